Context: an optimization exercise on an open-source flow, tuned for small area. The choices shown serve that exercise and are no tape-out recipe. At most, simulation tests tie the RTL to the original design; equivalence was not proved. The runs stand in the order in which they began. Some may have run side by side, so a run need not build on the results above it, and the first need not be the original design. The series may have gaps, and a smaller design here may also do less where the tests do not look. No functional check of the RTL was part of run 16. The clock input has no modelled driver; a real chip could not lean on it and would need a root buffer or a full tree. Power and IR drop assume default switching activity.

File: flow/run.sh
#!/bin/bash
# synth_recipe.tcl (not shown) runs the flow's synth.tcl, then flattens the netlist and writes it again
# the make line also repeats each setting of config.mk as NAME=value (left out here)
make -C /OpenROAD-flow-scripts/flow DESIGN_CONFIG=/design/flow/config.mk WORK_HOME=/design/flow/orfs CLKGATE_MAP_FILE= SYNTH_SCRIPT=/design/flow/synth_recipe.tcl finish
File: flow/config.mk
export PLATFORM = sky130hd
export DESIGN_NAME = process
export DESIGN_NICKNAME = process
export VERILOG_FILES = /design/flow/design.v
export SDC_FILE = /design/flow/constraint.sdc
export NUM_CORES = 4
export LEC_CHECK = 0
export CAP_MARGIN = 20
export CORE_MARGIN = 2
export CORE_UTILIZATION = 40
export SLEW_MARGIN = 20
File: flow/constraint.sdc
create_clock -name core_clock -period 10.0 [get_ports {clka}]
set_input_delay 2.0000 -clock core_clock [delete_from_list [all_inputs] [get_ports {clka}]]
set_output_delay 2.0000 -clock core_clock [all_outputs]
set_load 0.01 [all_outputs]
File: flow/design.v
`timescale 1ns / 1ps
module process(Rout,Gout,Bout,OKout,Rin,Gin,Bin,operation,value,clka,reset,OKin);
input clka,reset,OKin;
input [7:0]Rin,Gin,Bin,value;
input [2:0]operation;
output reg [7:0]Rout,Gout,Bout;
output reg OKout;
wire [8:0]Rinc = Rin + value;
wire [8:0]Ginc = Gin + value;
wire [8:0]Binc = Bin + value;
wire [8:0]Rdec = Rin - value;
wire [8:0]Gdec = Gin - value;
wire [8:0]Bdec = Bin - value;
wire [7:0]Gray = (Rin >> 2) + (Rin >> 5) + (Rin >> 6) + (Gin >>1) + (Gin >>4) + (Gin >>6) + (Bin >>4) + (Bin >>5) + (Bin >>6);
always@(posedge clka)
    begin
        if(reset)
            begin
                Rout <= 8'd0;
			    Gout <= 8'd0;
			    Bout <= 8'd0;
			    OKout <= 1'b0;
            end
        else
            begin
                OKout <= OKin;
                if(!OKin)
                    begin
                        Rout <= 8'd0;
                        Gout <= 8'd0;
                        Bout <= 8'd0;
                    end
                else if(operation == 3'b000) 
                    begin
                        if(Rinc[8]) Rout <= 8'd255;
                        else Rout <= Rinc[7:0];
                        if(Ginc[8]) Gout <= 8'd255;
                        else Gout <= Ginc[7:0];
                        if(Binc[8]) Bout <= 8'd255;
                        else Bout <= Binc[7:0];
                    end
                else if(operation == 3'b001) 
                    begin
                        if(Rdec[8]) Rout <= 8'd0;
                        else Rout <= Rdec[7:0];
                        if(Gdec[8]) Gout <= 8'd0;
                        else Gout <= Gdec[7:0];
                        if(Bdec[8]) Bout <= 8'd0;
                        else Bout <= Bdec[7:0];
                    end
                else if(operation == 3'b010) 
                    begin
                        Rout <= Gray;
                        Gout <= Gray;
                        Bout <= Gray;
                    end
                else if(operation == 3'b011) 
                    begin
                        Rout <= Rin;
                        Gout <= 8'd0;
                        Bout <= 8'd0;
                    end
                else if(operation == 3'b100) 
                    begin
                        Rout <= 8'd0;
                        Gout <= Gin;
                        Bout <= 8'd0;
                    end
                else if(operation == 3'b101) 
                    begin
                        Rout <= 8'd0;
                        Gout <= 8'd0;
                        Bout <= Bin;
                    end
                else if(operation == 3'b110) 
                    begin
                        if(Gray > value) Rout <= 8'd0;
                        else Rout <= 8'd255;
                        if(Gray > value) Gout <= 8'd0;
                        else Gout <= 8'd255;
                        if(Gray > value) Bout <= 8'd0;
                        else Bout <= 8'd255;
                    end
                else 
                    begin
                        Rout <= 255 - Rin;
                        Gout <= 255 - Gin;
                        Bout <= 255 - Bin;
                    end
            end
    end
endmodule
==> impl_metrics.yaml, run 1 <==
run_status:
  run_status: "complete, no violations"
place:
  port_buffers: 62
  gp_congestion: 0.971
  post-dp-hpwl_um: 13200
  post-place-ws_ps: 1390
  detailed_place.area_sq_um: 5570
  dpl.cell_count: 815
setup_path:
  path_delay_family: "adder cells"
  cell_by_cell_trace_of_the_critical_path: "clkdlybuf4s50_1, inv_1, fa_1, inv_1, fa_1, fa_1, inv_1, fa_1, inv_1, ha_1, nor2b_1, o31a_1, o21ai_1, xnor2_1, inv_1, ha_1, nand4_1, or4_1, a21oi_2, nor2_2, a32oi_1, a211oi_1"
  critPathMostFrequentCell: "sky130_fd_sc_hd__inv_1"
  crit_path_top_delay_cell: "sky130_fd_sc_hd__clkdlybuf4s50_1"
  worst_ep_arrival_time_ps: 8490
  crit_buf_inv: 6
  critical-path-max-stage-delay_ps: 660
  critPathMaxFanout: 12
  timing.setup.critical_path_class: "input pin to flip-flop"
  cp.required_ps: 10160
  critPathCaptureType: "flip-flop"
  timing.critical_path.from_type: "input pin"
detailed_routing:
  avgRoutedWirePerCell_um: 20.3
  dr.first_iter.drc_count: 463
  route.detailed.vias_per_inst: 5.82
  via_count: 4766
  antenna_violating_nets_left: 0
  route.detailed.drc: 0
  drt-pass1-iter-count: 5
  detail_route.wirelength_um: 16700
layout:
  filler_cell_count: 1212
  multiInputGateArea_sq_um: 3940
  layoutNonFillerInstCount: 819
  register_area_sq_um: 500
  drive_gt1_share_pct: 4.17
  syn_to_final_growth_pct: 16.1
  fin_area_sq_um: 5650
  finalNetCount: 810
  antenna_cells: 0
  share_of_the_core_filled_with_cells_in_the_final_layout_pct: 47.2
pwr:
  vdd_drop_max_mv: 0.151
  p_leak_nw: 2.44
  total_power_after_layout_uw: 956
  p_per_area_nw_per_um2: 169
floorplanning:
  fp-row-count: 40
  die_outline_area_sq_um: 13100
  boundaryPins: 63
  chipWidth_um: 114
  fp.dieH_um: 114
  design.core.area_sq_um: 12000
  initial_utilization_pct: 40.7
yosys:
  synth_nets: 767
  synth-async-reset-ratio_pct: 0
  synth_ff_type: "sky130_fd_sc_hd__dfxtp_1"
  ys_seq_area_share_pct: 10.3
  synth.top_cell.area_share_pct: 18.8
  largest_area_contributor_in_the_netlist: "sky130_fd_sc_hd__ha_1"
  ys_seq_elements: 25
  syn_inst: 630
  mapped_area_sq_um: 4870
  synth.distinct_cells: 69
  ys_warnings: 1
  synthesis.area_per_instance_sq_um: 7.72
  synth_top_cells_by_area: "sky130_fd_sc_hd__ha_1, sky130_fd_sc_hd__fa_1, sky130_fd_sc_hd__dfxtp_1"
  number_of_enable_type_register_cells_in_the_synthesized_netlist: 0
worst_hold_path:
  hold_path_class: "input pin to flip-flop"
sta:
  max-slew-margin-rel_pct: 40.8
  post-route-period-util_pct: 83.3
  layout_min_cycle_time_ps: 8330
  worst-slew-pin-transition_ps: 881
  rsz0062_at_grt: "no"
  report.final.slew_viol_count: 0
  hold_slack_ps: 2490
  setup_tns_ps: 0
  final_hold_viol_count: 0
  fmax_mhz: 120
  count_of_endpoints_failing_setup_in_the_final_report: 0
  setup_ws_ps: 1670
global_route:
  maximum_number_of_pins_on_one_net_before_global_route_repair: 52
  grt_pass1_vias: 4646
  groute.usage.overall_pct: 26.2
  grt_pass1_wl_um: 26100
  gr-total-overflow: 0
  grt_antenna_before_repair: 0
clocking:
  path_clk_slew_ps: 80
  ctsResizeCount: 0
  clock_tree_from_tritoncts: "yes"
  cts-htree-levels: 1
  tritoncts.num_buffers: 3
  cts_root_buf: "sky130_fd_sc_hd__clkbuf_16"
  cts_setup_buffers: 0
  hold_buffers: 0
  cts_sinks: 25
  clockBufferDepth: 2
run:
  maximum_capacitance_violations: 0
[power by group]
part / leakage (nW) / switching (mW) / internal, mW
Clock: 0.0409 / 0.0485 / 0.0545
Combinational: 2.20 / 0.438 / 0.301
Sequential: 0.205 / 0.00290 / 0.110
[final cells by class]
type                            count  share of cell area (%)
Clock buffer                        3                    1.33
Inverter                           80                    5.31
Multi-Input combinational cell    497                    69.6
Clock inverter                      1                  0.0886
Timing Repair Buffer               66                    11.5
Sequential cell                    25                    8.86
Tap cell                          147                    3.25
[flip-flops by register name (all words and copies together) (netlist names)]
name / count
Gout: 8
Rout: 8
Bout: 8
OKout: 1
[cells by family (layout without fill, tap and decap cells)]
group / after synthesis / count (layout) / share of synthesized area, %
adder cells (fa/ha/maj): 99 / 99 / 29.5
flip-flops: 25 / 25 / 10.3
multiplexers: 2 / 2 / 0.437
AND/OR/NAND/NOR: 174 / 174 / 18.5
XOR/XNOR: 31 / 31 / 5.58
AO/OA/AOI/OAI: 191 / 191 / 26.9
buffers and inverters: 108 / 150 / 8.82
[layer usage]
| layer | GRT usage [%] | vias to the layer above | wire, um |
|---|---|---|---|
| met1 | 35.7 | 2242 | 7420 |
| li1 | - | 2312 | - |
| met2 | 42.8 | 178 | 7620 |
| met4 | 10.2 | 0 | 618 |
| met3 | 2.65 | 34 | 1010 |
| met5 | 0 | - | 0 |
[Yosys cell counts (all sizes together) (3+ instances only)]
cell type / n
nand3b: 4
nor4: 6
or3: 6
o21ai: 37
xnor2: 25
o31a: 3
xor2: 6
nand4: 4
nand2b: 19
a21o: 3
dfxtp: 25
o211ai: 3
o32ai: 3
a32oi: 3
inv: 80
ha: 73
a211oi: 17
o21bai: 10
nor3: 17
a21oi: 48
a22oi: 3
buf: 19
a31oi: 9
nor2: 42
fa: 26
nor2b: 9
nand2: 45
o31ai: 3
o21a: 11
clkbuf: 9
a221oi: 17
nand3: 9
or4: 4
[path summary, 6_finish.rpt]
path                  cells past startpoint  endpoint   start
worst max-delay path                     22   Gout[4]  Rin[6]
worst min-delay path                      4   Bout[0]  Bin[0]
[placed cells by master, fill, tap and decap left out, types with 4 or more instances in the layout]
master,count
sky130_fd_sc_hd__o21a_1,11
sky130_fd_sc_hd__nor2_1,41
sky130_fd_sc_hd__xor2_1,6
sky130_fd_sc_hd__buf_4,4
sky130_fd_sc_hd__o21bai_1,10
sky130_fd_sc_hd__xnor2_1,25
sky130_fd_sc_hd__nand3b_1,4
sky130_fd_sc_hd__dfxtp_1,25
sky130_fd_sc_hd__a211oi_1,14
sky130_fd_sc_hd__nand2_1,45
sky130_fd_sc_hd__nand4_1,4
sky130_fd_sc_hd__inv_1,80
sky130_fd_sc_hd__ha_1,73
sky130_fd_sc_hd__a221oi_1,15
sky130_fd_sc_hd__nor2b_1,9
sky130_fd_sc_hd__nor3_1,17
sky130_fd_sc_hd__nand2b_1,19
sky130_fd_sc_hd__fa_1,26
sky130_fd_sc_hd__o21ai_0,31
sky130_fd_sc_hd__clkdlybuf4s50_1,62
sky130_fd_sc_hd__or3_1,6
sky130_fd_sc_hd__o21ai_1,6
sky130_fd_sc_hd__a21oi_1,46
sky130_fd_sc_hd__a31oi_1,9
sky130_fd_sc_hd__nand3_1,8
[worst min-delay path, cell delays in order]
cell,delay (ps)
sky130_fd_sc_hd__clkdlybuf4s50_1,450
sky130_fd_sc_hd__inv_1,70
sky130_fd_sc_hd__ha_1,130
sky130_fd_sc_hd__a211oi_1,70
==> run 2: changes to the inputs <==
==> flow/design.v (replaced) <==
`timescale 1ns / 1ps
module pp_fa(input a, input b, input c, output s, output co);
    assign s  = a ^ b ^ c;
    assign co = (a & b) | (a & c) | (b & c);
endmodule
module pp_ha(input a, input b, output s, output co);
    assign s  = a ^ b;
    assign co = a & b;
endmodule
module process(Rout,Gout,Bout,OKout,Rin,Gin,Bin,operation,value,clka,reset,OKin);
input clka,reset,OKin;
input [7:0]Rin,Gin,Bin,value;
input [2:0]operation;
output reg [7:0]Rout,Gout,Bout;
output reg OKout;
wire en = OKin & ~reset;
wire op_inc = (operation == 3'd0);
wire op_dec = (operation == 3'd1);
wire op_gry = (operation == 3'd2);
wire op_red = (operation == 3'd3);
wire op_grn = (operation == 3'd4);
wire op_blu = (operation == 3'd5);
wire op_thr = (operation == 3'd6);
wire op_inv = (operation == 3'd7);
wire [7:0] b = op_inc ? value : ((op_dec | op_thr) ? ~value : 8'd0);
wire cin = op_dec;
wire [8:0] Rc, Gc, Bc;
wire [8:0] Rs, Gs, Bs;
assign Rc[0] = cin;
assign Gc[0] = cin;
assign Bc[0] = cin;
genvar j;
generate
    for (j = 0; j < 8; j = j + 1) begin : add
        pp_fa fr(Rin[j], b[j], Rc[j], Rs[j], Rc[j+1]);
        pp_fa fg(Gin[j], b[j], Gc[j], Gs[j], Gc[j+1]);
        pp_fa fb(Bin[j], b[j], Bc[j], Bs[j], Bc[j+1]);
    end
endgenerate
assign Rs[8] = Rc[8];
assign Gs[8] = Gc[8];
assign Bs[8] = Bc[8];
wire s0a, c0a, s0b, c0b, s0c, c0c, s0d, c0d;
pp_fa f0a(Rin[2], Rin[5], Rin[6], s0a, c0a);
pp_fa f0b(Gin[1], Gin[4], Gin[6], s0b, c0b);
pp_fa f0c(Bin[4], Bin[5], Bin[6], s0c, c0c);
pp_fa f0d(s0a, s0b, s0c, s0d, c0d);
wire s1a, c1a, s1b, c1b, s1c, c1c, s1d, c1d, s1e, c1e, s1f, c1f;
pp_fa f1a(Rin[3], Rin[6], Rin[7], s1a, c1a);
pp_fa f1b(Gin[2], Gin[5], Gin[7], s1b, c1b);
pp_fa f1c(Bin[5], Bin[6], Bin[7], s1c, c1c);
pp_fa f1d(c0a, c0b, c0c, s1d, c1d);
pp_fa f1e(s1a, s1b, s1c, s1e, c1e);
pp_fa f1f(s1d, s1e, c0d, s1f, c1f);
wire s2a, c2a, s2b, c2b, s2c, c2c, s2d, c2d, s2e, c2e, s2f, c2f;
pp_fa f2a(Rin[4], Rin[7], Gin[3], s2a, c2a);
pp_fa f2b(Gin[6], Bin[6], Bin[7], s2b, c2b);
pp_fa f2c(c1a, c1b, c1c, s2c, c2c);
pp_fa f2d(s2a, s2b, s2c, s2d, c2d);
pp_fa f2e(c1d, c1e, c1f, s2e, c2e);
pp_ha h2f(s2d, s2e, s2f, c2f);
wire s3a, c3a, s3b, c3b, s3c, c3c, s3d, c3d, s3e, c3e;
pp_fa f3a(Rin[5], Gin[4], Gin[7], s3a, c3a);
pp_fa f3b(Bin[7], c2a, c2b, s3b, c3b);
pp_fa f3c(c2c, c2d, c2e, s3c, c3c);
pp_fa f3d(s3a, s3b, s3c, s3d, c3d);
pp_ha h3e(s3d, c2f, s3e, c3e);
wire s4a, c4a, s4b, c4b, s4c, c4c;
pp_fa f4a(Rin[6], Gin[5], c3a, s4a, c4a);
pp_fa f4b(c3b, c3c, c3d, s4b, c4b);
pp_fa f4c(s4a, s4b, c3e, s4c, c4c);
wire s5a, c5a, s5b, c5b;
pp_fa f5a(Rin[7], Gin[6], c4a, s5a, c5a);
pp_fa f5b(s5a, c4b, c4c, s5b, c5b);
wire s6a, c6a;
pp_fa f6a(Gin[7], c5a, c5b, s6a, c6a);
wire [7:0] Y = {c6a, s6a, s5b, s4c, s3e, s2f, s1f, s0d};
wire [8:0] gt;
assign gt[0] = 1'b0;
genvar i;
generate
    for (i = 0; i < 8; i = i + 1) begin : cmp
        assign gt[i+1] = (Y[i] & b[i]) | (Y[i] & gt[i]) | (b[i] & gt[i]);
    end
endgenerate
wire white = ~gt[8];
wire rP = en & (op_inc | (op_dec & Rs[8]) | op_red | (op_thr & white));
wire rQ = en & ((op_inc & Rs[8]) | op_inv | (op_thr & white));
wire gP = en & (op_inc | (op_dec & Gs[8]) | op_grn | (op_thr & white));
wire gQ = en & ((op_inc & Gs[8]) | op_inv | (op_thr & white));
wire bP = en & (op_inc | (op_dec & Bs[8]) | op_blu | (op_thr & white));
wire bQ = en & ((op_inc & Bs[8]) | op_inv | (op_thr & white));
wire [7:0] yo = Y & {8{en & op_gry}};
integer k;
reg [7:0] Rn, Gn, Bn;
always @* begin
    for (k = 0; k < 8; k = k + 1) begin
        Rn[k] = (Rs[k] ? rP : rQ) | yo[k];
        Gn[k] = (Gs[k] ? gP : gQ) | yo[k];
        Bn[k] = (Bs[k] ? bP : bQ) | yo[k];
    end
end
always @(posedge clka) begin
    OKout <= en;
    Rout <= Rn;
    Gout <= Gn;
    Bout <= Bn;
end
endmodule
--- a/flow/config.mk
+++ b/flow/config.mk
@@ -5,6 +5,7 @@
 export SDC_FILE = /design/flow/constraint.sdc
 export NUM_CORES = 4
 export LEC_CHECK = 0
+export ABC_AREA = 1
 export CAP_MARGIN = 20
 export CORE_MARGIN = 2
 export CORE_UTILIZATION = 40
==> run 2 against run 1 <==
Against the previous run:
- sequential share of layout area is 5.9 points higher
- first-iteration DRC count is 79% lower
- via count is 54% lower
- critical path type unchanged
- critical path depth is 2 higher
- power is 47% lower
- wire length is 61% lower
- final cell count is 42% lower
- non-clock buffer count is 2 lower
- combinational power is 55% lower
==> impl_metrics.yaml, run 2 <==
run_status:
  run_status: "complete, no violations"
sta:
  layout_min_cycle_time_ps: 8100
  worst-slew-pin-transition_ps: 573
  report.final.slew_viol_count: 0
  fmax_mhz: 124
  max-slew-margin-rel_pct: 61.8
  post-route-period-util_pct: 81.0
  final_hold_viol_count: 0
  setup_tns_ps: 0
  count_of_endpoints_failing_setup_in_the_final_report: 0
  rsz0062_at_grt: "no"
clocking:
  cts_root_buf: "sky130_fd_sc_hd__clkbuf_8"
  hold_buffers: 0
  clock_tree_from_tritoncts: "yes"
  path_clk_slew_ps: 90
  cts_sinks: 25
  cts-htree-levels: 1
  cts_setup_buffers: 0
  ctsResizeCount: 0
  tritoncts.num_buffers: 3
  clockBufferDepth: 2
setup_path:
  critPathCaptureType: "flip-flop"
  cp.required_ps: 10220
  worst_ep_arrival_time_ps: 8310
  timing.critical_path.from_type: "input pin"
  path_delay_family: "adder cells"
  critPathMostFrequentCell: "sky130_fd_sc_hd__fa_1"
  critical-path-max-stage-delay_ps: 610
  timing.setup.critical_path_class: "input pin to flip-flop"
  critPathMaxFanout: 8
  cell_by_cell_trace_of_the_critical_path: "clkdlybuf4s50_1, inv_1, fa_1, fa_1, fa_1, inv_1, fa_1, fa_1, fa_1, fa_1, inv_1, fa_1, fa_1, inv_1, fa_1, o21ai_0, inv_1, nand2_1, nand2_1, nand2_1, nand3_2, nand2_2, nand2_1, nand3_1"
  crit_path_top_delay_cell: "sky130_fd_sc_hd__clkdlybuf4s50_1"
  crit_buf_inv: 6
layout:
  leading_registers_by_flop_count: "Bout (8), Gout (8), Rout (8)"
  finalNetCount: 488
  register_area_sq_um: 500
  antenna_cells: 0
  filler_cell_count: 597
  mostFrequentLayoutCell: "sky130_fd_sc_hd__inv_1"
  drive_gt1_share_pct: 5.28
  syn_to_final_growth_pct: 29.6
  layout_common_cells: "sky130_fd_sc_hd__inv_1, sky130_fd_sc_hd__nand2_1, sky130_fd_sc_hd__clkdlybuf4s50_1"
  multiInputGateArea_sq_um: 1730
floorplanning:
  die_outline_area_sq_um: 7200
  fp.dieH_um: 84.9
  design.core.area_sq_um: 6350
  chipWidth_um: 84.9
  initial_utilization_pct: 41.2
  fp-row-count: 29
  boundaryPins: 63
pwr:
  p_leak_nw: 1.72
  combPwrFrac_pct: 65.2
  vdd_drop_max_mv: 0.0923
  net-switching-power_uw: 221
  power_switching_share_pct: 43.4
  clock_power_share_pct: 11.9
  share_seq_of_total_power_pct: 22.9
  cellInternalPower_uw: 289
  total_power_after_layout_uw: 511
  p_per_area_nw_per_um2: 151
global_route:
  maximum_number_of_pins_on_one_net_before_global_route_repair: 23
  groute.usage.overall_pct: 20.0
  grt_pass1_wl_um: 11300
  grt_antenna_before_repair: 0
  gr-total-overflow: 0
  grt_pass1_vias: 2360
yosys:
  ys_warnings: 1
  synth_ff_type: "sky130_fd_sc_hd__dfxtp_1"
  synth_top_cells_by_area: "sky130_fd_sc_hd__fa_1, sky130_fd_sc_hd__dfxtp_1, sky130_fd_sc_hd__inv_1"
  ys_seq_elements: 25
  synth-async-reset-ratio_pct: 0
  yosysMostFrequentCell: "sky130_fd_sc_hd__inv_1"
  ys_seq_area_share_pct: 19.1
  synth.top_cell.area_share_pct: 37.5
  largest_area_contributor_in_the_netlist: "sky130_fd_sc_hd__fa_1"
  synthesis.area_per_instance_sq_um: 7.88
  mapped_area_sq_um: 2620
  syn_inst: 332
  synth.top_cells.by_count: "sky130_fd_sc_hd__inv_1, sky130_fd_sc_hd__nand2_1, sky130_fd_sc_hd__fa_1, sky130_fd_sc_hd__nand3_1, sky130_fd_sc_hd__dfxtp_1"
  synth.distinct_cells: 23
  synth_nets: 421
  number_of_enable_type_register_cells_in_the_synthesized_netlist: 0
run:
  maximum_capacitance_violations: 0
place:
  port_buffers: 62
  post-dp-hpwl_um: 5700
  gp_congestion: 0.851
detailed_routing:
  dr.first_iter.drc_count: 97
  drt-pass1-iter-count: 4
  detail_route.wirelength_um: 6560
  avgRoutedWirePerCell_um: 13.8
  antenna_violating_nets_left: 0
  via_count: 2195
  route.detailed.drc: 0
  route.detailed.vias_per_inst: 4.62
worst_hold_path:
  hold_path_class: "input pin to flip-flop"
run 2: cell count changes after synthesis, sizes merged, moves of 20 or more:
cell   change
a21oi     -46
fa        +23
ha        -71
inv       +20
nand2     +34
nand3     +44
nor2      -37
o21ai     -29
xnor2     -25
run 2: path summary, 6_finish.rpt:
kind    from       to  slack [ps]  cells after the start
max   Gin[7]  Rout[7]        1900                     24
min     OKin    OKout        2510                      4
run 2: power by group through the flow:
stage                     logic (mW)  clock network, mW  registers [mW]
after CTS                      0.337             0.0622           0.117
final                          0.333             0.0607           0.117
after global placement         0.329                  0           0.120
after detailed placement       0.335                  0           0.119
after global routing           0.391             0.0659           0.118
after floorplan                0.218                  0           0.127
run 2: logic make-up after synthesis:
| logic type | Yosys count | share of synthesized area (%) |
|---|---|---|
| AND/OR/NAND/NOR | 141 | 24.7 |
| buffers and inverters | 102 | 14.6 |
| adder cells (fa/ha/maj) | 51 | 38.5 |
| flip-flops | 25 | 19.1 |
| AO/OA/AOI/OAI | 13 | 3.01 |
run 2: area by class of cell:
| type | instances | share of cell area (%) |
|---|---|---|
| sequential | 25 | 14.8 |
| timing repair buffer | 64 | 18.8 |
| tap | 77 | 2.84 |
| inverter | 100 | 11.1 |
| multi-input combinational | 205 | 51.1 |
| clock inverter | 1 | 0.222 |
| clock buffer | 3 | 1.22 |
run 2: metal layers:
layer	global-route usage [%]	wire [um]	up-vias
li1	-	-	1109
met1	26.1	2860	1013
met2	34.8	3200	59
met3	1.75	274	14
met4	7.36	222	0
met5	0	0	-
run 2: through the flow:
| step | util, % | instance area [sq um] | setup slack (ps) | hold slack (ps) | instances |
|---|---|---|---|---|---|
| 2_1_floorplan | - | 2620 | 2520 | 2300 | 332 |
| 3_3_place_gp | 52.6 | 3340 | 1620 | 2740 | 471 |
| 3_5_place_dp | 52.6 | 3340 | 1570 | 2730 | 471 |
| 4_1_cts | 53.4 | 3390 | 1860 | 2510 | 475 |
| 5_1_grt | 53.4 | 3390 | 1490 | 2530 | 475 |
| 6_report | 53.4 | 3390 | 1900 | 2510 | 475 |
==> run 3: changes to the inputs <==
--- a/flow/design.v
+++ b/flow/design.v
@@ -6,6 +6,15 @@
 module pp_ha(input a, input b, output s, output co);
     assign s  = a ^ b;
     assign co = a & b;
+endmodule
+module pp_bop(input v, input inc, input dt, output b);
+    assign b = v ? inc : dt;
+endmodule
+module pp_maj(input a, input b, input c, output m);
+    assign m = (a & b) | (a & c) | (b & c);
+endmodule
+module pp_omux(input s, input P, input Q, input yn, output o);
+    assign o = (s ? P : Q) | ~yn;
 endmodule
 module process(Rout,Gout,Bout,OKout,Rin,Gin,Bin,operation,value,clka,reset,OKin);
 input clka,reset,OKin;
@@ -22,7 +31,14 @@
 wire op_blu = (operation == 3'd5);
 wire op_thr = (operation == 3'd6);
 wire op_inv = (operation == 3'd7);
-wire [7:0] b = op_inc ? value : ((op_dec | op_thr) ? ~value : 8'd0);
+wire [7:0] b;
+wire op_dt = op_dec | op_thr;
+genvar m;
+generate
+    for (m = 0; m < 8; m = m + 1) begin : bop
+        pp_bop u(value[m], op_inc, op_dt, b[m]);
+    end
+endgenerate
 wire cin = op_dec;
 wire [8:0] Rc, Gc, Bc;
 wire [8:0] Rs, Gs, Bs;
@@ -77,10 +93,11 @@
 wire [7:0] Y = {c6a, s6a, s5b, s4c, s3e, s2f, s1f, s0d};
 wire [8:0] gt;
 assign gt[0] = 1'b0;
+assign gt[1] = Y[0] & b[0];
 genvar i;
 generate
-    for (i = 0; i < 8; i = i + 1) begin : cmp
-        assign gt[i+1] = (Y[i] & b[i]) | (Y[i] & gt[i]) | (b[i] & gt[i]);
+    for (i = 1; i < 8; i = i + 1) begin : cmp
+        pp_maj u(Y[i], b[i], gt[i], gt[i+1]);
     end
 endgenerate
 wire white = ~gt[8];
@@ -90,16 +107,17 @@
 wire gQ = en & ((op_inc & Gs[8]) | op_inv | (op_thr & white));
 wire bP = en & (op_inc | (op_dec & Bs[8]) | op_blu | (op_thr & white));
 wire bQ = en & ((op_inc & Bs[8]) | op_inv | (op_thr & white));
-wire [7:0] yo = Y & {8{en & op_gry}};
-integer k;
-reg [7:0] Rn, Gn, Bn;
-always @* begin
-    for (k = 0; k < 8; k = k + 1) begin
-        Rn[k] = (Rs[k] ? rP : rQ) | yo[k];
-        Gn[k] = (Gs[k] ? gP : gQ) | yo[k];
-        Bn[k] = (Bs[k] ? bP : bQ) | yo[k];
+wire selY = en & op_gry;
+wire [7:0] yn = ~(Y & {8{selY}});
+wire [7:0] Rn, Gn, Bn;
+genvar k;
+generate
+    for (k = 0; k < 8; k = k + 1) begin : omux
+        pp_omux ur(Rs[k], rP, rQ, yn[k], Rn[k]);
+        pp_omux ug(Gs[k], gP, gQ, yn[k], Gn[k]);
+        pp_omux ub(Bs[k], bP, bQ, yn[k], Bn[k]);
     end
-end
+endgenerate
 always @(posedge clka) begin
     OKout <= en;
     Rout <= Rn;
--- a/flow/config.mk
+++ b/flow/config.mk
@@ -5,8 +5,10 @@
 export SDC_FILE = /design/flow/constraint.sdc
 export NUM_CORES = 4
 export LEC_CHECK = 0
-export ABC_AREA = 1
 export CAP_MARGIN = 20
 export CORE_MARGIN = 2
-export CORE_UTILIZATION = 40
+export CORE_UTILIZATION = 70
+export CTS_BUF_LIST = sky130_fd_sc_hd__clkbuf_2 sky130_fd_sc_hd__clkbuf_4
+export PLACE_DENSITY = 0.8
 export SLEW_MARGIN = 20
+export SYNTH_HIERARCHICAL = 1
==> run 3 against run 2 <==
Against the previous run:
- the run now fails in global routing (5_1_grt)
- area after synthesis is 12% lower
- synthesized cell count down 45%
==> impl_metrics.yaml, run 3 <==
run_status:
  run_status: "did not finish"
  failing_step: "global routing (5_1_grt)"
  error_line: "[ERROR GRT-0232] Routing congestion too high. Check the congestion heatmap in the GUI."
clocking:
  clockBufferDepth: 2
  ctsResizeCount: 0
  cts_setup_buffers: 0
  cts_sinks: 25
  cts_root_buf: "sky130_fd_sc_hd__clkbuf_4"
  hold_buffers: 0
  tritoncts.num_buffers: 3
  cts-htree-levels: 1
yosys:
  synth.distinct_cells: 25
  synth_ff_type: "sky130_fd_sc_hd__dfxtp_1"
  ys_seq_elements: 25
  syn_inst: 181
  synth-async-reset-ratio_pct: 0
  largest_area_contributor_in_the_netlist: "sky130_fd_sc_hd__fa_1"
  ys_seq_area_share_pct: 21.9
  synthesis.area_per_instance_sq_um: 12.6
  ys_warnings: 7
  synth.top_cell.area_share_pct: 42.9
  synth_nets: 270
  synth.top_cells.by_count: "sky130_fd_sc_hd__fa_1, sky130_fd_sc_hd__nand2_1, sky130_fd_sc_hd__dfxtp_1"
  yosysMostFrequentCell: "sky130_fd_sc_hd__fa_1"
  synth_top_cells_by_area: "sky130_fd_sc_hd__fa_1, sky130_fd_sc_hd__dfxtp_1, sky130_fd_sc_hd__mux2i_1"
  number_of_enable_type_register_cells_in_the_synthesized_netlist: 0
  mapped_area_sq_um: 2290
place:
  post-dp-hpwl_um: 6470
  dpl.cell_count: 283
  port_buffers: 62
  gp_congestion: 0.901
  detailed_place.area_sq_um: 2940
floorplanning:
  fp.dieH_um: 61.2
  initial_utilization_pct: 74.3
  boundaryPins: 63
  fp-row-count: 20
  chipWidth_um: 61.2
global_route:
  maximum_number_of_pins_on_one_net_before_global_route_repair: 16
  gr-total-overflow: 4
  groute.usage.overall_pct: 67.4
[run 3: power by group through the flow]
stage / registers, mW / clock network (mW) / logic [mW]
floorplan: 0.124 / 0 / 0.161
global placement: 0.117 / 0 / 0.249
detailed placement: 0.119 / 0 / 0.279
CTS: 0.117 / 0.0476 / 0.295
[run 3: per-stage QoR]
| stage | power (mW) | setup WS, ps | hold WS [ps] | utilization (%) |
|---|---|---|---|---|
| 2_1_floorplan | 0.285 | 2180 | 2220 | - |
| 3_3_place_gp | 0.366 | 1140 | 2660 | 95.4 |
| 4_1_cts | 0.459 | 768 | 2350 | 96.3 |
| 3_5_place_dp | 0.397 | 571 | 2680 | 95.4 |
[run 3: cell families after synthesis]
kind of cell               after synthesis  share of synthesized area, %
AOI/OAI and AO/OA                       10                          2.52
adders and majority gates               58                          47.4
buffers and inverters                    7                          1.75
DFF                                     25                          21.9
muxes                                   32                          15.7
and+or+nand+nor                         49                          10.7
[run 3: worst max path at each step]
stage | end | slack (ps) | from | cells after the start
3_3_place_gp | Rout[6] | 1140 | Rin[6] | 18
2_1_floorplan | Rout[0] | 2180 | Rin[3] | 17
4_1_cts | Rout[4] | 770 | Rin[7] | 18
3_5_place_dp | Rout[4] | 570 | Rin[6] | 18
[run 3: routing by layer]
metal	GRT usage (%)	GRT overflow
met2	88.0	0
met4	66.8	4
met3	47.1	0
met5	4.29	0
met1	68.5	0
[run 3: Yosys stat by module, one instance, submodules excluded]
module	flops+latches	area, sq um	times used	cells inside
pp_ha	0	12.5	2	1
process	25	753	1	67
pp_bop	0	15.0	8	1
pp_fa	0	20.0	49	1
pp_omux	0	13.8	24	2
pp_maj	0	11.3	7	1
==> run 4: changes to the inputs <==
--- a/flow/config.mk
+++ b/flow/config.mk
@@ -7,8 +7,6 @@
 export LEC_CHECK = 0
 export CAP_MARGIN = 20
 export CORE_MARGIN = 2
-export CORE_UTILIZATION = 70
-export CTS_BUF_LIST = sky130_fd_sc_hd__clkbuf_2 sky130_fd_sc_hd__clkbuf_4
-export PLACE_DENSITY = 0.8
+export CORE_UTILIZATION = 55
 export SLEW_MARGIN = 20
 export SYNTH_HIERARCHICAL = 1
==> run 4 against run 3 <==
Against the previous run:
- now clean on timing, DRC and antenna
- synthesized cell count unchanged
- area after synthesis is the same
==> impl_metrics.yaml, run 4 <==
run_status:
  run_status: "complete, no violations"
setup_path:
  critical-path-max-stage-delay_ps: 700
  crit_buf_inv: 1
  timing.setup.critical_path_class: "input pin to flip-flop"
  timing.critical_path.from_type: "input pin"
  cell_by_cell_trace_of_the_critical_path: "clkdlybuf4s50_1, fa_1, fa_1, fa_1, fa_1, fa_1, fa_1, fa_1, fa_1, fa_1, fa_1, maj3_2, maj3_2, nor2_1, nand3_1, a31oi_1, mux2i_1, nand2_1"
  crit_path_top_delay_cell: "sky130_fd_sc_hd__a31oi_1"
  critical_path_depth: 18
  critPathMaxFanout: 8
  worst_ep_arrival_time_ps: 8980
  cp.required_ps: 10200
  path_delay_family: "adder cells"
  critPathCaptureType: "flip-flop"
  timing.critical_path.from: "Gin[7]"
  critPathMostFrequentCell: "sky130_fd_sc_hd__fa_1"
run:
  maximum_capacitance_violations: 0
sta:
  report.final.slew_viol_count: 0
  rsz0062_at_grt: "no"
  max-slew-margin-rel_pct: 42.6
  setup_tns_ps: 0
  post-route-period-util_pct: 87.8
  final_hold_viol_count: 0
  fmax_mhz: 114
  count_of_endpoints_failing_setup_in_the_final_report: 0
  worst-slew-pin-transition_ps: 857
  layout_min_cycle_time_ps: 8780
yosys:
  yosysMostFrequentCell: "sky130_fd_sc_hd__fa_1"
  synth.top_cells.by_count: "sky130_fd_sc_hd__fa_1, sky130_fd_sc_hd__nand2_1, sky130_fd_sc_hd__dfxtp_1"
  number_of_enable_type_register_cells_in_the_synthesized_netlist: 0
  synth.mux.area_fraction_pct: 15.7
  synth_top_cells_by_area: "sky130_fd_sc_hd__fa_1, sky130_fd_sc_hd__dfxtp_1, sky130_fd_sc_hd__mux2i_1"
  ys_seq_elements: 25
  synth-compound-area-share_pct: 2.52
  synthesis.area_per_instance_sq_um: 12.6
  synth_top_family_by_area: "adder cells"
  mapped_area_sq_um: 2290
  synth.top_cell.area_share_pct: 42.9
  synth_ff_type: "sky130_fd_sc_hd__dfxtp_1"
  synth_nets: 270
  ys_seq_area_share_pct: 21.9
  synthSimpleGateAreaFrac_pct: 10.7
  yosys.area_share.adder_pct: 47.4
  synth-async-reset-ratio_pct: 0
  largest_area_contributor_in_the_netlist: "sky130_fd_sc_hd__fa_1"
  syn_inst: 181
  synthXorXnorAreaFrac_pct: 0
  synth.distinct_cells: 25
  ys_warnings: 7
worst_hold_path:
  hold_path_class: "input pin to flip-flop"
  hold_depth: 3
  end_of_the_worst_hold_path: "OKout"
  hold_start: "reset"
global_route:
  grt_antenna_before_repair: 0
  groute.usage.overall_pct: 25.8
  maximum_number_of_pins_on_one_net_before_global_route_repair: 15
  grt_pass1_vias: 1727
  grt_pass1_wl_um: 8430
  gr-total-overflow: 0
layout:
  drive_gt1_share_pct: 9.05
  layout_common_cells: "sky130_fd_sc_hd__clkdlybuf4s50_1, sky130_fd_sc_hd__fa_1, sky130_fd_sc_hd__nand2_1"
  fin_area_sq_um: 2990
  syn_to_final_growth_pct: 30.6
  finalNetCount: 333
  layoutNonFillerInstCount: 293
  mostFrequentLayoutCell: "sky130_fd_sc_hd__clkdlybuf4s50_1"
  leading_registers_by_flop_count: "Bout (8), Gout (8), Rout (8)"
  antenna_cells: 0
floorplanning:
  boundaryPins: 63
  die_outline_area_sq_um: 4690
  fp.dieH_um: 68.5
  fp-row-count: 23
  chipWidth_um: 68.5
  design.core.area_sq_um: 4000
  initial_utilization_pct: 57.2
clocking:
  path_clk_slew_ps: 90
  tritoncts.num_buffers: 3
  cts_sinks: 25
  clockBufferDepth: 2
  cts-htree-levels: 1
  hold_buffers: 0
  ctsResizeCount: 0
  cts_setup_buffers: 0
  cts_root_buf: "sky130_fd_sc_hd__clkbuf_8"
  clock_tree_from_tritoncts: "yes"
detailed_routing:
  antenna_violating_nets_left: 0
  dr.first_iter.drc_count: 107
  avgRoutedWirePerCell_um: 18.3
  top_layer: "met4"
  route.detailed.drc: 0
  dr_wl_met2_um: 2740
  via_count: 1610
  route.detailed.vias_per_inst: 5.49
  detail_route.wirelength_um: 5350
  wl_met1_um: 2290
  wl_met3_um: 254
  drt-pass1-iter-count: 4
pwr:
  p_per_area_nw_per_um2: 146
  vdd_drop_max_mv: 0.0999
  p_leak_nw: 1.34
  total_power_after_layout_uw: 437
place:
  detailed_place.area_sq_um: 2940
  post-dp-hpwl_um: 4530
  gp_congestion: 0.936
  dpl.cell_count: 289
  port_buffers: 62
==> run 4: cell counts after synthesis <==
No cell type changed its count.
==> run 4: cells by family after synthesis <==
logic type / count (synthesis)
adder cells (fa/ha/maj): 58
AND/OR/NAND/NOR: 49
multiplexers: 32
flip-flops: 25
AO/OA/AOI/OAI: 10
buffers and inverters: 7
==> run 4: final cells by class <==
cell class	instances	area, sq um
clock buffers	3	41.3
multi-input cells	149	1750
well taps	50	62.6
repair buffers	62	621
inverters	3	11.3
flip-flops and latches	25	500
clock inverters	1	5.00
fillers	270	1010
==> run 4: worst max path at each step <==
stage               endpoint  slack, ps
floorplan            Rout[0]       2180
global placement     Rout[5]       1050
detailed placement   Rout[1]        920
CTS                  Rout[1]       1190
global route         Rout[2]        920
finish               Rout[5]       1220
==> run 4: metal layers <==
| layer | GRT usage, % | up-vias |
|---|---|---|
| li1 | - | 725 |
| met1 | 34.3 | 806 |
| met3 | 1.95 | 8 |
| met4 | 8.00 | 0 |
| met5 | 0 | - |
| met2 | 45.2 | 71 |
==> run 4: report_power, final <==
group | total [mW] | internal (mW) | switching (mW) | leakage (nW)
combinational | 0.262 | 0.136 | 0.126 | 1.11
sequential | 0.115 | 0.112 | 0.00318 | 0.205
clock | 0.0592 | 0.0279 | 0.0313 | 0.0255
==> run 4: modules after synthesis, one instance, submodules excluded <==
module / area (sq um) / cells inside
pp_fa: 20.0 / 1
pp_maj: 11.3 / 1
pp_omux: 13.8 / 2
pp_bop: 15.0 / 1
pp_ha: 12.5 / 1
process: 753 / 67
==> run 4: metrics by stage <==
step,utilization [%],hold WS [ps],setup slack (ps)
2_1_floorplan,-,2220,2180
3_3_place_gp,73.6,2660,1050
3_5_place_dp,73.6,2670,917
4_1_cts,74.7,2380,1190
5_1_grt,74.7,2410,921
6_report,74.7,2380,1220
==> run 5: changes to the inputs <==
==> flow/flow/run.sh (new file) <==
#!/bin/bash
# Own layout flow: the standard flow (standard.sh) with three changes:
#  * synthesis is synth_recipe.tcl unchanged except that ABC maps each module for
#    area with area.abc (no buffering/upsizing) instead of ORFS's speed script;
#  * the port buffers are buf_1 instead of the buffer_ports default;
#  * everything else (floorplan, PDN, taps, CTS, routing) is the standard flow.
set -euo pipefail
WORK=$(pwd)
mkdir -p "$WORK/own"
sed 's#log_cmd abc {\*}$abc_args#log_cmd abc -script $::env(OWN_ABC_SCRIPT) {*}[lrange $abc_args 2 end]#' \
  "$FLOW_HOME/scripts/synth.tcl" > "$WORK/own/synth_mod.tcl"
grep -q OWN_ABC_SCRIPT "$WORK/own/synth_mod.tcl"
export OWN_SYNTH_MOD="$WORK/own/synth_mod.tcl"
export OWN_ABC_SCRIPT="$WORK/flow/area.abc"
bash standard.sh \
  "SYNTH_SCRIPT=$WORK/flow/own_synth.tcl" \
  "BUFFER_PORTS_ARGS=-buffer_cell sky130_fd_sc_hd__buf_1" \
  finish > "$WORK/standard_flow.log" 2>&1
==> flow/flow/area.abc (new file) <==
strash
&get -n
&dch -f
&nf -R 1000
&put
==> flow/flow/own_synth.tcl (new file) <==
# The standard synthesis (synth_recipe.tcl) with one change: ORFS's synth.tcl is used as
# synth_mod.tcl, a copy whose ABC call maps for area with flow/area.abc (written by run.sh).
proc synth {args} { yosys synth -nofsm -noshare {*}$args }
source $::env(OWN_SYNTH_MOD)
# left out here: clear keep_hierarchy, flatten, clean up, hide names made inside functions, write 1_2_yosys.v
==> flow/standard.sh (new file) <==
#!/bin/bash
# synth_recipe.tcl (not shown) runs the flow's synth.tcl, then flattens the netlist and writes it again
# the make line also repeats each setting of config.mk as NAME=value (left out here)
make -C /OpenROAD-flow-scripts/flow DESIGN_CONFIG=/design/flow/config.mk WORK_HOME=/design/flow/orfs CLKGATE_MAP_FILE= SYNTH_SCRIPT=/design/flow/synth_recipe.tcl "${@:-finish}"
removed: flow/run.sh
==> run 5 against run 4 <==
Against the previous run:
- synthesized cell count down 3.3%
- non-clock buffer count up 1
- still clean
- global-route usage about the same
- hold slack worse by 300 ps
- die area down 5.0%
- utilization down 6.9 points
- critical path depth down 1
- sequential share of layout area up 3.1 points
- sequential cell count unchanged
- via count down 1.4%
- first-iteration DRC count up 18%
- cell area down 16%
==> impl_metrics.yaml, run 5 <==
setup_path:
  critPathCaptureType: "flip-flop"
  critPathMaxFanout: 8
  cp.required_ps: 10200
  crit_path_top_delay_cell: "sky130_fd_sc_hd__a31oi_1"
  worst_ep_arrival_time_ps: 8940
  critPathMostFrequentCell: "sky130_fd_sc_hd__fa_1"
  critical-path-max-stage-delay_ps: 730
  timing.setup.critical_path_class: "input pin to flip-flop"
  timing.critical_path.from_type: "input pin"
  cell_by_cell_trace_of_the_critical_path: "buf_1, fa_1, fa_1, fa_1, fa_1, fa_1, fa_1, fa_1, fa_1, maj3_1, maj3_1, maj3_1, maj3_1, or3_1, a31oi_1, mux2i_1, nand2_1"
layout:
  antenna_cells: 0
  fin_area_sq_um: 2520
  leading_registers_by_flop_count: "Bout (8), Gout (8), Rout (8)"
  layoutNonFillerInstCount: 290
  finalNetCount: 332
  drive_gt1_share_pct: 2.07
  register_area_sq_um: 500
  layout_common_cells: "sky130_fd_sc_hd__buf_1, sky130_fd_sc_hd__fa_1, sky130_fd_sc_hd__nand2_1"
  mostFrequentLayoutCell: "sky130_fd_sc_hd__buf_1"
  multiInputGateArea_sq_um: 1670
  filler_cell_count: 307
  syn_to_final_growth_pct: 16.2
worst_hold_path:
  hold_path_class: "input pin to flip-flop"
yosys:
  synthesis.area_per_instance_sq_um: 12.4
  synth_ff_type: "sky130_fd_sc_hd__dfxtp_1"
  synth-async-reset-ratio_pct: 0
  synth_nets: 264
  synth.top_cell.area_share_pct: 45.3
  synth.top_cells.by_count: "sky130_fd_sc_hd__fa_1, sky130_fd_sc_hd__nand2_1, sky130_fd_sc_hd__dfxtp_1"
  synth_top_cells_by_area: "sky130_fd_sc_hd__fa_1, sky130_fd_sc_hd__dfxtp_1, sky130_fd_sc_hd__mux2i_1"
  number_of_enable_type_register_cells_in_the_synthesized_netlist: 0
  mapped_area_sq_um: 2170
  synth.distinct_cells: 19
  syn_inst: 175
  ys_seq_area_share_pct: 23.1
  ys_seq_elements: 25
  yosysMostFrequentCell: "sky130_fd_sc_hd__fa_1"
  largest_area_contributor_in_the_netlist: "sky130_fd_sc_hd__fa_1"
  ys_warnings: 7
place:
  dpl.cell_count: 286
  post-dp-hpwl_um: 4290
  gp_congestion: 0.892
  post-place-ws_ps: 1000
  detailed_place.area_sq_um: 2470
  port_buffers: 62
floorplanning:
  chipWidth_um: 66.8
  initial_utilization_pct: 58.3
  fp-row-count: 22
  fp.dieH_um: 66.8
  die_outline_area_sq_um: 4460
  boundaryPins: 63
  design.core.area_sq_um: 3720
detailed_routing:
  via_count: 1588
  drt-pass1-iter-count: 4
  dr.first_iter.drc_count: 126
  avgRoutedWirePerCell_um: 17.1
  route.detailed.drc: 0
  detail_route.wirelength_um: 4960
  route.detailed.vias_per_inst: 5.48
  antenna_violating_nets_left: 0
clocking:
  clockBufferDepth: 2
  ctsResizeCount: 0
  hold_buffers: 0
  cts_root_buf: "sky130_fd_sc_hd__clkbuf_8"
  clock_tree_from_tritoncts: "yes"
  path_clk_slew_ps: 80
  cts_setup_buffers: 0
  cts_sinks: 25
  tritoncts.num_buffers: 3
  cts-htree-levels: 1
sta:
  setup_ws_ps: 1260
  report.final.slew_viol_count: 0
  fmax_mhz: 114
  post-route-period-util_pct: 87.4
  worst-slew-pin-transition_ps: 960
  count_of_endpoints_failing_setup_in_the_final_report: 0
  final_hold_viol_count: 0
  max-slew-margin-rel_pct: 35.7
  rsz0062_at_grt: "no"
  setup_tns_ps: 0
  layout_min_cycle_time_ps: 8740
pwr:
  p_per_area_nw_per_um2: 156
  p_leak_nw: 1.13
  vdd_drop_max_mv: 0.112
global_route:
  grt_pass1_wl_um: 8250
  grt_pass1_vias: 1736
  maximum_number_of_pins_on_one_net_before_global_route_repair: 14
  grt_antenna_before_repair: 0
  groute.usage.overall_pct: 25.8
  gr-total-overflow: 0
run:
  maximum_capacitance_violations: 0
run_status:
  run_status: "complete, no violations"
==> run 5: worst paths after layout <==
path | cells after the start | endpoint | from
hold / removal | 3 | OKout | OKin
setup / recovery | 17 | Rout[5] | Rin[6]
==> run 5: cell families after synthesis <==
logic type	after synthesis	share of synthesized area, %
AO/OA/AOI/OAI	10	2.54
flip-flops	25	23.1
adder cells (fa/ha/maj)	58	49.7
multiplexers	32	15.2
AND/OR/NAND/NOR	48	9.12
buffers and inverters	2	0.347
==> run 5: per-stage QoR <==
stage / hold WS (ps) / total power [mW] / util [%]
2_1_floorplan: 2210 / 0.268 / -
3_3_place_gp: 2340 / 0.331 / 66.6
3_5_place_dp: 2350 / 0.337 / 66.6
4_1_cts: 2080 / 0.395 / 67.8
5_1_grt: 2130 / 0.429 / 67.8
6_report: 2080 / 0.393 / 67.8
==> run 5: where the power goes <==
group / switching [mW] / internal (mW) / total (mW)
sequential: 0.00281 / 0.112 / 0.114
combinational: 0.119 / 0.102 / 0.221
clock: 0.0291 / 0.0284 / 0.0575
total: 0.151 / 0.242 / 0.393
==> run 5: cell type report <==
cell class / count / share of cell area [%]
Timing Repair Buffer: 63 / 9.54
Inverter: 2 / 0.298
Multi-Input combinational cell: 148 / 66.1
Sequential cell: 25 / 19.9
Tap cell: 48 / 2.38
Clock buffer: 4 / 1.79
==> run 5: Yosys stat by module (local to each module, per instance) <==
module,cell area (sq um),cells
pp_bop,11.3,1
process,671,61
pp_maj,10.0,1
pp_omux,13.8,2
pp_fa,20.0,1
pp_ha,12.5,1
==> run 5: per-layer routing <==
layer | share of wire [%] | global-route usage, %
met1 | 42 | 34.8
met2 | 48 | 42.4
met3 | 7.7 | 3.89
met4 | 2.1 | 9.95
met5 | 0 | 0
==> run 5: worst max-delay path, delay by kind of cell <==
kind                       cells  cell delay [ps]
and+or+nand+nor                2              570
buffers and inverters          1              290
AOI/OAI and AO/OA              1              730
adders and majority gates     12             5180
muxes                          1              170
==> run 6: changes to the inputs <==
--- a/flow/design.v
+++ b/flow/design.v
@@ -7,8 +7,8 @@
     assign s  = a ^ b;
     assign co = a & b;
 endmodule
-module pp_bop(input v, input inc, input dt, output b);
-    assign b = v ? inc : dt;
+module pp_bop(input v, input ninc, input ndt, output b);
+    assign b = ~(v ? ninc : ndt);
 endmodule
 module pp_maj(input a, input b, input c, output m);
     assign m = (a & b) | (a & c) | (b & c);
@@ -36,7 +36,7 @@
 genvar m;
 generate
     for (m = 0; m < 8; m = m + 1) begin : bop
-        pp_bop u(value[m], op_inc, op_dt, b[m]);
+        pp_bop u(value[m], ~op_inc, ~op_dt, b[m]);
     end
 endgenerate
 wire cin = op_dec;
==> run 6 against run 5 <==
Against the previous run:
- wire length rose by 4.6%
- final cell count decreased by 0.34%
- power up 1.4%
- first-iteration DRC count shrank 32%
- synthesized cell count stayed put
- maximum frequency barely moved
- sequential cell count unchanged
- clock-buffer cell count down 1
- combinational power about the same
- sequential power about the same
- non-clock buffer count is 1 lower
- clock power grew 4.2%
- largest cell class unchanged
- largest power group unchanged
==> impl_metrics.yaml, run 6 <==
pwr:
  net-switching-power_uw: 156
  total_power_after_layout_uw: 399
  vdd_drop_max_mv: 0.103
  clock_power_share_pct: 15.0
  share_seq_of_total_power_pct: 28.7
  combPwrFrac_pct: 56.2
  p_per_area_nw_per_um2: 159
  power_switching_share_pct: 39.2
  p_leak_nw: 1.13
  cellInternalPower_uw: 242
clocking:
  cts-htree-levels: 1
  cts_sinks: 25
  clock_tree_from_tritoncts: "yes"
  cts_root_buf: "sky130_fd_sc_hd__clkbuf_8"
  clockBufferDepth: 2
  tritoncts.num_buffers: 3
  hold_buffers: 0
  path_clk_slew_ps: 90
  cts_setup_buffers: 0
  ctsResizeCount: 0
yosys:
  ys_seq_area_share_pct: 23.2
  mapped_area_sq_um: 2160
  synth_nets: 264
  ys_warnings: 7
  yosysMostFrequentCell: "sky130_fd_sc_hd__fa_1"
  synthesis.area_per_instance_sq_um: 12.3
  number_of_enable_type_register_cells_in_the_synthesized_netlist: 0
  synth-async-reset-ratio_pct: 0
  synth_ff_type: "sky130_fd_sc_hd__dfxtp_1"
  ys_seq_elements: 25
  synth.distinct_cells: 19
  largest_area_contributor_in_the_netlist: "sky130_fd_sc_hd__fa_1"
  synth_top_cells_by_area: "sky130_fd_sc_hd__fa_1, sky130_fd_sc_hd__dfxtp_1, sky130_fd_sc_hd__mux2i_1"
  synth.top_cells.by_count: "sky130_fd_sc_hd__fa_1, sky130_fd_sc_hd__nand2_1, sky130_fd_sc_hd__mux2i_1"
  syn_inst: 175
  synth.top_cell.area_share_pct: 45.4
layout:
  antenna_cells: 0
  layout_common_cells: "sky130_fd_sc_hd__buf_1, sky130_fd_sc_hd__fa_1, sky130_fd_sc_hd__nand2_1"
  drive_gt1_share_pct: 2.07
  fin_area_sq_um: 2510
  finalNetCount: 331
  syn_to_final_growth_pct: 16.0
  leading_registers_by_flop_count: "Bout (8), Gout (8), Rout (8)"
  mostFrequentLayoutCell: "sky130_fd_sc_hd__buf_1"
  layoutNonFillerInstCount: 289
  share_of_the_core_filled_with_cells_in_the_final_layout_pct: 67.4
  filler_cell_count: 320
floorplanning:
  chipWidth_um: 66.7
  die_outline_area_sq_um: 4440
  fp-row-count: 22
  boundaryPins: 63
  fp.dieH_um: 66.7
  initial_utilization_pct: 58.1
  design.core.area_sq_um: 3720
detailed_routing:
  dr.first_iter.drc_count: 86
  detail_route.wirelength_um: 5190
  via_count: 1606
  route.detailed.vias_per_inst: 5.56
  route.detailed.drc: 0
  avgRoutedWirePerCell_um: 18.0
  antenna_violating_nets_left: 0
  drt-pass1-iter-count: 4
global_route:
  grt_pass1_wl_um: 8270
  maximum_number_of_pins_on_one_net_before_global_route_repair: 16
  gr-total-overflow: 0
  groute.usage.overall_pct: 26.1
  grt_antenna_before_repair: 0
  grt_pass1_vias: 1783
setup_path:
  critPathMostFrequentCell: "sky130_fd_sc_hd__fa_1"
  worst_ep_arrival_time_ps: 8950
  timing.setup.critical_path_class: "input pin to flip-flop"
  critical-path-max-stage-delay_ps: 730
  critPathCaptureType: "flip-flop"
  crit_path_top_delay_cell: "sky130_fd_sc_hd__a31oi_1"
  cp.required_ps: 10210
  timing.critical_path.from_type: "input pin"
  cell_by_cell_trace_of_the_critical_path: "buf_1, fa_1, fa_1, fa_1, fa_1, fa_1, fa_1, fa_1, fa_1, fa_1, fa_1, maj3_1, maj3_1, or3_1, a31oi_1, mux2i_1, nand2_1"
  critPathMaxFanout: 8
sta:
  setup_tns_ps: 0
  fmax_mhz: 114
  count_of_endpoints_failing_setup_in_the_final_report: 0
  setup_ws_ps: 1260
  rsz0062_at_grt: "no"
  post-route-period-util_pct: 87.4
  worst-slew-pin-transition_ps: 871
  final_hold_viol_count: 0
  report.final.slew_viol_count: 0
  max-slew-margin-rel_pct: 41.7
  layout_min_cycle_time_ps: 8740
  hold_slack_ps: 2090
place:
  dpl.cell_count: 285
  gp_congestion: 0.863
  post-place-ws_ps: 945
  detailed_place.area_sq_um: 2450
  post-dp-hpwl_um: 4430
  port_buffers: 62
worst_hold_path:
  hold_start: "OKin"
  end_of_the_worst_hold_path: "OKout"
  hold_depth: 3
  hold_path_class: "input pin to flip-flop"
run:
  maximum_capacitance_violations: 0
run_status:
  run_status: "complete, no violations"
## run 6: kinds of logic after synthesis
group | share of synthesized area [%]
buffers and inverters | 0.521
multiplexers | 14.8
adder cells (fa/ha/maj) | 49.8
flip-flops | 23.2
AO/OA/AOI/OAI | 2.84
AND/OR/NAND/NOR | 8.81
## run 6: power by group through the flow
| stage | Clock [mW] | Combinational, mW | Sequential, mW |
|---|---|---|---|
| after floorplan | 0 | 0.146 | 0.123 |
| after global placement | 0 | 0.216 | 0.116 |
| after detailed placement | 0 | 0.221 | 0.117 |
| after CTS | 0.0605 | 0.224 | 0.115 |
| after global routing | 0.0642 | 0.250 | 0.116 |
| final | 0.0599 | 0.224 | 0.115 |
## run 6: per-module statistics from Yosys, one instance, submodules excluded
module	cells	area (sq um)	copies in the design	flip-flops and latches
pp_fa	1	20.0	49	0
pp_maj	1	10.0	7	0
process	61	673	1	25
pp_omux	2	13.8	24	0
pp_ha	1	12.5	2	0
pp_bop	1	10.0	8	0
## run 6: layer usage
metal  up-vias  part of all wire, %  GRT usage (%)
met3        15                  6.9           3.04
li1        713                    -              -
met5         -                    0              0
met4         0                  2.8           10.2
met2        75                   50           45.6
met1       803                   40           33.1
## run 6: worst max path at each step
stage | startpoint | endpoint | cells past startpoint
4_1_cts | Rin[7] | Bout[6] | 17
2_1_floorplan | Rin[3] | Bout[0] | 16
3_5_place_dp | Rin[7] | Bout[5] | 17
6_report | Rin[7] | Bout[6] | 17
3_3_place_gp | Rin[6] | Bout[5] | 17
5_1_grt | Rin[7] | Bout[6] | 17
## run 6: cell type report
type | instances | area (sq um) | share of cell area [%]
Clock buffer | 3 | 41.3 | 1.65
Clock inverter | 1 | 7.51 | 0.300
Inverter | 3 | 11.3 | 0.449
Multi-Input combinational cell | 147 | 1650 | 66.0
Sequential cell | 25 | 500 | 20.0
Tap cell | 48 | 60.1 | 2.40
Timing Repair Buffer | 62 | 233 | 9.29
## run 6: worst max-delay path: cells and delay by family
family          cells  cell delay [ps]
mux                 1              190
fa+ha+maj          12             5230
simple gates        2              520
compound gates      1              730
buf+inv             1              290
==> run 7: changes to the inputs <==
--- a/flow/config.mk
+++ b/flow/config.mk
@@ -8,5 +8,7 @@
 export CAP_MARGIN = 20
 export CORE_MARGIN = 2
 export CORE_UTILIZATION = 55
+export CTS_CLUSTER_DIAMETER = 200
+export CTS_CLUSTER_SIZE = 30
 export SLEW_MARGIN = 20
 export SYNTH_HIERARCHICAL = 1
==> run 7 against run 6 <==
Against the previous run:
- via count stayed put
- largest cell class unchanged
- sequential cell count unchanged
- sequential power about the same
==> impl_metrics.yaml, run 7 <==
yosys:
  syn_inst: 175
  synth-async-reset-ratio_pct: 0
  number_of_enable_type_register_cells_in_the_synthesized_netlist: 0
  ys_seq_area_share_pct: 23.2
  synth.top_cell.area_share_pct: 45.4
  synthesis.area_per_instance_sq_um: 12.3
  yosysMostFrequentCell: "sky130_fd_sc_hd__fa_1"
  synth.distinct_cells: 19
  synth_ff_type: "sky130_fd_sc_hd__dfxtp_1"
  synth_nets: 264
  synth_top_cells_by_area: "sky130_fd_sc_hd__fa_1, sky130_fd_sc_hd__dfxtp_1, sky130_fd_sc_hd__mux2i_1"
  largest_area_contributor_in_the_netlist: "sky130_fd_sc_hd__fa_1"
  ys_warnings: 7
  ys_seq_elements: 25
  synth.top_cells.by_count: "sky130_fd_sc_hd__fa_1, sky130_fd_sc_hd__nand2_1, sky130_fd_sc_hd__mux2i_1"
  mapped_area_sq_um: 2160
worst_hold_path:
  end_of_the_worst_hold_path: "OKout"
  hold_depth: 3
  hold_start: "OKin"
  hold_path_class: "input pin to flip-flop"
clocking:
  hold_buffers: 0
  cts-htree-levels: 1
  clockBufferDepth: 2
  cts_root_buf: "sky130_fd_sc_hd__clkbuf_8"
  cts_sinks: 25
  tritoncts.num_buffers: 3
  path_clk_slew_ps: 90
  clock_tree_from_tritoncts: "yes"
  cts_setup_buffers: 0
  ctsResizeCount: 0
floorplanning:
  initial_utilization_pct: 58.1
  fp.dieH_um: 66.7
  die_outline_area_sq_um: 4440
  boundaryPins: 63
  design.core.area_sq_um: 3720
  fp-row-count: 22
  chipWidth_um: 66.7
layout:
  syn_to_final_growth_pct: 16.0
  multiInputGateArea_sq_um: 1650
  finalNetCount: 331
  share_of_the_core_filled_with_cells_in_the_final_layout_pct: 67.4
  drive_gt1_share_pct: 2.07
  register_area_sq_um: 500
  mostFrequentLayoutCell: "sky130_fd_sc_hd__buf_1"
  filler_cell_count: 320
  layout_common_cells: "sky130_fd_sc_hd__buf_1, sky130_fd_sc_hd__fa_1, sky130_fd_sc_hd__nand2_1"
  leading_registers_by_flop_count: "Bout (8), Gout (8), Rout (8)"
  antenna_cells: 0
global_route:
  grt_pass1_wl_um: 8270
  grt_pass1_vias: 1783
  maximum_number_of_pins_on_one_net_before_global_route_repair: 16
  groute.usage.overall_pct: 26.1
  grt_antenna_before_repair: 0
  gr-total-overflow: 0
sta:
  setup_tns_ps: 0
  worst-slew-pin-transition_ps: 871
  fmax_mhz: 114
  count_of_endpoints_failing_setup_in_the_final_report: 0
  max-slew-margin-rel_pct: 41.7
  final_hold_viol_count: 0
  report.final.slew_viol_count: 0
  rsz0062_at_grt: "no"
  post-route-period-util_pct: 87.4
  layout_min_cycle_time_ps: 8740
  setup_ws_ps: 1260
detailed_routing:
  route.detailed.drc: 0
  route.detailed.vias_per_inst: 5.56
  dr.first_iter.drc_count: 86
  via_count: 1606
  drt-pass1-iter-count: 4
  detail_route.wirelength_um: 5190
  avgRoutedWirePerCell_um: 18.0
  antenna_violating_nets_left: 0
setup_path:
  timing.setup.critical_path_class: "input pin to flip-flop"
  cp.required_ps: 10210
  critPathMaxFanout: 8
  worst_ep_arrival_time_ps: 8950
  critPathCaptureType: "flip-flop"
  timing.critical_path.from_type: "input pin"
pwr:
  p_leak_nw: 1.13
  p_per_area_nw_per_um2: 159
  vdd_drop_max_mv: 0.103
place:
  post-place-ws_ps: 945
  post-dp-hpwl_um: 4430
  gp_congestion: 0.863
  port_buffers: 62
run_status:
  run_status: "complete, no violations"
run:
  maximum_capacitance_violations: 0
## run 7: cell counts in the layout (fill, tap and decap cells not counted)
No cell type changed its count.
## run 7: worst max-delay path, cell delays in order
cell	delay, ps
sky130_fd_sc_hd__buf_1	290
sky130_fd_sc_hd__fa_1	510
sky130_fd_sc_hd__fa_1	510
sky130_fd_sc_hd__fa_1	420
sky130_fd_sc_hd__fa_1	390
sky130_fd_sc_hd__fa_1	470
sky130_fd_sc_hd__fa_1	400
sky130_fd_sc_hd__fa_1	470
sky130_fd_sc_hd__fa_1	430
sky130_fd_sc_hd__fa_1	400
sky130_fd_sc_hd__fa_1	490
sky130_fd_sc_hd__maj3_1	360
sky130_fd_sc_hd__maj3_1	380
sky130_fd_sc_hd__or3_1	400
sky130_fd_sc_hd__a31oi_1	730
sky130_fd_sc_hd__mux2i_1	190
sky130_fd_sc_hd__nand2_1	120
## run 7: power breakdown
part / switching (mW) / internal, mW / total (mW)
logic: 0.122 / 0.103 / 0.224
clock network: 0.0317 / 0.0282 / 0.0599
registers: 0.00306 / 0.112 / 0.115
## run 7: cells by family after synthesis
| kind of cell | after synthesis | share of synthesized area [%] |
|---|---|---|
| AO/OA/AOI/OAI | 11 | 2.84 |
| multiplexers | 32 | 14.8 |
| buffers and inverters | 3 | 0.521 |
| flip-flops | 25 | 23.2 |
| adder cells (fa/ha/maj) | 58 | 49.8 |
| AND/OR/NAND/NOR | 46 | 8.81 |
## run 7: metal layers
metal / share of wire (%) / global-route usage [%]
met1: 40 / 33.1
met2: 50 / 45.6
met3: 6.9 / 3.04
met4: 2.8 / 10.2
met5: 0 / 0
## run 7: per-module statistics from Yosys, one instance, submodules excluded
module / cells / flops+latches / copies in the design
pp_bop: 1 / 0 / 8
pp_fa: 1 / 0 / 49
pp_omux: 2 / 0 / 24
process: 61 / 25 / 1
pp_maj: 1 / 0 / 7
pp_ha: 1 / 0 / 2
## run 7: worst max path at each step
stage	endpoint	from	depth (start not counted)	slack [ps]
after CTS	Bout[6]	Rin[7]	17	1170
final	Bout[6]	Rin[7]	17	1260
after floorplan	Bout[0]	Rin[3]	16	1910
after global placement	Bout[5]	Rin[6]	17	1150
after detailed placement	Bout[5]	Rin[7]	17	950
after global routing	Bout[6]	Rin[7]	17	950
## run 7: final cells by class
class	instances	area share, %
multi-input cells	147	66.0
repair buffers	62	9.29
flip-flops and latches	25	20.0
clock buffers	3	1.65
well taps	48	2.40
clock inverters	1	0.300
inverters	3	0.449
## run 7: per-stage QoR
step	instances	power (mW)	area [sq um]	hold WS [ps]
floorplan	175	0.269	2160	2210
global placement	285	0.332	2450	2330
detailed placement	285	0.339	2450	2350
CTS	289	0.399	2500	2070
global route	289	0.430	2510	2130
finish	289	0.399	2510	2090
==> run 8: changes to the inputs <==
--- a/flow/flow/run.sh
+++ b/flow/flow/run.sh
@@ -15,4 +15,5 @@
 bash standard.sh \
   "SYNTH_SCRIPT=$WORK/flow/own_synth.tcl" \
   "BUFFER_PORTS_ARGS=-buffer_cell sky130_fd_sc_hd__buf_1" \
+  "CTS_ARGS=-repair_clock_nets -dont_use_dummy_load -buf_list sky130_fd_sc_hd__clkbuf_8 -root_buf sky130_fd_sc_hd__clkbuf_8" \
   finish > "$WORK/standard_flow.log" 2>&1
--- a/flow/config.mk
+++ b/flow/config.mk
@@ -8,7 +8,5 @@
 export CAP_MARGIN = 20
 export CORE_MARGIN = 2
 export CORE_UTILIZATION = 55
-export CTS_CLUSTER_DIAMETER = 200
-export CTS_CLUSTER_SIZE = 30
 export SLEW_MARGIN = 20
 export SYNTH_HIERARCHICAL = 1
==> run 8 against run 7 <==
Against the previous run:
- clock power is 9.0% lower
- critical path depth stayed put
- combinational power hardly changed
- cell area is 0.30% lower
- maximum frequency is 0.40% lower
- critical endpoint unchanged
- highest routed layer unchanged
==> impl_metrics.yaml, run 8 <==
run_status:
  run_status: "complete, no violations"
setup_path:
  critPathCaptureType: "flip-flop"
  timing.critical_path.from_type: "input pin"
  timing.setup.critical_path_class: "input pin to flip-flop"
  cp.required_ps: 10210
  worst_ep_arrival_time_ps: 8990
  critPathMaxFanout: 8
detailed_routing:
  route.detailed.drc: 0
  drt-pass1-iter-count: 4
  route.detailed.vias_per_inst: 5.66
  avgRoutedWirePerCell_um: 18.0
  detail_route.wirelength_um: 5180
  via_count: 1631
  dr.first_iter.drc_count: 82
  antenna_violating_nets_left: 0
global_route:
  maximum_number_of_pins_on_one_net_before_global_route_repair: 16
  gr-total-overflow: 0
  grt_pass1_vias: 1794
  grt_antenna_before_repair: 0
  groute.usage.overall_pct: 26.2
  grt_pass1_wl_um: 8290
sta:
  final_hold_viol_count: 0
  worst-slew-pin-transition_ps: 929
  count_of_endpoints_failing_setup_in_the_final_report: 0
  setup_ws_ps: 1220
  setup_tns_ps: 0
  fmax_mhz: 114
  report.final.slew_viol_count: 0
  rsz0062_at_grt: "no"
  layout_min_cycle_time_ps: 8780
  max-slew-margin-rel_pct: 37.8
  post-route-period-util_pct: 87.8
layout:
  leading_registers_by_flop_count: "Bout (8), Gout (8), Rout (8)"
  multiInputGateArea_sq_um: 1650
  filler_cell_count: 324
  layout_common_cells: "sky130_fd_sc_hd__buf_1, sky130_fd_sc_hd__fa_1, sky130_fd_sc_hd__nand2_1"
  syn_to_final_growth_pct: 15.7
  finalNetCount: 331
  layoutNonFillerInstCount: 288
  register_area_sq_um: 500
  mostFrequentLayoutCell: "sky130_fd_sc_hd__buf_1"
  antenna_cells: 0
  drive_gt1_share_pct: 1.67
clocking:
  cts_root_buf: "sky130_fd_sc_hd__clkbuf_8"
  cts_setup_buffers: 0
  cts-htree-levels: 1
  tritoncts.num_buffers: 3
  cts_sinks: 25
  clock_tree_from_tritoncts: "yes"
  path_clk_slew_ps: 90
  clockBufferDepth: 2
  hold_buffers: 0
  ctsResizeCount: 0
yosys:
  ys_seq_elements: 25
  number_of_enable_type_register_cells_in_the_synthesized_netlist: 0
  synth.top_cell.area_share_pct: 45.4
  synth.distinct_cells: 19
  yosysMostFrequentCell: "sky130_fd_sc_hd__fa_1"
  ys_warnings: 7
  mapped_area_sq_um: 2160
  synth_top_cells_by_area: "sky130_fd_sc_hd__fa_1, sky130_fd_sc_hd__dfxtp_1, sky130_fd_sc_hd__mux2i_1"
  largest_area_contributor_in_the_netlist: "sky130_fd_sc_hd__fa_1"
  ys_seq_area_share_pct: 23.2
  synth_ff_type: "sky130_fd_sc_hd__dfxtp_1"
  synth-async-reset-ratio_pct: 0
  synth.top_cells.by_count: "sky130_fd_sc_hd__fa_1, sky130_fd_sc_hd__nand2_1, sky130_fd_sc_hd__mux2i_1"
  syn_inst: 175
  synth_nets: 264
  synthesis.area_per_instance_sq_um: 12.3
floorplanning:
  chipWidth_um: 66.7
  boundaryPins: 63
  die_outline_area_sq_um: 4440
  fp.dieH_um: 66.7
  fp-row-count: 22
  design.core.area_sq_um: 3720
  initial_utilization_pct: 58.1
place:
  post-place-ws_ps: 945
  gp_congestion: 0.863
  post-dp-hpwl_um: 4430
  dpl.cell_count: 285
  port_buffers: 62
pwr:
  vdd_drop_max_mv: 0.113
  p_leak_nw: 1.13
  p_per_area_nw_per_um2: 157
  total_power_after_layout_uw: 393
run:
  maximum_capacitance_violations: 0
worst_hold_path:
  hold_path_class: "input pin to flip-flop"
==> run 8: cell families after synthesis <==
| family | after synthesis | synth area share, % |
|---|---|---|
| muxes | 32 | 14.8 |
| and+or+nand+nor | 46 | 8.81 |
| DFF | 25 | 23.2 |
| adders and majority gates | 58 | 49.8 |
| buffers and inverters | 3 | 0.521 |
| AOI/OAI and AO/OA | 11 | 2.84 |
==> run 8: layout make-up <==
class | count | share of cell area [%]
clock buffers | 3 | 1.65
well taps | 48 | 2.40
flip-flops and latches | 25 | 20.0
multi-input cells | 147 | 66.1
inverters | 3 | 0.451
repair buffers | 62 | 9.31
==> run 8: power breakdown <==
group          internal, mW  switching (mW)
logic                 0.102           0.121
registers             0.112         0.00309
clock network        0.0269          0.0277
==> run 8: path summary, 6_finish.rpt <==
kind | slack, ps | cells past startpoint | endpoint | startpoint
max | 1220 | 17 | Bout[6] | Bin[6]
min | 2090 | 3 | OKout | OKin
==> run 8: through the flow <==
| stage | cell area [sq um] | hold slack [ps] | util (%) |
|---|---|---|---|
| 3_5_place_dp | 2450 | 2350 | 66.0 |
| 2_1_floorplan | 2160 | 2210 | - |
| 4_1_cts | 2490 | 2060 | 67.1 |
| 3_3_place_gp | 2450 | 2330 | 66.0 |
| 5_1_grt | 2500 | 2120 | 67.2 |
| 6_report | 2500 | 2090 | 67.2 |
==> run 8: metal layers <==
metal / wire (um) / GRT usage (%) / part of all wire, %
met1: 2050 / 32.5 / 40
met2: 2620 / 45.6 / 51
met3: 357 / 4.22 / 6.9
met4: 142 / 10.5 / 2.7
met5: 0 / 0 / 0
==> run 8: worst max-delay path: stages <==
cell	delay (ps)
sky130_fd_sc_hd__buf_1	330
sky130_fd_sc_hd__fa_1	510
sky130_fd_sc_hd__fa_1	470
sky130_fd_sc_hd__fa_1	420
sky130_fd_sc_hd__fa_1	400
sky130_fd_sc_hd__fa_1	470
sky130_fd_sc_hd__fa_1	400
sky130_fd_sc_hd__fa_1	470
sky130_fd_sc_hd__fa_1	430
sky130_fd_sc_hd__fa_1	400
sky130_fd_sc_hd__fa_1	490
sky130_fd_sc_hd__maj3_1	360
sky130_fd_sc_hd__maj3_1	370
sky130_fd_sc_hd__or3_1	390
sky130_fd_sc_hd__a31oi_1	770
sky130_fd_sc_hd__mux2i_1	190
sky130_fd_sc_hd__nand2_1	120
==> run 8: per-module statistics from Yosys (local to each module, per instance) <==
module / area (sq um) / cells inside / flops+latches
pp_fa: 20.0 / 1 / 0
pp_omux: 13.8 / 2 / 0
pp_maj: 10.0 / 1 / 0
process: 673 / 61 / 25
pp_ha: 12.5 / 1 / 0
pp_bop: 10.0 / 1 / 0
==> run 9: changes to the inputs <==
--- a/flow/flow/run.sh
+++ b/flow/flow/run.sh
@@ -15,5 +15,5 @@
 bash standard.sh \
   "SYNTH_SCRIPT=$WORK/flow/own_synth.tcl" \
   "BUFFER_PORTS_ARGS=-buffer_cell sky130_fd_sc_hd__buf_1" \
-  "CTS_ARGS=-repair_clock_nets -dont_use_dummy_load -buf_list sky130_fd_sc_hd__clkbuf_8 -root_buf sky130_fd_sc_hd__clkbuf_8" \
+  "CTS_ARGS=-sink_clustering_enable -repair_clock_nets -dont_use_dummy_load" \
   finish > "$WORK/standard_flow.log" 2>&1
==> run 9 against run 8 <==
Against the previous run:
- clock-buffer cell count did not move
- synthesized cell count did not move
- wire length did not move
- via count did not move
- non-clock buffer count did not move
- utilization did not move
- largest cell class unchanged
==> impl_metrics.yaml, run 9 <==
layout:
  drive_gt1_share_pct: 1.67
  share_of_the_core_filled_with_cells_in_the_final_layout_pct: 67.2
  finalNetCount: 331
  antenna_cells: 0
  fin_area_sq_um: 2500
  filler_cell_count: 324
  layoutNonFillerInstCount: 288
  syn_to_final_growth_pct: 15.7
  layout_common_cells: "sky130_fd_sc_hd__buf_1, sky130_fd_sc_hd__fa_1, sky130_fd_sc_hd__nand2_1"
  mostFrequentLayoutCell: "sky130_fd_sc_hd__buf_1"
  leading_registers_by_flop_count: "Bout (8), Gout (8), Rout (8)"
yosys:
  largest_area_contributor_in_the_netlist: "sky130_fd_sc_hd__fa_1"
  number_of_enable_type_register_cells_in_the_synthesized_netlist: 0
  ys_warnings: 7
  synth.top_cells.by_count: "sky130_fd_sc_hd__fa_1, sky130_fd_sc_hd__nand2_1, sky130_fd_sc_hd__mux2i_1"
  mapped_area_sq_um: 2160
  synth-async-reset-ratio_pct: 0
  syn_inst: 175
  yosysMostFrequentCell: "sky130_fd_sc_hd__fa_1"
  ys_seq_area_share_pct: 23.2
  synthesis.area_per_instance_sq_um: 12.3
  synth_nets: 264
  synth_top_cells_by_area: "sky130_fd_sc_hd__fa_1, sky130_fd_sc_hd__dfxtp_1, sky130_fd_sc_hd__mux2i_1"
  ys_seq_elements: 25
  synth_ff_type: "sky130_fd_sc_hd__dfxtp_1"
  synth.distinct_cells: 19
  synth.top_cell.area_share_pct: 45.4
detailed_routing:
  via_count: 1631
  route.detailed.vias_per_inst: 5.66
  avgRoutedWirePerCell_um: 18.0
  route.detailed.drc: 0
  detail_route.wirelength_um: 5180
  antenna_violating_nets_left: 0
  dr.first_iter.drc_count: 82
  drt-pass1-iter-count: 4
pwr:
  total_power_after_layout_uw: 393
  p_per_area_nw_per_um2: 157
  vdd_drop_max_mv: 0.113
  p_leak_nw: 1.13
global_route:
  maximum_number_of_pins_on_one_net_before_global_route_repair: 16
  grt_antenna_before_repair: 0
  groute.usage.overall_pct: 26.2
  grt_pass1_vias: 1794
  grt_pass1_wl_um: 8290
  gr-total-overflow: 0
clocking:
  cts_sinks: 25
  tritoncts.num_buffers: 3
  path_clk_slew_ps: 90
  ctsResizeCount: 0
  clockBufferDepth: 2
  hold_buffers: 0
  cts-htree-levels: 1
  cts_setup_buffers: 0
  cts_root_buf: "sky130_fd_sc_hd__clkbuf_8"
  clock_tree_from_tritoncts: "yes"
sta:
  layout_min_cycle_time_ps: 8780
  final_hold_viol_count: 0
  worst-slew-pin-transition_ps: 929
  max-slew-margin-rel_pct: 37.8
  post-route-period-util_pct: 87.8
  rsz0062_at_grt: "no"
  setup_tns_ps: 0
  fmax_mhz: 114
  report.final.slew_viol_count: 0
  count_of_endpoints_failing_setup_in_the_final_report: 0
floorplanning:
  die_outline_area_sq_um: 4440
  design.core.area_sq_um: 3720
  boundaryPins: 63
  initial_utilization_pct: 58.1
  chipWidth_um: 66.7
  fp.dieH_um: 66.7
  fp-row-count: 22
setup_path:
  worst_ep_arrival_time_ps: 8990
  timing.critical_path.from_type: "input pin"
  timing.setup.critical_path_class: "input pin to flip-flop"
  critPathCaptureType: "flip-flop"
  critPathMaxFanout: 8
  cp.required_ps: 10210
place:
  gp_congestion: 0.863
  detailed_place.area_sq_um: 2450
  port_buffers: 62
  post-dp-hpwl_um: 4430
  dpl.cell_count: 285
worst_hold_path:
  hold_path_class: "input pin to flip-flop"
run:
  maximum_capacitance_violations: 0
run_status:
  run_status: "complete, no violations"
run 9: final timing paths:
path	from	to	cells past startpoint
setup / recovery	Bin[6]	Bout[6]	17
hold / removal	OKin	OKout	3
run 9: final cells by class:
cell class,count,area [sq um],share of cell area [%]
clock buffer,3,41.3,1.65
sequential,25,500,20.0
inverter,3,11.3,0.451
multi-input combinational,147,1650,66.1
timing repair buffer,62,233,9.31
tap,48,60.1,2.40
run 9: logic make-up after synthesis:
family                     synth area share [%]
AOI/OAI and AO/OA                          2.84
adders and majority gates                  49.8
buffers and inverters                     0.521
DFF                                        23.2
muxes                                      14.8
and+or+nand+nor                            8.81
run 9: routing by layer:
metal / vias to the layer above / wire [um] / track usage, %
li1: 712 / - / -
met1: 827 / 2050 / 32.5
met2: 77 / 2620 / 45.6
met3: 15 / 357 / 4.22
met4: 0 / 142 / 10.5
met5: - / 0 / 0
run 9: Yosys stat by module, one instance, submodules excluded:
module / area (sq um) / copies in the design
pp_bop: 10.0 / 8
pp_fa: 20.0 / 49
pp_ha: 12.5 / 2
pp_maj: 10.0 / 7
pp_omux: 13.8 / 24
process: 673 / 1
run 9: where the power goes:
group          internal [mW]  switching (mW)
Combinational          0.102           0.121
Sequential             0.112         0.00309
Clock                 0.0269          0.0277
Total                  0.241           0.152
run 9: through the flow:
stage / worst slack, ps / hold slack, ps
after global routing: 952 / 2120
final: 1220 / 2090
after CTS: 1180 / 2060
after global placement: 1150 / 2330
after detailed placement: 945 / 2350
after floorplan: 1910 / 2210
run 9: critical path, stage by stage:
cell and delay (ps):
sky130_fd_sc_hd__buf_1 330, sky130_fd_sc_hd__fa_1 510, sky130_fd_sc_hd__fa_1 470, sky130_fd_sc_hd__fa_1 420, sky130_fd_sc_hd__fa_1 400, sky130_fd_sc_hd__fa_1 470, sky130_fd_sc_hd__fa_1 400, sky130_fd_sc_hd__fa_1 470
sky130_fd_sc_hd__fa_1 430, sky130_fd_sc_hd__fa_1 400, sky130_fd_sc_hd__fa_1 490, sky130_fd_sc_hd__maj3_1 360, sky130_fd_sc_hd__maj3_1 370, sky130_fd_sc_hd__or3_1 390, sky130_fd_sc_hd__a31oi_1 770, sky130_fd_sc_hd__mux2i_1 190
sky130_fd_sc_hd__nand2_1 120
==> run 10: changes to the inputs <==
--- a/flow/flow/run.sh
+++ b/flow/flow/run.sh
@@ -15,5 +15,5 @@
 bash standard.sh \
   "SYNTH_SCRIPT=$WORK/flow/own_synth.tcl" \
   "BUFFER_PORTS_ARGS=-buffer_cell sky130_fd_sc_hd__buf_1" \
-  "CTS_ARGS=-sink_clustering_enable -repair_clock_nets -dont_use_dummy_load" \
+  "CTS_ARGS=-repair_clock_nets -dont_use_dummy_load -buf_list sky130_fd_sc_hd__clkbuf_8 -root_buf sky130_fd_sc_hd__clkbuf_8 -sink_clustering_enable -sink_clustering_size 25 -sink_clustering_max_diameter 500" \
   finish > "$WORK/standard_flow.log" 2>&1
==> run 10 against run 9 <==
Against the previous run:
- synthesized cell count unchanged
- via count unchanged
- sequential share of layout area unchanged
- maximum frequency unchanged
- sequential power about the same
- power unchanged
- die area unchanged
- cell area unchanged
- final cell count unchanged
- sequential cell count unchanged
- critical path depth unchanged
- clock power about the same
- critical endpoint unchanged
- highest routed layer unchanged
==> impl_metrics.yaml, run 10 <==
detailed_routing:
  route.detailed.vias_per_inst: 5.66
  avgRoutedWirePerCell_um: 18.0
  drt-pass1-iter-count: 4
  via_count: 1631
  route.detailed.drc: 0
  dr.first_iter.drc_count: 82
  antenna_violating_nets_left: 0
  detail_route.wirelength_um: 5180
yosys:
  synth_nets: 264
  synth.top_cells.by_count: "sky130_fd_sc_hd__fa_1, sky130_fd_sc_hd__nand2_1, sky130_fd_sc_hd__mux2i_1"
  yosysMostFrequentCell: "sky130_fd_sc_hd__fa_1"
  ys_seq_elements: 25
  synthesis.area_per_instance_sq_um: 12.3
  number_of_enable_type_register_cells_in_the_synthesized_netlist: 0
  ys_warnings: 7
  mapped_area_sq_um: 2160
  ys_seq_area_share_pct: 23.2
  synth-async-reset-ratio_pct: 0
  synth_top_cells_by_area: "sky130_fd_sc_hd__fa_1, sky130_fd_sc_hd__dfxtp_1, sky130_fd_sc_hd__mux2i_1"
  synth.distinct_cells: 19
  syn_inst: 175
  largest_area_contributor_in_the_netlist: "sky130_fd_sc_hd__fa_1"
  synth_ff_type: "sky130_fd_sc_hd__dfxtp_1"
  synth.top_cell.area_share_pct: 45.4
clocking:
  hold_buffers: 0
  path_clk_slew_ps: 90
  cts_root_buf: "sky130_fd_sc_hd__clkbuf_8"
  cts_setup_buffers: 0
  cts-htree-levels: 1
  clockBufferDepth: 2
  ctsResizeCount: 0
  cts_sinks: 25
  clock_tree_from_tritoncts: "yes"
  tritoncts.num_buffers: 3
floorplanning:
  design.core.area_sq_um: 3720
  fp.dieH_um: 66.7
  boundaryPins: 63
  fp-row-count: 22
  die_outline_area_sq_um: 4440
  initial_utilization_pct: 58.1
  chipWidth_um: 66.7
worst_hold_path:
  hold_path_class: "input pin to flip-flop"
  end_of_the_worst_hold_path: "OKout"
  hold_depth: 3
  hold_start: "OKin"
setup_path:
  timing.setup.critical_path_class: "input pin to flip-flop"
  critPathMaxFanout: 8
  critPathCaptureType: "flip-flop"
  timing.critical_path.from_type: "input pin"
  worst_ep_arrival_time_ps: 8990
  cp.required_ps: 10210
global_route:
  grt_antenna_before_repair: 0
  groute.usage.overall_pct: 26.2
  grt_pass1_vias: 1794
  gr-total-overflow: 0
  maximum_number_of_pins_on_one_net_before_global_route_repair: 16
  grt_pass1_wl_um: 8290
sta:
  hold_slack_ps: 2090
  final_hold_viol_count: 0
  count_of_endpoints_failing_setup_in_the_final_report: 0
  fmax_mhz: 114
  report.final.slew_viol_count: 0
  max-slew-margin-rel_pct: 37.8
  setup_ws_ps: 1220
  post-route-period-util_pct: 87.8
  worst-slew-pin-transition_ps: 929
  setup_tns_ps: 0
  layout_min_cycle_time_ps: 8780
  rsz0062_at_grt: "no"
place:
  post-place-ws_ps: 945
  gp_congestion: 0.863
  post-dp-hpwl_um: 4430
  port_buffers: 62
  detailed_place.area_sq_um: 2450
layout:
  mostFrequentLayoutCell: "sky130_fd_sc_hd__buf_1"
  drive_gt1_share_pct: 1.67
  multiInputGateArea_sq_um: 1650
  syn_to_final_growth_pct: 15.7
  filler_cell_count: 324
  layout_common_cells: "sky130_fd_sc_hd__buf_1, sky130_fd_sc_hd__fa_1, sky130_fd_sc_hd__nand2_1"
  fin_area_sq_um: 2500
  leading_registers_by_flop_count: "Bout (8), Gout (8), Rout (8)"
  finalNetCount: 331
  antenna_cells: 0
  register_area_sq_um: 500
run_status:
  run_status: "complete, no violations"
pwr:
  p_leak_nw: 1.13
  total_power_after_layout_uw: 393
  vdd_drop_max_mv: 0.113
  p_per_area_nw_per_um2: 157
run:
  maximum_capacitance_violations: 0
-- run 10: cell counts in the layout (fill, tap and decap cells not counted) --
No cell type changed its count.
-- run 10: stage by stage --
stage	std cells	util, %
after global routing	288	67.2
final	288	67.2
after detailed placement	285	66.0
after floorplan	175	-
after global placement	285	66.0
after CTS	288	67.1
-- run 10: final cells by class --
| class | count | area share (%) |
|---|---|---|
| inverters | 3 | 0.451 |
| well taps | 48 | 2.40 |
| repair buffers | 62 | 9.31 |
| flip-flops and latches | 25 | 20.0 |
| multi-input cells | 147 | 66.1 |
| clock buffers | 3 | 1.65 |
-- run 10: worst max-delay path by stage --
stage               startpoint       to  slack [ps]  depth (start not counted)
finish                  Bin[6]  Bout[6]        1220                         17
global route            Rin[7]  Bout[6]         950                         17
CTS                     Rin[7]  Bout[6]        1180                         17
detailed placement      Rin[7]  Bout[5]         950                         17
global placement        Rin[6]  Bout[5]        1150                         17
floorplan               Rin[3]  Bout[0]        1910                         16
-- run 10: cell families (layout without fill, tap and decap cells) --
kind of cell / Yosys count / count (layout) / share of synthesized area [%]
flops: 25 / 25 / 23.2
mux: 32 / 32 / 14.8
simple gates: 46 / 46 / 8.81
fa+ha+maj: 58 / 58 / 49.8
compound gates: 11 / 11 / 2.84
buf+inv: 3 / 68 / 0.521
-- run 10: critical path, stage by stage --
cell and delay [ps]:
sky130_fd_sc_hd__buf_1 330, sky130_fd_sc_hd__fa_1 510, sky130_fd_sc_hd__fa_1 470, sky130_fd_sc_hd__fa_1 420, sky130_fd_sc_hd__fa_1 400, sky130_fd_sc_hd__fa_1 470, sky130_fd_sc_hd__fa_1 400, sky130_fd_sc_hd__fa_1 470
sky130_fd_sc_hd__fa_1 430, sky130_fd_sc_hd__fa_1 400, sky130_fd_sc_hd__fa_1 490, sky130_fd_sc_hd__maj3_1 360, sky130_fd_sc_hd__maj3_1 370, sky130_fd_sc_hd__or3_1 390, sky130_fd_sc_hd__a31oi_1 770, sky130_fd_sc_hd__mux2i_1 190
sky130_fd_sc_hd__nand2_1 120
-- run 10: modules after synthesis, one instance, submodules excluded --
module   copies in the design  cells  flip-flops and latches  area (sq um)
process                     1     61                      25           673
pp_bop                      8      1                       0          10.0
pp_maj                      7      1                       0          10.0
pp_ha                       2      1                       0          12.5
pp_omux                    24      2                       0          13.8
pp_fa                      49      1                       0          20.0
-- run 10: metal layers --
| metal | vias to the layer above | GRT usage (%) | part of all wire (%) | wire (um) |
|---|---|---|---|---|
| li1 | 712 | - | - | - |
| met1 | 827 | 32.5 | 40 | 2050 |
| met2 | 77 | 45.6 | 51 | 2620 |
| met3 | 15 | 4.22 | 6.9 | 357 |
| met4 | 0 | 10.5 | 2.7 | 142 |
| met5 | - | 0 | 0 | 0 |
-- run 10: report_power, final --
| part | internal [mW] | switching (mW) | total [mW] |
|---|---|---|---|
| Combinational | 0.102 | 0.121 | 0.224 |
| Clock | 0.0269 | 0.0277 | 0.0545 |
| Sequential | 0.112 | 0.00309 | 0.115 |
==> run 11: changes to the inputs <==
--- a/flow/flow/run.sh
+++ b/flow/flow/run.sh
@@ -15,5 +15,5 @@
 bash standard.sh \
   "SYNTH_SCRIPT=$WORK/flow/own_synth.tcl" \
   "BUFFER_PORTS_ARGS=-buffer_cell sky130_fd_sc_hd__buf_1" \
-  "CTS_ARGS=-repair_clock_nets -dont_use_dummy_load -buf_list sky130_fd_sc_hd__clkbuf_8 -root_buf sky130_fd_sc_hd__clkbuf_8 -sink_clustering_enable -sink_clustering_size 25 -sink_clustering_max_diameter 500" \
+  "CTS_ARGS=-repair_clock_nets -dont_use_dummy_load -sink_clustering_enable -sink_clustering_size 25 -sink_clustering_max_diameter 500 -sink_clustering_levels 1" \
   finish > "$WORK/standard_flow.log" 2>&1
==> run 11 against run 10 <==
Against the previous run:
- hold slack did not move
- final cell count did not move
- largest power group unchanged
- critical path depth did not move
- highest routed layer unchanged
- clock-buffer cell count did not move
- combinational power barely moved
- still clean
- die area did not move
==> impl_metrics.yaml, run 11 <==
run:
  maximum_capacitance_violations: 0
yosys:
  synthesis.area_per_instance_sq_um: 12.3
  synthXorXnorAreaFrac_pct: 0
  synth.mux.area_fraction_pct: 14.8
  synth.top_cells.by_count: "sky130_fd_sc_hd__fa_1, sky130_fd_sc_hd__nand2_1, sky130_fd_sc_hd__mux2i_1"
  mapped_area_sq_um: 2160
  synth-async-reset-ratio_pct: 0
  yosysMostFrequentCell: "sky130_fd_sc_hd__fa_1"
  synthSimpleGateAreaFrac_pct: 8.81
  synth.distinct_cells: 19
  ys_warnings: 7
  ys_seq_area_share_pct: 23.2
  synth_ff_type: "sky130_fd_sc_hd__dfxtp_1"
  synth_top_family_by_area: "adder cells"
  largest_area_contributor_in_the_netlist: "sky130_fd_sc_hd__fa_1"
  ys_seq_elements: 25
  syn_inst: 175
  synth_nets: 264
  synth-compound-area-share_pct: 2.84
  yosys.area_share.adder_pct: 49.8
  synth_top_cells_by_area: "sky130_fd_sc_hd__fa_1, sky130_fd_sc_hd__dfxtp_1, sky130_fd_sc_hd__mux2i_1"
  synth.top_cell.area_share_pct: 45.4
  number_of_enable_type_register_cells_in_the_synthesized_netlist: 0
global_route:
  maximum_number_of_pins_on_one_net_before_global_route_repair: 16
  gr-total-overflow: 0
  groute.usage.overall_pct: 26.2
  grt_pass1_wl_um: 8290
  grt_pass1_vias: 1794
  grt_antenna_before_repair: 0
clocking:
  tritoncts.num_buffers: 3
  hold_buffers: 0
  cts-htree-levels: 1
  cts_setup_buffers: 0
  clock_tree_from_tritoncts: "yes"
  cts_root_buf: "sky130_fd_sc_hd__clkbuf_8"
  clockBufferDepth: 2
  cts_sinks: 25
  path_clk_slew_ps: 90
  ctsResizeCount: 0
worst_hold_path:
  hold_depth: 3
  end_of_the_worst_hold_path: "OKout"
  hold_start: "OKin"
  hold_path_class: "input pin to flip-flop"
detailed_routing:
  wl_met1_um: 2050
  via_count: 1631
  route.detailed.vias_per_inst: 5.66
  drt-pass1-iter-count: 4
  route.detailed.drc: 0
  dr_wl_met2_um: 2620
  top_layer: "met4"
  antenna_violating_nets_left: 0
  detail_route.wirelength_um: 5180
  avgRoutedWirePerCell_um: 18.0
  dr.first_iter.drc_count: 82
  wl_met3_um: 357
pwr:
  vdd_drop_max_mv: 0.113
  clock_power_share_pct: 13.9
  p_leak_nw: 1.13
  share_seq_of_total_power_pct: 29.2
  p_per_area_nw_per_um2: 157
  combPwrFrac_pct: 56.9
  net-switching-power_uw: 152
  power_switching_share_pct: 38.7
  cellInternalPower_uw: 241
sta:
  layout_min_cycle_time_ps: 8780
  rsz0062_at_grt: "no"
  worst-slew-pin-transition_ps: 929
  report.final.slew_viol_count: 0
  fmax_mhz: 114
  setup_tns_ps: 0
  final_hold_viol_count: 0
  count_of_endpoints_failing_setup_in_the_final_report: 0
  max-slew-margin-rel_pct: 37.8
  post-route-period-util_pct: 87.8
setup_path:
  timing.setup.critical_path_class: "input pin to flip-flop"
  timing.critical_path.from_type: "input pin"
  critPathMaxFanout: 8
  critPathCaptureType: "flip-flop"
  worst_ep_arrival_time_ps: 8990
  cp.required_ps: 10210
layout:
  share_of_the_core_filled_with_cells_in_the_final_layout_pct: 67.2
  syn_to_final_growth_pct: 15.7
  finalNetCount: 331
  filler_cell_count: 324
  leading_registers_by_flop_count: "Bout (8), Gout (8), Rout (8)"
  mostFrequentLayoutCell: "sky130_fd_sc_hd__buf_1"
  drive_gt1_share_pct: 1.67
  antenna_cells: 0
  layout_common_cells: "sky130_fd_sc_hd__buf_1, sky130_fd_sc_hd__fa_1, sky130_fd_sc_hd__nand2_1"
floorplanning:
  design.core.area_sq_um: 3720
  fp.dieH_um: 66.7
  boundaryPins: 63
  fp-row-count: 22
  die_outline_area_sq_um: 4440
  initial_utilization_pct: 58.1
  chipWidth_um: 66.7
place:
  port_buffers: 62
  gp_congestion: 0.863
  post-dp-hpwl_um: 4430
run_status:
  run_status: "complete, no violations"
==> run 11: layout make-up <==
cell class / instances / area (sq um) / share of cell area [%]
Inverter: 3 / 11.3 / 0.451
Sequential cell: 25 / 500 / 20.0
Timing Repair Buffer: 62 / 233 / 9.31
Tap cell: 48 / 60.1 / 2.40
Multi-Input combinational cell: 147 / 1650 / 66.1
Clock buffer: 3 / 41.3 / 1.65
==> run 11: how the worst max path moves through the flow <==
stage	startpoint	endpoint	slack, ps
after floorplan	Rin[3]	Bout[0]	1910
after detailed placement	Rin[7]	Bout[5]	950
after global placement	Rin[6]	Bout[5]	1150
after CTS	Rin[7]	Bout[6]	1180
after global routing	Rin[7]	Bout[6]	950
final	Bin[6]	Bout[6]	1220
==> run 11: kinds of logic after synthesis <==
| group | count (synthesis) |
|---|---|
| AOI/OAI and AO/OA | 11 |
| adders and majority gates | 58 |
| buffers and inverters | 3 |
| DFF | 25 |
| muxes | 32 |
| and+or+nand+nor | 46 |
==> run 11: power groups by stage <==
stage	sequential (mW)	combinational (mW)	clock (mW)
final	0.115	0.224	0.0545
after global routing	0.116	0.250	0.0604
after CTS	0.115	0.225	0.0561
after detailed placement	0.117	0.221	0
after global placement	0.116	0.216	0
after floorplan	0.123	0.146	0
==> run 11: metal layers <==
layer	global-route usage, %	vias up
met5	0	-
met3	4.22	15
met2	45.6	77
met1	32.5	827
li1	-	712
met4	10.5	0
==> run 11: worst max-delay path, stage by stage <==
cell and delay, ps:
sky130_fd_sc_hd__buf_1 330, sky130_fd_sc_hd__fa_1 510, sky130_fd_sc_hd__fa_1 470, sky130_fd_sc_hd__fa_1 420
sky130_fd_sc_hd__fa_1 400, sky130_fd_sc_hd__fa_1 470, sky130_fd_sc_hd__fa_1 400, sky130_fd_sc_hd__fa_1 470
sky130_fd_sc_hd__fa_1 430, sky130_fd_sc_hd__fa_1 400, sky130_fd_sc_hd__fa_1 490, sky130_fd_sc_hd__maj3_1 360
sky130_fd_sc_hd__maj3_1 370, sky130_fd_sc_hd__or3_1 390, sky130_fd_sc_hd__a31oi_1 770, sky130_fd_sc_hd__mux2i_1 190
sky130_fd_sc_hd__nand2_1 120
==> run 11: modules after synthesis (local to each module, per instance) <==
module / cells / flops+latches / area, sq um
pp_bop: 1 / 0 / 10.0
pp_fa: 1 / 0 / 20.0
pp_ha: 1 / 0 / 12.5
pp_maj: 1 / 0 / 10.0
pp_omux: 2 / 0 / 13.8
process: 61 / 25 / 673
==> run 11: per-stage QoR <==
| stage | worst slack, ps | cells | cell area, sq um | power [mW] | hold slack [ps] |
|---|---|---|---|---|---|
| 2_1_floorplan | 1910 | 175 | 2160 | 0.269 | 2210 |
| 3_3_place_gp | 1150 | 285 | 2450 | 0.332 | 2330 |
| 3_5_place_dp | 945 | 285 | 2450 | 0.339 | 2350 |
| 4_1_cts | 1180 | 288 | 2490 | 0.396 | 2060 |
| 5_1_grt | 952 | 288 | 2500 | 0.426 | 2120 |
| 6_report | 1220 | 288 | 2500 | 0.393 | 2090 |
==> run 12: changes to the inputs <==
==> flow/flow/run.sh (replaced) <==
#!/bin/bash
# Own layout flow: the standard flow (standard.sh) with three changes:
#  * synthesis is synth_recipe.tcl unchanged except that ABC maps each module for
#    area with area.abc (no buffering/upsizing) instead of ORFS's speed script;
#  * the port buffers are buf_1 instead of the buffer_ports default;
#  * CTS runs without a dummy load, and post_cts.tcl then drives every clock sink from
#    the root clock buffer alone (one clkbuf instead of a root and two leaves);
#  * everything else (floorplan, PDN, taps, placement, routing) is the standard flow.
set -euo pipefail
WORK=$(pwd)
mkdir -p "$WORK/own"
sed 's#log_cmd abc {\*}$abc_args#log_cmd abc -script $::env(OWN_ABC_SCRIPT) {*}[lrange $abc_args 2 end]#' \
  "$FLOW_HOME/scripts/synth.tcl" > "$WORK/own/synth_mod.tcl"
grep -q OWN_ABC_SCRIPT "$WORK/own/synth_mod.tcl"
export OWN_SYNTH_MOD="$WORK/own/synth_mod.tcl"
export OWN_ABC_SCRIPT="$WORK/flow/area.abc"
export OWN_CLKBUF=sky130_fd_sc_hd__clkbuf_16
bash standard.sh \
  "SYNTH_SCRIPT=$WORK/flow/own_synth.tcl" \
  "BUFFER_PORTS_ARGS=-buffer_cell sky130_fd_sc_hd__buf_1" \
  "CTS_ARGS=-sink_clustering_enable -repair_clock_nets -dont_use_dummy_load" \
  "POST_CTS_TCL=$WORK/flow/post_cts.tcl" \
  finish > "$WORK/standard_flow.log" 2>&1
==> flow/flow/post_cts.tcl (new file) <==
# POST_CTS hook: the clock tree is one buffer. CTS builds a root buffer and a few leaf
# buffers; this moves every sink of the leaf buffers onto the root buffer's net, removes the
# leaf buffers, sizes the root buffer and legalises the placement again.
set block [ord::get_db_block]
set root [$block findInst clkbuf_0_clka]
if { $root == "NULL" } { error "post_cts: no root clock buffer" }
set rootnet [[$root findITerm X] getNet]
set moved 0
foreach inst [$block getInsts] {
  if { $inst == $root } { continue }
  set master [[$inst getMaster] getName]
  if { ![string match "sky130_fd_sc_hd__clkbuf_*" $master] } { continue }
  set in [$inst findITerm A]
  if { [$in getNet] != $rootnet } { continue }
  set outnet [[$inst findITerm X] getNet]
  foreach it [$outnet getITerms] {
    if { [$it getInst] == $inst } { continue }
    $it disconnect
    $it connect $rootnet
    incr moved
  }
  $in disconnect
  [$inst findITerm X] disconnect
  odb::dbInst_destroy $inst
  odb::dbNet_destroy $outnet
}
puts "post_cts: moved $moved clock sinks onto [$rootnet getName]"
replace_cell [get_cells clkbuf_0_clka] $::env(OWN_CLKBUF)
detailed_placement
estimate_parasitics -placement
report_clock_properties
report_check_types -max_slew -max_capacitance
==> run 12 against run 11 <==
Against the previous run:
- still clean
- area after synthesis did not move
- sequential power barely moved
- hold slack improved by 100 ps
- final cell count fell by 0.69%
- via count rose by 1.0%
- sequential share of layout area rose by 0.13 points
- first-iteration DRC count rose by 68%
- non-clock buffer count did not move
- combinational power barely moved
- cell area fell by 0.65%
- critical path type unchanged
- largest cell class unchanged
==> impl_metrics.yaml, run 12 <==
run_status:
  run_status: "complete, no violations"
place:
  post-dp-hpwl_um: 4430
  detailed_place.area_sq_um: 2450
  gp_congestion: 0.863
  port_buffers: 62
  dpl.cell_count: 285
layout:
  finalNetCount: 329
  layoutNonFillerInstCount: 286
  share_of_the_core_filled_with_cells_in_the_final_layout_pct: 66.8
  fin_area_sq_um: 2480
  drive_gt1_share_pct: 0.840
  layout_common_cells: "sky130_fd_sc_hd__buf_1, sky130_fd_sc_hd__fa_1, sky130_fd_sc_hd__nand2_1"
  syn_to_final_growth_pct: 14.9
  leading_registers_by_flop_count: "Bout (8), Gout (8), Rout (8)"
  mostFrequentLayoutCell: "sky130_fd_sc_hd__buf_1"
  antenna_cells: 0
detailed_routing:
  dr.first_iter.drc_count: 138
  route.detailed.vias_per_inst: 5.76
  detail_route.wirelength_um: 5140
  drt-pass1-iter-count: 7
  antenna_violating_nets_left: 0
  avgRoutedWirePerCell_um: 18.0
  route.detailed.drc: 0
  via_count: 1648
yosys:
  mapped_area_sq_um: 2160
  synth.mux.area_fraction_pct: 14.8
  synth_nets: 264
  syn_inst: 175
  synth.top_cell.area_share_pct: 45.4
  yosys.area_share.adder_pct: 49.8
  synth.top_cells.by_count: "sky130_fd_sc_hd__fa_1, sky130_fd_sc_hd__nand2_1, sky130_fd_sc_hd__mux2i_1"
  synth.distinct_cells: 19
  ys_seq_elements: 25
  synth_ff_type: "sky130_fd_sc_hd__dfxtp_1"
  synth-compound-area-share_pct: 2.84
  synth_top_family_by_area: "adder cells"
  yosysMostFrequentCell: "sky130_fd_sc_hd__fa_1"
  number_of_enable_type_register_cells_in_the_synthesized_netlist: 0
  ys_warnings: 7
  synthSimpleGateAreaFrac_pct: 8.81
  largest_area_contributor_in_the_netlist: "sky130_fd_sc_hd__fa_1"
  ys_seq_area_share_pct: 23.2
  synth-async-reset-ratio_pct: 0
  synthXorXnorAreaFrac_pct: 0
  synthesis.area_per_instance_sq_um: 12.3
  synth_top_cells_by_area: "sky130_fd_sc_hd__fa_1, sky130_fd_sc_hd__dfxtp_1, sky130_fd_sc_hd__mux2i_1"
global_route:
  grt_pass1_wl_um: 8250
  groute.usage.overall_pct: 27.4
  gr-total-overflow: 0
  grt_pass1_vias: 1777
  maximum_number_of_pins_on_one_net_before_global_route_repair: 26
  grt_antenna_before_repair: 0
pwr:
  vdd_drop_max_mv: 0.127
  cellInternalPower_uw: 232
  combPwrFrac_pct: 58.6
  p_per_area_nw_per_um2: 154
  share_seq_of_total_power_pct: 30.1
  power_switching_share_pct: 39.1
  clock_power_share_pct: 11.3
  net-switching-power_uw: 149
  p_leak_nw: 1.12
sta:
  layout_min_cycle_time_ps: 8880
  post-route-period-util_pct: 88.8
  final_hold_viol_count: 0
  worst-slew-pin-transition_ps: 926
  fmax_mhz: 113
  setup_tns_ps: 0
  hold_slack_ps: 2190
  rsz0062_at_grt: "no"
  max-slew-margin-rel_pct: 38.0
  report.final.slew_viol_count: 0
  count_of_endpoints_failing_setup_in_the_final_report: 0
setup_path:
  worst_ep_arrival_time_ps: 8980
  critPathCaptureType: "flip-flop"
  cp.required_ps: 10100
  timing.critical_path.from_type: "input pin"
  timing.setup.critical_path_class: "input pin to flip-flop"
  critPathMaxFanout: 8
floorplanning:
  initial_utilization_pct: 58.1
  fp.dieH_um: 66.7
  boundaryPins: 63
  fp-row-count: 22
  design.core.area_sq_um: 3720
  chipWidth_um: 66.7
  die_outline_area_sq_um: 4440
clocking:
  path_clk_slew_ps: 90
  cts_sinks: 25
worst_hold_path:
  hold_path_class: "input pin to flip-flop"
run:
  maximum_capacitance_violations: 0
==> run 12: cell counts after synthesis <==
Identical to the previous run, type by type.
==> run 12: layout make-up <==
type / count / area, sq um
Multi-Input combinational cell: 147 / 1650
Fill cell: 323 / 1230
Sequential cell: 25 / 500
Timing Repair Buffer: 62 / 233
Tap cell: 48 / 60.1
Clock buffer: 1 / 25.0
Inverter: 3 / 11.3
==> run 12: path summary, 6_finish.rpt <==
kind | from | to | slack (ps) | cells after the start
hold / removal | OKin | OKout | 2190 | 3
setup / recovery | Rin[7] | Bout[6] | 1120 | 17
==> run 12: metal layers <==
metal	part of all wire, %	wire length (um)	vias to the layer above	track usage [%]
met5	0	0	-	0
met4	2.7	138	0	7.91
li1	-	-	709	-
met2	50	2600	105	48.1
met3	10	512	15	3.89
met1	37	1900	819	35.5
==> run 12: worst max-delay path, stage by stage <==
cell and delay, ps:
sky130_fd_sc_hd__buf_1 300, sky130_fd_sc_hd__fa_1 510, sky130_fd_sc_hd__fa_1 510, sky130_fd_sc_hd__fa_1 420, sky130_fd_sc_hd__fa_1 400, sky130_fd_sc_hd__fa_1 470, sky130_fd_sc_hd__fa_1 400, sky130_fd_sc_hd__fa_1 470
sky130_fd_sc_hd__fa_1 430, sky130_fd_sc_hd__fa_1 400, sky130_fd_sc_hd__fa_1 490, sky130_fd_sc_hd__maj3_1 360, sky130_fd_sc_hd__maj3_1 370, sky130_fd_sc_hd__or3_1 390, sky130_fd_sc_hd__a31oi_1 770, sky130_fd_sc_hd__mux2i_1 180
sky130_fd_sc_hd__nand2_1 120
==> run 12: power groups by stage <==
stage	registers [mW]	logic (mW)	clock network, mW
2_1_floorplan	0.123	0.146	0
3_3_place_gp	0.116	0.216	0
3_5_place_dp	0.117	0.221	0
5_1_grt	0.116	0.250	0.0472
6_report	0.115	0.223	0.0432
==> run 12: stage by stage <==
step / total power, mW / worst slack (ps)
global placement: 0.332 / 1150
global route: 0.413 / 843
finish: 0.381 / 1120
floorplan: 0.269 / 1910
detailed placement: 0.339 / 945
==> run 12: logic make-up (layout without fill, tap and decap cells) <==
| group | count (synthesis) | in the layout |
|---|---|---|
| buffers and inverters | 3 | 66 |
| muxes | 32 | 32 |
| AOI/OAI and AO/OA | 11 | 11 |
| DFF | 25 | 25 |
| and+or+nand+nor | 46 | 46 |
| adders and majority gates | 58 | 58 |
==> run 12: Yosys stat by module (local to each module, per instance) <==
module / cells inside / cell area, sq um / copies in the design / flops+latches
pp_ha: 1 / 12.5 / 2 / 0
process: 61 / 673 / 1 / 25
pp_bop: 1 / 10.0 / 8 / 0
pp_omux: 2 / 13.8 / 24 / 0
pp_maj: 1 / 10.0 / 7 / 0
pp_fa: 1 / 20.0 / 49 / 0
==> run 13: changes to the inputs <==
==> flow/flow/run.sh (replaced) <==
#!/bin/bash
# Own layout flow: the standard flow (standard.sh) with three changes:
#  * synthesis is synth_recipe.tcl unchanged except that ABC maps each module for
#    area with area.abc (no buffering/upsizing) instead of ORFS's speed script;
#  * the port buffers are buf_1 instead of the buffer_ports default;
#  * CTS runs without a dummy load;
#  * everything else (floorplan, PDN, taps, CTS, routing) is the standard flow.
set -euo pipefail
WORK=$(pwd)
mkdir -p "$WORK/own"
sed 's#log_cmd abc {\*}$abc_args#log_cmd abc -script $::env(OWN_ABC_SCRIPT) {*}[lrange $abc_args 2 end]#' \
  "$FLOW_HOME/scripts/synth.tcl" > "$WORK/own/synth_mod.tcl"
grep -q OWN_ABC_SCRIPT "$WORK/own/synth_mod.tcl"
export OWN_SYNTH_MOD="$WORK/own/synth_mod.tcl"
export OWN_ABC_SCRIPT="$WORK/flow/area.abc"
bash standard.sh \
  "SYNTH_SCRIPT=$WORK/flow/own_synth.tcl" \
  "BUFFER_PORTS_ARGS=-buffer_cell sky130_fd_sc_hd__buf_1" \
  "CTS_ARGS=-sink_clustering_enable -repair_clock_nets -dont_use_dummy_load" \
  finish > "$WORK/standard_flow.log" 2>&1
removed: flow/flow/post_cts.tcl
==> run 13 against run 12 <==
Against the previous run:
- first-iteration DRC count down 41%
- wire length rose by 0.68%
- critical path type unchanged
- sequential cell count unchanged
==> impl_metrics.yaml, run 13 <==
run_status:
  run_status: "complete, no violations"
clocking:
  cts_sinks: 25
  cts-htree-levels: 1
  clock_tree_from_tritoncts: "yes"
  clockBufferDepth: 2
  cts_root_buf: "sky130_fd_sc_hd__clkbuf_8"
  path_clk_slew_ps: 90
  tritoncts.num_buffers: 3
  cts_setup_buffers: 0
  hold_buffers: 0
  ctsResizeCount: 0
layout:
  leading_registers_by_flop_count: "Bout (8), Gout (8), Rout (8)"
  finalNetCount: 331
  drive_gt1_share_pct: 1.67
  layoutNonFillerInstCount: 288
  share_of_the_core_filled_with_cells_in_the_final_layout_pct: 67.2
  mostFrequentLayoutCell: "sky130_fd_sc_hd__buf_1"
  antenna_cells: 0
  fin_area_sq_um: 2500
  layout_common_cells: "sky130_fd_sc_hd__buf_1, sky130_fd_sc_hd__fa_1, sky130_fd_sc_hd__nand2_1"
  filler_cell_count: 324
  syn_to_final_growth_pct: 15.7
global_route:
  maximum_number_of_pins_on_one_net_before_global_route_repair: 16
  grt_pass1_vias: 1794
  grt_antenna_before_repair: 0
  groute.usage.overall_pct: 26.2
  gr-total-overflow: 0
  grt_pass1_wl_um: 8290
yosys:
  synth-async-reset-ratio_pct: 0
  synth_ff_type: "sky130_fd_sc_hd__dfxtp_1"
  ys_seq_elements: 25
  largest_area_contributor_in_the_netlist: "sky130_fd_sc_hd__fa_1"
  synth.distinct_cells: 19
  synth.top_cells.by_count: "sky130_fd_sc_hd__fa_1, sky130_fd_sc_hd__nand2_1, sky130_fd_sc_hd__mux2i_1"
  ys_warnings: 7
  ys_seq_area_share_pct: 23.2
  synthSimpleGateAreaFrac_pct: 8.81
  synth-compound-area-share_pct: 2.84
  synth_nets: 264
  yosysMostFrequentCell: "sky130_fd_sc_hd__fa_1"
  synth_top_cells_by_area: "sky130_fd_sc_hd__fa_1, sky130_fd_sc_hd__dfxtp_1, sky130_fd_sc_hd__mux2i_1"
  number_of_enable_type_register_cells_in_the_synthesized_netlist: 0
  synth.top_cell.area_share_pct: 45.4
  synthXorXnorAreaFrac_pct: 0
  synth.mux.area_fraction_pct: 14.8
  mapped_area_sq_um: 2160
  synth_top_family_by_area: "adder cells"
  yosys.area_share.adder_pct: 49.8
  synthesis.area_per_instance_sq_um: 12.3
  syn_inst: 175
place:
  detailed_place.area_sq_um: 2450
  gp_congestion: 0.863
  dpl.cell_count: 285
  post-place-ws_ps: 945
  post-dp-hpwl_um: 4430
  port_buffers: 62
detailed_routing:
  detail_route.wirelength_um: 5180
  avgRoutedWirePerCell_um: 18.0
  dr_wl_met2_um: 2620
  antenna_violating_nets_left: 0
  top_layer: "met4"
  dr.first_iter.drc_count: 82
  drt-pass1-iter-count: 4
  wl_met1_um: 2050
  route.detailed.vias_per_inst: 5.66
  via_count: 1631
  route.detailed.drc: 0
  wl_met3_um: 357
floorplanning:
  die_outline_area_sq_um: 4440
  initial_utilization_pct: 58.1
  design.core.area_sq_um: 3720
  chipWidth_um: 66.7
  fp-row-count: 22
  boundaryPins: 63
  fp.dieH_um: 66.7
run:
  maximum_capacitance_violations: 0
pwr:
  total_power_after_layout_uw: 393
  p_leak_nw: 1.13
  p_per_area_nw_per_um2: 157
  vdd_drop_max_mv: 0.113
setup_path:
  cell_by_cell_trace_of_the_critical_path: "buf_1, fa_1, fa_1, fa_1, fa_1, fa_1, fa_1, fa_1, fa_1, fa_1, fa_1, maj3_1, maj3_1, or3_1, a31oi_1, mux2i_1, nand2_1"
  critPathMostFrequentCell: "sky130_fd_sc_hd__fa_1"
  critPathMaxFanout: 8
  worst_ep_arrival_time_ps: 8990
  timing.setup.critical_path_class: "input pin to flip-flop"
  crit_buf_inv: 1
  crit_path_top_delay_cell: "sky130_fd_sc_hd__a31oi_1"
  cp.required_ps: 10210
  timing.critical_path.from_type: "input pin"
  critical-path-max-stage-delay_ps: 770
  path_delay_family: "adder cells"
  critPathCaptureType: "flip-flop"
sta:
  fmax_mhz: 114
  count_of_endpoints_failing_setup_in_the_final_report: 0
  worst-slew-pin-transition_ps: 929
  max-slew-margin-rel_pct: 37.8
  rsz0062_at_grt: "no"
  report.final.slew_viol_count: 0
  final_hold_viol_count: 0
  layout_min_cycle_time_ps: 8780
  setup_ws_ps: 1220
  hold_slack_ps: 2090
  setup_tns_ps: 0
  post-route-period-util_pct: 87.8
worst_hold_path:
  hold_path_class: "input pin to flip-flop"
==> run 13: final timing paths <==
check             startpoint       to  slack [ps]  cells after the start
setup / recovery      Bin[6]  Bout[6]        1220                     17
hold / removal          OKin    OKout        2090                      3
==> run 13: tightest hold or removal path, cell delays in order <==
cell and delay, ps:
sky130_fd_sc_hd__buf_1 60, sky130_fd_sc_hd__nand2b_1 170, sky130_fd_sc_hd__clkinv_1 90
==> run 13: routing by layer <==
layer / vias up / track usage (%)
li1: 712 / -
met1: 827 / 32.5
met2: 77 / 45.6
met3: 15 / 4.22
met4: 0 / 10.5
met5: - / 0
==> run 13: kinds of logic after synthesis <==
logic type | Yosys count
adder cells (fa/ha/maj) | 58
multiplexers | 32
AO/OA/AOI/OAI | 11
flip-flops | 25
AND/OR/NAND/NOR | 46
buffers and inverters | 3
==> run 13: power by group <==
group,total (mW),switching (mW),internal (mW)
Clock,0.0545,0.0277,0.0269
Sequential,0.115,0.00309,0.112
Combinational,0.224,0.121,0.102
==> run 13: final cells by class <==
type	instances	area [sq um]	share of cell area, %
clock buffers	3	41.3	1.65
inverters	3	11.3	0.451
multi-input cells	147	1650	66.1
flip-flops and latches	25	500	20.0
well taps	48	60.1	2.40
repair buffers	62	233	9.31
==> run 13: Yosys stat by module (local to each module, per instance) <==
module,times used,area [sq um],cells inside
pp_maj,7,10.0,1
pp_fa,49,20.0,1
pp_bop,8,10.0,1
pp_ha,2,12.5,1
process,1,673,61
pp_omux,24,13.8,2
==> run 14: changes to the inputs <==
--- a/flow/design.v
+++ b/flow/design.v
@@ -7,8 +7,8 @@
     assign s  = a ^ b;
     assign co = a & b;
 endmodule
-module pp_bop(input v, input ninc, input ndt, output b);
-    assign b = ~(v ? ninc : ndt);
+module pp_bop(input v, input nx, input ny, output b);
+    assign b = ~(v ? nx : ny);
 endmodule
 module pp_maj(input a, input b, input c, output m);
     assign m = (a & b) | (a & c) | (b & c);
@@ -31,15 +31,16 @@
 wire op_blu = (operation == 3'd5);
 wire op_thr = (operation == 3'd6);
 wire op_inv = (operation == 3'd7);
+wire op_nz = |operation;
+wire op_x = ~(op_dec | op_thr);
 wire [7:0] b;
-wire op_dt = op_dec | op_thr;
 genvar m;
 generate
     for (m = 0; m < 8; m = m + 1) begin : bop
-        pp_bop u(value[m], ~op_inc, ~op_dt, b[m]);
+        pp_bop u(value[m], ~op_x, ~op_nz, b[m]);
     end
 endgenerate
-wire cin = op_dec;
+wire cin = op_nz;
 wire [8:0] Rc, Gc, Bc;
 wire [8:0] Rs, Gs, Bs;
 assign Rc[0] = cin;
--- a/flow/flow/run.sh
+++ b/flow/flow/run.sh
@@ -3,8 +3,9 @@
 #  * synthesis is synth_recipe.tcl unchanged except that ABC maps each module for
 #    area with area.abc (no buffering/upsizing) instead of ORFS's speed script;
 #  * the port buffers are buf_1 instead of the buffer_ports default;
-#  * CTS runs without a dummy load;
-#  * everything else (floorplan, PDN, taps, CTS, routing) is the standard flow.
+#  * CTS runs without a dummy load, and post_cts.tcl then drives every clock sink from
+#    the root clock buffer alone (one clkbuf instead of a root and two leaves);
+#  * everything else (floorplan, PDN, taps, placement, routing) is the standard flow.
 set -euo pipefail
 WORK=$(pwd)
 mkdir -p "$WORK/own"
@@ -13,8 +14,10 @@
 grep -q OWN_ABC_SCRIPT "$WORK/own/synth_mod.tcl"
 export OWN_SYNTH_MOD="$WORK/own/synth_mod.tcl"
 export OWN_ABC_SCRIPT="$WORK/flow/area.abc"
+export OWN_CLKBUF=sky130_fd_sc_hd__clkbuf_16
 bash standard.sh \
   "SYNTH_SCRIPT=$WORK/flow/own_synth.tcl" \
   "BUFFER_PORTS_ARGS=-buffer_cell sky130_fd_sc_hd__buf_1" \
   "CTS_ARGS=-sink_clustering_enable -repair_clock_nets -dont_use_dummy_load" \
+  "POST_CTS_TCL=$WORK/flow/post_cts.tcl" \
   finish > "$WORK/standard_flow.log" 2>&1
==> flow/flow/post_cts.tcl (new file) <==
# POST_CTS hook: the clock tree is one buffer. CTS builds a root buffer and a few leaf
# buffers; this moves every sink of the leaf buffers onto the root buffer's net, removes the
# leaf buffers, sizes the root buffer and legalises the placement again.
set block [ord::get_db_block]
set root [$block findInst clkbuf_0_clka]
if { $root == "NULL" } { error "post_cts: no root clock buffer" }
set rootnet [[$root findITerm X] getNet]
set moved 0
foreach inst [$block getInsts] {
  if { $inst == $root } { continue }
  set master [[$inst getMaster] getName]
  if { ![string match "sky130_fd_sc_hd__clkbuf_*" $master] } { continue }
  set in [$inst findITerm A]
  if { [$in getNet] != $rootnet } { continue }
  set outnet [[$inst findITerm X] getNet]
  foreach it [$outnet getITerms] {
    if { [$it getInst] == $inst } { continue }
    $it disconnect
    $it connect $rootnet
    incr moved
  }
  $in disconnect
  [$inst findITerm X] disconnect
  odb::dbInst_destroy $inst
  odb::dbNet_destroy $outnet
}
puts "post_cts: moved $moved clock sinks onto [$rootnet getName]"
replace_cell [get_cells clkbuf_0_clka] $::env(OWN_CLKBUF)
detailed_placement
estimate_parasitics -placement
report_clock_properties
report_check_types -max_slew -max_capacitance
==> run 14 against run 13 <==
Against the previous run:
- largest cell class unchanged
- still clean
- combinational power barely moved
- die area fell by 0.11%
- global-route usage rose by 0.29 points
- first-iteration DRC count rose to 2.7 times the previous value
- critical endpoint is now Bout[4]
- area after synthesis fell by 0.12%
- utilization fell by 0.24 points
- sequential power barely moved
- via count fell by 1.3%
- maximum frequency fell by 0.64%
- sequential share of layout area rose by 0.070 points
==> impl_metrics.yaml, run 14 <==
run_status:
  run_status: "complete, no violations"
layout:
  finalNetCount: 330
  leading_registers_by_flop_count: "Bout (8), Gout (8), Rout (8)"
  mostFrequentLayoutCell: "sky130_fd_sc_hd__buf_1"
  syn_to_final_growth_pct: 15.4
  share_of_the_core_filled_with_cells_in_the_final_layout_pct: 67.0
  layout_common_cells: "sky130_fd_sc_hd__buf_1, sky130_fd_sc_hd__fa_1, sky130_fd_sc_hd__nand2_1"
  antenna_cells: 0
  drive_gt1_share_pct: 1.26
worst_hold_path:
  hold_path_class: "input pin to flip-flop"
yosys:
  synth-async-reset-ratio_pct: 0
  synthesis.area_per_instance_sq_um: 12.4
  synth.top_cell.area_share_pct: 45.5
  synth_top_cells_by_area: "sky130_fd_sc_hd__fa_1, sky130_fd_sc_hd__dfxtp_1, sky130_fd_sc_hd__mux2i_1"
  yosysMostFrequentCell: "sky130_fd_sc_hd__fa_1"
  number_of_enable_type_register_cells_in_the_synthesized_netlist: 0
  syn_inst: 174
  synth.distinct_cells: 19
  ys_seq_area_share_pct: 23.2
  mapped_area_sq_um: 2160
  synth.top_cells.by_count: "sky130_fd_sc_hd__fa_1, sky130_fd_sc_hd__nand2_1, sky130_fd_sc_hd__mux2i_1"
  synth_nets: 263
  largest_area_contributor_in_the_netlist: "sky130_fd_sc_hd__fa_1"
  ys_seq_elements: 25
  synth_ff_type: "sky130_fd_sc_hd__dfxtp_1"
  ys_warnings: 7
global_route:
  gr-total-overflow: 0
  grt_antenna_before_repair: 0
  gr-usage-met2_pct: 44.1
  busiest_layer: "met2"
  gr-usage-met1_pct: 36.2
  grt_pass1_wl_um: 7980
  maximum_number_of_pins_on_one_net_before_global_route_repair: 26
  groute.usage.overall_pct: 26.5
  grt_util_met3_pct: 3.04
  grt_pass1_vias: 1684
sta:
  report.final.slew_viol_count: 0
  count_of_endpoints_failing_setup_in_the_final_report: 0
  post-route-period-util_pct: 88.3
  worst-slew-pin-transition_ps: 867
  setup_tns_ps: 0
  final_hold_viol_count: 0
  rsz0062_at_grt: "no"
  max-slew-margin-rel_pct: 41.9
  layout_min_cycle_time_ps: 8830
  fmax_mhz: 113
detailed_routing:
  via_count: 1610
  route.detailed.vias_per_inst: 5.61
  drt-pass1-iter-count: 8
  avgRoutedWirePerCell_um: 16.7
  detail_route.wirelength_um: 4790
  dr.first_iter.drc_count: 222
  antenna_violating_nets_left: 0
  route.detailed.drc: 0
setup_path:
  critPathMaxFanout: 8
  cp.required_ps: 10100
  worst_ep_arrival_time_ps: 8930
  critPathCaptureType: "flip-flop"
  timing.critical_path.from_type: "input pin"
  timing.setup.critical_path_class: "input pin to flip-flop"
place:
  port_buffers: 62
  post-dp-hpwl_um: 4180
  gp_congestion: 0.889
run:
  maximum_capacitance_violations: 0
floorplanning:
  chipWidth_um: 66.6
  fp-row-count: 22
  die_outline_area_sq_um: 4440
  boundaryPins: 63
  design.core.area_sq_um: 3720
  fp.dieH_um: 66.6
  initial_utilization_pct: 58.0
clocking:
  path_clk_slew_ps: 100
  cts_sinks: 25
pwr:
  vdd_drop_max_mv: 0.0857
  p_leak_nw: 1.03
  p_per_area_nw_per_um2: 153
## run 14: changes by cell type after synthesis
cell | previous run | this run
sky130_fd_sc_hd__nor4b_1 | 0 | 1
sky130_fd_sc_hd__o22ai_1 | 0 | 1
sky130_fd_sc_hd__nor2_1 | 3 | 2
sky130_fd_sc_hd__nor2b_1 | 1 | 0
sky130_fd_sc_hd__nor3b_1 | 1 | 0
## run 14: kinds of logic (layout without fill, tap and decap cells)
kind of cell               after synthesis  after routing  share of synthesized area [%]
and+or+nand+nor                         44             44                           8.41
adders and majority gates               58             58                           49.9
muxes                                   32             32                           14.8
DFF                                     25             25                           23.2
AOI/OAI and AO/OA                       12             12                           3.13
buffers and inverters                    3             68                          0.522
## run 14: critical path, cell delays in order
cell and delay, ps:
sky130_fd_sc_hd__buf_1 320, sky130_fd_sc_hd__fa_1 520, sky130_fd_sc_hd__fa_1 470, sky130_fd_sc_hd__fa_1 410
sky130_fd_sc_hd__fa_1 390, sky130_fd_sc_hd__fa_1 470, sky130_fd_sc_hd__fa_1 390, sky130_fd_sc_hd__fa_1 480
sky130_fd_sc_hd__fa_1 420, sky130_fd_sc_hd__fa_1 390, sky130_fd_sc_hd__fa_1 470, sky130_fd_sc_hd__maj3_1 350
sky130_fd_sc_hd__maj3_1 380, sky130_fd_sc_hd__or3_1 400, sky130_fd_sc_hd__a31oi_1 730, sky130_fd_sc_hd__mux2i_1 200
sky130_fd_sc_hd__nand2_1 130
## run 14: final cells by class
cell class | count | area (sq um)
clock buffers | 1 | 25.0
inverters | 3 | 11.3
well taps | 48 | 60.1
repair buffers | 64 | 248
multi-input cells | 146 | 1650
flip-flops and latches | 25 | 500
fillers | 319 | 1230
## run 14: power breakdown
part	switching (mW)	internal (mW)
Combinational	0.117	0.105
Sequential	0.00272	0.112
Clock	0.0252	0.0184
## run 14: final timing paths
kind	startpoint	to	slack [ps]	cells after the start
worst max-delay path	Bin[6]	Bout[4]	1170	17
worst min-delay path	OKin	OKout	2160	3
## run 14: metrics by stage
step / power (mW) / instance area, sq um / setup slack (ps) / hold slack (ps) / std cells
floorplan: 0.277 / 2160 / 1910 / 2210 / 174
global placement: 0.335 / 2460 / 1150 / 2320 / 286
detailed placement: 0.339 / 2460 / 991 / 2340 / 286
global route: 0.418 / 2490 / 926 / 2210 / 287
finish: 0.380 / 2490 / 1170 / 2160 / 287
## run 14: per-layer routing
layer | wire (um) | vias up
met2 | 2400 | 97
met4 | 131 | 0
li1 | - | 711
met3 | 377 | 15
met1 | 1890 | 787
met5 | 0 | -
## run 14: Yosys stat by module (local to each module, per instance)
module	area [sq um]	times used	flops+latches	cells
pp_bop	10.0	8	0	1
pp_fa	20.0	49	0	1
pp_ha	12.5	2	0	1
pp_maj	10.0	7	0	1
pp_omux	13.8	24	0	2
process	671	1	25	60
==> run 15: changes to the inputs <==
--- a/flow/flow/post_cts.tcl
+++ b/flow/flow/post_cts.tcl
@@ -26,6 +26,20 @@
 }
 puts "post_cts: moved $moved clock sinks onto [$rootnet getName]"
 replace_cell [get_cells clkbuf_0_clka] $::env(OWN_CLKBUF)
+# put the buffer at the centre of its sinks; detailed_placement legalises it
+set sx 0
+set sy 0
+set n 0
+foreach it [$rootnet getITerms] {
+  set inst [$it getInst]
+  if { $inst == $root } { continue }
+  set bb [$inst getBBox]
+  set sx [expr { $sx + ([$bb xMin] + [$bb xMax]) / 2 }]
+  set sy [expr { $sy + ([$bb yMin] + [$bb yMax]) / 2 }]
+  incr n
+}
+$root setPlacementStatus PLACED
+$root setLocation [expr { $sx / $n }] [expr { $sy / $n }]
 detailed_placement
 estimate_parasitics -placement
 report_clock_properties
==> run 15 against run 14 <==
Against the previous run:
- clock-buffer cell count stayed put
- area after synthesis is the same
- synthesized cell count did not move
- non-clock buffer count did not move
- cell area did not move
- hold slack worse by 1.3 ps
- critical path depth unchanged
- largest power group unchanged
- highest routed layer unchanged
==> impl_metrics.yaml, run 15 <==
run_status:
  run_status: "complete, no violations"
yosys:
  synth_top_cells_by_area: "sky130_fd_sc_hd__fa_1, sky130_fd_sc_hd__dfxtp_1, sky130_fd_sc_hd__mux2i_1"
  yosys.area_share.adder_pct: 49.9
  synth_ff_type: "sky130_fd_sc_hd__dfxtp_1"
  ys_seq_elements: 25
  ys_seq_area_share_pct: 23.2
  synth.distinct_cells: 19
  synth_top_family_by_area: "adder cells"
  synth_nets: 263
  synthSimpleGateAreaFrac_pct: 8.41
  mapped_area_sq_um: 2160
  synthesis.area_per_instance_sq_um: 12.4
  synth.top_cell.area_share_pct: 45.5
  synth.top_cells.by_count: "sky130_fd_sc_hd__fa_1, sky130_fd_sc_hd__nand2_1, sky130_fd_sc_hd__mux2i_1"
  synth-compound-area-share_pct: 3.13
  ys_warnings: 7
  synth.mux.area_fraction_pct: 14.8
  number_of_enable_type_register_cells_in_the_synthesized_netlist: 0
  largest_area_contributor_in_the_netlist: "sky130_fd_sc_hd__fa_1"
  yosysMostFrequentCell: "sky130_fd_sc_hd__fa_1"
  syn_inst: 174
  synthXorXnorAreaFrac_pct: 0
  synth-async-reset-ratio_pct: 0
setup_path:
  critPathMaxFanout: 8
  worst_ep_arrival_time_ps: 8980
  cp.required_ps: 10100
  crit_path_top_delay_cell: "sky130_fd_sc_hd__a31oi_1"
  critPathMostFrequentCell: "sky130_fd_sc_hd__fa_1"
  timing.setup.critical_path_class: "input pin to flip-flop"
  critical-path-max-stage-delay_ps: 750
  timing.critical_path.from_type: "input pin"
  timing.critical_path.from: "Bin[6]"
  critPathCaptureType: "flip-flop"
  cell_by_cell_trace_of_the_critical_path: "buf_1, fa_1, fa_1, fa_1, fa_1, fa_1, fa_1, fa_1, fa_1, fa_1, fa_1, maj3_1, maj3_1, or3_1, a31oi_1, mux2i_1, nand2_1"
layout:
  multiInputGateArea_sq_um: 1650
  layoutNonFillerInstCount: 287
  fin_area_sq_um: 2490
  filler_cell_count: 316
  drive_gt1_share_pct: 1.26
  layout_common_cells: "sky130_fd_sc_hd__buf_1, sky130_fd_sc_hd__fa_1, sky130_fd_sc_hd__nand2_1"
  leading_registers_by_flop_count: "Bout (8), Gout (8), Rout (8)"
  share_of_the_core_filled_with_cells_in_the_final_layout_pct: 67.0
  register_area_sq_um: 500
  mostFrequentLayoutCell: "sky130_fd_sc_hd__buf_1"
  finalNetCount: 330
  antenna_cells: 0
  syn_to_final_growth_pct: 15.4
detailed_routing:
  route.detailed.drc: 0
  detail_route.wirelength_um: 4870
  dr.first_iter.drc_count: 216
  avgRoutedWirePerCell_um: 17.0
  antenna_violating_nets_left: 0
  via_count: 1604
  drt-pass1-iter-count: 7
  route.detailed.vias_per_inst: 5.59
place:
  detailed_place.area_sq_um: 2460
  post-place-ws_ps: 991
  post-dp-hpwl_um: 4180
  gp_congestion: 0.889
  port_buffers: 62
  dpl.cell_count: 286
worst_hold_path:
  hold_path_class: "input pin to flip-flop"
  hold_start: "OKin"
floorplanning:
  boundaryPins: 63
  design.core.area_sq_um: 3720
  initial_utilization_pct: 58.0
  chipWidth_um: 66.6
  fp.dieH_um: 66.6
  die_outline_area_sq_um: 4440
  fp-row-count: 22
global_route:
  maximum_number_of_pins_on_one_net_before_global_route_repair: 26
  groute.usage.overall_pct: 27.0
  gr-total-overflow: 0
  grt_antenna_before_repair: 0
  grt_pass1_vias: 1685
  grt_pass1_wl_um: 7980
clocking:
  path_clk_slew_ps: 100
  cts_sinks: 25
sta:
  post-route-period-util_pct: 88.8
  layout_min_cycle_time_ps: 8880
  worst-slew-pin-transition_ps: 895
  final_hold_viol_count: 0
  rsz0062_at_grt: "no"
  setup_ws_ps: 1120
  report.final.slew_viol_count: 0
  fmax_mhz: 113
  count_of_endpoints_failing_setup_in_the_final_report: 0
  setup_tns_ps: 0
  max-slew-margin-rel_pct: 40.0
pwr:
  p_per_area_nw_per_um2: 154
  vdd_drop_max_mv: 0.0836
  p_leak_nw: 1.03
run:
  maximum_capacitance_violations: 0
[run 15: cell counts in the layout (fill, tap and decap cells not counted)]
No cell type changed its count.
[run 15: logic make-up (layout without fill, tap and decap cells)]
family,after synthesis,after routing
adder cells (fa/ha/maj),58,58
AND/OR/NAND/NOR,44,44
multiplexers,32,32
buffers and inverters,3,68
AO/OA/AOI/OAI,12,12
flip-flops,25,25
[run 15: worst paths after layout]
path,to,depth (start not counted)
worst min-delay path,OKout,3
worst max-delay path,Bout[4],17
[run 15: critical path, delay by kind of cell]
family	cells	cell delay [ps]
AOI/OAI and AO/OA	1	750
muxes	1	200
and+or+nand+nor	2	540
buffers and inverters	1	330
adders and majority gates	12	5130
[run 15: Yosys stat by module (local to each module, per instance)]
| module | times used | cell area [sq um] | cells |
|---|---|---|---|
| process | 1 | 671 | 60 |
| pp_fa | 49 | 20.0 | 1 |
| pp_omux | 24 | 13.8 | 2 |
| pp_ha | 2 | 12.5 | 1 |
| pp_bop | 8 | 10.0 | 1 |
| pp_maj | 7 | 10.0 | 1 |
[run 15: routing by layer]
metal  wire length (um)  track usage (%)  part of all wire [%]  up-vias
li1                   -                -                     -      711
met1               1870             35.2                    38      784
met2               2440             45.5                    50       90
met3                388             4.05                   8.0       19
met4                172             9.95                   3.5        0
met5                  0                0                     0        -
[run 15: through the flow]
step,hold slack (ps),power (mW)
global placement,2320,0.335
detailed placement,2340,0.339
floorplan,2210,0.277
finish,2160,0.384
global route,2210,0.418
[run 15: cell type report]
type	instances	share of cell area, %
repair buffers	64	9.95
multi-input cells	146	66.1
clock buffers	1	1.01
well taps	48	2.41
inverters	3	0.452
flip-flops and latches	25	20.1
[run 15: report_power, final]
| part | internal, mW | total (mW) | switching, mW |
|---|---|---|---|
| Sequential | 0.112 | 0.115 | 0.00283 |
| Combinational | 0.105 | 0.225 | 0.119 |
| Clock | 0.0185 | 0.0450 | 0.0265 |
| Total | 0.236 | 0.384 | 0.149 |
==> run 16: changes to the inputs <==
==> flow/design.v (replaced) <==
`timescale 1ns / 1ps
module pp_fa(input a, input b, input c, output s, output co);
    assign s  = a ^ b ^ c;
    assign co = (a & b) | (a & c) | (b & c);
endmodule
module pp_ha(input a, input b, output s, output co);
    assign s  = a ^ b;
    assign co = a & b;
endmodule
module pp_bop(input v, input nx, input ny, input z, input gz, output b);
    assign b = ~(v ? nx : ny) | (z & gz);
endmodule
module pp_majn(input a, input bn, input c, output m);
    assign m = (a & ~bn) | (a & c) | (~bn & c);
endmodule
module pp_omux(input s, input P, input Q, input yn, output o);
    assign o = (s ? P : Q) | ~yn;
endmodule
module process(Rout,Gout,Bout,OKout,Rin,Gin,Bin,operation,value,clka,reset,OKin);
input clka,reset,OKin;
input [7:0]Rin,Gin,Bin,value;
input [2:0]operation;
output reg [7:0]Rout,Gout,Bout;
output reg OKout;
wire en = OKin & ~reset;
wire op_inc = (operation == 3'd0);
wire op_dec = (operation == 3'd1);
wire op_gry = (operation == 3'd2);
wire op_red = (operation == 3'd3);
wire op_grn = (operation == 3'd4);
wire op_blu = (operation == 3'd5);
wire op_thr = (operation == 3'd6);
wire op_inv = (operation == 3'd7);
wire s0a, c0a, s0b, c0b, s0c, c0c, z0, c0d;
pp_fa f0a(Rin[2], Rin[5], Rin[6], s0a, c0a);
pp_fa f0b(Gin[4], Gin[6], Bin[4], s0b, c0b);
pp_fa f0c(s0a, s0b, Bin[5], s0c, c0c);
pp_ha h0d(s0c, Bin[6], z0, c0d);
wire s1a, c1a, s1b, c1b, s1c, c1c, s1d, c1d, s1e, c1e, z1, c1f;
pp_fa f1a(Rin[3], Rin[6], Rin[7], s1a, c1a);
pp_fa f1b(Gin[5], Gin[7], Bin[5], s1b, c1b);
pp_fa f1c(Bin[6], Bin[7], c0a, s1c, c1c);
pp_fa f1d(c0b, c0c, c0d, s1d, c1d);
pp_fa f1e(s1a, s1b, s1c, s1e, c1e);
pp_ha h1f(s1e, s1d, z1, c1f);
wire s2a, c2a, s2b, c2b, s2c, c2c, s2d, c2d, z2, c2e;
pp_fa f2a(Rin[4], Rin[7], Gin[6], s2a, c2a);
pp_fa f2b(Bin[6], Bin[7], c1a, s2b, c2b);
pp_fa f2c(c1b, c1c, c1d, s2c, c2c);
pp_fa f2d(s2a, s2b, s2c, s2d, c2d);
pp_fa f2e(s2d, c1e, c1f, z2, c2e);
wire s3a, c3a, s3b, c3b, s3c, c3c, z3, c3d;
pp_fa f3a(Rin[5], Gin[7], Bin[7], s3a, c3a);
pp_fa f3b(c2a, c2b, c2c, s3b, c3b);
pp_fa f3c(s3a, s3b, c2d, s3c, c3c);
pp_ha h3d(s3c, c2e, z3, c3d);
wire s4a, c4a, z4, c4b;
pp_fa f4a(Rin[6], c3a, c3b, s4a, c4a);
pp_fa f4b(s4a, c3c, c3d, z4, c4b);
wire z5, c5a;
pp_fa f5a(Rin[7], c4a, c4b, z5, c5a);
wire [6:0] Z = {c5a, z5, z4, z3, z2, z1, z0};
wire op_gz = op_gry | op_thr;
wire bx = ~(op_dec | op_gz);
wire by = ~(op_inc | op_gz);
wire [7:0] zb = {Z, 1'b0};
wire [7:0] b;
genvar m;
generate
    for (m = 0; m < 8; m = m + 1) begin : bop
        pp_bop u(value[m], ~bx, ~by, zb[m], op_gz, b[m]);
    end
endgenerate
wire cin = by;
wire [8:0] Rc, Gc, Bc;
wire [8:0] Rs, Gs, Bs;
assign Rc[0] = cin;
assign Gc[0] = cin;
assign Bc[0] = cin;
genvar j;
generate
    for (j = 0; j < 8; j = j + 1) begin : add
        pp_fa fr(Rin[j], b[j], Rc[j], Rs[j], Rc[j+1]);
        pp_fa fg(Gin[j], b[j], Gc[j], Gs[j], Gc[j+1]);
        pp_fa fb(Bin[j], b[j], Bc[j], Bs[j], Bc[j+1]);
    end
endgenerate
assign Rs[8] = Rc[8];
assign Gs[8] = Gc[8];
assign Bs[8] = Bc[8];
wire [7:0] Y = Gs[8:1];
wire [8:0] gt;
assign gt[0] = 1'b0;
assign gt[1] = Y[0] & ~value[0];
genvar i;
generate
    for (i = 1; i < 8; i = i + 1) begin : cmp
        pp_majn u(Y[i], value[i], gt[i], gt[i+1]);
    end
endgenerate
wire white = ~gt[8];
wire rP = en & (op_inc | (op_dec & Rs[8]) | op_red | (op_thr & white));
wire rQ = en & ((op_inc & Rs[8]) | op_inv | (op_thr & white));
wire gP = en & (op_inc | (op_dec & Gs[8]) | op_grn | (op_thr & white));
wire gQ = en & ((op_inc & Gs[8]) | op_inv | (op_thr & white));
wire bP = en & (op_inc | (op_dec & Bs[8]) | op_blu | (op_thr & white));
wire bQ = en & ((op_inc & Bs[8]) | op_inv | (op_thr & white));
wire selY = en & op_gry;
wire [7:0] yn = ~(Y & {8{selY}});
wire [7:0] Rn, Gn, Bn;
genvar k;
generate
    for (k = 0; k < 8; k = k + 1) begin : omux
        pp_omux ur(Rs[k], rP, rQ, yn[k], Rn[k]);
        pp_omux ug(Gs[k], gP, gQ, yn[k], Gn[k]);
        pp_omux ub(Bs[k], bP, bQ, yn[k], Bn[k]);
    end
endgenerate
always @(posedge clka) begin
    OKout <= en;
    Rout <= Rn;
    Gout <= Gn;
    Bout <= Bn;
end
endmodule
==> flow/flow/run.sh (replaced) <==
#!/bin/bash
# Own layout flow: the standard flow (standard.sh) with three changes:
#  * synthesis is synth_recipe.tcl unchanged except that ABC maps each module for
#    area with area.abc (no buffering/upsizing) instead of ORFS's speed script;
#  * the port buffers are buf_1 instead of the buffer_ports default;
#  * CTS runs without a dummy load;
#  * everything else (floorplan, PDN, taps, CTS, routing) is the standard flow.
set -euo pipefail
WORK=$(pwd)
mkdir -p "$WORK/own"
sed 's#log_cmd abc {\*}$abc_args#log_cmd abc -script $::env(OWN_ABC_SCRIPT) {*}[lrange $abc_args 2 end]#' \
  "$FLOW_HOME/scripts/synth.tcl" > "$WORK/own/synth_mod.tcl"
grep -q OWN_ABC_SCRIPT "$WORK/own/synth_mod.tcl"
export OWN_SYNTH_MOD="$WORK/own/synth_mod.tcl"
export OWN_ABC_SCRIPT="$WORK/flow/area.abc"
bash standard.sh \
  "SYNTH_SCRIPT=$WORK/flow/own_synth.tcl" \
  "BUFFER_PORTS_ARGS=-buffer_cell sky130_fd_sc_hd__buf_1" \
  "CTS_ARGS=-sink_clustering_enable -repair_clock_nets -dont_use_dummy_load" \
  finish > "$WORK/standard_flow.log" 2>&1
removed: flow/flow/post_cts.tcl
==> run 16 against run 15 <==
Against the previous run:
- critical path type unchanged
- maximum frequency down 3.6%
- area after synthesis shrank 1.3%
- die area is 1.2% lower
- final cell count is 10% higher
==> impl_metrics.yaml, run 16 <==
setup_path:
  timing.critical_path.from_type: "input pin"
  worst_ep_arrival_time_ps: 9410
  timing.setup.critical_path_class: "input pin to flip-flop"
  critPathCaptureType: "flip-flop"
  critPathMaxFanout: 8
  cp.required_ps: 10200
clocking:
  clock_tree_from_tritoncts: "yes"
  tritoncts.num_buffers: 3
  cts_setup_buffers: 0
  hold_buffers: 0
  cts-htree-levels: 1
  cts_sinks: 25
  cts_root_buf: "sky130_fd_sc_hd__clkbuf_8"
  path_clk_slew_ps: 70
  clockBufferDepth: 2
  ctsResizeCount: 0
yosys:
  synth.distinct_cells: 19
  synth.top_cells.by_count: "sky130_fd_sc_hd__fa_1, sky130_fd_sc_hd__nand2_1, sky130_fd_sc_hd__dfxtp_1"
  largest_area_contributor_in_the_netlist: "sky130_fd_sc_hd__fa_1"
  syn_inst: 202
  synth_top_cells_by_area: "sky130_fd_sc_hd__fa_1, sky130_fd_sc_hd__dfxtp_1, sky130_fd_sc_hd__mux2i_1"
  mapped_area_sq_um: 2130
  ys_warnings: 7
  number_of_enable_type_register_cells_in_the_synthesized_netlist: 0
  ys_seq_elements: 25
  ys_seq_area_share_pct: 23.5
  synth.top_cell.area_share_pct: 40.4
  synth_ff_type: "sky130_fd_sc_hd__dfxtp_1"
  synth-async-reset-ratio_pct: 0
  synth_nets: 286
  synthesis.area_per_instance_sq_um: 10.5
run_status:
  run_status: "complete, no violations"
detailed_routing:
  avgRoutedWirePerCell_um: 14.4
  antenna_violating_nets_left: 0
  dr.first_iter.drc_count: 121
  route.detailed.vias_per_inst: 5.32
  drt-pass1-iter-count: 4
  route.detailed.drc: 0
  detail_route.wirelength_um: 4560
  via_count: 1682
sta:
  report.final.slew_viol_count: 0
  worst-slew-pin-transition_ps: 985
  layout_min_cycle_time_ps: 9210
  max-slew-margin-rel_pct: 33.8
  setup_tns_ps: 0
  hold_slack_ps: 2080
  fmax_mhz: 109
  post-route-period-util_pct: 92.1
  rsz0062_at_grt: "no"
  count_of_endpoints_failing_setup_in_the_final_report: 0
  final_hold_viol_count: 0
pwr:
  vdd_drop_max_mv: 0.0915
  p_per_area_nw_per_um2: 172
  p_leak_nw: 1.05
run:
  maximum_capacitance_violations: 0
layout:
  drive_gt1_share_pct: 1.49
  antenna_cells: 0
  fin_area_sq_um: 2470
  share_of_the_core_filled_with_cells_in_the_final_layout_pct: 67.0
  mostFrequentLayoutCell: "sky130_fd_sc_hd__buf_1"
  leading_registers_by_flop_count: "Bout (8), Gout (8), Rout (8)"
  layout_common_cells: "sky130_fd_sc_hd__buf_1, sky130_fd_sc_hd__nand2_1, sky130_fd_sc_hd__fa_1"
  finalNetCount: 354
  syn_to_final_growth_pct: 16.0
global_route:
  grt_util_met3_pct: 4.77
  groute.usage.overall_pct: 24.0
  busiest_layer: "met2"
  gr-total-overflow: 0
  grt_pass1_vias: 1772
  grt_pass1_wl_um: 7830
  gr-usage-met1_pct: 28.3
  grt_antenna_before_repair: 0
  maximum_number_of_pins_on_one_net_before_global_route_repair: 15
  gr-usage-met2_pct: 44.4
floorplanning:
  chipWidth_um: 66.2
  initial_utilization_pct: 57.7
  boundaryPins: 63
  die_outline_area_sq_um: 4390
  fp-row-count: 22
  design.core.area_sq_um: 3690
  fp.dieH_um: 66.2
place:
  post-dp-hpwl_um: 4110
  port_buffers: 62
  gp_congestion: 0.892
  detailed_place.area_sq_um: 2430
worst_hold_path:
  hold_depth: 3
  hold_start: "OKin"
  end_of_the_worst_hold_path: "OKout"
  hold_path_class: "input pin to flip-flop"
run 16: cell count changes after synthesis, sizes merged, moves of 7 or more:
| cell | before | now |
|---|---|---|
| a22oi | 0 | 8 |
| clkinv | 3 | 11 |
| maj3 | 7 | 0 |
| mux2i | 32 | 24 |
| nand2 | 36 | 43 |
| nor2 | 2 | 10 |
| o21ai | 1 | 10 |
run 16: cell families after synthesis:
logic type | Yosys count | share of synthesized area (%)
buf+inv | 11 | 1.94
other cells | 1 | 0.176
compound gates | 33 | 9.05
fa+ha+maj | 46 | 42.2
flops | 25 | 23.5
mux | 24 | 11.3
simple gates | 62 | 11.9
run 16: how the worst max path moves through the flow:
stage               startpoint      end  slack [ps]  depth (start not counted)
floorplan               Rin[2]  Bout[0]        1360                         22
global placement        Rin[6]  Bout[5]         590                         23
detailed placement      Rin[6]  Bout[5]         470                         23
CTS                     Rin[6]  Bout[5]         740                         23
global route            Rin[6]  Bout[6]         300                         23
finish                  Rin[6]  Bout[5]         790                         23
run 16: per-layer routing:
metal  share of wire [%]  vias up
li1                    -      808
met2                  52       56
met5                   0        -
met4                 1.2        0
met3                 5.5        6
met1                  42      812
run 16: cell type report:
type                            count  area, sq um
Clock buffer                        3         41.3
Tap cell                           48         60.1
Inverter                           11         41.3
Timing Repair Buffer               63          240
Sequential cell                    25          500
Fill cell                         327         1220
Multi-Input combinational cell    166         1590
run 16: per-module statistics from Yosys (local to each module, per instance):
module / area (sq um) / flip-flops and latches
pp_ha: 12.5 / 0
pp_majn: 12.5 / 0
process: 683 / 25
pp_omux: 13.8 / 0
pp_fa: 20.0 / 0
pp_bop: 16.3 / 0
run 16: worst max-delay path: stages:
cell,delay [ps]
sky130_fd_sc_hd__buf_1,290
sky130_fd_sc_hd__fa_1,510
sky130_fd_sc_hd__fa_1,490
sky130_fd_sc_hd__ha_1,220
sky130_fd_sc_hd__fa_1,380
sky130_fd_sc_hd__fa_1,510
sky130_fd_sc_hd__fa_1,440
sky130_fd_sc_hd__fa_1,470
sky130_fd_sc_hd__a22oi_1,150
sky130_fd_sc_hd__o21ai_0,270
sky130_fd_sc_hd__fa_1,480
sky130_fd_sc_hd__fa_1,380
sky130_fd_sc_hd__fa_1,380
sky130_fd_sc_hd__fa_1,380
sky130_fd_sc_hd__fa_1,510
sky130_fd_sc_hd__nor2_1,130
sky130_fd_sc_hd__a21oi_1,60
sky130_fd_sc_hd__nor2_1,90
sky130_fd_sc_hd__a21oi_1,40
sky130_fd_sc_hd__nand3b_1,250
sky130_fd_sc_hd__a31oi_1,660
sky130_fd_sc_hd__mux2i_1,190
sky130_fd_sc_hd__nand2_1,110
run 16: power by group:
part	internal, mW	switching [mW]
Clock	0.0269	0.0286
Combinational	0.115	0.139
Sequential	0.113	0.00324
run 16: through the flow:
stage / power (mW) / std cells / setup WS (ps)
after CTS: 0.432 / 316 / 740
after global routing: 0.468 / 316 / 299
after floorplan: 0.304 / 202 / 1360
after global placement: 0.376 / 313 / 592
final: 0.426 / 316 / 789
after detailed placement: 0.376 / 313 / 472
==> run 17: changes to the inputs <==
--- a/flow/design.v
+++ b/flow/design.v
@@ -9,6 +9,9 @@
 endmodule
 module pp_bop(input v, input nx, input ny, input z, input gz, output b);
     assign b = ~(v ? nx : ny) | (z & gz);
+endmodule
+module pp_bop0(input v, input nx, input ny, output b);
+    assign b = ~(v ? nx : ny);
 endmodule
 module pp_majn(input a, input bn, input c, output m);
     assign m = (a & ~bn) | (a & c) | (~bn & c);
@@ -63,12 +66,12 @@
 wire op_gz = op_gry | op_thr;
 wire bx = ~(op_dec | op_gz);
 wire by = ~(op_inc | op_gz);
-wire [7:0] zb = {Z, 1'b0};
 wire [7:0] b;
+pp_bop0 bop0(value[0], ~bx, ~by, b[0]);
 genvar m;
 generate
-    for (m = 0; m < 8; m = m + 1) begin : bop
-        pp_bop u(value[m], ~bx, ~by, zb[m], op_gz, b[m]);
+    for (m = 1; m < 8; m = m + 1) begin : bop
+        pp_bop u(value[m], ~bx, ~by, Z[m-1], op_gz, b[m]);
     end
 endgenerate
 wire cin = by;
==> run 17 against run 16 <==
Against the previous run:
- still clean
- die area is 0.44% lower
- sequential cell count stayed put
- global-route usage rose by 1.2 points
- wire length rose by 8.8%
- via count rose by 0.77%
- cell area is 0.41% lower
- maximum frequency decreased by 1.3%
- critical path type unchanged
- largest power group unchanged
==> impl_metrics.yaml, run 17 <==
detailed_routing:
  route.detailed.drc: 0
  dr.first_iter.drc_count: 68
  drt-pass1-iter-count: 4
  antenna_violating_nets_left: 0
  via_count: 1695
  detail_route.wirelength_um: 4960
  route.detailed.vias_per_inst: 5.42
  avgRoutedWirePerCell_um: 15.9
sta:
  setup_tns_ps: 0
  fmax_mhz: 107
  report.final.slew_viol_count: 0
  setup_ws_ps: 665
  worst-slew-pin-transition_ps: 861
  final_hold_viol_count: 0
  rsz0062_at_grt: "no"
  hold_slack_ps: 2090
  post-route-period-util_pct: 93.3
  count_of_endpoints_failing_setup_in_the_final_report: 0
  max-slew-margin-rel_pct: 42.2
  layout_min_cycle_time_ps: 9330
worst_hold_path:
  hold_start: "OKin"
  hold_path_class: "input pin to flip-flop"
  end_of_the_worst_hold_path: "OKout"
  hold_depth: 3
setup_path:
  timing.critical_path.from_type: "input pin"
  critPathMaxFanout: 8
  critPathMostFrequentCell: "sky130_fd_sc_hd__fa_1"
  timing.setup.critical_path_class: "input pin to flip-flop"
  critical-path-max-stage-delay_ps: 680
  cp.required_ps: 10190
  worst_ep_arrival_time_ps: 9530
  critPathCaptureType: "flip-flop"
  crit_buf_inv: 1
  cell_by_cell_trace_of_the_critical_path: "buf_1, fa_1, fa_1, ha_1, fa_1, fa_1, fa_1, fa_1, a22oi_1, o21ai_0, fa_1, fa_1, fa_1, fa_1, fa_1, nor2_1, a21oi_1, nor2_1, a21oi_1, nand3b_1, a31oi_1, mux2i_1, nand2_1"
  crit_path_top_delay_cell: "sky130_fd_sc_hd__a31oi_1"
  path_delay_family: "adder cells"
pwr:
  total_power_after_layout_uw: 429
  p_per_area_nw_per_um2: 174
  p_leak_nw: 1.05
  vdd_drop_max_mv: 0.0866
layout:
  mostFrequentLayoutCell: "sky130_fd_sc_hd__buf_1"
  multiInputGateArea_sq_um: 1580
  layout_common_cells: "sky130_fd_sc_hd__buf_1, sky130_fd_sc_hd__nand2_1, sky130_fd_sc_hd__fa_1"
  filler_cell_count: 313
  fin_area_sq_um: 2460
  finalNetCount: 351
  drive_gt1_share_pct: 1.51
  antenna_cells: 0
  leading_registers_by_flop_count: "Bout (8), Gout (8), Rout (8)"
  layoutNonFillerInstCount: 313
  syn_to_final_growth_pct: 16.1
  share_of_the_core_filled_with_cells_in_the_final_layout_pct: 66.7
  register_area_sq_um: 500
yosys:
  synth-async-reset-ratio_pct: 0
  synth_nets: 283
  ys_seq_area_share_pct: 23.6
  synth.top_cells.by_count: "sky130_fd_sc_hd__fa_1, sky130_fd_sc_hd__nand2_1, sky130_fd_sc_hd__dfxtp_1, sky130_fd_sc_hd__mux2i_1"
  synthesis.area_per_instance_sq_um: 10.7
  synth_top_cells_by_area: "sky130_fd_sc_hd__fa_1, sky130_fd_sc_hd__dfxtp_1, sky130_fd_sc_hd__mux2i_1"
  number_of_enable_type_register_cells_in_the_synthesized_netlist: 0
  synth.distinct_cells: 18
  mapped_area_sq_um: 2120
  largest_area_contributor_in_the_netlist: "sky130_fd_sc_hd__fa_1"
  ys_warnings: 7
  synth_ff_type: "sky130_fd_sc_hd__dfxtp_1"
  synth.top_cell.area_share_pct: 40.6
  syn_inst: 199
  ys_seq_elements: 25
global_route:
  grt_antenna_before_repair: 0
  grt_pass1_vias: 1753
  gr-total-overflow: 0
  grt_pass1_wl_um: 8110
  maximum_number_of_pins_on_one_net_before_global_route_repair: 16
  groute.usage.overall_pct: 25.3
clocking:
  cts_setup_buffers: 0
  ctsResizeCount: 0
  cts_sinks: 25
  path_clk_slew_ps: 60
  tritoncts.num_buffers: 3
  cts-htree-levels: 1
  clockBufferDepth: 2
  clock_tree_from_tritoncts: "yes"
  cts_root_buf: "sky130_fd_sc_hd__clkbuf_8"
  hold_buffers: 0
floorplanning:
  chipWidth_um: 66.1
  initial_utilization_pct: 57.5
  die_outline_area_sq_um: 4370
  boundaryPins: 63
  fp-row-count: 22
  fp.dieH_um: 66.1
  design.core.area_sq_um: 3690
place:
  dpl.cell_count: 310
  post-place-ws_ps: 418
  post-dp-hpwl_um: 4370
  port_buffers: 62
  detailed_place.area_sq_um: 2420
  gp_congestion: 0.880
run_status:
  run_status: "complete, no violations"
run:
  maximum_capacitance_violations: 0
-- run 17: cell count changes after synthesis, sizes merged --
cell / before / now
mux2i: 24 / 25
conb: 1 / 0
clkinv: 11 / 10
o21ai: 10 / 9
a22oi: 8 / 7
-- run 17: final cells by class --
| class | count | share of cell area, % |
|---|---|---|
| Clock buffer | 3 | 1.68 |
| Inverter | 10 | 1.53 |
| Multi-Input combinational cell | 164 | 64.3 |
| Sequential cell | 25 | 20.3 |
| Timing Repair Buffer | 63 | 9.76 |
| Tap cell | 48 | 2.44 |
-- run 17: how the worst max path moves through the flow --
stage                          to   start  slack (ps)  cells after the start
after floorplan           Bout[0]  Rin[2]        1360                     22
after global placement    Bout[5]  Rin[6]         620                     23
after detailed placement  Bout[1]  Rin[6]         420                     23
after CTS                 Bout[5]  Rin[6]         670                     23
after global routing      Bout[6]  Rin[6]         190                     23
final                     Bout[5]  Rin[6]         670                     23
-- run 17: cell families (layout without fill, tap and decap cells) --
| group | after synthesis | in the layout | share of synthesized area [%] |
|---|---|---|---|
| flops | 25 | 25 | 23.6 |
| mux | 25 | 25 | 11.8 |
| compound gates | 31 | 31 | 8.50 |
| simple gates | 62 | 62 | 11.9 |
| buf+inv | 10 | 76 | 1.77 |
| fa+ha+maj | 46 | 46 | 42.4 |
-- run 17: routing by layer --
| layer | up-vias | global-route usage, % | routed length, um |
|---|---|---|---|
| li1 | 801 | - | - |
| met5 | - | 0 | 0 |
| met4 | 0 | 4.59 | 71 |
| met2 | 66 | 46.1 | 2580 |
| met3 | 9 | 3.07 | 253 |
| met1 | 819 | 32.4 | 2060 |
-- run 17: per-module statistics from Yosys (local to each module, per instance) --
module   times used  cells  cell area (sq um)  flops+latches
process           1     62                679             25
pp_fa            43      1               20.0              0
pp_bop            7      3               16.3              0
pp_omux          24      2               13.8              0
pp_ha             3      1               12.5              0
pp_majn           7      3               12.5              0
pp_bop0           1      1               10.0              0
-- run 17: report_power, final --
part           internal, mW  switching (mW)  total [mW]
clock                0.0269          0.0280      0.0549
sequential            0.113         0.00358       0.117
combinational         0.116           0.142       0.258
==> run 18: changes to the inputs <==
==> flow/flow/run.sh (replaced) <==
#!/bin/bash
# Own layout flow: the standard flow (standard.sh) with these changes:
#  * synthesis is synth_recipe.tcl unchanged except that ABC maps each module for
#    area with area.abc (no buffering/upsizing) instead of ORFS's speed script;
#  * the port buffers are buf_1 instead of the buffer_ports default;
#  * CTS runs without a dummy load, and post_cts.tcl makes its root buffer clkbuf_1;
#  * everything else (floorplan, PDN, taps, CTS, routing) is the standard flow.
set -euo pipefail
WORK=$(pwd)
mkdir -p "$WORK/own"
sed 's#log_cmd abc {\*}$abc_args#log_cmd abc -script $::env(OWN_ABC_SCRIPT) {*}[lrange $abc_args 2 end]#' \
  "$FLOW_HOME/scripts/synth.tcl" > "$WORK/own/synth_mod.tcl"
grep -q OWN_ABC_SCRIPT "$WORK/own/synth_mod.tcl"
export OWN_SYNTH_MOD="$WORK/own/synth_mod.tcl"
export OWN_ABC_SCRIPT="$WORK/flow/area.abc"
export OWN_CLKROOT=sky130_fd_sc_hd__clkbuf_1
bash standard.sh \
  "SYNTH_SCRIPT=$WORK/flow/own_synth.tcl" \
  "BUFFER_PORTS_ARGS=-buffer_cell sky130_fd_sc_hd__buf_1" \
  "CTS_ARGS=-sink_clustering_enable -repair_clock_nets -dont_use_dummy_load" \
  "POST_CTS_TCL=$WORK/flow/post_cts.tcl" \
  finish > "$WORK/standard_flow.log" 2>&1
==> flow/flow/post_cts.tcl (new file) <==
# POST_CTS hook: CTS makes a root clock buffer that drives only the leaf clock buffers,
# which then drive the flip-flops. The root needs little drive, so it becomes the
# smallest clock buffer; placement is legalised again afterwards.
set root [get_cells -quiet clkbuf_0_clka]
if { [llength $root] == 1 } {
  replace_cell $root $::env(OWN_CLKROOT)
  detailed_placement
  estimate_parasitics -placement
  puts "post_cts: root clock buffer is now $::env(OWN_CLKROOT)"
}
==> run 18 against run 17 <==
Against the previous run:
- critical endpoint unchanged
- sequential share of layout area up 0.083 points
- power fell by 1.8%
- cell area down 0.41%
==> impl_metrics.yaml, run 18 <==
setup_path:
  critPathMaxFanout: 8
  timing.critical_path.from_type: "input pin"
  timing.setup.critical_path_class: "input pin to flip-flop"
  worst_ep_arrival_time_ps: 9510
  critPathCaptureType: "flip-flop"
  cp.required_ps: 10260
yosys:
  yosys.area_share.adder_pct: 42.4
  synth_top_family_by_area: "adder cells"
  mapped_area_sq_um: 2120
  ys_seq_area_share_pct: 23.6
  number_of_enable_type_register_cells_in_the_synthesized_netlist: 0
  synthesis.area_per_instance_sq_um: 10.7
  synth_top_cells_by_area: "sky130_fd_sc_hd__fa_1, sky130_fd_sc_hd__dfxtp_1, sky130_fd_sc_hd__mux2i_1"
  synth-compound-area-share_pct: 8.50
  ys_warnings: 7
  synth.distinct_cells: 18
  synth.mux.area_fraction_pct: 11.8
  synth-async-reset-ratio_pct: 0
  ys_seq_elements: 25
  synthXorXnorAreaFrac_pct: 0
  synth_nets: 283
  largest_area_contributor_in_the_netlist: "sky130_fd_sc_hd__fa_1"
  synth.top_cells.by_count: "sky130_fd_sc_hd__fa_1, sky130_fd_sc_hd__nand2_1, sky130_fd_sc_hd__dfxtp_1, sky130_fd_sc_hd__mux2i_1"
  synth.top_cell.area_share_pct: 40.6
  syn_inst: 199
  synthSimpleGateAreaFrac_pct: 11.9
  synth_ff_type: "sky130_fd_sc_hd__dfxtp_1"
detailed_routing:
  route.detailed.drc: 0
  antenna_violating_nets_left: 0
  via_count: 1681
  avgRoutedWirePerCell_um: 15.8
  drt-pass1-iter-count: 4
  route.detailed.vias_per_inst: 5.37
  detail_route.wirelength_um: 4960
  dr.first_iter.drc_count: 68
floorplanning:
  fp.dieH_um: 66.1
  chipWidth_um: 66.1
  die_outline_area_sq_um: 4370
  initial_utilization_pct: 57.5
  design.core.area_sq_um: 3690
  fp-row-count: 22
  boundaryPins: 63
global_route:
  grt_antenna_before_repair: 0
  maximum_number_of_pins_on_one_net_before_global_route_repair: 16
  gr-total-overflow: 0
  grt_pass1_vias: 1753
  groute.usage.overall_pct: 25.3
  grt_pass1_wl_um: 8110
run:
  maximum_capacitance_violations: 0
layout:
  leading_registers_by_flop_count: "Bout (8), Gout (8), Rout (8)"
  syn_to_final_growth_pct: 15.6
  antenna_cells: 0
  filler_cell_count: 314
  mostFrequentLayoutCell: "sky130_fd_sc_hd__buf_1"
  layout_common_cells: "sky130_fd_sc_hd__buf_1, sky130_fd_sc_hd__nand2_1, sky130_fd_sc_hd__fa_1"
  drive_gt1_share_pct: 1.13
  finalNetCount: 351
place:
  post-dp-hpwl_um: 4370
  gp_congestion: 0.880
  port_buffers: 62
sta:
  max-slew-margin-rel_pct: 41.3
  worst-slew-pin-transition_ps: 873
  rsz0062_at_grt: "no"
  report.final.slew_viol_count: 0
  setup_tns_ps: 0
  layout_min_cycle_time_ps: 9240
  post-route-period-util_pct: 92.4
  fmax_mhz: 108
  final_hold_viol_count: 0
  hold_slack_ps: 2020
  count_of_endpoints_failing_setup_in_the_final_report: 0
worst_hold_path:
  hold_start: "OKin"
  hold_path_class: "input pin to flip-flop"
  end_of_the_worst_hold_path: "OKout"
  hold_depth: 3
run_status:
  run_status: "complete, no violations"
clocking:
  cts_sinks: 25
  path_clk_slew_ps: 60
  clock_tree_from_tritoncts: "yes"
pwr:
  p_leak_nw: 1.04
  p_per_area_nw_per_um2: 172
  vdd_drop_max_mv: 0.0853
==> run 18: cell counts after synthesis <==
No cell type changed its count.
==> run 18: modules after synthesis (local to each module, per instance) <==
module | cells inside | area (sq um)
pp_omux | 2 | 13.8
pp_fa | 1 | 20.0
pp_ha | 1 | 12.5
pp_bop0 | 1 | 10.0
process | 62 | 679
pp_bop | 3 | 16.3
pp_majn | 3 | 12.5
==> run 18: metal layers <==
layer  global-route usage [%]  share of wire (%)
met1                     32.4                 42
met2                     46.1                 52
met3                     3.07                4.8
met4                     4.59                1.2
met5                        0                  0
==> run 18: critical path, cell delays in order <==
cell	delay, ps
sky130_fd_sc_hd__buf_1	270
sky130_fd_sc_hd__fa_1	520
sky130_fd_sc_hd__fa_1	500
sky130_fd_sc_hd__ha_1	220
sky130_fd_sc_hd__fa_1	390
sky130_fd_sc_hd__fa_1	510
sky130_fd_sc_hd__fa_1	440
sky130_fd_sc_hd__fa_1	470
sky130_fd_sc_hd__a22oi_1	160
sky130_fd_sc_hd__o21ai_0	280
sky130_fd_sc_hd__fa_1	500
sky130_fd_sc_hd__fa_1	390
sky130_fd_sc_hd__fa_1	380
sky130_fd_sc_hd__fa_1	390
sky130_fd_sc_hd__fa_1	510
sky130_fd_sc_hd__nor2_1	130
sky130_fd_sc_hd__a21oi_1	60
sky130_fd_sc_hd__nor2_1	90
sky130_fd_sc_hd__a21oi_1	40
sky130_fd_sc_hd__nand3b_1	260
sky130_fd_sc_hd__a31oi_1	670
sky130_fd_sc_hd__mux2i_1	190
sky130_fd_sc_hd__nand2_1	110
==> run 18: cell type report <==
cell class / count / area (sq um) / share of cell area, %
Multi-Input combinational cell: 164 / 1580 / 64.5
Sequential cell: 25 / 500 / 20.4
Timing Repair Buffer: 63 / 240 / 9.80
Tap cell: 48 / 60.1 / 2.45
Inverter: 10 / 37.5 / 1.53
Clock buffer: 3 / 31.3 / 1.28
==> run 18: how the worst max path moves through the flow <==
stage,from,end,slack [ps]
finish,Rin[6],Bout[5],760
global route,Rin[6],Bout[6],280
detailed placement,Rin[6],Bout[1],420
global placement,Rin[6],Bout[5],620
floorplan,Rin[2],Bout[0],1360
==> run 18: metrics by stage <==
step                std cells  area (sq um)  setup WS [ps]  util (%)  total power [mW]
global placement          310          2420            616      65.6             0.375
finish                    313          2450            758      66.5             0.422
floorplan                 199          2120           1360         -             0.304
global route              313          2450            276      66.5             0.463
detailed placement        310          2420            418      65.6             0.378
==> run 18: power by group <==
part | leakage [nW] | total (mW) | switching (mW) | internal [mW]
Clock | 0.0156 | 0.0473 | 0.0278 | 0.0195
Sequential | 0.204 | 0.117 | 0.00358 | 0.113
Combinational | 0.823 | 0.258 | 0.142 | 0.116
Total | 1.04 | 0.422 | 0.173 | 0.249
==> run 18: logic make-up after synthesis <==
kind of cell	count (synthesis)
AND/OR/NAND/NOR	62
adder cells (fa/ha/maj)	46
AO/OA/AOI/OAI	31
multiplexers	25
flip-flops	25
buffers and inverters	10
==> run 19: changes to the inputs <==
--- a/flow/flow/run.sh
+++ b/flow/flow/run.sh
@@ -17,6 +17,6 @@
 bash standard.sh \
   "SYNTH_SCRIPT=$WORK/flow/own_synth.tcl" \
   "BUFFER_PORTS_ARGS=-buffer_cell sky130_fd_sc_hd__buf_1" \
-  "CTS_ARGS=-sink_clustering_enable -repair_clock_nets -dont_use_dummy_load" \
+  "CTS_ARGS=-sink_clustering_enable -repair_clock_nets -dont_use_dummy_load -buf_list sky130_fd_sc_hd__clkbuf_8" \
   "POST_CTS_TCL=$WORK/flow/post_cts.tcl" \
   finish > "$WORK/standard_flow.log" 2>&1
--- a/flow/config.mk
+++ b/flow/config.mk
@@ -7,6 +7,6 @@
 export LEC_CHECK = 0
 export CAP_MARGIN = 20
 export CORE_MARGIN = 2
-export CORE_UTILIZATION = 55
+export CORE_UTILIZATION = 65
 export SLEW_MARGIN = 20
 export SYNTH_HIERARCHICAL = 1
==> run 19 against run 18 <==
Against the previous run:
- still clean on timing, DRC and antenna
- clock-buffer cell count is the same
- critical path depth is the same
- hold slack got worse by 8.5 ps
- maximum frequency is 1.0% higher
- area after synthesis did not move
- highest routed layer unchanged
==> impl_metrics.yaml, run 19 <==
yosys:
  synth-async-reset-ratio_pct: 0
  number_of_enable_type_register_cells_in_the_synthesized_netlist: 0
  ys_seq_elements: 25
  synth_top_cells_by_area: "sky130_fd_sc_hd__fa_1, sky130_fd_sc_hd__dfxtp_1, sky130_fd_sc_hd__mux2i_1"
  mapped_area_sq_um: 2120
  synth_nets: 283
  syn_inst: 199
  ys_seq_area_share_pct: 23.6
  largest_area_contributor_in_the_netlist: "sky130_fd_sc_hd__fa_1"
  ys_warnings: 7
  synth.distinct_cells: 18
  synth.top_cell.area_share_pct: 40.6
  synthesis.area_per_instance_sq_um: 10.7
  synth.top_cells.by_count: "sky130_fd_sc_hd__fa_1, sky130_fd_sc_hd__nand2_1, sky130_fd_sc_hd__dfxtp_1, sky130_fd_sc_hd__mux2i_1"
  synth_ff_type: "sky130_fd_sc_hd__dfxtp_1"
detailed_routing:
  route.detailed.vias_per_inst: 5.52
  dr.first_iter.drc_count: 93
  via_count: 1707
  route.detailed.drc: 0
  avgRoutedWirePerCell_um: 15.0
  drt-pass1-iter-count: 4
  detail_route.wirelength_um: 4650
  antenna_violating_nets_left: 0
pwr:
  cellInternalPower_uw: 248
  share_seq_of_total_power_pct: 27.7
  clock_power_share_pct: 11.2
  combPwrFrac_pct: 61.1
  p_leak_nw: 1.04
  p_per_area_nw_per_um2: 171
  net-switching-power_uw: 171
  power_switching_share_pct: 40.7
  vdd_drop_max_mv: 0.0911
floorplanning:
  fp-row-count: 20
  boundaryPins: 63
  initial_utilization_pct: 68.9
  fp.dieH_um: 61.1
  die_outline_area_sq_um: 3730
  design.core.area_sq_um: 3080
  chipWidth_um: 61.1
place:
  port_buffers: 62
  detailed_place.area_sq_um: 2410
  gp_congestion: 0.871
  post-dp-hpwl_um: 4030
worst_hold_path:
  hold_path_class: "input pin to flip-flop"
run:
  maximum_capacitance_violations: 0
layout:
  finalNetCount: 351
  layout_common_cells: "sky130_fd_sc_hd__buf_1, sky130_fd_sc_hd__nand2_1, sky130_fd_sc_hd__fa_1"
  filler_cell_count: 213
  mostFrequentLayoutCell: "sky130_fd_sc_hd__buf_1"
  fin_area_sq_um: 2450
  antenna_cells: 0
  leading_registers_by_flop_count: "Bout (8), Gout (8), Rout (8)"
  drive_gt1_share_pct: 1.13
  syn_to_final_growth_pct: 15.4
clocking:
  clock_tree_from_tritoncts: "yes"
  cts_sinks: 25
  path_clk_slew_ps: 80
sta:
  post-route-period-util_pct: 91.5
  rsz0062_at_grt: "no"
  report.final.slew_viol_count: 0
  hold_slack_ps: 2010
  final_hold_viol_count: 0
  layout_min_cycle_time_ps: 9150
  setup_tns_ps: 0
  count_of_endpoints_failing_setup_in_the_final_report: 0
  fmax_mhz: 109
  worst-slew-pin-transition_ps: 958
  max-slew-margin-rel_pct: 35.6
global_route:
  maximum_number_of_pins_on_one_net_before_global_route_repair: 15
  grt_pass1_vias: 1723
  gr-total-overflow: 0
  grt_antenna_before_repair: 0
  groute.usage.overall_pct: 28.5
  grt_pass1_wl_um: 7630
setup_path:
  critPathMaxFanout: 8
  critPathCaptureType: "flip-flop"
  cp.required_ps: 10280
  timing.critical_path.from_type: "input pin"
  worst_ep_arrival_time_ps: 9430
  timing.setup.critical_path_class: "input pin to flip-flop"
run_status:
  run_status: "complete, no violations"
==> run 19: logic make-up after synthesis <==
group | after synthesis | synth area share (%)
flops | 25 | 23.6
mux | 25 | 11.8
compound gates | 31 | 8.50
simple gates | 62 | 11.9
fa+ha+maj | 46 | 42.4
buf+inv | 10 | 1.77
==> run 19: routing by layer <==
metal	global-route usage [%]	share of wire, %
met5	0	0
met4	11.5	3.9
met3	5.88	6.1
met2	48.5	50
met1	35.6	40
==> run 19: final timing paths <==
path                    from  slack (ps)  cells after the start  endpoint
worst max-delay path  Rin[6]         850                     23   Rout[4]
worst min-delay path    OKin        2010                      3     OKout
==> run 19: critical path: stages <==
cell	delay, ps
sky130_fd_sc_hd__buf_1	260
sky130_fd_sc_hd__fa_1	500
sky130_fd_sc_hd__fa_1	500
sky130_fd_sc_hd__ha_1	230
sky130_fd_sc_hd__fa_1	380
sky130_fd_sc_hd__fa_1	510
sky130_fd_sc_hd__fa_1	440
sky130_fd_sc_hd__fa_1	480
sky130_fd_sc_hd__a22oi_1	170
sky130_fd_sc_hd__o21ai_0	280
sky130_fd_sc_hd__fa_1	490
sky130_fd_sc_hd__fa_1	380
sky130_fd_sc_hd__fa_1	390
sky130_fd_sc_hd__fa_1	390
sky130_fd_sc_hd__fa_1	510
sky130_fd_sc_hd__nor2_1	130
sky130_fd_sc_hd__a21oi_1	60
sky130_fd_sc_hd__nor2_1	90
sky130_fd_sc_hd__a21oi_1	40
sky130_fd_sc_hd__nand3b_1	260
sky130_fd_sc_hd__a21oi_1	650
sky130_fd_sc_hd__mux2i_1	180
sky130_fd_sc_hd__nand2_1	120
==> run 19: cell type report <==
class                   count  area [sq um]  share of cell area, %
flip-flops and latches     25           500                   20.5
clock buffers               3          31.3                   1.28
repair buffers             63           240                   9.82
well taps                  44          55.1                   2.25
multi-input cells         164          1580                   64.7
inverters                  10          37.5                   1.53
==> run 19: through the flow <==
stage	worst slack (ps)	power, mW	utilization (%)	instances
floorplan	1360	0.304	-	199
finish	850	0.419	79.5	309
global placement	664	0.370	78.5	306
detailed placement	551	0.375	78.5	306
global route	427	0.457	79.5	309
==> run 19: power by group through the flow <==
stage	Clock [mW]	Combinational, mW	Sequential, mW
2_1_floorplan	0	0.178	0.126
3_3_place_gp	0	0.251	0.118
3_5_place_dp	0	0.257	0.118
5_1_grt	0.0513	0.289	0.117
6_report	0.0469	0.256	0.116
==> run 19: Yosys stat by module (local to each module, per instance) <==
module,cells inside,flip-flops and latches
pp_bop,3,0
pp_majn,3,0
pp_omux,2,0
pp_fa,1,0
pp_bop0,1,0
process,62,25
pp_ha,1,0
==> run 20: changes to the inputs <==
--- a/flow/design.v
+++ b/flow/design.v
@@ -7,8 +7,15 @@
     assign s  = a ^ b;
     assign co = a & b;
 endmodule
-module pp_bop(input v, input nx, input ny, input z, input gz, output b);
-    assign b = ~(v ? nx : ny) | (z & gz);
+module pp_bop1(input v, input nx, input ny, input zg, input gz, output br, output bg);
+    wire f = ~(v ? nx : ny);
+    assign br = f;
+    assign bg = f | (zg & gz);
+endmodule
+module pp_bop2(input v, input nx, input ny, input zr, input zg, input gz, output br, output bg);
+    wire f = ~(v ? nx : ny);
+    assign br = f | (zr & gz);
+    assign bg = f | (zg & gz);
 endmodule
 module pp_bop0(input v, input nx, input ny, output b);
     assign b = ~(v ? nx : ny);
@@ -34,58 +41,54 @@
 wire op_blu = (operation == 3'd5);
 wire op_thr = (operation == 3'd6);
 wire op_inv = (operation == 3'd7);
-wire s0a, c0a, s0b, c0b, s0c, c0c, z0, c0d;
-pp_fa f0a(Rin[2], Rin[5], Rin[6], s0a, c0a);
-pp_fa f0b(Gin[4], Gin[6], Bin[4], s0b, c0b);
-pp_fa f0c(s0a, s0b, Bin[5], s0c, c0c);
-pp_ha h0d(s0c, Bin[6], z0, c0d);
-wire s1a, c1a, s1b, c1b, s1c, c1c, s1d, c1d, s1e, c1e, z1, c1f;
-pp_fa f1a(Rin[3], Rin[6], Rin[7], s1a, c1a);
-pp_fa f1b(Gin[5], Gin[7], Bin[5], s1b, c1b);
-pp_fa f1c(Bin[6], Bin[7], c0a, s1c, c1c);
-pp_fa f1d(c0b, c0c, c0d, s1d, c1d);
-pp_fa f1e(s1a, s1b, s1c, s1e, c1e);
-pp_ha h1f(s1e, s1d, z1, c1f);
-wire s2a, c2a, s2b, c2b, s2c, c2c, s2d, c2d, z2, c2e;
-pp_fa f2a(Rin[4], Rin[7], Gin[6], s2a, c2a);
-pp_fa f2b(Bin[6], Bin[7], c1a, s2b, c2b);
-pp_fa f2c(c1b, c1c, c1d, s2c, c2c);
-pp_fa f2d(s2a, s2b, s2c, s2d, c2d);
-pp_fa f2e(s2d, c1e, c1f, z2, c2e);
-wire s3a, c3a, s3b, c3b, s3c, c3c, z3, c3d;
-pp_fa f3a(Rin[5], Gin[7], Bin[7], s3a, c3a);
-pp_fa f3b(c2a, c2b, c2c, s3b, c3b);
-pp_fa f3c(s3a, s3b, c2d, s3c, c3c);
-pp_ha h3d(s3c, c2e, z3, c3d);
-wire s4a, c4a, z4, c4b;
-pp_fa f4a(Rin[6], c3a, c3b, s4a, c4a);
-pp_fa f4b(s4a, c3c, c3d, z4, c4b);
-wire z5, c5a;
-pp_fa f5a(Rin[7], c4a, c4b, z5, c5a);
-wire [6:0] Z = {c5a, z5, z4, z3, z2, z1, z0};
+wire s0a, c0a, s0b, c0b, w0, c0c;
+pp_fa f0a(Rin[5], Rin[6], Gin[4], s0a, c0a);
+pp_fa f0b(Gin[6], Bin[4], Bin[5], s0b, c0b);
+pp_fa f0c(s0a, s0b, Bin[6], w0, c0c);
+wire s1a, c1a, s1b, c1b, s1c, c1c, s1d, c1d, w1, c1e;
+pp_fa f1a(Rin[6], Rin[7], Gin[5], s1a, c1a);
+pp_fa f1b(Gin[7], Bin[5], Bin[6], s1b, c1b);
+pp_fa f1c(Bin[7], c0a, c0b, s1c, c1c);
+pp_fa f1d(s1a, s1b, s1c, s1d, c1d);
+pp_ha h1e(s1d, c0c, w1, c1e);
+wire s2a, c2a, s2b, c2b, s2c, c2c, w2, c2d;
+pp_fa f2a(Rin[7], Gin[6], Bin[6], s2a, c2a);
+pp_fa f2b(Bin[7], c1a, c1b, s2b, c2b);
+pp_fa f2c(c1c, c1d, c1e, s2c, c2c);
+pp_fa f2d(s2a, s2b, s2c, w2, c2d);
+wire s3a, c3a, s3b, c3b, w3, c3c;
+pp_fa f3a(Gin[7], Bin[7], c2a, s3a, c3a);
+pp_fa f3b(c2b, c2c, c2d, s3b, c3b);
+pp_ha h3c(s3a, s3b, w3, c3c);
+wire w4, c4a;
+pp_fa f4a(c3a, c3b, c3c, w4, c4a);
+wire [5:0] W = {c4a, w4, w3, w2, w1, w0};
 wire op_gz = op_gry | op_thr;
 wire bx = ~(op_dec | op_gz);
 wire by = ~(op_inc | op_gz);
-wire [7:0] b;
-pp_bop0 bop0(value[0], ~bx, ~by, b[0]);
+wire [7:0] br, bg;
+wire [8:0] Rc, Gc, Bc;
+wire [8:0] Rs, Gs, Bs;
+wire [6:0] Z = Rs[8:2];
+pp_bop0 bop0(value[0], ~bx, ~by, br[0]);
+assign bg[0] = br[0];
+pp_bop1 bop1(value[1], ~bx, ~by, Z[0], op_gz, br[1], bg[1]);
 genvar m;
 generate
-    for (m = 1; m < 8; m = m + 1) begin : bop
-        pp_bop u(value[m], ~bx, ~by, Z[m-1], op_gz, b[m]);
+    for (m = 2; m < 8; m = m + 1) begin : bop
+        pp_bop2 u(value[m], ~bx, ~by, W[m-2], Z[m-1], op_gz, br[m], bg[m]);
     end
 endgenerate
 wire cin = by;
-wire [8:0] Rc, Gc, Bc;
-wire [8:0] Rs, Gs, Bs;
 assign Rc[0] = cin;
 assign Gc[0] = cin;
 assign Bc[0] = cin;
 genvar j;
 generate
     for (j = 0; j < 8; j = j + 1) begin : add
-        pp_fa fr(Rin[j], b[j], Rc[j], Rs[j], Rc[j+1]);
-        pp_fa fg(Gin[j], b[j], Gc[j], Gs[j], Gc[j+1]);
-        pp_fa fb(Bin[j], b[j], Bc[j], Bs[j], Bc[j+1]);
+        pp_fa fr(Rin[j], br[j], Rc[j], Rs[j], Rc[j+1]);
+        pp_fa fg(Gin[j], bg[j], Gc[j], Gs[j], Gc[j+1]);
+        pp_fa fb(Bin[j], bg[j], Bc[j], Bs[j], Bc[j+1]);
     end
 endgenerate
 assign Rs[8] = Rc[8];
--- a/flow/flow/run.sh
+++ b/flow/flow/run.sh
@@ -17,6 +17,6 @@
 bash standard.sh \
   "SYNTH_SCRIPT=$WORK/flow/own_synth.tcl" \
   "BUFFER_PORTS_ARGS=-buffer_cell sky130_fd_sc_hd__buf_1" \
-  "CTS_ARGS=-sink_clustering_enable -repair_clock_nets -dont_use_dummy_load -buf_list sky130_fd_sc_hd__clkbuf_8" \
+  "CTS_ARGS=-sink_clustering_enable -repair_clock_nets -dont_use_dummy_load" \
   "POST_CTS_TCL=$WORK/flow/post_cts.tcl" \
   finish > "$WORK/standard_flow.log" 2>&1
--- a/flow/config.mk
+++ b/flow/config.mk
@@ -7,6 +7,6 @@
 export LEC_CHECK = 0
 export CAP_MARGIN = 20
 export CORE_MARGIN = 2
-export CORE_UTILIZATION = 65
+export CORE_UTILIZATION = 55
 export SLEW_MARGIN = 20
 export SYNTH_HIERARCHICAL = 1
==> run 20 against run 19 <==
Against the previous run:
- still clean on timing, DRC and antenna
- non-clock buffer count rose by 2
- clock-buffer cell count did not move
- sequential cell count did not move
- first-iteration DRC count fell by 15%
- largest cell class unchanged
- largest power group unchanged
==> impl_metrics.yaml, run 20 <==
global_route:
  gr-usage-met2_pct: 42.5
  gr-total-overflow: 0
  grt_pass1_wl_um: 7470
  grt_pass1_vias: 1626
  busiest_layer: "met2"
  gr-usage-met1_pct: 29.6
  grt_antenna_before_repair: 0
  maximum_number_of_pins_on_one_net_before_global_route_repair: 16
  grt_util_met3_pct: 3.77
  groute.usage.overall_pct: 23.4
run_status:
  run_status: "complete, no violations"
detailed_routing:
  route.detailed.vias_per_inst: 5.29
  antenna_violating_nets_left: 0
  detail_route.wirelength_um: 4490
  via_count: 1630
  route.detailed.drc: 0
  dr.first_iter.drc_count: 79
  drt-pass1-iter-count: 4
  avgRoutedWirePerCell_um: 14.6
floorplanning:
  design.core.area_sq_um: 3630
  fp.dieH_um: 65.2
  initial_utilization_pct: 56.7
  fp-row-count: 22
  boundaryPins: 63
  die_outline_area_sq_um: 4250
  chipWidth_um: 65.2
yosys:
  synth.top_cell.area_share_pct: 36.9
  synth-async-reset-ratio_pct: 0
  ys_warnings: 7
  synth_nets: 270
  yosysMostFrequentCell: "sky130_fd_sc_hd__nand2_1"
  synth.top_cells.by_count: "sky130_fd_sc_hd__nand2_1, sky130_fd_sc_hd__fa_1, sky130_fd_sc_hd__mux2i_1"
  synth_top_cells_by_area: "sky130_fd_sc_hd__fa_1, sky130_fd_sc_hd__dfxtp_1, sky130_fd_sc_hd__mux2i_1"
  synth_ff_type: "sky130_fd_sc_hd__dfxtp_1"
  mapped_area_sq_um: 2060
  ys_seq_area_share_pct: 24.3
  number_of_enable_type_register_cells_in_the_synthesized_netlist: 0
  largest_area_contributor_in_the_netlist: "sky130_fd_sc_hd__fa_1"
  synth.distinct_cells: 18
  synthesis.area_per_instance_sq_um: 10.7
  ys_seq_elements: 25
  syn_inst: 192
sta:
  worst-slew-pin-transition_ps: 845
  rsz0062_at_grt: "no"
  layout_min_cycle_time_ps: 9160
  fmax_mhz: 109
  post-route-period-util_pct: 91.6
  report.final.slew_viol_count: 0
  setup_ws_ps: 842
  count_of_endpoints_failing_setup_in_the_final_report: 0
  final_hold_viol_count: 0
  max-slew-margin-rel_pct: 43.2
  setup_tns_ps: 0
layout:
  layoutNonFillerInstCount: 308
  filler_cell_count: 325
  leading_registers_by_flop_count: "Bout (8), Gout (8), Rout (8)"
  finalNetCount: 340
  layout_common_cells: "sky130_fd_sc_hd__buf_1, sky130_fd_sc_hd__nand2_1, sky130_fd_sc_hd__fa_1"
  drive_gt1_share_pct: 1.92
  syn_to_final_growth_pct: 16.8
  mostFrequentLayoutCell: "sky130_fd_sc_hd__buf_1"
  share_of_the_core_filled_with_cells_in_the_final_layout_pct: 66.3
  antenna_cells: 0
clocking:
  path_clk_slew_ps: 60
  clock_tree_from_tritoncts: "yes"
  cts_sinks: 25
setup_path:
  cp.required_ps: 10290
  worst_ep_arrival_time_ps: 9450
  timing.critical_path.from_type: "input pin"
  critPathMaxFanout: 8
  critPathCaptureType: "flip-flop"
  timing.setup.critical_path_class: "input pin to flip-flop"
place:
  port_buffers: 62
  post-dp-hpwl_um: 4010
  post-place-ws_ps: 486
  dpl.cell_count: 305
  gp_congestion: 0.879
pwr:
  p_per_area_nw_per_um2: 147
  p_leak_nw: 1.08
  vdd_drop_max_mv: 0.0830
worst_hold_path:
  hold_path_class: "input pin to flip-flop"
run:
  maximum_capacitance_violations: 0
-- run 20: cell count changes after synthesis, sizes merged --
cell	change
a21o	+13
a22oi	-7
clkinv	-7
mux2i	+7
o21ai	-7
fa	-5
ha	-1
-- run 20: layer usage --
metal	vias up	wire, um
li1	788	-
met4	0	42
met1	788	1870
met5	-	0
met2	49	2330
met3	5	247
-- run 20: path summary, 6_finish.rpt --
path	startpoint	to	slack [ps]	cells past startpoint
setup / recovery	Rin[6]	Bout[7]	840	24
hold / removal	OKin	OKout	1980	3
-- run 20: logic make-up (layout without fill, tap and decap cells) --
logic type | Yosys count | in the layout | share of synthesized area [%]
simple gates | 62 | 62 | 12.3
fa+ha+maj | 40 | 40 | 38.1
mux | 32 | 32 | 15.5
compound gates | 30 | 30 | 9.23
flops | 25 | 25 | 24.3
buf+inv | 3 | 71 | 0.546
-- run 20: critical path: stages --
cell and delay, ps:
sky130_fd_sc_hd__buf_1 160, sky130_fd_sc_hd__fa_1 450, sky130_fd_sc_hd__fa_1 540, sky130_fd_sc_hd__fa_1 420
sky130_fd_sc_hd__ha_1 220, sky130_fd_sc_hd__fa_1 470, sky130_fd_sc_hd__fa_1 410, sky130_fd_sc_hd__fa_1 440
sky130_fd_sc_hd__ha_1 290, sky130_fd_sc_hd__a21o_1 200, sky130_fd_sc_hd__fa_1 410, sky130_fd_sc_hd__fa_1 480
sky130_fd_sc_hd__a21o_1 220, sky130_fd_sc_hd__fa_1 410, sky130_fd_sc_hd__fa_1 380, sky130_fd_sc_hd__fa_1 520
sky130_fd_sc_hd__nor2_1 140, sky130_fd_sc_hd__a21oi_1 70, sky130_fd_sc_hd__nand2_1 80, sky130_fd_sc_hd__a21oi_1 60
sky130_fd_sc_hd__nand3b_1 240, sky130_fd_sc_hd__a31oi_1 540, sky130_fd_sc_hd__mux2i_1 180, sky130_fd_sc_hd__nand2_1 100
-- run 20: area by class of cell --
class                      instances  area [sq um]  share of cell area (%)
clock buffer                       3          31.3                    1.30
inverter                           3          11.3                   0.468
multi-input combinational        164          1550                    64.3
sequential                        25           500                    20.8
tap                               48          60.1                    2.49
timing repair buffer              65           255                    10.6
-- run 20: report_power, final --
part           leakage, nW  switching, mW  internal [mW]
Sequential           0.205        0.00264          0.111
Combinational        0.857          0.105         0.0887
Clock               0.0156         0.0279         0.0195
-- run 20: Yosys stat by module, one instance, submodules excluded --
module / copies in the design / flops+latches / area, sq um
process: 1 / 25 / 679
pp_bop2: 6 / 0 / 25.0
pp_fa: 38 / 0 / 20.0
pp_bop1: 1 / 0 / 17.5
pp_omux: 24 / 0 / 13.8
pp_ha: 2 / 0 / 12.5
pp_majn: 7 / 0 / 12.5
pp_bop0: 1 / 0 / 10.0
-- run 20: stage by stage --
| step | total power [mW] | instance area (sq um) | hold slack [ps] |
|---|---|---|---|
| after global routing | 0.388 | 2410 | 2030 |
| after floorplan | 0.255 | 2060 | 2210 |
| after detailed placement | 0.311 | 2380 | 2340 |
| after global placement | 0.308 | 2380 | 2330 |
| final | 0.355 | 2410 | 1980 |
==> run 21: changes to the inputs <==
==> flow/flow/area.abc (replaced) <==
strash
&get -n
&deepsyn -T 10
&put
&get -n
&dch -f
&nf -R 1000
&put
==> run 21 against run 20 <==
Against the previous run:
- utilization barely moved
- power rose by 4.6%
- combinational power rose by 7%
- sequential power barely moved
- sequential share of layout area barely moved
- clock power rose by 1%
- maximum frequency fell by 3.3%
- die area fell by 0.29%
- setup slack got worse by 310 ps
- via count rose by 2.0%
- clock-buffer cell count did not move
- critical path type unchanged
==> impl_metrics.yaml, run 21 <==
pwr:
  total_power_after_layout_uw: 371
  power_switching_share_pct: 38.8
  combPwrFrac_pct: 55.9
  p_leak_nw: 1.12
  cellInternalPower_uw: 227
  share_seq_of_total_power_pct: 31.1
  vdd_drop_max_mv: 0.0838
  clock_power_share_pct: 12.9
  p_per_area_nw_per_um2: 154
  net-switching-power_uw: 144
detailed_routing:
  drt-pass1-iter-count: 4
  via_count: 1663
  dr.first_iter.drc_count: 51
  avgRoutedWirePerCell_um: 15.0
  route.detailed.vias_per_inst: 5.40
  detail_route.wirelength_um: 4620
  antenna_violating_nets_left: 0
  route.detailed.drc: 0
sta:
  max-slew-margin-rel_pct: 31.5
  worst-slew-pin-transition_ps: 1020
  report.final.slew_viol_count: 0
  hold_slack_ps: 1920
  layout_min_cycle_time_ps: 9470
  setup_tns_ps: 0
  post-route-period-util_pct: 94.7
  rsz0062_at_grt: "no"
  count_of_endpoints_failing_setup_in_the_final_report: 0
  final_hold_viol_count: 0
  fmax_mhz: 106
place:
  port_buffers: 62
  gp_congestion: 0.900
  post-dp-hpwl_um: 4060
setup_path:
  path_delay_family: "adder cells"
  crit_buf_inv: 2
  timing.setup.critical_path_class: "input pin to flip-flop"
  timing.critical_path.from_type: "input pin"
  crit_path_top_delay_cell: "sky130_fd_sc_hd__fa_1"
  critical-path-max-stage-delay_ps: 570
  critPathMaxFanout: 8
  critPathCaptureType: "flip-flop"
  critPathMostFrequentCell: "sky130_fd_sc_hd__fa_1"
  worst_ep_arrival_time_ps: 9690
  cp.required_ps: 10220
floorplanning:
  fp.dieH_um: 65.1
  design.core.area_sq_um: 3630
  chipWidth_um: 65.1
  boundaryPins: 63
  initial_utilization_pct: 56.5
  fp-row-count: 22
  die_outline_area_sq_um: 4240
worst_hold_path:
  hold_depth: 3
  hold_path_class: "input pin to flip-flop"
  hold_start: "OKin"
  end_of_the_worst_hold_path: "OKout"
yosys:
  synth.top_cells.by_count: "sky130_fd_sc_hd__nand2_1, sky130_fd_sc_hd__fa_1, sky130_fd_sc_hd__mux2i_1"
  synth.mux.area_fraction_pct: 15.6
  syn_inst: 191
  yosysMostFrequentCell: "sky130_fd_sc_hd__nand2_1"
  synthXorXnorAreaFrac_pct: 0
  ys_warnings: 7
  synth-async-reset-ratio_pct: 0
  synthSimpleGateAreaFrac_pct: 11.8
  synth.top_cell.area_share_pct: 37.0
  synth-compound-area-share_pct: 9.32
  ys_seq_area_share_pct: 24.4
  synth_nets: 269
  synth_top_family_by_area: "adder cells"
  yosys.area_share.adder_pct: 38.2
  synth.distinct_cells: 15
  synthesis.area_per_instance_sq_um: 10.8
  number_of_enable_type_register_cells_in_the_synthesized_netlist: 0
  synth_top_cells_by_area: "sky130_fd_sc_hd__fa_1, sky130_fd_sc_hd__dfxtp_1, sky130_fd_sc_hd__mux2i_1"
  largest_area_contributor_in_the_netlist: "sky130_fd_sc_hd__fa_1"
  mapped_area_sq_um: 2050
  ys_seq_elements: 25
  synth_ff_type: "sky130_fd_sc_hd__dfxtp_1"
run_status:
  run_status: "complete, no violations"
layout:
  mostFrequentLayoutCell: "sky130_fd_sc_hd__buf_1"
  drive_gt1_share_pct: 2.31
  syn_to_final_growth_pct: 17.2
  antenna_cells: 0
  leading_registers_by_flop_count: "Bout (8), Gout (8), Rout (8)"
  finalNetCount: 340
  layout_common_cells: "sky130_fd_sc_hd__buf_1, sky130_fd_sc_hd__nand2_1, sky130_fd_sc_hd__fa_1"
run:
  maximum_capacitance_violations: 0
global_route:
  grt_pass1_wl_um: 7830
  grt_util_met3_pct: 4.11
  gr-usage-met1_pct: 29.6
  busiest_layer: "met2"
  gr-usage-met2_pct: 45.0
  gr-total-overflow: 0
  maximum_number_of_pins_on_one_net_before_global_route_repair: 16
  grt_pass1_vias: 1737
  groute.usage.overall_pct: 24.6
  grt_antenna_before_repair: 0
clocking:
  path_clk_slew_ps: 90
  cts_sinks: 25
  clock_tree_from_tritoncts: "yes"
[run 21: area by class of cell]
| type | count | area [sq um] |
|---|---|---|
| clock buffers | 3 | 31.3 |
| fillers | 324 | 1220 |
| inverters | 4 | 15.0 |
| multi-input cells | 162 | 1540 |
| flip-flops and latches | 25 | 500 |
| well taps | 48 | 60.1 |
| repair buffers | 66 | 263 |
[run 21: Yosys stat by module, one instance, submodules excluded, excerpt]
module / cells inside / times used
pp_fa: 1 / 38
pp_bop2: 3 / 6
process: 61 / 1
pp_omux: 2 / 24
pp_ha: 1 / 2
pp_majn: 3 / 7
pp_bop1: 2 / 1
[run 21: stage by stage]
stage / area (sq um) / util (%) / setup WS [ps] / cells
floorplan: 2050 / - / 877 / 191
global placement: 2380 / 65.4 / 320 / 305
detailed placement: 2380 / 65.4 / 162 / 305
global route: 2410 / 66.3 / 80.2 / 308
finish: 2410 / 66.3 / 530 / 308
[run 21: cells by family after synthesis]
kind of cell,after synthesis
and+or+nand+nor,60
adders and majority gates,40
muxes,32
AOI/OAI and AO/OA,30
DFF,25
buffers and inverters,4
[run 21: power by group through the flow]
stage | logic (mW) | clock network (mW) | registers, mW
2_1_floorplan | 0.142 | 0 | 0.125
5_1_grt | 0.237 | 0.0523 | 0.117
3_5_place_dp | 0.208 | 0 | 0.118
3_3_place_gp | 0.206 | 0 | 0.118
6_report | 0.208 | 0.0480 | 0.115
[run 21: how the worst max path moves through the flow]
stage / start / to / slack [ps] / cells past startpoint
6_report: Rin[6] / Bout[3] / 530 / 29
5_1_grt: Rin[6] / Bout[3] / 80 / 29
3_5_place_dp: Rin[6] / Bout[3] / 160 / 29
3_3_place_gp: Rin[6] / Bout[3] / 320 / 29
2_1_floorplan: Rin[5] / Bout[0] / 880 / 28
[run 21: per-layer routing]
layer  vias to the layer above  part of all wire (%)
li1                        776                     -
met1                       802                    40
met2                        77                    52
met3                         8                   6.8
met4                         0                   1.4
met5                         -                     0
[run 21: worst min-delay path: stages]
cell and delay, ps:
sky130_fd_sc_hd__buf_1 70, sky130_fd_sc_hd__nand2b_1 80, sky130_fd_sc_hd__clkinv_1 80
==> run 22: changes to the inputs <==
--- a/flow/flow/run.sh
+++ b/flow/flow/run.sh
@@ -17,6 +17,6 @@
 bash standard.sh \
   "SYNTH_SCRIPT=$WORK/flow/own_synth.tcl" \
   "BUFFER_PORTS_ARGS=-buffer_cell sky130_fd_sc_hd__buf_1" \
-  "CTS_ARGS=-sink_clustering_enable -repair_clock_nets -dont_use_dummy_load" \
+  "CTS_ARGS=-sink_clustering_enable -repair_clock_nets -dont_use_dummy_load -buf_list sky130_fd_sc_hd__clkbuf_8" \
   "POST_CTS_TCL=$WORK/flow/post_cts.tcl" \
   finish > "$WORK/standard_flow.log" 2>&1
==> flow/flow/area.abc (replaced) <==
strash
&get -n
&dch -f
&nf -R 1000
&put
--- a/flow/config.mk
+++ b/flow/config.mk
@@ -7,6 +7,6 @@
 export LEC_CHECK = 0
 export CAP_MARGIN = 20
 export CORE_MARGIN = 2
-export CORE_UTILIZATION = 55
+export CORE_UTILIZATION = 65
 export SLEW_MARGIN = 20
 export SYNTH_HIERARCHICAL = 1
==> run 22 against run 21 <==
Against the previous run:
- still clean on timing, DRC and antenna
- sequential share of layout area increased by 0.19 points
- clock-buffer cell count did not move
- die area down 14%
- setup slack improved by 130 ps
- synthesized cell count rose by 0.52%
- hold slack gained 78 ps
- critical path type unchanged
==> impl_metrics.yaml, run 22 <==
detailed_routing:
  via_count: 1667
  dr.first_iter.drc_count: 100
  route.detailed.vias_per_inst: 5.52
  route.detailed.drc: 0
  drt-pass1-iter-count: 5
  avgRoutedWirePerCell_um: 15.2
  antenna_violating_nets_left: 0
  detail_route.wirelength_um: 4600
layout:
  filler_cell_count: 228
  antenna_cells: 0
  fin_area_sq_um: 2390
  leading_registers_by_flop_count: "Bout (8), Gout (8), Rout (8)"
  mostFrequentLayoutCell: "sky130_fd_sc_hd__buf_1"
  syn_to_final_growth_pct: 15.8
  drive_gt1_share_pct: 1.16
  layout_common_cells: "sky130_fd_sc_hd__buf_1, sky130_fd_sc_hd__nand2_1, sky130_fd_sc_hd__fa_1"
  register_area_sq_um: 500
  finalNetCount: 338
  multiInputGateArea_sq_um: 1550
floorplanning:
  boundaryPins: 63
  fp.dieH_um: 60.3
  design.core.area_sq_um: 3030
  die_outline_area_sq_um: 3640
  fp-row-count: 20
  initial_utilization_pct: 68.1
  chipWidth_um: 60.3
pwr:
  cellInternalPower_uw: 221
  share_seq_of_total_power_pct: 31.4
  vdd_drop_max_mv: 0.0989
  net-switching-power_uw: 142
  power_switching_share_pct: 39.1
  total_power_after_layout_uw: 362
  combPwrFrac_pct: 55.5
  clock_power_share_pct: 13.1
  p_leak_nw: 1.07
  p_per_area_nw_per_um2: 152
yosys:
  synth-compound-area-share_pct: 9.23
  ys_warnings: 7
  ys_seq_area_share_pct: 24.3
  synth.top_cell.area_share_pct: 36.9
  yosys.area_share.adder_pct: 38.1
  synthesis.area_per_instance_sq_um: 10.7
  synth.distinct_cells: 18
  ys_seq_elements: 25
  synth.mux.area_fraction_pct: 15.5
  yosysMostFrequentCell: "sky130_fd_sc_hd__nand2_1"
  synthSimpleGateAreaFrac_pct: 12.3
  synthXorXnorAreaFrac_pct: 0
  mapped_area_sq_um: 2060
  syn_inst: 192
  number_of_enable_type_register_cells_in_the_synthesized_netlist: 0
  synth.top_cells.by_count: "sky130_fd_sc_hd__nand2_1, sky130_fd_sc_hd__fa_1, sky130_fd_sc_hd__mux2i_1"
  synth_top_family_by_area: "adder cells"
  synth_ff_type: "sky130_fd_sc_hd__dfxtp_1"
  synth-async-reset-ratio_pct: 0
  synth_nets: 270
  largest_area_contributor_in_the_netlist: "sky130_fd_sc_hd__fa_1"
  synth_top_cells_by_area: "sky130_fd_sc_hd__fa_1, sky130_fd_sc_hd__dfxtp_1, sky130_fd_sc_hd__mux2i_1"
worst_hold_path:
  hold_depth: 3
  hold_path_class: "input pin to flip-flop"
setup_path:
  critical_path_depth: 24
  crit_path_top_delay_cell: "sky130_fd_sc_hd__a31oi_1"
  timing.critical_path.from_type: "input pin"
  cell_by_cell_trace_of_the_critical_path: "buf_1, fa_1, fa_1, fa_1, ha_1, fa_1, fa_1, fa_1, ha_1, a21o_1, fa_1, fa_1, a21o_1, fa_1, fa_1, fa_1, nor2_1, a21oi_1, nor2_1, a21oi_1, nand3b_1, a31oi_1, mux2i_1, nand2_1"
  path_delay_family: "adder cells"
  critical-path-max-stage-delay_ps: 640
  critPathMostFrequentCell: "sky130_fd_sc_hd__fa_1"
  critPathMaxFanout: 8
  crit_buf_inv: 1
  worst_ep_arrival_time_ps: 9620
  timing.setup.critical_path_class: "input pin to flip-flop"
  critPathCaptureType: "flip-flop"
  cp.required_ps: 10280
sta:
  count_of_endpoints_failing_setup_in_the_final_report: 0
  max-slew-margin-rel_pct: 34.5
  final_hold_viol_count: 0
  fmax_mhz: 107
  setup_tns_ps: 0
  worst-slew-pin-transition_ps: 974
  post-route-period-util_pct: 93.4
  report.final.slew_viol_count: 0
  hold_slack_ps: 2000
  layout_min_cycle_time_ps: 9340
  rsz0062_at_grt: "no"
run:
  maximum_capacitance_violations: 0
clocking:
  clock_tree_from_tritoncts: "yes"
  path_clk_slew_ps: 70
  cts_sinks: 25
place:
  port_buffers: 62
  gp_congestion: 0.945
  detailed_place.area_sq_um: 2360
  post-dp-hpwl_um: 3970
global_route:
  grt_pass1_wl_um: 7420
  maximum_number_of_pins_on_one_net_before_global_route_repair: 16
  grt_pass1_vias: 1649
  grt_antenna_before_repair: 0
  groute.usage.overall_pct: 28.2
  gr-total-overflow: 0
run_status:
  run_status: "complete, no violations"
-- run 22: changes by cell type after synthesis, sizes merged, moves of 2 or more --
cell,change
a31oi,+4
nor2,-3
a21o,-3
nand2,+3
o21ai,-2
-- run 22: per-stage QoR --
step	worst slack [ps]	utilization, %	cells
global route	406	78.8	302
finish	659	78.8	302
global placement	547	77.8	299
detailed placement	377	77.8	299
floorplan	1150	-	192
-- run 22: kinds of logic after synthesis --
logic type,after synthesis
and+or+nand+nor,62
adders and majority gates,40
muxes,32
AOI/OAI and AO/OA,30
DFF,25
buffers and inverters,3
-- run 22: layer usage --
layer	routed length (um)	vias up	global-route usage (%)
li1	-	783	-
met5	0	-	0
met4	140	0	11.1
met1	1830	787	36.9
met2	2360	83	46.6
met3	268	14	5.19
-- run 22: modules after synthesis, one instance, submodules excluded --
module   cells  cell area (sq um)
pp_bop0      1               10.0
process     62                679
pp_bop2      3               25.0
pp_ha        1               12.5
pp_bop1      2               17.5
pp_fa        1               20.0
pp_omux      2               13.8
pp_majn      3               12.5
-- run 22: path summary, 6_finish.rpt --
check / slack, ps / start / to
min: 2000 / OKin / OKout
max: 660 / Rin[6] / Bout[5]
-- run 22: area by class of cell --
type | count | area share (%)
tap | 44 | 2.31
inverter | 3 | 0.472
timing repair buffer | 63 | 10.1
sequential | 25 | 21.0
multi-input combinational | 164 | 64.9
clock buffer | 3 | 1.31
-- run 22: power by group through the flow --
stage | logic, mW | registers, mW | clock network (mW)
3_3_place_gp | 0.191 | 0.115 | 0
5_1_grt | 0.224 | 0.114 | 0.0523
2_1_floorplan | 0.134 | 0.121 | 0
6_report | 0.201 | 0.114 | 0.0476
3_5_place_dp | 0.199 | 0.116 | 0
-- run 22: worst min-delay path, stage by stage --
cell	delay [ps]
sky130_fd_sc_hd__buf_1	70
sky130_fd_sc_hd__nand2b_1	160
sky130_fd_sc_hd__clkinv_1	70
==> run 23: changes to the inputs <==
--- a/flow/config.mk
+++ b/flow/config.mk
@@ -7,6 +7,6 @@
 export LEC_CHECK = 0
 export CAP_MARGIN = 20
 export CORE_MARGIN = 2
-export CORE_UTILIZATION = 65
+export CORE_UTILIZATION = 80
 export SLEW_MARGIN = 20
 export SYNTH_HIERARCHICAL = 1
==> run 23 against run 22 <==
Against the previous run:
- the run now fails in global routing (5_1_grt)
- synthesized cell count is the same
- area after synthesis is the same
==> impl_metrics.yaml, run 23 <==
place:
  port_buffers: 62
  post-place-ws_ps: 118
  gp_congestion: 1.04
  post-dp-hpwl_um: 6010
floorplanning:
  boundaryPins: 63
  fp.dieH_um: 54.8
  fp-row-count: 18
  initial_utilization_pct: 83.9
  chipWidth_um: 54.8
yosys:
  synth_ff_type: "sky130_fd_sc_hd__dfxtp_1"
  mapped_area_sq_um: 2060
  yosysMostFrequentCell: "sky130_fd_sc_hd__nand2_1"
  synth_top_cells_by_area: "sky130_fd_sc_hd__fa_1, sky130_fd_sc_hd__dfxtp_1, sky130_fd_sc_hd__mux2i_1"
  synth.top_cell.area_share_pct: 36.9
  synth-async-reset-ratio_pct: 0
  synth.top_cells.by_count: "sky130_fd_sc_hd__nand2_1, sky130_fd_sc_hd__fa_1, sky130_fd_sc_hd__mux2i_1"
  synth.distinct_cells: 18
  ys_seq_area_share_pct: 24.3
  synthesis.area_per_instance_sq_um: 10.7
  synth_nets: 270
  number_of_enable_type_register_cells_in_the_synthesized_netlist: 0
  syn_inst: 192
  ys_seq_elements: 25
  largest_area_contributor_in_the_netlist: "sky130_fd_sc_hd__fa_1"
  ys_warnings: 7
run_status:
  failing_step: "global routing (5_1_grt)"
  error_line: "[ERROR GRT-0116] Global routing finished with congestion. Check the congestion regions in the DRC Viewer."
  run_status: "did not finish"
global_route:
  grt_pass1_wl_um: 15700
  grt_pass1_vias: 2924
  gr-total-overflow: 114
  maximum_number_of_pins_on_one_net_before_global_route_repair: 16
  groute.usage.overall_pct: 81.5
clocking:
  cts_sinks: 25
-- run 23: cell counts after synthesis --
Identical to the previous run, type by type.
-- run 23: Yosys stat by module (local to each module, per instance) --
| module | times used | flops+latches | area, sq um | cells inside |
|---|---|---|---|---|
| pp_bop2 | 6 | 0 | 25.0 | 3 |
| pp_bop1 | 1 | 0 | 17.5 | 2 |
| pp_fa | 38 | 0 | 20.0 | 1 |
| process | 1 | 25 | 679 | 62 |
| pp_bop0 | 1 | 0 | 10.0 | 1 |
| pp_ha | 2 | 0 | 12.5 | 1 |
| pp_majn | 7 | 0 | 12.5 | 3 |
| pp_omux | 24 | 0 | 13.8 | 2 |
-- run 23: through the flow --
| stage | util [%] | cells | cell area, sq um |
|---|---|---|---|
| floorplan | - | 192 | 2060 |
| global placement | 95.3 | 285 | 2340 |
| detailed placement | 95.3 | 285 | 2340 |
-- run 23: power groups by stage --
| stage | clock network (mW) | logic [mW] | registers [mW] |
|---|---|---|---|
| after floorplan | 0 | 0.134 | 0.121 |
| after global placement | 0 | 0.187 | 0.115 |
| after detailed placement | 0 | 0.211 | 0.116 |
-- run 23: cells by family after synthesis --
| group | count (synthesis) | share of synthesized area [%] |
|---|---|---|
| compound gates | 30 | 9.23 |
| simple gates | 62 | 12.3 |
| fa+ha+maj | 40 | 38.1 |
| mux | 32 | 15.5 |
| flops | 25 | 24.3 |
| buf+inv | 3 | 0.546 |
-- run 23: worst min path at each step --
stage	slack, ps	cells past startpoint	to
3_5_place_dp	2360	3	OKout
3_3_place_gp	2330	3	OKout
2_1_floorplan	2210	2	OKout
-- run 23: per-layer routing --
metal  GRT overflow  track usage [%]
met1              0             72.1
met4             63              114
met3              0             52.5
met2             51              105
met5              0                0
==> run 24: changes to the inputs <==
--- a/flow/config.mk
+++ b/flow/config.mk
@@ -7,6 +7,6 @@
 export LEC_CHECK = 0
 export CAP_MARGIN = 20
 export CORE_MARGIN = 2
-export CORE_UTILIZATION = 80
+export CORE_UTILIZATION = 72
 export SLEW_MARGIN = 20
 export SYNTH_HIERARCHICAL = 1
==> run 24 against run 23 <==
Against the previous run:
- synthesized cell count is the same
- the run now finishes clean
- area after synthesis is the same
==> impl_metrics.yaml, run 24 <==
detailed_routing:
  route.detailed.vias_per_inst: 6.08
  dr.first_iter.drc_count: 78
  detail_route.wirelength_um: 5130
  avgRoutedWirePerCell_um: 17.7
  antenna_violating_nets_left: 0
  route.detailed.drc: 0
  drt-pass1-iter-count: 4
  via_count: 1764
worst_hold_path:
  hold_path_class: "input pin to flip-flop"
pwr:
  p_leak_nw: 1.07
  power_switching_share_pct: 39.5
  share_seq_of_total_power_pct: 31.1
  clock_power_share_pct: 12.9
  total_power_after_layout_uw: 365
  vdd_drop_max_mv: 0.185
  combPwrFrac_pct: 56.0
  p_per_area_nw_per_um2: 154
  cellInternalPower_uw: 221
  net-switching-power_uw: 144
layout:
  drive_gt1_share_pct: 1.54
  finalNetCount: 339
  leading_registers_by_flop_count: "Bout (8), Gout (8), Rout (8)"
  mostFrequentLayoutCell: "sky130_fd_sc_hd__buf_1"
  layout_common_cells: "sky130_fd_sc_hd__buf_1, sky130_fd_sc_hd__nand2_1, sky130_fd_sc_hd__fa_1"
  antenna_cells: 0
  filler_cell_count: 153
  syn_to_final_growth_pct: 15.4
sta:
  final_hold_viol_count: 0
  setup_tns_ps: 0
  hold_slack_ps: 2020
  fmax_mhz: 105
  max-slew-margin-rel_pct: 27.7
  post-route-period-util_pct: 95.6
  rsz0062_at_grt: "no"
  layout_min_cycle_time_ps: 9560
  report.final.slew_viol_count: 0
  count_of_endpoints_failing_setup_in_the_final_report: 0
  worst-slew-pin-transition_ps: 1080
  setup_ws_ps: 442
floorplanning:
  chipWidth_um: 57.5
  die_outline_area_sq_um: 3310
  design.core.area_sq_um: 2730
  boundaryPins: 63
  initial_utilization_pct: 75.4
  fp.dieH_um: 57.5
  fp-row-count: 19
setup_path:
  critPathMaxFanout: 8
  critPathCaptureType: "flip-flop"
  timing.critical_path.from_type: "input pin"
  cp.required_ps: 10270
  worst_ep_arrival_time_ps: 9820
  timing.setup.critical_path_class: "input pin to flip-flop"
yosys:
  ys_warnings: 7
  ys_seq_area_share_pct: 24.3
  number_of_enable_type_register_cells_in_the_synthesized_netlist: 0
  ys_seq_elements: 25
  mapped_area_sq_um: 2060
  synthesis.area_per_instance_sq_um: 10.7
  synth.top_cells.by_count: "sky130_fd_sc_hd__nand2_1, sky130_fd_sc_hd__fa_1, sky130_fd_sc_hd__mux2i_1"
  syn_inst: 192
  yosysMostFrequentCell: "sky130_fd_sc_hd__nand2_1"
  synth_ff_type: "sky130_fd_sc_hd__dfxtp_1"
  synth_top_cells_by_area: "sky130_fd_sc_hd__fa_1, sky130_fd_sc_hd__dfxtp_1, sky130_fd_sc_hd__mux2i_1"
  synth-async-reset-ratio_pct: 0
  largest_area_contributor_in_the_netlist: "sky130_fd_sc_hd__fa_1"
  synth.top_cell.area_share_pct: 36.9
  synth.distinct_cells: 18
  synth_nets: 270
run_status:
  run_status: "complete, no violations"
global_route:
  grt_pass1_vias: 1871
  gr-total-overflow: 0
  grt_pass1_wl_um: 8560
  grt_antenna_before_repair: 0
  groute.usage.overall_pct: 34.5
  maximum_number_of_pins_on_one_net_before_global_route_repair: 16
place:
  post-dp-hpwl_um: 4260
  gp_congestion: 0.942
  post-place-ws_ps: 226
  port_buffers: 62
clocking:
  cts_sinks: 25
  path_clk_slew_ps: 70
  clock_tree_from_tritoncts: "yes"
run:
  maximum_capacitance_violations: 0
-- run 24: worst paths after layout --
check	start	end	cells after the start
hold / removal	OKin	OKout	3
setup / recovery	Rin[6]	Gout[6]	24
-- run 24: cell type report --
type / count / area [sq um] / area share, %
inverters: 3 / 11.3 / 0.473
multi-input cells: 164 / 1550 / 65.1
clock buffers: 3 / 31.3 / 1.32
well taps: 31 / 38.8 / 1.63
repair buffers: 64 / 248 / 10.4
flip-flops and latches: 25 / 500 / 21.0
-- run 24: through the flow --
| step | instances | instance area [sq um] | utilization (%) |
|---|---|---|---|
| floorplan | 192 | 2060 | - |
| global placement | 287 | 2350 | 85.9 |
| detailed placement | 287 | 2350 | 85.9 |
| global route | 290 | 2380 | 87.0 |
| finish | 290 | 2380 | 87.0 |
-- run 24: per-module statistics from Yosys (local to each module, per instance) --
| module | copies in the design | cells |
|---|---|---|
| pp_omux | 24 | 2 |
| pp_bop1 | 1 | 2 |
| pp_ha | 2 | 1 |
| pp_fa | 38 | 1 |
| pp_bop0 | 1 | 1 |
| process | 1 | 62 |
| pp_bop2 | 6 | 3 |
| pp_majn | 7 | 3 |
-- run 24: logic make-up after synthesis --
kind of cell,count (synthesis),share of synthesized area (%)
simple gates,62,12.3
fa+ha+maj,40,38.1
mux,32,15.5
compound gates,30,9.23
flops,25,24.3
buf+inv,3,0.546
-- run 24: worst max-delay path: stages --
cell and delay (ps):
sky130_fd_sc_hd__buf_1 170, sky130_fd_sc_hd__fa_1 460, sky130_fd_sc_hd__fa_1 550, sky130_fd_sc_hd__fa_1 440, sky130_fd_sc_hd__ha_1 230, sky130_fd_sc_hd__fa_1 470, sky130_fd_sc_hd__fa_1 400, sky130_fd_sc_hd__fa_1 440
sky130_fd_sc_hd__ha_1 300, sky130_fd_sc_hd__a21o_1 200, sky130_fd_sc_hd__fa_1 410, sky130_fd_sc_hd__fa_1 490, sky130_fd_sc_hd__a21o_1 230, sky130_fd_sc_hd__fa_1 430, sky130_fd_sc_hd__fa_1 410, sky130_fd_sc_hd__fa_1 530
sky130_fd_sc_hd__nor2_1 150, sky130_fd_sc_hd__a21oi_1 70, sky130_fd_sc_hd__nor2_1 120, sky130_fd_sc_hd__a21oi_1 50, sky130_fd_sc_hd__nand3b_1 270, sky130_fd_sc_hd__a21oi_1 670, sky130_fd_sc_hd__mux2i_1 200, sky130_fd_sc_hd__nand2_1 130
-- run 24: power groups by stage --
| stage | registers (mW) | clock network [mW] | logic, mW |
|---|---|---|---|
| floorplan | 0.121 | 0 | 0.134 |
| global placement | 0.115 | 0 | 0.190 |
| detailed placement | 0.116 | 0 | 0.200 |
| global route | 0.114 | 0.0498 | 0.226 |
| finish | 0.113 | 0.0471 | 0.205 |
-- run 24: metal layers --
metal / track usage (%) / vias up / share of wire, %
met5: 0 / - / 0
met4: 13.6 / 0 / 4.2
met3: 6.35 / 25 / 6.7
met2: 63.1 / 113 / 53
met1: 39.4 / 842 / 36
li1: - / 784 / -
==> run 25: changes to the inputs <==
--- a/flow/flow/run.sh
+++ b/flow/flow/run.sh
@@ -3,7 +3,8 @@
 #  * synthesis is synth_recipe.tcl unchanged except that ABC maps each module for
 #    area with area.abc (no buffering/upsizing) instead of ORFS's speed script;
 #  * the port buffers are buf_1 instead of the buffer_ports default;
-#  * CTS runs without a dummy load, and post_cts.tcl makes its root buffer clkbuf_1;
+#  * CTS uses clkbuf_8 buffers without a dummy load, and post_cts.tcl makes its root
+#    buffer clkbuf_1;
 #  * everything else (floorplan, PDN, taps, CTS, routing) is the standard flow.
 set -euo pipefail
 WORK=$(pwd)
--- a/flow/config.mk
+++ b/flow/config.mk
@@ -7,6 +7,6 @@
 export LEC_CHECK = 0
 export CAP_MARGIN = 20
 export CORE_MARGIN = 2
-export CORE_UTILIZATION = 72
+export CORE_UTILIZATION = 65
 export SLEW_MARGIN = 20
 export SYNTH_HIERARCHICAL = 1
==> run 25 against run 24 <==
Against the previous run:
- sequential power hardly changed
- sequential share of layout area down 0.077 points
- area after synthesis unchanged
- clock power is 1% higher
- global-route usage decreased by 6.3 points
- setup slack improved by 220 ps
- power decreased by 0.82%
- clock-buffer cell count is the same
- critical path depth is the same
- non-clock buffer count fell by 1
- via count shrank 5.5%
- cell area is 0.37% higher
==> impl_metrics.yaml, run 25 <==
yosys:
  synth.top_cells.by_count: "sky130_fd_sc_hd__nand2_1, sky130_fd_sc_hd__fa_1, sky130_fd_sc_hd__mux2i_1"
  synth-async-reset-ratio_pct: 0
  synth_ff_type: "sky130_fd_sc_hd__dfxtp_1"
  synth.distinct_cells: 18
  synth_top_cells_by_area: "sky130_fd_sc_hd__fa_1, sky130_fd_sc_hd__dfxtp_1, sky130_fd_sc_hd__mux2i_1"
  syn_inst: 192
  synthesis.area_per_instance_sq_um: 10.7
  ys_warnings: 7
  ys_seq_area_share_pct: 24.3
  number_of_enable_type_register_cells_in_the_synthesized_netlist: 0
  ys_seq_elements: 25
  largest_area_contributor_in_the_netlist: "sky130_fd_sc_hd__fa_1"
  synth_nets: 270
  yosysMostFrequentCell: "sky130_fd_sc_hd__nand2_1"
  mapped_area_sq_um: 2060
  synth.top_cell.area_share_pct: 36.9
global_route:
  groute.usage.overall_pct: 28.2
  gr-total-overflow: 0
  grt_antenna_before_repair: 0
  grt_pass1_vias: 1649
  grt_pass1_wl_um: 7420
  maximum_number_of_pins_on_one_net_before_global_route_repair: 16
sta:
  count_of_endpoints_failing_setup_in_the_final_report: 0
  max-slew-margin-rel_pct: 34.5
  worst-slew-pin-transition_ps: 974
  report.final.slew_viol_count: 0
  setup_ws_ps: 659
  fmax_mhz: 107
  rsz0062_at_grt: "no"
  post-route-period-util_pct: 93.4
  setup_tns_ps: 0
  hold_slack_ps: 2000
  final_hold_viol_count: 0
  layout_min_cycle_time_ps: 9340
place:
  post-place-ws_ps: 377
  port_buffers: 62
  detailed_place.area_sq_um: 2360
  post-dp-hpwl_um: 3970
  gp_congestion: 0.945
  dpl.cell_count: 299
setup_path:
  timing.critical_path.from_type: "input pin"
  critPathMostFrequentCell: "sky130_fd_sc_hd__fa_1"
  crit_path_top_delay_cell: "sky130_fd_sc_hd__a31oi_1"
  critPathCaptureType: "flip-flop"
  critPathMaxFanout: 8
  worst_ep_arrival_time_ps: 9620
  cell_by_cell_trace_of_the_critical_path: "buf_1, fa_1, fa_1, fa_1, ha_1, fa_1, fa_1, fa_1, ha_1, a21o_1, fa_1, fa_1, a21o_1, fa_1, fa_1, fa_1, nor2_1, a21oi_1, nor2_1, a21oi_1, nand3b_1, a31oi_1, mux2i_1, nand2_1"
  critical-path-max-stage-delay_ps: 640
  path_delay_family: "adder cells"
  cp.required_ps: 10280
  crit_buf_inv: 1
  timing.setup.critical_path_class: "input pin to flip-flop"
worst_hold_path:
  hold_depth: 3
  hold_path_class: "input pin to flip-flop"
  end_of_the_worst_hold_path: "OKout"
  hold_start: "OKin"
floorplanning:
  die_outline_area_sq_um: 3640
  chipWidth_um: 60.3
  design.core.area_sq_um: 3030
  boundaryPins: 63
  fp.dieH_um: 60.3
  initial_utilization_pct: 68.1
  fp-row-count: 20
pwr:
  cellInternalPower_uw: 221
  p_leak_nw: 1.07
  total_power_after_layout_uw: 362
  combPwrFrac_pct: 55.5
  clock_power_share_pct: 13.1
  vdd_drop_max_mv: 0.0989
  net-switching-power_uw: 142
  p_per_area_nw_per_um2: 152
  power_switching_share_pct: 39.1
  share_seq_of_total_power_pct: 31.4
layout:
  layoutNonFillerInstCount: 302
  layout_common_cells: "sky130_fd_sc_hd__buf_1, sky130_fd_sc_hd__nand2_1, sky130_fd_sc_hd__fa_1"
  filler_cell_count: 228
  multiInputGateArea_sq_um: 1550
  register_area_sq_um: 500
  finalNetCount: 338
  antenna_cells: 0
  share_of_the_core_filled_with_cells_in_the_final_layout_pct: 78.8
  syn_to_final_growth_pct: 15.8
  fin_area_sq_um: 2390
  mostFrequentLayoutCell: "sky130_fd_sc_hd__buf_1"
  drive_gt1_share_pct: 1.16
  leading_registers_by_flop_count: "Bout (8), Gout (8), Rout (8)"
detailed_routing:
  detail_route.wirelength_um: 4600
  antenna_violating_nets_left: 0
  via_count: 1667
  dr.first_iter.drc_count: 100
  route.detailed.vias_per_inst: 5.52
  drt-pass1-iter-count: 5
  route.detailed.drc: 0
  avgRoutedWirePerCell_um: 15.2
clocking:
  path_clk_slew_ps: 70
  cts_sinks: 25
  clock_tree_from_tritoncts: "yes"
run:
  maximum_capacitance_violations: 0
run_status:
  run_status: "complete, no violations"
-- run 25: logic make-up (layout without fill, tap and decap cells) --
group / after synthesis / after routing / share of synthesized area, %
and+or+nand+nor: 62 / 62 / 12.3
adders and majority gates: 40 / 40 / 38.1
AOI/OAI and AO/OA: 30 / 30 / 9.23
DFF: 25 / 25 / 24.3
buffers and inverters: 3 / 69 / 0.546
muxes: 32 / 32 / 15.5
-- run 25: routing by layer --
metal,GRT usage (%),vias up,wire length (um)
li1,-,783,-
met1,36.9,787,1830
met2,46.6,83,2360
met3,5.19,14,268
met4,11.1,0,140
met5,0,-,0
-- run 25: worst min-delay path, stage by stage --
cell,delay [ps]
sky130_fd_sc_hd__buf_1,70
sky130_fd_sc_hd__nand2b_1,160
sky130_fd_sc_hd__clkinv_1,70
-- run 25: worst max-delay path by stage --
| stage | startpoint | slack [ps] | end | depth (start not counted) |
|---|---|---|---|---|
| finish | Rin[6] | 660 | Bout[5] | 24 |
| detailed placement | Rin[6] | 380 | Gout[7] | 24 |
| global route | Rin[6] | 410 | Bout[2] | 24 |
| global placement | Rin[6] | 550 | Bout[6] | 24 |
| floorplan | Rin[5] | 1150 | Bout[0] | 23 |
-- run 25: cell type report --
class	count	share of cell area (%)
multi-input cells	164	64.9
flip-flops and latches	25	21.0
repair buffers	63	10.1
well taps	44	2.31
clock buffers	3	1.31
inverters	3	0.472
-- run 25: per-module statistics from Yosys, one instance, submodules excluded --
| module | flops+latches | cells inside | copies in the design |
|---|---|---|---|
| pp_majn | 0 | 3 | 7 |
| pp_omux | 0 | 2 | 24 |
| pp_bop1 | 0 | 2 | 1 |
| pp_bop2 | 0 | 3 | 6 |
| pp_ha | 0 | 1 | 2 |
| process | 25 | 62 | 1 |
| pp_fa | 0 | 1 | 38 |
| pp_bop0 | 0 | 1 | 1 |
-- run 25: power by group through the flow --
stage                     clock network (mW)  logic (mW)  registers, mW
after global placement                     0       0.191          0.115
after detailed placement                   0       0.199          0.116
after global routing                  0.0523       0.224          0.114
after floorplan                            0       0.134          0.121
final                                 0.0476       0.201          0.114
==> run 26: changes to the inputs <==
--- a/flow/design.v
+++ b/flow/design.v
@@ -64,8 +64,8 @@
 pp_fa f4a(c3a, c3b, c3c, w4, c4a);
 wire [5:0] W = {c4a, w4, w3, w2, w1, w0};
 wire op_gz = op_gry | op_thr;
-wire bx = ~(op_dec | op_gz);
-wire by = ~(op_inc | op_gz);
+wire bx = op_inc;
+wire by = op_dec;
 wire [7:0] br, bg;
 wire [8:0] Rc, Gc, Bc;
 wire [8:0] Rs, Gs, Bs;
==> run 26 against run 25 <==
Against the previous run:
- setup slack worse by 50 ps
- global-route usage is 0.94 points higher
- maximum frequency fell by 0.53%
- clock-buffer cell count stayed put
- via count rose by 2.0%
- critical endpoint is now Bout[3]
- largest cell class unchanged
- highest routed layer unchanged
==> impl_metrics.yaml, run 26 <==
pwr:
  total_power_after_layout_uw: 377
  net-switching-power_uw: 149
  combPwrFrac_pct: 57.0
  p_per_area_nw_per_um2: 156
  vdd_drop_max_mv: 0.0898
  p_leak_nw: 1.20
  cellInternalPower_uw: 229
  clock_power_share_pct: 12.9
  share_seq_of_total_power_pct: 30.1
  power_switching_share_pct: 39.4
floorplanning:
  chipWidth_um: 60.1
  fp-row-count: 20
  die_outline_area_sq_um: 3620
  design.core.area_sq_um: 3030
  boundaryPins: 63
  fp.dieH_um: 60.1
  initial_utilization_pct: 67.6
layout:
  mostFrequentLayoutCell: "sky130_fd_sc_hd__buf_1"
  leading_registers_by_flop_count: "Bout (8), Gout (8), Rout (8)"
  layout_common_cells: "sky130_fd_sc_hd__buf_1, sky130_fd_sc_hd__nand2_1, sky130_fd_sc_hd__fa_1"
  finalNetCount: 340
  share_of_the_core_filled_with_cells_in_the_final_layout_pct: 79.7
  antenna_cells: 0
  drive_gt1_share_pct: 3.08
  syn_to_final_growth_pct: 17.8
run_status:
  run_status: "complete, no violations"
global_route:
  grt_pass1_wl_um: 7600
  grt_antenna_before_repair: 0
  grt_pass1_vias: 1739
  maximum_number_of_pins_on_one_net_before_global_route_repair: 17
  gr-total-overflow: 0
  groute.usage.overall_pct: 29.1
yosys:
  ys_seq_elements: 25
  synth_ff_type: "sky130_fd_sc_hd__dfxtp_1"
  synth.top_cells.by_count: "sky130_fd_sc_hd__nand2_1, sky130_fd_sc_hd__fa_1, sky130_fd_sc_hd__mux2i_1"
  synth.distinct_cells: 18
  syn_inst: 189
  yosysMostFrequentCell: "sky130_fd_sc_hd__nand2_1"
  synth.top_cell.area_share_pct: 37.1
  ys_warnings: 7
  synth_top_cells_by_area: "sky130_fd_sc_hd__fa_1, sky130_fd_sc_hd__dfxtp_1, sky130_fd_sc_hd__mux2i_1"
  synth_nets: 267
  synth-async-reset-ratio_pct: 0
  number_of_enable_type_register_cells_in_the_synthesized_netlist: 0
  ys_seq_area_share_pct: 24.4
  largest_area_contributor_in_the_netlist: "sky130_fd_sc_hd__fa_1"
  mapped_area_sq_um: 2050
  synthesis.area_per_instance_sq_um: 10.8
setup_path:
  cp.required_ps: 10280
  timing.critical_path.from: "Gin[6]"
  timing.critical_path.from_type: "input pin"
  worst_ep_arrival_time_ps: 9680
  critPathCaptureType: "flip-flop"
  critPathMostFrequentCell: "sky130_fd_sc_hd__fa_1"
  critical-path-max-stage-delay_ps: 680
  cell_by_cell_trace_of_the_critical_path: "buf_1, fa_1, fa_1, fa_1, ha_1, fa_1, fa_1, fa_1, ha_1, a21o_1, fa_1, a21o_1, fa_1, fa_1, fa_1, fa_1, nor2_1, a21oi_1, nor2_1, a21oi_1, nand3b_1, a31oi_1, mux2i_1, nand2_1"
  crit_path_top_delay_cell: "sky130_fd_sc_hd__a31oi_1"
  critPathMaxFanout: 8
  timing.setup.critical_path_class: "input pin to flip-flop"
detailed_routing:
  detail_route.wirelength_um: 4720
  drt-pass1-iter-count: 4
  antenna_violating_nets_left: 0
  dr.first_iter.drc_count: 87
  route.detailed.drc: 0
  via_count: 1701
  route.detailed.vias_per_inst: 5.60
  avgRoutedWirePerCell_um: 15.5
worst_hold_path:
  hold_start: "OKin"
  hold_path_class: "input pin to flip-flop"
sta:
  setup_tns_ps: 0
  final_hold_viol_count: 0
  post-route-period-util_pct: 93.9
  report.final.slew_viol_count: 0
  fmax_mhz: 106
  worst-slew-pin-transition_ps: 1040
  max-slew-margin-rel_pct: 30.5
  count_of_endpoints_failing_setup_in_the_final_report: 0
  rsz0062_at_grt: "no"
  setup_ws_ps: 609
  layout_min_cycle_time_ps: 9390
clocking:
  path_clk_slew_ps: 90
  clock_tree_from_tritoncts: "yes"
  cts_sinks: 25
place:
  gp_congestion: 0.903
  post-place-ws_ps: 309
  port_buffers: 62
  post-dp-hpwl_um: 4040
run:
  maximum_capacitance_violations: 0
run 26: cell count changes after synthesis:
| cell | change |
|---|---|
| sky130_fd_sc_hd__nor3_1 | -1 |
| sky130_fd_sc_hd__nand2_1 | -1 |
| sky130_fd_sc_hd__nand2b_1 | -1 |
| sky130_fd_sc_hd__nor3b_1 | +1 |
| sky130_fd_sc_hd__o21ai_0 | -1 |
| sky130_fd_sc_hd__or3_1 | -1 |
| sky130_fd_sc_hd__nor2b_1 | +1 |
run 26: power by group through the flow:
stage / logic, mW / registers (mW) / clock network (mW)
global placement: 0.206 / 0.116 / 0
global route: 0.239 / 0.115 / 0.0540
floorplan: 0.147 / 0.122 / 0
finish: 0.215 / 0.113 / 0.0487
detailed placement: 0.212 / 0.116 / 0
run 26: critical path, delay by kind of cell:
kind                     cells  cell delay, ps
AO/OA/AOI/OAI                5            1220
buffers and inverters        1             160
multiplexers                 1             200
adder cells (fa/ha/maj)     13            5500
AND/OR/NAND/NOR              4             590
run 26: layout make-up:
class	instances	area [sq um]
clock buffer	3	31.3
fill	227	616
inverter	3	11.3
multi-input combinational	161	1540
sequential	25	500
tap	44	55.1
timing repair buffer	68	278
run 26: cell families (layout without fill, tap and decap cells):
family                     after synthesis  count (layout)  synth area share, %
and+or+nand+nor                         60              60                 12.0
buffers and inverters                    3              74                0.550
muxes                                   32              32                 15.6
AOI/OAI and AO/OA                       29              29                 9.04
DFF                                     25              25                 24.4
adders and majority gates               40              40                 38.4
run 26: Yosys stat by module, one instance, submodules excluded, excerpt:
| module | cell area (sq um) | flip-flops and latches | times used | cells |
|---|---|---|---|---|
| pp_omux | 13.8 | 0 | 24 | 2 |
| pp_bop1 | 17.5 | 0 | 1 | 2 |
| pp_fa | 20.0 | 0 | 38 | 1 |
| pp_bop2 | 25.0 | 0 | 6 | 3 |
| process | 667 | 25 | 1 | 59 |
| pp_majn | 12.5 | 0 | 7 | 3 |
| pp_ha | 12.5 | 0 | 2 | 1 |
run 26: worst paths after layout:
check | cells after the start | to | slack, ps
worst max-delay path | 24 | Bout[3] | 610
worst min-delay path | 3 | OKout | 1970
run 26: through the flow:
step,hold WS (ps),instances,cell area [sq um]
floorplan,2210,189,2050
global placement,2330,301,2380
detailed placement,2340,301,2380
global route,2010,304,2410
finish,1970,304,2410
run 26: layer usage:
layer	vias up	GRT usage [%]	routed length [um]
met1	800	36.4	1850
met3	20	4.33	359
met5	-	0	0
met2	95	50.3	2370
li1	786	-	-
met4	0	11.7	143
==> run 27: changes to the inputs <==
--- a/flow/design.v
+++ b/flow/design.v
@@ -64,8 +64,8 @@
 pp_fa f4a(c3a, c3b, c3c, w4, c4a);
 wire [5:0] W = {c4a, w4, w3, w2, w1, w0};
 wire op_gz = op_gry | op_thr;
-wire bx = op_inc;
-wire by = op_dec;
+wire bx = ~(op_dec | op_gz);
+wire by = ~(op_inc | op_gz);
 wire [7:0] br, bg;
 wire [8:0] Rc, Gc, Bc;
 wire [8:0] Rs, Gs, Bs;
--- a/flow/config.mk
+++ b/flow/config.mk
@@ -8,5 +8,6 @@
 export CAP_MARGIN = 20
 export CORE_MARGIN = 2
 export CORE_UTILIZATION = 65
+export GPL_TIMING_DRIVEN = 0
 export SLEW_MARGIN = 20
 export SYNTH_HIERARCHICAL = 1
==> run 27 against run 26 <==
Against the previous run:
- clock power shrank 4.5%
- setup slack gained 110 ps
- sequential share of layout area grew 0.28 points
- area after synthesis grew 0.61%
- die area grew 0.57%
- non-clock buffer count shrank 6
- maximum frequency grew 1.2%
- first-iteration DRC count shrank 60%
- utilization shrank 1.1 points
- wire length shrank 10%
- cell area shrank 1.3%
- global-route usage shrank 2.2 points
- critical endpoint is now Bout[1]
==> impl_metrics.yaml, run 27 <==
run_status:
  run_status: "complete, no violations"
sta:
  layout_min_cycle_time_ps: 9280
  rsz0062_at_grt: "no"
  count_of_endpoints_failing_setup_in_the_final_report: 0
  report.final.slew_viol_count: 0
  fmax_mhz: 108
  max-slew-margin-rel_pct: 35.4
  setup_tns_ps: 0
  post-route-period-util_pct: 92.8
  worst-slew-pin-transition_ps: 962
  final_hold_viol_count: 0
setup_path:
  crit_buf_inv: 1
  crit_path_top_delay_cell: "sky130_fd_sc_hd__a31oi_1"
  critPathMostFrequentCell: "sky130_fd_sc_hd__fa_1"
  timing.setup.critical_path_class: "input pin to flip-flop"
  cell_by_cell_trace_of_the_critical_path: "buf_1, fa_1, fa_1, fa_1, ha_1, fa_1, fa_1, fa_1, ha_1, a21o_1, fa_1, fa_1, fa_1, a21o_1, fa_1, fa_1, nor2_1, a21oi_1, nor2_1, a21oi_1, nand3b_1, a31oi_1, mux2i_1, nand2_1"
  cp.required_ps: 10300
  critPathMaxFanout: 8
  timing.critical_path.from_type: "input pin"
  path_delay_family: "adder cells"
  critical-path-max-stage-delay_ps: 590
  worst_ep_arrival_time_ps: 9580
  critPathCaptureType: "flip-flop"
floorplanning:
  die_outline_area_sq_um: 3640
  boundaryPins: 63
  design.core.area_sq_um: 3030
  fp.dieH_um: 60.3
  initial_utilization_pct: 68.1
  fp-row-count: 20
  chipWidth_um: 60.3
global_route:
  grt_pass1_vias: 1609
  grt_pass1_wl_um: 7010
  grt_antenna_before_repair: 0
  gr-total-overflow: 0
  maximum_number_of_pins_on_one_net_before_global_route_repair: 16
  groute.usage.overall_pct: 26.9
place:
  post-dp-hpwl_um: 3720
  gp_congestion: 0.880
  port_buffers: 62
yosys:
  largest_area_contributor_in_the_netlist: "sky130_fd_sc_hd__fa_1"
  synth.distinct_cells: 18
  number_of_enable_type_register_cells_in_the_synthesized_netlist: 0
  synthesis.area_per_instance_sq_um: 10.7
  synth.top_cells.by_count: "sky130_fd_sc_hd__nand2_1, sky130_fd_sc_hd__fa_1, sky130_fd_sc_hd__mux2i_1"
  synth.top_cell.area_share_pct: 36.9
  yosysMostFrequentCell: "sky130_fd_sc_hd__nand2_1"
  ys_warnings: 7
  ys_seq_elements: 25
  synth_nets: 270
  synth_top_cells_by_area: "sky130_fd_sc_hd__fa_1, sky130_fd_sc_hd__dfxtp_1, sky130_fd_sc_hd__mux2i_1"
  mapped_area_sq_um: 2060
  synth_ff_type: "sky130_fd_sc_hd__dfxtp_1"
  syn_inst: 192
  ys_seq_area_share_pct: 24.3
  synth-async-reset-ratio_pct: 0
layout:
  filler_cell_count: 229
  syn_to_final_growth_pct: 15.5
  drive_gt1_share_pct: 0.778
  leading_registers_by_flop_count: "Bout (8), Gout (8), Rout (8)"
  layout_common_cells: "sky130_fd_sc_hd__buf_1, sky130_fd_sc_hd__nand2_1, sky130_fd_sc_hd__fa_1"
  multiInputGateArea_sq_um: 1550
  finalNetCount: 337
  antenna_cells: 0
  share_of_the_core_filled_with_cells_in_the_final_layout_pct: 78.6
  mostFrequentLayoutCell: "sky130_fd_sc_hd__buf_1"
  register_area_sq_um: 500
pwr:
  p_leak_nw: 1.06
  combPwrFrac_pct: 55.0
  p_per_area_nw_per_um2: 149
  clock_power_share_pct: 13.1
  vdd_drop_max_mv: 0.104
  share_seq_of_total_power_pct: 31.9
  power_switching_share_pct: 38.4
  net-switching-power_uw: 136
  cellInternalPower_uw: 219
detailed_routing:
  dr.first_iter.drc_count: 35
  detail_route.wirelength_um: 4230
  route.detailed.drc: 0
  route.detailed.vias_per_inst: 5.23
  via_count: 1575
  antenna_violating_nets_left: 0
  drt-pass1-iter-count: 4
  avgRoutedWirePerCell_um: 14.0
clocking:
  cts_sinks: 25
  path_clk_slew_ps: 80
  clock_tree_from_tritoncts: "yes"
worst_hold_path:
  hold_path_class: "input pin to flip-flop"
run:
  maximum_capacitance_violations: 0
run 27: cell type report:
class,instances,area share (%)
inverter,3,0.473
sequential,25,21.0
clock buffer,3,1.31
timing repair buffer,62,9.78
tap,44,2.31
multi-input combinational,164,65.1
run 27: kinds of logic (layout without fill, tap and decap cells):
| logic type | count (synthesis) | count (layout) | synth area share (%) |
|---|---|---|---|
| adder cells (fa/ha/maj) | 40 | 40 | 38.1 |
| AND/OR/NAND/NOR | 62 | 62 | 12.3 |
| multiplexers | 32 | 32 | 15.5 |
| AO/OA/AOI/OAI | 30 | 30 | 9.23 |
| flip-flops | 25 | 25 | 24.3 |
| buffers and inverters | 3 | 68 | 0.546 |
run 27: final timing paths:
kind | cells past startpoint | end | from | slack (ps)
setup / recovery | 24 | Bout[1] | Rin[6] | 720
hold / removal | 3 | OKout | OKin | 1990
run 27: worst min-delay path: stages:
cell and delay, ps:
sky130_fd_sc_hd__buf_1 60, sky130_fd_sc_hd__nand2b_1 170, sky130_fd_sc_hd__clkinv_1 70
run 27: per-module statistics from Yosys, one instance, submodules excluded:
module   cell area, sq um  flops+latches  times used
pp_bop0              10.0              0           1
pp_bop1              17.5              0           1
pp_majn              12.5              0           7
pp_omux              13.8              0          24
process               679             25           1
pp_bop2              25.0              0           6
pp_ha                12.5              0           2
pp_fa                20.0              0          38
run 27: per-layer routing:
layer | up-vias | GRT usage, % | wire (um)
li1 | 783 | - | -
met1 | 731 | 30.1 | 1660
met2 | 53 | 51.7 | 2300
met3 | 8 | 4.76 | 177
met4 | 0 | 7.30 | 86
met5 | - | 0 | 0
run 27: metrics by stage:
step                      cells  hold slack, ps  power [mW]  area (sq um)  setup slack (ps)
after floorplan             192            2210       0.255          2060              1150
after global placement      298            2340       0.305          2350               538
after detailed placement    298            2340       0.312          2350               352
after global routing        301            2000       0.388          2380               311
final                       301            1990       0.355          2380               721
run 27: power by group through the flow:
stage / Clock, mW / Sequential [mW] / Combinational, mW
2_1_floorplan: 0 / 0.121 / 0.134
3_3_place_gp: 0 / 0.115 / 0.190
3_5_place_dp: 0 / 0.115 / 0.196
5_1_grt: 0.0524 / 0.114 / 0.221
6_report: 0.0465 / 0.113 / 0.195
==> run 28: changes to the inputs <==
--- a/flow/design.v
+++ b/flow/design.v
@@ -64,8 +64,8 @@
 pp_fa f4a(c3a, c3b, c3c, w4, c4a);
 wire [5:0] W = {c4a, w4, w3, w2, w1, w0};
 wire op_gz = op_gry | op_thr;
-wire bx = ~(op_dec | op_gz);
-wire by = ~(op_inc | op_gz);
+wire bx = op_inc;
+wire by = op_dec;
 wire [7:0] br, bg;
 wire [8:0] Rc, Gc, Bc;
 wire [8:0] Rs, Gs, Bs;
==> run 28 against run 27 <==
Against the previous run:
- still clean
- synthesized cell count is 1.6% lower
- first-iteration DRC count grew to 3.2 times the previous value
- via count is 5.5% higher
- clock power is 3% higher
==> impl_metrics.yaml, run 28 <==
yosys:
  synth.top_cells.by_count: "sky130_fd_sc_hd__nand2_1, sky130_fd_sc_hd__fa_1, sky130_fd_sc_hd__mux2i_1"
  mapped_area_sq_um: 2050
  synth.top_cell.area_share_pct: 37.1
  synth.distinct_cells: 18
  largest_area_contributor_in_the_netlist: "sky130_fd_sc_hd__fa_1"
  ys_seq_area_share_pct: 24.4
  synth_ff_type: "sky130_fd_sc_hd__dfxtp_1"
  number_of_enable_type_register_cells_in_the_synthesized_netlist: 0
  synth_top_cells_by_area: "sky130_fd_sc_hd__fa_1, sky130_fd_sc_hd__dfxtp_1, sky130_fd_sc_hd__mux2i_1"
  synth-async-reset-ratio_pct: 0
  yosysMostFrequentCell: "sky130_fd_sc_hd__nand2_1"
  ys_warnings: 7
  ys_seq_elements: 25
  synth_nets: 267
  syn_inst: 189
  synthesis.area_per_instance_sq_um: 10.8
floorplanning:
  die_outline_area_sq_um: 3620
  chipWidth_um: 60.1
  fp-row-count: 20
  initial_utilization_pct: 67.6
  fp.dieH_um: 60.1
  design.core.area_sq_um: 3030
  boundaryPins: 63
detailed_routing:
  avgRoutedWirePerCell_um: 14.4
  antenna_violating_nets_left: 0
  via_count: 1662
  detail_route.wirelength_um: 4300
  route.detailed.vias_per_inst: 5.56
  route.detailed.drc: 0
  dr.first_iter.drc_count: 112
  drt-pass1-iter-count: 4
place:
  port_buffers: 62
  post-place-ws_ps: 259
  dpl.cell_count: 295
  detailed_place.area_sq_um: 2340
  post-dp-hpwl_um: 3660
  gp_congestion: 0.870
layout:
  syn_to_final_growth_pct: 15.9
  share_of_the_core_filled_with_cells_in_the_final_layout_pct: 78.4
  layout_common_cells: "sky130_fd_sc_hd__buf_1, sky130_fd_sc_hd__nand2_1, sky130_fd_sc_hd__fa_1"
  drive_gt1_share_pct: 1.18
  finalNetCount: 335
  leading_registers_by_flop_count: "Bout (8), Gout (8), Rout (8)"
  antenna_cells: 0
  filler_cell_count: 223
  mostFrequentLayoutCell: "sky130_fd_sc_hd__buf_1"
  fin_area_sq_um: 2370
  layoutNonFillerInstCount: 299
global_route:
  gr-total-overflow: 0
  maximum_number_of_pins_on_one_net_before_global_route_repair: 17
  grt_antenna_before_repair: 0
  groute.usage.overall_pct: 27.3
  grt_pass1_wl_um: 7160
  grt_pass1_vias: 1668
sta:
  worst-slew-pin-transition_ps: 1010
  setup_tns_ps: 0
  final_hold_viol_count: 0
  layout_min_cycle_time_ps: 9400
  rsz0062_at_grt: "no"
  setup_ws_ps: 600
  hold_slack_ps: 2000
  report.final.slew_viol_count: 0
  count_of_endpoints_failing_setup_in_the_final_report: 0
  max-slew-margin-rel_pct: 32.7
  post-route-period-util_pct: 94.0
  fmax_mhz: 106
worst_hold_path:
  hold_path_class: "input pin to flip-flop"
setup_path:
  critPathCaptureType: "flip-flop"
  timing.setup.critical_path_class: "input pin to flip-flop"
  timing.critical_path.from_type: "input pin"
  critPathMaxFanout: 8
  cp.required_ps: 10270
  worst_ep_arrival_time_ps: 9670
pwr:
  vdd_drop_max_mv: 0.101
  total_power_after_layout_uw: 369
  p_leak_nw: 1.17
  p_per_area_nw_per_um2: 156
run:
  maximum_capacitance_violations: 0
clocking:
  clock_tree_from_tritoncts: "yes"
  path_clk_slew_ps: 90
  cts_sinks: 25
run_status:
  run_status: "complete, no violations"
run 28: cell types whose count changed in the layout (fill, tap and decap cells not counted), sizes merged:
cell    delta
or3        -1
nand2      -1
nor3       -1
nor2b      +1
nor3b      +1
o21ai      -1
nand2b     -1
buf        +1
run 28: path summary, 6_finish.rpt:
| kind | from | endpoint | slack [ps] | cells past startpoint |
|---|---|---|---|---|
| hold / removal | OKin | OKout | 2000 | 3 |
| setup / recovery | Gin[6] | Bout[3] | 600 | 24 |
run 28: cell type report:
class	instances	area (sq um)	share of cell area [%]
sequential	25	500	21.1
multi-input combinational	161	1540	64.7
timing repair buffer	63	240	10.1
tap	44	55.1	2.32
inverter	3	11.3	0.474
clock buffer	3	31.3	1.32
run 28: cell families (layout without fill, tap and decap cells):
kind of cell / count (synthesis) / in the layout / synth area share [%]
compound gates: 29 / 29 / 9.04
fa+ha+maj: 40 / 40 / 38.4
buf+inv: 3 / 69 / 0.550
flops: 25 / 25 / 24.4
mux: 32 / 32 / 15.6
simple gates: 60 / 60 / 12.0
run 28: worst max-delay path: stages:
cell and delay (ps):
sky130_fd_sc_hd__buf_1 160, sky130_fd_sc_hd__fa_1 460, sky130_fd_sc_hd__fa_1 500, sky130_fd_sc_hd__fa_1 410, sky130_fd_sc_hd__ha_1 240, sky130_fd_sc_hd__fa_1 460, sky130_fd_sc_hd__fa_1 390, sky130_fd_sc_hd__fa_1 450
sky130_fd_sc_hd__ha_1 310, sky130_fd_sc_hd__a21o_1 200, sky130_fd_sc_hd__fa_1 410, sky130_fd_sc_hd__fa_1 400, sky130_fd_sc_hd__fa_1 500, sky130_fd_sc_hd__a21o_1 230, sky130_fd_sc_hd__fa_1 410, sky130_fd_sc_hd__fa_1 520
sky130_fd_sc_hd__nor2_1 130, sky130_fd_sc_hd__a21oi_1 60, sky130_fd_sc_hd__nor2_1 100, sky130_fd_sc_hd__a21oi_1 40, sky130_fd_sc_hd__nand3b_1 260, sky130_fd_sc_hd__a31oi_1 720, sky130_fd_sc_hd__mux2i_1 210, sky130_fd_sc_hd__nand2_1 120
run 28: power by group:
group	switching, mW	internal, mW	total [mW]
Clock	0.0283	0.0195	0.0478
Sequential	0.00251	0.111	0.113
Combinational	0.112	0.0963	0.208
run 28: per-module statistics from Yosys (local to each module, per instance):
module | cells | copies in the design | cell area [sq um] | flops+latches
pp_ha | 1 | 2 | 12.5 | 0
process | 59 | 1 | 667 | 25
pp_majn | 3 | 7 | 12.5 | 0
pp_bop0 | 1 | 1 | 10.0 | 0
pp_omux | 2 | 24 | 13.8 | 0
pp_fa | 1 | 38 | 20.0 | 0
pp_bop1 | 2 | 1 | 17.5 | 0
pp_bop2 | 3 | 6 | 25.0 | 0
run 28: layer usage:
metal / vias up / track usage (%) / wire length (um) / part of all wire (%)
li1: 772 / - / - / -
met3: 14 / 5.19 / 269 / 6.3
met4: 0 / 8.25 / 95 / 2.2
met5: - / 0 / 0 / 0
met2: 83 / 49.2 / 2230 / 52
met1: 793 / 32.9 / 1700 / 40
==> run 29: changes to the inputs <==
--- a/flow/config.mk
+++ b/flow/config.mk
@@ -5,9 +5,9 @@
 export SDC_FILE = /design/flow/constraint.sdc
 export NUM_CORES = 4
 export LEC_CHECK = 0
-export CAP_MARGIN = 20
+export CAP_MARGIN = 0
 export CORE_MARGIN = 2
 export CORE_UTILIZATION = 65
 export GPL_TIMING_DRIVEN = 0
-export SLEW_MARGIN = 20
+export SLEW_MARGIN = 0
 export SYNTH_HIERARCHICAL = 1
==> run 29 against run 28 <==
Against the previous run:
- wire length fell by 0.49%
- synthesized cell count unchanged
- first-iteration DRC count down 22%
- still clean
- critical path depth is the same
- utilization shrank 0.25 points
- area after synthesis unchanged
- global-route usage unchanged
- maximum frequency shrank 0.21%
- die area did not move
- cell area is 0.32% lower
- sequential power about the same
- critical path type unchanged
==> impl_metrics.yaml, run 29 <==
run_status:
  run_status: "complete, no violations"
floorplanning:
  chipWidth_um: 60.1
  fp-row-count: 20
  die_outline_area_sq_um: 3620
  design.core.area_sq_um: 3030
  initial_utilization_pct: 67.6
  boundaryPins: 63
  fp.dieH_um: 60.1
layout:
  mostFrequentLayoutCell: "sky130_fd_sc_hd__buf_1"
  filler_cell_count: 226
  layout_common_cells: "sky130_fd_sc_hd__buf_1, sky130_fd_sc_hd__nand2_1, sky130_fd_sc_hd__fa_1"
  drive_gt1_share_pct: 0.787
  antenna_cells: 0
  leading_registers_by_flop_count: "Bout (8), Gout (8), Rout (8)"
  syn_to_final_growth_pct: 15.6
  finalNetCount: 334
pwr:
  p_leak_nw: 1.17
  share_seq_of_total_power_pct: 30.7
  clock_power_share_pct: 12.9
  net-switching-power_uw: 143
  p_per_area_nw_per_um2: 156
  power_switching_share_pct: 38.7
  combPwrFrac_pct: 56.4
  cellInternalPower_uw: 227
  total_power_after_layout_uw: 369
  vdd_drop_max_mv: 0.103
sta:
  worst-slew-pin-transition_ps: 1110
  layout_min_cycle_time_ps: 9420
  post-route-period-util_pct: 94.2
  setup_tns_ps: 0
  hold_slack_ps: 1980
  report.final.slew_viol_count: 0
  final_hold_viol_count: 0
  count_of_endpoints_failing_setup_in_the_final_report: 0
  rsz0062_at_grt: "no"
  fmax_mhz: 106
  setup_ws_ps: 580
  max-slew-margin-rel_pct: 25.7
yosys:
  syn_inst: 189
  synthesis.area_per_instance_sq_um: 10.8
  synth_ff_type: "sky130_fd_sc_hd__dfxtp_1"
  synth_nets: 267
  synth.top_cell.area_share_pct: 37.1
  synth.distinct_cells: 18
  ys_seq_elements: 25
  synth_top_cells_by_area: "sky130_fd_sc_hd__fa_1, sky130_fd_sc_hd__dfxtp_1, sky130_fd_sc_hd__mux2i_1"
  ys_warnings: 7
  mapped_area_sq_um: 2050
  ys_seq_area_share_pct: 24.4
  synth-async-reset-ratio_pct: 0
  yosysMostFrequentCell: "sky130_fd_sc_hd__nand2_1"
  number_of_enable_type_register_cells_in_the_synthesized_netlist: 0
  synth.top_cells.by_count: "sky130_fd_sc_hd__nand2_1, sky130_fd_sc_hd__fa_1, sky130_fd_sc_hd__mux2i_1"
  largest_area_contributor_in_the_netlist: "sky130_fd_sc_hd__fa_1"
detailed_routing:
  drt-pass1-iter-count: 4
  via_count: 1647
  dr.first_iter.drc_count: 87
  avgRoutedWirePerCell_um: 14.4
  route.detailed.drc: 0
  detail_route.wirelength_um: 4280
  route.detailed.vias_per_inst: 5.53
  antenna_violating_nets_left: 0
setup_path:
  cp.required_ps: 10280
  timing.critical_path.from: "Gin[6]"
  timing.critical_path.from_type: "input pin"
  timing.setup.critical_path_class: "input pin to flip-flop"
  critPathCaptureType: "flip-flop"
  worst_ep_arrival_time_ps: 9700
  critPathMaxFanout: 8
global_route:
  grt_pass1_vias: 1668
  maximum_number_of_pins_on_one_net_before_global_route_repair: 17
  groute.usage.overall_pct: 27.3
  grt_pass1_wl_um: 7160
  gr-total-overflow: 0
  grt_antenna_before_repair: 0
worst_hold_path:
  hold_path_class: "input pin to flip-flop"
  hold_start: "OKin"
  hold_depth: 3
place:
  port_buffers: 62
  post-dp-hpwl_um: 3660
  post-place-ws_ps: 259
  gp_congestion: 0.870
clocking:
  clock_tree_from_tritoncts: "yes"
  path_clk_slew_ps: 90
  cts_sinks: 25
run:
  maximum_capacitance_violations: 0
==> run 29: critical path: stages <==
cell,delay (ps)
sky130_fd_sc_hd__buf_1,160
sky130_fd_sc_hd__fa_1,460
sky130_fd_sc_hd__fa_1,510
sky130_fd_sc_hd__fa_1,410
sky130_fd_sc_hd__ha_1,240
sky130_fd_sc_hd__fa_1,460
sky130_fd_sc_hd__fa_1,390
sky130_fd_sc_hd__fa_1,450
sky130_fd_sc_hd__ha_1,310
sky130_fd_sc_hd__a21o_1,200
sky130_fd_sc_hd__fa_1,400
sky130_fd_sc_hd__fa_1,400
sky130_fd_sc_hd__fa_1,500
sky130_fd_sc_hd__a21o_1,230
sky130_fd_sc_hd__fa_1,410
sky130_fd_sc_hd__fa_1,520
sky130_fd_sc_hd__nor2_1,130
sky130_fd_sc_hd__a21oi_1,60
sky130_fd_sc_hd__nor2_1,100
sky130_fd_sc_hd__a21oi_1,40
sky130_fd_sc_hd__nand3b_1,260
sky130_fd_sc_hd__a31oi_1,750
sky130_fd_sc_hd__mux2i_1,210
sky130_fd_sc_hd__nand2_1,110
==> run 29: final timing paths <==
check,endpoint,slack [ps]
setup / recovery,Bout[3],580
hold / removal,OKout,1980
==> run 29: modules after synthesis (local to each module, per instance) <==
module   flops+latches  copies in the design  area (sq um)
process             25                     1           667
pp_bop2              0                     6          25.0
pp_fa                0                    38          20.0
pp_bop1              0                     1          17.5
pp_omux              0                    24          13.8
pp_ha                0                     2          12.5
pp_majn              0                     7          12.5
pp_bop0              0                     1          10.0
==> run 29: cell families (layout without fill, tap and decap cells) <==
family                     count (synthesis)  in the layout  synth area share (%)
and+or+nand+nor                           60             60                  12.0
adders and majority gates                 40             40                  38.4
buffers and inverters                      3             68                 0.550
AOI/OAI and AO/OA                         29             29                  9.04
DFF                                       25             25                  24.4
muxes                                     32             32                  15.6
==> run 29: power by group through the flow <==
stage	Clock, mW	Combinational (mW)	Sequential (mW)
5_1_grt	0.0540	0.235	0.115
6_report	0.0478	0.208	0.113
3_5_place_dp	0	0.207	0.116
3_3_place_gp	0	0.204	0.116
2_1_floorplan	0	0.147	0.122
==> run 29: metal layers <==
metal	routed length, um	track usage [%]
met2	2190	49.2
met1	1710	32.9
met5	0	0
met4	115	8.25
met3	264	5.19
==> run 29: area by class of cell <==
cell class,instances,area (sq um),area share (%)
Multi-Input combinational cell,161,1540,64.9
Sequential cell,25,500,21.1
Inverter,3,11.3,0.476
Tap cell,44,55.1,2.33
Clock buffer,3,31.3,1.32
Timing Repair Buffer,62,233,9.83
==> run 29: stage by stage <==
stage / utilization (%) / cell area, sq um / std cells
global route: 78.2 / 2370 / 298
finish: 78.2 / 2370 / 298
global placement: 77.1 / 2340 / 295
detailed placement: 77.1 / 2340 / 295
floorplan: - / 2050 / 189

port drivers added, routing unchanged:
The results above use ideal ports. As a check the final layouts listed here were re-extracted and re-timed, cells and wires unchanged. Step 1 assumes that a clkbuf_16 drives the clock port and a buf_2 every other input. Step 2 times the ports against the registers' clock, not the clock port: input delays grow and output delays shrink by t, the midpoint of the rising clock arrivals with the driver on. a / b / c = ideal / step 1 / step 2; a / b = the first two.
| run | t, ns | setup slack, ns | hold WS [ns] | worst slew at a driven data input, ns |
|---|---|---|---|---|
| run 1 | 0.314 | 1.671 / 1.678 / 1.365 | 2.493 / 2.479 / 2.760 | 0.04 |
| run 2 | 0.294 | 1.905 / 1.909 / 1.614 | 2.510 / 2.508 / 2.760 | 0.04 |
| run 4 | 0.288 | 1.220 / 1.218 / 0.930 | 2.383 / 2.381 / 2.670 | 0.04 |
| run 5 | 0.283 | 1.261 / 1.264 / 0.981 | 2.083 / 2.083 / 2.366 | 0.04 |
| run 6 | 0.292 | 1.260 / 1.265 / 0.973 | 2.089 / 2.085 / 2.377 | 0.04 |
| run 7 | 0.292 | 1.260 / 1.265 / 0.973 | 2.089 / 2.085 / 2.377 | 0.04 |
| run 8 | 0.281 | 1.225 / 1.222 / 0.941 | 2.085 / 2.084 / 2.365 | 0.04 |
| run 9 | 0.281 | 1.225 / 1.222 / 0.941 | 2.085 / 2.084 / 2.365 | 0.04 |
| run 10 | 0.281 | 1.225 / 1.222 / 0.941 | 2.085 / 2.084 / 2.365 | 0.04 |
| run 11 | 0.281 | 1.225 / 1.222 / 0.941 | 2.085 / 2.084 / 2.365 | 0.04 |
| run 12 | 0.183 | 1.124 / 1.130 / 0.946 | 2.189 / 2.185 / 2.369 | 0.04 |
| run 13 | 0.281 | 1.225 / 1.222 / 0.941 | 2.085 / 2.084 / 2.365 | 0.04 |
| run 14 | 0.187 | 1.168 / 1.177 / 0.990 | 2.164 / 2.157 / 2.344 | 0.04 |
| run 15 | 0.196 | 1.120 / 1.137 / 0.941 | 2.163 / 2.149 / 2.345 | 0.04 |
| run 16 | 0.282 | 0.789 / 0.787 / 0.505 | 2.079 / 2.078 / 2.360 | 0.03 |
| run 17 | 0.283 | 0.665 / 0.671 / 0.387 | 2.093 / 2.087 / 2.371 | 0.03 |
| run 18 | 0.355 | 0.758 / 0.761 / 0.405 | 2.017 / 2.015 / 2.370 | 0.03 |
| run 19 | 0.357 | 0.850 / 0.849 / 0.492 | 2.009 / 2.007 / 2.364 | 0.04 |
| run 20 | 0.378 | 0.842 / 0.845 / 0.467 | 1.984 / 1.984 / 2.362 | 0.03 |
| run 21 | 0.355 | 0.530 / 0.533 / 0.178 | 1.919 / 1.917 / 2.272 | 0.04 |
| run 22 | 0.364 | 0.659 / 0.650 / 0.285 | 1.997 / 2.000 / 2.364 | 0.04 |
| run 24 | 0.354 | 0.442 / 0.440 / 0.085 | 2.017 / 2.021 / 2.375 | 0.04 |
| run 25 | 0.364 | 0.659 / 0.650 / 0.285 | 1.997 / 2.000 / 2.364 | 0.04 |
| run 26 | 0.367 | 0.609 / 0.609 / 0.242 | 1.969 / 1.971 / 2.339 | 0.04 |
| run 27 | 0.366 | 0.721 / 0.720 / 0.354 | 1.987 / 1.990 / 2.356 | 0.04 |
| run 28 | 0.361 | 0.600 / 0.605 / 0.243 | 1.997 / 1.993 / 2.355 | 0.03 |
| run 29 | 0.370 | 0.580 / 0.584 / 0.214 | 1.982 / 1.978 / 2.349 | 0.03 |
After both steps every run listed still meets setup and hold. For run 20, which loses most, drivers alone change the setup slack by +0.003 ns; drivers and shift together by -0.375 ns.
